This is an optimization exercise on Yosys and OpenROAD, whose aim is small area, not a production implementation. RTL that was checked went through simulation tests only; none was proved equivalent to the original. Order is by start time. A run may have started before the one above it ended, and the first run may already hold edits. Some runs may be left out. An edit can pass the tests and still lose a function that they never use. The RTL of runs 7 to 9 was laid out without a check of its function. The clock port is modelled as an ideal driver; clocking choices that lean on that would not hold on a real chip.

<file path="design/flow/config.mk">
export PLATFORM = sky130hd
export DESIGN_NAME = sdram_controller
export DESIGN_NICKNAME = sdram_controller
export VERILOG_FILES = /design/flow/design.v
export SDC_FILE = /design/flow/constraint.sdc
export NUM_CORES = 4
export LEC_CHECK = 0
export CAP_MARGIN = 20
export CORE_MARGIN = 2
export CORE_UTILIZATION = 40
export PLACE_DENSITY = 0.6
export SLEW_MARGIN = 20
</file>
<file path="design/flow/constraint.sdc">
create_clock -name core_clock -period 7.5 [get_ports {clk}]
set_input_delay 1.5000 -clock core_clock [delete_from_list [all_inputs] [get_ports {clk}]]
set_output_delay 1.5000 -clock core_clock [all_outputs]
set_load 0.01 [all_outputs]
</file>
<file path="design/flow/design.v">
module sdram_controller (
    wr_addr,
    wr_data,
    wr_enable,
    rd_addr,
    rd_data,
    rd_ready,
    rd_enable,
    busy, rst_n, clk,
    addr, bank_addr, data_in, data_out, data_oe, clock_enable, cs_n, ras_n, cas_n, we_n,
    data_mask_low, data_mask_high
);
parameter ROW_WIDTH = 13;
parameter COL_WIDTH = 9;
parameter BANK_WIDTH = 2;
parameter SDRADDR_WIDTH = ROW_WIDTH > COL_WIDTH ? ROW_WIDTH : COL_WIDTH;
parameter HADDR_WIDTH = BANK_WIDTH + ROW_WIDTH + COL_WIDTH;
parameter CLK_FREQUENCY = 133;   
parameter REFRESH_TIME =  32;    
parameter REFRESH_COUNT = 8192;  
localparam CYCLES_BETWEEN_REFRESH = ( CLK_FREQUENCY
                                      * 1_000
                                      * REFRESH_TIME
                                    ) / REFRESH_COUNT;
localparam IDLE      = 5'b00000;
localparam INIT_NOP1 = 5'b01000,
           INIT_PRE1 = 5'b01001,
           INIT_NOP1_1=5'b00101,
           INIT_REF1 = 5'b01010,
           INIT_NOP2 = 5'b01011,
           INIT_REF2 = 5'b01100,
           INIT_NOP3 = 5'b01101,
           INIT_LOAD = 5'b01110,
           INIT_NOP4 = 5'b01111;
localparam REF_PRE  =  5'b00001,
           REF_NOP1 =  5'b00010,
           REF_REF  =  5'b00011,
           REF_NOP2 =  5'b00100;
localparam READ_ACT  = 5'b10000,
           READ_NOP1 = 5'b10001,
           READ_CAS  = 5'b10010,
           READ_NOP2 = 5'b10011,
           READ_READ = 5'b10100;
localparam WRIT_ACT  = 5'b11000,
           WRIT_NOP1 = 5'b11001,
           WRIT_CAS  = 5'b11010,
           WRIT_NOP2 = 5'b11011;
localparam CMD_PALL = 8'b10010001,
           CMD_REF  = 8'b10001000,
           CMD_NOP  = 8'b10111000,
           CMD_MRS  = 8'b10000000,
           CMD_BACT = 8'b10011000,
           CMD_READ = 8'b10101001,
           CMD_WRIT = 8'b10100001;
input  [HADDR_WIDTH-1:0]   wr_addr;
input  [15:0]              wr_data;
input                      wr_enable;
input  [HADDR_WIDTH-1:0]   rd_addr;
output [15:0]              rd_data;
input                      rd_enable;
output                     rd_ready;
output                     busy;
input                      rst_n;
input                      clk;
output [SDRADDR_WIDTH-1:0] addr;
output [BANK_WIDTH-1:0]    bank_addr;
input  [15:0]              data_in;
output [15:0]              data_out;
output                     data_oe;
output                     clock_enable;
output                     cs_n;
output                     ras_n;
output                     cas_n;
output                     we_n;
output                     data_mask_low;
output                     data_mask_high;
reg  [HADDR_WIDTH-1:0]   haddr_r;
reg  [15:0]              wr_data_r;
reg  [15:0]              rd_data_r;
reg                      busy;
reg                      data_mask_low_r;
reg                      data_mask_high_r;
reg [SDRADDR_WIDTH-1:0]  addr_r;
reg [BANK_WIDTH-1:0]     bank_addr_r;
reg                      rd_ready_r;
wire                     data_mask_low, data_mask_high;
assign data_mask_high = data_mask_high_r;
assign data_mask_low  = data_mask_low_r;
assign rd_data        = rd_data_r;
reg [3:0] state_cnt;
reg [9:0] refresh_cnt;
reg [7:0] command;
reg [4:0] state;
reg [7:0] command_nxt;
reg [3:0] state_cnt_nxt;
reg [4:0] next;
assign {clock_enable, cs_n, ras_n, cas_n, we_n} = command[7:3];
assign bank_addr      = (state[4]) ? bank_addr_r : command[2:1];
assign addr           = (state[4] | state == INIT_LOAD) ? addr_r : { {SDRADDR_WIDTH-11{1'b0}}, command[0], 10'd0 };
assign data_out = wr_data_r;
assign data_oe  = (state == WRIT_CAS);
assign rd_ready = rd_ready_r;
always @ (posedge clk)
  if (~rst_n)
    begin
    state <= INIT_NOP1;
    command <= CMD_NOP;
    state_cnt <= 4'hf;
    haddr_r <= {HADDR_WIDTH{1'b0}};
    wr_data_r <= 16'b0;
    rd_data_r <= 16'b0;
    busy <= 1'b0;
    end
  else
    begin
    state <= next;
    command <= command_nxt;
    if (!state_cnt)
      state_cnt <= state_cnt_nxt;
    else
      state_cnt <= state_cnt - 1'b1;
    if (wr_enable)
      wr_data_r <= wr_data;
    if (state == READ_READ)
      begin
      rd_data_r <= data_in;
      rd_ready_r <= 1'b1;
      end
    else
      rd_ready_r <= 1'b0;
    busy <= state[4];
    if (rd_enable)
      haddr_r <= rd_addr;
    else if (wr_enable)
      haddr_r <= wr_addr;
    end
always @ (posedge clk)
 if (~rst_n)
   refresh_cnt <= 10'b0;
 else
   if (state == REF_NOP2)
     refresh_cnt <= 10'b0;
   else
     refresh_cnt <= refresh_cnt + 1'b1;
always @*
begin
    if (state[4])
      {data_mask_low_r, data_mask_high_r} = 2'b00;
    else
      {data_mask_low_r, data_mask_high_r} = 2'b11;
   bank_addr_r = 2'b00;
   addr_r = {SDRADDR_WIDTH{1'b0}};
   if (state == READ_ACT | state == WRIT_ACT)
     begin
     bank_addr_r = haddr_r[HADDR_WIDTH-1:HADDR_WIDTH-(BANK_WIDTH)];
     addr_r = haddr_r[HADDR_WIDTH-(BANK_WIDTH+1):HADDR_WIDTH-(BANK_WIDTH+ROW_WIDTH)];
     end
   else if (state == READ_CAS | state == WRIT_CAS)
     begin
     bank_addr_r = haddr_r[HADDR_WIDTH-1:HADDR_WIDTH-(BANK_WIDTH)];
     addr_r = {
               {SDRADDR_WIDTH-(11){1'b0}},
               1'b1,                        
               {10-COL_WIDTH{1'b0}},
               haddr_r[COL_WIDTH-1:0]
              };
     end
   else if (state == INIT_LOAD)
     begin
     addr_r = {{SDRADDR_WIDTH-10{1'b0}}, 10'b1000110000};
     end
end
always @*
begin
   state_cnt_nxt = 4'd0;
   command_nxt = CMD_NOP;
   if (state == IDLE)
        if (refresh_cnt >= CYCLES_BETWEEN_REFRESH)
          begin
          next = REF_PRE;
          command_nxt = CMD_PALL;
          end
        else if (rd_enable)
          begin
          next = READ_ACT;
          command_nxt = CMD_BACT;
          end
        else if (wr_enable)
          begin
          next = WRIT_ACT;
          command_nxt = CMD_BACT;
          end
        else
          begin
          next = IDLE;
          end
    else
      if (!state_cnt)
        case (state)
          INIT_NOP1:
            begin
            next = INIT_PRE1;
            command_nxt = CMD_PALL;
            end
          INIT_PRE1:
            begin
            next = INIT_NOP1_1;
            end
          INIT_NOP1_1:
            begin
            next = INIT_REF1;
            command_nxt = CMD_REF;
            end
          INIT_REF1:
            begin
            next = INIT_NOP2;
            state_cnt_nxt = 4'd7;
            end
          INIT_NOP2:
            begin
            next = INIT_REF2;
            command_nxt = CMD_REF;
            end
          INIT_REF2:
            begin
            next = INIT_NOP3;
            state_cnt_nxt = 4'd7;
            end
          INIT_NOP3:
            begin
            next = INIT_LOAD;
            command_nxt = CMD_MRS;
            end
          INIT_LOAD:
            begin
            next = INIT_NOP4;
            state_cnt_nxt = 4'd1;
            end
          REF_PRE:
            begin
            next = REF_NOP1;
            end
          REF_NOP1:
            begin
            next = REF_REF;
            command_nxt = CMD_REF;
            end
          REF_REF:
            begin
            next = REF_NOP2;
            state_cnt_nxt = 4'd7;
            end
          WRIT_ACT:
            begin
            next = WRIT_NOP1;
            state_cnt_nxt = 4'd1;
            end
          WRIT_NOP1:
            begin
            next = WRIT_CAS;
            command_nxt = CMD_WRIT;
            end
          WRIT_CAS:
            begin
            next = WRIT_NOP2;
            state_cnt_nxt = 4'd1;
            end
          READ_ACT:
            begin
            next = READ_NOP1;
            state_cnt_nxt = 4'd1;
            end
          READ_NOP1:
            begin
            next = READ_CAS;
            command_nxt = CMD_READ;
            end
          READ_CAS:
            begin
            next = READ_NOP2;
            state_cnt_nxt = 4'd1;
            end
          READ_NOP2:
            begin
            next = READ_READ;
            end
          default:
            begin
            next = IDLE;
            end
          endcase
      else
        begin
        next = state;
        command_nxt = command;
        end
end
endmodule
</file>
<file path="design/flow/run.sh">
#!/bin/bash
# synth_recipe.tcl (not shown) runs the flow's synth.tcl, then flattens the netlist and writes it again
# the make line also repeats each setting of config.mk as NAME=value (left out here)
make -C /OpenROAD-flow-scripts/flow DESIGN_CONFIG=/design/flow/config.mk WORK_HOME=/design/flow/orfs CLKGATE_MAP_FILE= SYNTH_SCRIPT=/design/flow/synth_recipe.tcl finish
</file>
==> impl_metrics.tcl, run 1 <==
set metrics [dict create \
    outcome "no timing/DRC/antenna violations" \
    cts_sinks 92 \
    cts_hold_buf 0 \
    cts-root-buf "clkbuf_8" \
    cp_num_buf_inv 2 \
    top_level_ports 141 \
    synth-seq-cells 92 \
    gp_congestion 0.8983 \
    synth_top_family_by_area "simple AND/OR/NAND/NOR gates" \
    drt-total-wl_um 11350 \
    syn_area_um2 4209 \
    numCtsBuffers 9 \
    synth_ff_type "dfxtp_1" \
    finalHoldViolCount 0 \
    ys_warn_count 1 \
    cts_resized 0 \
    firstDrtPassIters 4 \
    clk_latency_ps 360 \
    viasPerCell 4.935 \
    synth_commonest_cells "nor2_1, dfxtp_1, mux2i_1, nand2_1, a21oi_1" \
    cp_slowest_cell "nor3_1" \
    grt.total_usage_pct 19.96 \
    synth_top_area_cell "dfxtp_1" \
    postCtsSetupRepairBufs 0 \
    critPathLaunchType "register" \
    yosys.area_share.simple_pct 20.78 \
    cap_violations 0 \
    worst_pin_slew_ps 872.9 \
    path_cells "inv_1, nor3_1, nor2_1, a21oi_1, clkdlybuf4s50_1" \
    grt_max_degree 62 \
    max_freq_ghz 0.2474 \
    syn-num-nets 588 \
    ys_seq_area_share_pct 44.00 \
    period_needed_ps 4042 \
    critPathMaxStageDelay_ps 710 \
    hp-class "reg -> reg" \
    synth_cells 494 \
    cp-end-kind "output port" \
    clk_path_buf_depth 2 \
    crit_arrival_ps 2540 \
    antenna_found_initial 0 \
    crit_path_max_fanout 8 \
    final.setup.tns_ps 0 \
    grt_pass1_vias 3506 \
    fin_crit_sh_pct 53.90 \
    async_reset_ff_share_pct 0 \
    synthTopCellsByArea "dfxtp_1, mux2i_1, nor2_1" \
    critPathTopFamily "simple AND/OR/NAND/NOR gates" \
    fp.dieW_um 106.6 \
    dp_hpwl_um 8119 \
    yosysMostFrequentCell "nor2_1" \
    synth_area_per_cell_um2 8.520 \
    crit_type "reg -> out" \
    num_vias 3736 \
    clock_skew_ps 10.06 \
    detail-route-antenna-nets 0 \
    drc_errors 0 \
    synthMuxAreaShare_pct 12.96 \
    setup_violations 0 \
    synth_top_area_share_pct 43.28 \
    area_growth_pct 38.94 \
    required_ps 6000 \
    synth-edff-count 1 \
    synth-xor-area-share_pct 1.665 \
    ys_types 58 \
    dieArea_um2 11360 \
    diodes 0 \
    grt_first_pass_wirelength_um 17950 \
    grt_setup_unrepaired "false" \
    routedWlPerCell_um 14.99 \
    drive_above_1_share_pct 5.636 \
    start_util_pct 40.95 \
    drt_iter0_markers 163 \
    rows 37 \
    drv_slew 0 \
    nFillCells 953 \
    nets 710 \
    die_h_um 106.6 \
    path_clk_slew_ps 90 \
    slew_headroom_pct 41.36 \
    h-tree-depth 3 \
    grt_overflow 0 \
    synth_compound_area_share_pct 12.63 \
    cts_tree "yes" \
    port_buffers 138 \
    synth_adder_area_share_pct 2.973 \
    placeableCoreArea_um2 10280 \
]
-- stage by stage --
step	instances	hold WS [ps]	setup WS, ps	utilization (%)	area [um^2]
after floorplan	494	423.8	4104	-	4209
after global placement	740	442.4	3198	54.86	5638
after detailed placement	740	436.6	3179	54.86	5638
after CTS	756	459.3	3409	56.83	5841
after global routing	757	481.8	3205	56.90	5848
final	757	457.2	3458	56.90	5848
-- final timing paths --
path         slack (ps)                    endpoint                        from  depth (start not counted)
max                3460                     addr[5]       state[4]$_SDFFE_PN0N_                          5
min                 460  rd_data_r[12]$_SDFFE_PN0P_  rd_data_r[12]$_SDFFE_PN0P_                          2
max reg2reg        4360                    register       state[1]$_SDFFE_PN0N_                          8
min reg2reg         460  rd_data_r[12]$_SDFFE_PN0P_  rd_data_r[12]$_SDFFE_PN0P_                          2
-- cell type report --
cell class / count / area [um^2] / share of cell area (%)
multi-input cells: 356 / 2155 / 36.84
flip-flops and latches: 92 / 1852 / 31.66
repair buffers: 143 / 1414 / 24.18
well taps: 136 / 170.2 / 2.910
clock buffers: 9 / 123.9 / 2.118
clock inverters: 7 / 78.83 / 1.348
inverters: 14 / 55.05 / 0.9414
-- routing by layer --
layer  GRT usage [%]  vias to the layer above  routed length (um)
li1                -                     1924                   -
met1           25.76                     1705                5208
met2           34.49                       96                5508
met3           2.492                       11                 447
met4           6.772                        0                 187
met5               0                        -                   0
-- cells in the final DEF, fill, tap and decap left out, types with 2 or more instances in the layout --
master and n:
a211o_1 2, a21oi_1 48, a311o_1 4, and2_1 4, and3_1 12, buf_4 4, clkbuf_8 9, clkdlybuf4s50_1 137
conb_1 2, dfxtp_1 91, ha_1 10, inv_1 10, inv_2 2, inv_4 2, inv_6 3, mux2i_1 53
nand2_1 53, nand3_1 15, nand4_1 2, nor2_1 94, nor2b_1 2, nor3_1 5, o21ai_0 6, o21ai_2 2
o221ai_1 2, o31ai_1 3, or3_1 3, xnor2_1 5, xor2_1 3
-- worst reg2reg max path, stage by stage, from the launching register on --
cell     delay [ps]
dfxtp_1         890
nor3_4          120
and2_1          310
nor3_1          560
inv_1           230
ha_1            350
and2_1          180
a311o_1         310
o32ai_1         110
-- kinds of logic (layout without fill, tap and decap cells) --
group,count (synthesis),count (layout)
other,2,2
adders and majority gates,10,10
buffers and inverters,46,173
DFF,92,92
and+or+nand+nor,199,199
AOI/OAI and AO/OA,83,83
muxes,54,54
xor gates and xnor gates,8,8
Power of run 1 is not shown: the default activity estimate is doubtful for this run.
==> run 2, diff against run 1 <==
==> design/flow/flow/run.sh (new file) <==
#!/bin/bash
# Standard ORFS layout, with each port buffered by the smallest buffer (buf_1).
set -euo pipefail
export BUFFER_PORTS_ARGS="-buffer_cell sky130_fd_sc_hd__buf_1"
bash standard.sh finish > flow_make.log 2>&1
==> design/flow/standard.sh (new file) <==
#!/bin/bash
# synth_recipe.tcl (not shown) runs the flow's synth.tcl, then flattens the netlist and writes it again
# the make line also repeats each setting of config.mk as NAME=value (left out here)
make -C /OpenROAD-flow-scripts/flow DESIGN_CONFIG=/design/flow/config.mk WORK_HOME=/design/flow/orfs CLKGATE_MAP_FILE= SYNTH_SCRIPT=/design/flow/synth_recipe.tcl "${@:-finish}"
removed: design/flow/run.sh
==> run 2 against run 1 <==
Critical endpoint is now addr[4]. Still clean. Hold slack hardly changed. Sequential share of layout area is 5.8 points higher. Synthesized area stayed put. Sequential cell count stayed put. Die area stayed put.
==> impl_metrics.tcl, run 2 <==
set metrics [dict create \
    outcome "no timing/DRC/antenna violations" \
    reg2reg_slack_ps 4370 \
    synth-seq-cells 92 \
    port_buffers 138 \
    slew_headroom_pct 39.68 \
    yosysMostFrequentCell "nor2_1" \
    grt_max_degree 62 \
    finalHoldViolCount 0 \
    setup_violations 0 \
    drc_errors 0 \
    rr_worst_depth 8 \
    placeableCoreArea_um2 10280 \
    fin_crit_sh_pct 48.36 \
    final_cell_mix "buf_1, nor2_1, dfxtp_1" \
    synth_cells 494 \
    syn_area_um2 4209 \
    synth_area_per_cell_um2 8.520 \
    gp_congestion 0.8679 \
    drt-total-wl_um 10520 \
    viasPerCell 5.029 \
    die_h_um 106.6 \
    rows 37 \
    crit_path_max_fanout 8 \
    final_common_cell "buf_1" \
    r2r_start "state[1]$_SDFFE_PN0N_" \
    cts_hold_buf 0 \
    final.setup.tns_ps 0 \
    fp.dieW_um 106.6 \
    start_util_pct 40.95 \
    dp_slack_ps 3569 \
    min_path_cells 2 \
    worst_pin_slew_ps 903.5 \
    dp_hpwl_um 7613 \
    max_freq_ghz 0.2757 \
    routedWlPerCell_um 13.94 \
    cap_violations 0 \
    cts_tree "yes" \
    synth_commonest_cells "nor2_1, dfxtp_1, mux2i_1, nand2_1, a21oi_1" \
    grt_overflow 0 \
    area_growth_pct 17.39 \
    critPathLaunchType "register" \
    async_reset_ff_share_pct 0 \
    cts_sinks 92 \
    crit_type "reg -> out" \
    path_clk_slew_ps 80 \
    firstDrtPassIters 4 \
    diodes 0 \
    nets 709 \
    drive_above_1_share_pct 5.008 \
    grt.total_usage_pct 18.60 \
    grt_pass1_vias 3492 \
    numCtsBuffers 9 \
    min_to "rd_data_r[14]$_SDFFE_PN0P_" \
    top_level_ports 141 \
    cts_resized 0 \
    h-tree-depth 3 \
    cp-end-kind "output port" \
    setup_ws_ps 3873 \
    synthTopCellsByArea "dfxtp_1, mux2i_1, nor2_1" \
    cts-root-buf "clkbuf_8" \
    postCtsSetupRepairBufs 0 \
    synth_top_area_share_pct 43.28 \
    grt_setup_unrepaired "false" \
    ys_types 58 \
    antenna_found_initial 0 \
    clk_path_buf_depth 2 \
    drv_slew 0 \
    num_vias 3797 \
    min_from "rd_data_r[14]$_SDFFE_PN0P_" \
    dieArea_um2 11360 \
    crit_arrival_ps 2130 \
    synth-edff-count 1 \
    clock_skew_ps 6.491 \
    period_needed_ps 3627 \
    syn-num-nets 588 \
    ys_seq_area_share_pct 44.00 \
    ys_warn_count 1 \
    drt_iter0_markers 245 \
    detail-route-antenna-nets 0 \
    hp-class "reg -> reg" \
    synth_top_area_cell "dfxtp_1" \
    required_ps 6000 \
    grt_first_pass_wirelength_um 17040 \
    clk_latency_ps 340 \
    synth_ff_type "dfxtp_1" \
]
## run 2: cell types whose count changed in the layout (fill, tap and decap cells not counted), moves of 2 or more
cell	change
clkbuf_1	+3
inv_6	-3
buf_1	+136
clkbuf_2	+2
clkdlybuf4s50_1	-137
## run 2: layout make-up
type / count / area, um^2
fill: 1043 / 5336
multi-input combinational: 356 / 2155
sequential: 92 / 1852
timing repair buffer: 142 / 548.0
tap: 136 / 170.2
clock buffer: 13 / 148.9
inverter: 14 / 55.05
clock inverter: 2 / 12.51
## run 2: cells by family after synthesis
logic type	count (synthesis)	share of synthesized area, %
simple gates	199	20.78
flops	92	44.00
compound gates	83	12.63
mux	54	12.96
buf+inv	46	4.816
fa+ha+maj	10	2.973
xor+xnor	8	1.665
other cells	2	0.1784
## run 2: how the worst max path moves through the flow
stage	startpoint	to	slack [ps]	cells past startpoint
4_1_cts	state[4]$_SDFFE_PN0N_	addr[5]	3790	5
5_1_grt	state[4]$_SDFFE_PN0N_	addr[5]	3590	5
2_1_floorplan	rst_n	register	4100	8
3_5_place_dp	rst_n	register	3570	8
6_report	state[4]$_SDFFE_PN0N_	addr[4]	3870	5
3_3_place_gp	rst_n	register	3690	8
## run 2: routing by layer
metal  up-vias  track usage [%]  wire length, um
li1       1919                -                -
met1      1742            25.12             4920
met2       123            30.07             4815
met3        13            3.343              609
met4         0            6.215              177
met5         -                0                0
## run 2: stage by stage
stage	cells	hold WS (ps)	instance area, um^2	util, %
2_1_floorplan	494	423.8	4209	-
4_1_cts	754	458.1	4936	48.03
6_report	755	457.5	4941	48.08
3_3_place_gp	739	440.2	4775	46.46
3_5_place_dp	739	446.2	4775	46.46
5_1_grt	755	485.1	4941	48.08
## run 2: critical path, cell delays in order (launching register included)
cell and delay (ps):
dfxtp_1 410, inv_1 180, nor3_1 700, nor2_1 150, a21oi_1 170, buf_1 170
Power of run 2 is not shown: the default activity estimate is doubtful for this run.
==> run 3, diff against run 2 <==
==> design/flow/design.v (replaced) <==
module sdram_controller (
    wr_addr,
    wr_data,
    wr_enable,
    rd_addr,
    rd_data,
    rd_ready,
    rd_enable,
    busy, rst_n, clk,
    addr, bank_addr, data_in, data_out, data_oe, clock_enable, cs_n, ras_n, cas_n, we_n,
    data_mask_low, data_mask_high
);
input  [23:0] wr_addr;
input  [15:0] wr_data;
input         wr_enable;
input  [23:0] rd_addr;
output [15:0] rd_data;
input         rd_enable;
output        rd_ready;
output        busy;
input         rst_n;
input         clk;
output [12:0] addr;
output [1:0]  bank_addr;
input  [15:0] data_in;
output [15:0] data_out;
output        data_oe;
output        clock_enable;
output        cs_n;
output        ras_n;
output        cas_n;
output        we_n;
output        data_mask_low;
output        data_mask_high;
localparam [9:0] C = 10'd1017;
reg [12:0] row_r;      
reg [8:0]  col_r;      
reg [1:0]  bank_r;     
reg [15:0] wr_data_r;
reg [15:0] rd_data_r;
reg [9:0]  rcnt;
reg        seq;        
reg        acc;        
reg        rd;         
reg [2:0]  phase;
wire post   = acc & phase[2] & phase[1] & (phase[0] | ~rd);
wire act    = acc & (phase == 3'd0);
wire cas    = acc & (phase == 3'd3);
wire dec    = (~seq & ~acc) | post;             
wire due    = rcnt[9] & ~rcnt[8];               
wire s_pall = seq & (rcnt == C + 10'd16 || rcnt == C - 10'd11);
wire s_ref  = seq & (rcnt == C + 10'd18 || rcnt == C + 10'd27 || rcnt == C - 10'd9);
wire s_mrs  = seq & (rcnt == C + 10'd36);
wire s_end  = (rcnt == C + 10'd38 || rcnt == C - 10'd1);
always @(posedge clk) begin
  if (rd_enable)
    {bank_r, col_r} <= {rd_addr[23:22], rd_addr[8:0]};
  else if (wr_enable)
    {bank_r, col_r} <= {wr_addr[23:22], wr_addr[8:0]};
  row_r <= rd_enable ? rd_addr[21:9] : wr_addr[21:9];
  if (wr_enable)
    wr_data_r <= wr_data;
  rd_data_r <= data_in;
  phase <= dec ? 3'd0 : phase + 3'd1;
  if (dec)
    rd <= rd_enable;
  if (~rst_n) begin
    seq  <= 1'b1;
    acc  <= 1'b0;
    rcnt <= C;
  end else if (dec) begin
    seq  <= due;
    acc  <= ~due & (rd_enable | wr_enable);
    rcnt <= due ? C - 10'd11 : rcnt + 10'd1;
  end else begin
    if (s_end)
      seq <= 1'b0;
    rcnt <= rcnt + 10'd1;
  end
end
assign clock_enable = 1'b1;
assign cs_n  = 1'b0;
assign ras_n = ~(act | s_pall | s_ref | s_mrs);
assign cas_n = ~(cas | s_ref | s_mrs);
assign we_n  = ~((cas & ~rd) | s_pall | s_mrs);
assign data_oe  = cas & ~rd;
assign data_out = wr_data_r;
assign data_mask_low  = ~acc | post;
assign data_mask_high = ~acc | post;
assign busy     = acc & (phase != 3'd0);
assign rd_ready = post & rd;
assign rd_data  = rd_data_r;
assign bank_addr = bank_r & {2{acc}};
assign addr[12:11] = row_r[12:11] & {2{acc}};
assign addr[10]    = acc ? (row_r[10] | ~act) : ~s_mrs;
assign addr[9]     = row_r[9] | ~acc;
assign addr[8:0]   = acc ? (act ? row_r[8:0] : col_r) : 9'h030;
endmodule
==> run 3 against run 2 <==
Global-route usage fell by 3.6 points. Die area shrank 32%. Register-to-register slack improved by 1200 ps. First-iteration DRC count shrank 78%.
==> impl_metrics.tcl, run 3 <==
set metrics [dict create \
    synth-seq-cells 72 \
    numCtsBuffers 9 \
    synth_ff_type "dfxtp_1" \
    path_clk_slew_ps 70 \
    crit_start "rcnt[5]$_SDFF_PN1_" \
    cp_num_buf_inv 1 \
    critPathTopFamily "simple AND/OR/NAND/NOR gates" \
    gp_congestion 0.7987 \
    r2r_start "acc$_SDFFE_PN0N_" \
    place_area_um2 3379 \
    diodes 0 \
    final_common_cell "buf_1" \
    largest_registers "rd_data_r: 16 flops, wr_data_r: 16 flops, row_r: 13 flops" \
    antenna_found_initial 0 \
    rr_worst_depth 4 \
    cts_sinks 72 \
    dieArea_um2 7705 \
    path_cells "or4_4, or4b_4, nor2_1, a21oi_1, buf_1" \
    clk_latency_ps 340 \
    worstSetupEndpoint "addr[10]" \
    synth-edff-count 28 \
    drv_slew 0 \
    cts_tree "yes" \
    grt_first_pass_wirelength_um 8769 \
    synth_cells 236 \
    critPathMaxStageDelay_ps 550 \
    required_ps 6000 \
    yosysMostFrequentCell "dfxtp_1" \
    fin_crit_sh_pct 47.85 \
    top_level_ports 141 \
    dp_hpwl_um 4279 \
    viasPerCell 4.449 \
    crit_arrival_ps 2090 \
    grt_max_degree 27 \
    final_area_um2 3573 \
    cts_resized 0 \
    slew_headroom_pct 40.69 \
    hold_ws_ps 457.9 \
    hp-class "reg -> reg" \
    setup_ws_ps 3911 \
    crit_path_max_fanout 6 \
    ys_types 33 \
    cts-root-buf "clkbuf_8" \
    grt_pass1_vias 1981 \
    routedWlPerCell_um 12.03 \
    placeableCoreArea_um2 6794 \
    cp_slowest_cell "or4_4" \
    area_growth_pct 27.27 \
    cp.depth 5 \
    final.setup.tns_ps 0 \
    grt_setup_unrepaired "false" \
    max_freq_ghz 0.2787 \
    fp.dieW_um 87.78 \
    h-tree-depth 3 \
    rows 30 \
    ys_seq_area_share_pct 61.32 \
    worst_pin_slew_ps 889.6 \
    cp-end-kind "output port" \
    die_h_um 87.78 \
    cts_hold_buf 0 \
    synthTopCellsByArea "dfxtp_1, edfxtp_1, mux2_2" \
    detail-route-antenna-nets 0 \
    outcome "no timing/DRC/antenna violations" \
    drive_above_1_share_pct 11.11 \
    clock_skew_ps 7.285 \
    clk_path_buf_depth 2 \
    async_reset_ff_share_pct 0 \
    synth_commonest_cells "dfxtp_1, nand2_1, edfxtp_1" \
    num_vias 2109 \
    drt-total-wl_um 5704 \
    setup_violations 0 \
    grt_overflow 0 \
    drc_errors 0 \
    crit_type "reg -> out" \
    nets 464 \
    worst_r2r_endpoint "seq$_SDFFE_PN1P_" \
    ys_warn_count 1 \
    cap_violations 0 \
    grt.total_usage_pct 14.95 \
    dp_slack_ps 4254 \
    postCtsSetupRepairBufs 0 \
    final_cell_mix "buf_1, dfxtp_1, nand2_1" \
    nFillCells 630 \
    synth_area_per_cell_um2 11.90 \
    drt_iter0_markers 53 \
    port_buffers 138 \
    syn-num-nets 327 \
    reg2reg_slack_ps 5580 \
    start_util_pct 41.33 \
    period_needed_ps 3589 \
    critPathLaunchType "register" \
    syn_area_um2 2808 \
    synth_top_area_share_pct 31.37 \
    synth_top_area_cell "dfxtp_1" \
    firstDrtPassIters 4 \
    finalHoldViolCount 0 \
]
run 3: routing by layer:
| layer | global-route usage (%) | part of all wire, % | up-vias |
|---|---|---|---|
| met3 | 5.655 | 6.8 | 4 |
| met5 | 0 | 0 | - |
| li1 | - | - | 1078 |
| met1 | 17.44 | 42 | 952 |
| met2 | 25.55 | 50 | 75 |
| met4 | 4.615 | 0.77 | 0 |
run 3: through the flow:
stage	utilization (%)	cells
3_5_place_dp	49.74	458
4_1_cts	52.60	474
3_3_place_gp	49.74	458
2_1_floorplan	-	236
6_report	52.60	474
5_1_grt	52.60	474
run 3: worst reg2reg max path: cells and delay by family, from the launching register on:
| family | cells | cell delay (ps) |
|---|---|---|
| DFF | 1 | 790 |
| AOI/OAI and AO/OA | 3 | 890 |
| and+or+nand+nor | 1 | 120 |
run 3: cell type report:
class                      count  area, um^2  area share (%)
clock inverter                 4       27.53          0.7703
inverter                      10       37.54           1.050
timing repair buffer         139       525.5           14.71
clock buffer                  12       166.4           4.657
multi-input combinational    141       974.7           27.28
tap                           96       120.1           3.361
sequential                    72        1722           48.18
run 3: kinds of logic after synthesis:
family / share of synthesized area (%)
and+or+nand+nor: 13.81
buffers and inverters: 3.966
other: 0.2675
DFF: 61.32
xor gates and xnor gates: 2.807
muxes: 9.626
AOI/OAI and AO/OA: 5.080
adders and majority gates: 3.119
run 3: worst min path at each step:
stage | from | slack (ps) | endpoint | depth (start not counted)
2_1_floorplan | phase[0]$_SDFF_PN0_ | 420 | phase[0]$_SDFF_PN0_ | 1
3_3_place_gp | phase[0]$_SDFF_PN0_ | 440 | phase[0]$_SDFF_PN0_ | 1
3_5_place_dp | phase[0]$_SDFF_PN0_ | 450 | phase[0]$_SDFF_PN0_ | 1
4_1_cts | phase[0]$_SDFF_PN0_ | 470 | phase[0]$_SDFF_PN0_ | 1
5_1_grt | phase[0]$_SDFF_PN0_ | 490 | phase[0]$_SDFF_PN0_ | 1
6_report | phase[0]$_SDFF_PN0_ | 460 | phase[0]$_SDFF_PN0_ | 1
Power of run 3 is not shown: the default activity estimate is doubtful for this run.
==> run 4, diff against run 3 <==
--- a/design/flow/config.mk
+++ b/design/flow/config.mk
@@ -10,2 +10,3 @@
 export CORE_UTILIZATION = 40
+export CTS_BUF_LIST = sky130_fd_sc_hd__clkbuf_4
 export PLACE_DENSITY = 0.6
==> run 4 against run 3 <==
Critical path type unchanged. Routed wire length is 0.51% lower. Highest routed layer unchanged. Sequential cell count unchanged. Still clean on timing, DRC and antenna. Clock-buffer cell count fell by 2. Synthesized cell count stayed put. Die area stayed put.
==> impl_metrics.tcl, run 4 <==
set metrics [dict create \
    critPathMaxStageDelay_ps 560 \
    grt_pass1_vias 1980 \
    critPathTopFamily "simple AND/OR/NAND/NOR gates" \
    clock_skew_ps 7.708 \
    numCtsBuffers 9 \
    worst_r2r_endpoint "seq$_SDFFE_PN1P_" \
    setup_ws_ps 3840 \
    use_met3_pct 5.090 \
    synth-seq-cells 72 \
    rows 30 \
    required_ps 6000 \
    drc_errors 0 \
    crit_arrival_ps 2160 \
    drv_slew 0 \
    async_reset_ff_share_pct 0 \
    largest_registers "rd_data_r: 16 flops, wr_data_r: 16 flops, row_r: 13 flops" \
    antenna_found_initial 0 \
    area_growth_pct 25.22 \
    grt_max_degree 27 \
    grt_setup_unrepaired "false" \
    hold_ws_ps 466.9 \
    placed_cells 458 \
    cts_resized 0 \
    diodes 0 \
    synth_cells 236 \
    synth_commonest_cells "dfxtp_1, nand2_1, edfxtp_1" \
    h-tree-depth 3 \
    firstDrtPassIters 4 \
    postCtsSetupRepairBufs 0 \
    cts-root-buf "clkbuf_4" \
    synthTopCellsByArea "dfxtp_1, edfxtp_1, mux2_2" \
    rr_worst_depth 4 \
    drt-total-wl_um 5675 \
    crit_type "reg -> out" \
    synth-edff-count 28 \
    hp-class "reg -> reg" \
    yosysMostFrequentCell "dfxtp_1" \
    grt_first_pass_wirelength_um 8776 \
    min_from "phase[0]$_SDFF_PN0_" \
    cp-end-kind "output port" \
    syn-num-nets 327 \
    dieArea_um2 7705 \
    r2r_start "acc$_SDFFE_PN0N_" \
    max_freq_ghz 0.2732 \
    nets 464 \
    period_needed_ps 3660 \
    port_buffers 138 \
    drt_iter0_markers 98 \
    synth_top_area_share_pct 31.37 \
    cap_violations 0 \
    routedWlPerCell_um 11.97 \
    grt_use_met1_pct 17.39 \
    worst_pin_slew_ps 867.2 \
    grt_overflow 0 \
    cts_hold_buf 0 \
    path_clk_slew_ps 120 \
    cts_sinks 72 \
    fp.dieW_um 87.78 \
    clk_latency_ps 400 \
    clk_path_buf_depth 2 \
    final_common_cell "buf_1" \
    setup_violations 0 \
    placeableCoreArea_um2 6794 \
    synth_ff_type "dfxtp_1" \
    nFillCells 635 \
    top_level_ports 141 \
    finalNonFillerCells 474 \
    cts_tree "yes" \
    synth_area_per_cell_um2 11.90 \
    fin_crit_sh_pct 48.81 \
    ys_seq_area_share_pct 61.32 \
    cp_num_buf_inv 1 \
    ys_warn_count 1 \
    syn_area_um2 2808 \
    ys_types 33 \
    outcome "no timing/DRC/antenna violations" \
    gp_congestion 0.7987 \
    synth_top_area_cell "dfxtp_1" \
    detail-route-antenna-nets 0 \
    start_util_pct 41.33 \
    dp_hpwl_um 4279 \
    cp.depth 5 \
    grt.total_usage_pct 14.90 \
    cp_slowest_cell "or4_4" \
    num_vias 2105 \
    dp_slack_ps 4254 \
    met2_usage_pct 25.62 \
    finalHoldViolCount 0 \
    crit_path_max_fanout 4 \
    viasPerCell 4.441 \
    die_h_um 87.78 \
    reg2reg_slack_ps 5570 \
    min_to "phase[0]$_SDFF_PN0_" \
    grt-busiest-layer "met2" \
    drive_above_1_share_pct 11.11 \
    min_path_cells 1 \
    critPathLaunchType "register" \
    final.setup.tns_ps 0 \
    final_cell_mix "buf_1, dfxtp_1, nand2_1" \
    slew_headroom_pct 42.19 \
    path_cells "or4_4, or4b_4, nor2_1, a21oi_1, buf_1" \
]
run 4: cell types whose count changed in the layout (fill, tap and decap cells not counted), sizes merged:
cell	delta
clkinv	+1
bufinv	+1
clkbuf	-2
run 4: final cells by class:
class | count | area [um^2] | share of cell area (%)
clock buffers | 10 | 75.07 | 2.135
clock inverters | 6 | 61.31 | 1.744
inverters | 10 | 37.54 | 1.068
multi-input cells | 141 | 974.7 | 27.72
flip-flops and latches | 72 | 1722 | 48.97
well taps | 96 | 120.1 | 3.416
repair buffers | 139 | 525.5 | 14.95
run 4: layer usage:
metal  vias to the layer above  routed length, um
li1                       1078                  -
met1                       948               2377
met2                        74               2862
met3                         5                390
met4                         0                 44
met5                         -                  0
run 4: worst max path at each step:
| stage | startpoint | endpoint |
|---|---|---|
| after floorplan | rcnt[5]$_SDFF_PN1_ | cas_n |
| final | rcnt[7]$_SDFF_PN1_ | addr[10] |
| after global placement | rcnt[5]$_SDFF_PN1_ | addr[10] |
| after detailed placement | phase[0]$_SDFF_PN0_ | addr[6] |
| after CTS | phase[0]$_SDFF_PN0_ | addr[6] |
| after global routing | phase[1]$_SDFF_PN0_ | addr[8] |
run 4: logic make-up (layout without fill, tap and decap cells):
family                   after synthesis  in the layout  share of synthesized area (%)
buffers and inverters                 23            165                          3.966
AND/OR/NAND/NOR                       78             78                          13.81
XOR/XNOR                               9              9                          2.807
AO/OA/AOI/OAI                         21             21                          5.080
adder cells (fa/ha/maj)                7              7                          3.119
multiplexers                          24             24                          9.626
flip-flops                            72             72                          61.32
other                                  2              2                         0.2675
run 4: per-stage QoR:
| step | area [um^2] | utilization [%] |
|---|---|---|
| final | 3516 | 51.75 |
| after global routing | 3516 | 51.75 |
| after CTS | 3516 | 51.75 |
| after detailed placement | 3379 | 49.74 |
| after global placement | 3379 | 49.74 |
| after floorplan | 2808 | - |
Power of run 4 is not shown: the default activity estimate is doubtful for this run.
==> run 5, diff against run 4 <==
==> design/flow/flow/run.sh (replaced) <==
#!/bin/bash
# Standard ORFS layout, with each port buffered by buf_1 and a small clock tree
# (no dummy clock loads).
set -euo pipefail
export BUFFER_PORTS_ARGS="-buffer_cell sky130_fd_sc_hd__buf_1"
export CTS_ARGS="-repair_clock_nets -dont_use_dummy_load -buf_list sky130_fd_sc_hd__clkbuf_8 -root_buf sky130_fd_sc_hd__clkbuf_8 -sink_clustering_enable -sink_clustering_size 40 -sink_clustering_max_diameter 200"
bash standard.sh finish > flow_make.log 2>&1
--- a/design/flow/config.mk
+++ b/design/flow/config.mk
@@ -10,3 +10,2 @@
 export CORE_UTILIZATION = 40
-export CTS_BUF_LIST = sky130_fd_sc_hd__clkbuf_4
 export PLACE_DENSITY = 0.6
==> run 5 against run 4 <==
First-iteration DRC count fell by 5.1%. Sequential cell count did not move. Largest cell class unchanged. Non-clock buffer count did not move. Synthesized area unchanged. Clock skew increased by 2.8 ps. Sequential share of layout area grew 0.17 points. Via count hardly changed. Global-route usage hardly changed. Routed wire length fell by 0.78%.
==> impl_metrics.tcl, run 5 <==
set metrics [dict create \
    outcome "no timing/DRC/antenna violations" \
    ys_types 33 \
    ys_warn_count 1 \
    crit_type "reg -> out" \
    critPathTopFamily "simple AND/OR/NAND/NOR gates" \
    grt_pass1_vias 1969 \
    nets 464 \
    crit_arrival_ps 2070 \
    final_common_cell "buf_1" \
    ys_seq_area_share_pct 61.32 \
    clock_skew_ps 10.48 \
    h-tree-depth 3 \
    place_area_um2 3379 \
    clk_path_buf_depth 2 \
    num_vias 2103 \
    yosys.area_share.simple_pct 13.81 \
    final.setup.tns_ps 0 \
    drc_errors 0 \
    synth_top_area_share_pct 31.37 \
    worst_pin_slew_ps 890.9 \
    critPathLaunchType "register" \
    placeableCoreArea_um2 6794 \
    clk_latency_ps 330 \
    cts_sinks 72 \
    synth_top_area_cell "dfxtp_1" \
    cts_hold_buf 0 \
    synth_commonest_cells "dfxtp_1, nand2_1, edfxtp_1" \
    final_cell_mix "buf_1, dfxtp_1, nand2_1" \
    detail-route-antenna-nets 0 \
    firstDrtPassIters 4 \
    postCtsSetupRepairBufs 0 \
    numCtsBuffers 9 \
    dp_hpwl_um 4279 \
    cts_resized 0 \
    max_freq_ghz 0.2801 \
    dieArea_um2 7705 \
    slew_headroom_pct 40.60 \
    port_buffers 138 \
    synth-edff-count 28 \
    syn_area_um2 2808 \
    drt_iter0_markers 93 \
    async_reset_ff_share_pct 0 \
    final_area_um2 3503 \
    cap_violations 0 \
    cts_tree "yes" \
    area_growth_pct 24.78 \
    grt_overflow 0 \
    path_cells "or4_4, or4b_4, nor2_1, a21oi_1, buf_1" \
    fin_crit_sh_pct 47.59 \
    synthTopCellsByArea "dfxtp_1, edfxtp_1, mux2_2" \
    synth_top_family_by_area "simple AND/OR/NAND/NOR gates" \
    synth-xor-area-share_pct 2.807 \
    synth_area_per_cell_um2 11.90 \
    grt_max_degree 27 \
    synth_cells 236 \
    synthMuxAreaShare_pct 9.626 \
    routedWlPerCell_um 12.06 \
    synth_adder_area_share_pct 3.119 \
    cp_num_buf_inv 1 \
    cp_slowest_cell "or4_4" \
    path_clk_slew_ps 60 \
    start_util_pct 41.33 \
    drv_slew 0 \
    synth_compound_area_share_pct 5.080 \
    viasPerCell 4.503 \
    period_needed_ps 3570 \
    gp_congestion 0.7987 \
    grt_setup_unrepaired "false" \
    finalHoldViolCount 0 \
    fp.dieW_um 87.78 \
    critPathMaxStageDelay_ps 560 \
    yosysMostFrequentCell "dfxtp_1" \
    setup_violations 0 \
    syn-num-nets 327 \
    synth_ff_type "dfxtp_1" \
    crit_path_max_fanout 4 \
    drt-total-wl_um 5631 \
    top_level_ports 141 \
    drive_above_1_share_pct 9.704 \
    antenna_found_initial 0 \
    synth-seq-cells 72 \
    cts-root-buf "clkbuf_8" \
    cp-end-kind "output port" \
    grt_first_pass_wirelength_um 8756 \
    nFillCells 634 \
    hp-class "reg -> reg" \
    required_ps 6000 \
    grt.total_usage_pct 14.94 \
    diodes 0 \
    largest_registers "rd_data_r: 16 flops, wr_data_r: 16 flops, row_r: 13 flops" \
    die_h_um 87.78 \
    rows 30 \
]
-- run 5: cell counts after synthesis --
Identical to the previous run, type by type.
-- run 5: final timing paths --
check / startpoint / endpoint / slack (ps) / cells after the start
setup / recovery: rcnt[7]$_SDFF_PN1_ / addr[10] / 3930 / 5
hold / removal: phase[0]$_SDFF_PN0_ / phase[0]$_SDFF_PN0_ / 460 / 1
setup reg to reg: acc$_SDFFE_PN0N_ / seq$_SDFFE_PN1P_ / 5580 / 4
hold reg to reg: phase[0]$_SDFF_PN0_ / phase[0]$_SDFF_PN0_ / 460 / 1
-- run 5: worst register-to-register path, cell delays in order (launching register included) --
cell	delay [ps]
dfxtp_1	780
nor2_1	120
a41o_1	310
a21oi_1	420
o21ai_0	150
-- run 5: per-layer routing --
metal  global-route usage (%)  share of wire (%)  routed length (um)  vias to the layer above
met3                    4.524                6.6                 374                        9
met5                        0                  0                   0                        -
met4                    6.713                1.5                  83                        0
li1                         -                  -                   -                     1072
met2                    25.55                 50                2794                       71
met1                    17.21                 42                2378                      951
-- run 5: cell families (layout without fill, tap and decap cells) --
kind of cell / Yosys count / after routing
AND/OR/NAND/NOR: 78 / 78
flip-flops: 72 / 72
multiplexers: 24 / 24
buffers and inverters: 23 / 158
AO/OA/AOI/OAI: 21 / 21
XOR/XNOR: 9 / 9
adder cells (fa/ha/maj): 7 / 7
other: 2 / 2
-- run 5: cell type report --
cell class / count / area [um^2] / share of cell area (%)
Sequential cell: 72 / 1722 / 49.14
Timing Repair Buffer: 139 / 525.5 / 15.00
Clock buffer: 9 / 123.9 / 3.536
Multi-Input combinational cell: 141 / 974.7 / 27.82
Inverter: 10 / 37.54 / 1.071
Tap cell: 96 / 120.1 / 3.429
-- run 5: metrics by stage --
| stage | setup WS [ps] | util, % | std cells | hold WS (ps) |
|---|---|---|---|---|
| final | 3930 | 51.57 | 467 | 456.7 |
| after global routing | 3708 | 51.57 | 467 | 493.4 |
| after CTS | 3873 | 51.57 | 467 | 464.0 |
| after detailed placement | 4254 | 49.74 | 458 | 448.3 |
| after global placement | 4287 | 49.74 | 458 | 442.3 |
| after floorplan | 4400 | - | 236 | 425.0 |
Power of run 5 is not shown: the default activity estimate is doubtful for this run.
==> run 6, diff against run 5 <==
==> design/flow/flow/run.sh (replaced) <==
#!/bin/bash
# Standard ORFS layout, with each port buffered by buf_1 and a small clock tree
# (no dummy clock loads).
set -euo pipefail
export BUFFER_PORTS_ARGS="-buffer_cell sky130_fd_sc_hd__buf_1"
export CTS_ARGS="-sink_clustering_enable -repair_clock_nets -dont_use_dummy_load -buf_list sky130_fd_sc_hd__clkbuf_4 -sink_clustering_size 24 -sink_clustering_max_diameter 100"
bash standard.sh finish > flow_make.log 2>&1
==> run 6 against run 5 <==
Still clean on timing, DRC and antenna. First-iteration DRC count increased by 17%. Global-route usage hardly changed. Clock skew increased by 2.6 ps. Register-to-register slack worse by 20 ps. Largest cell class unchanged.
==> impl_metrics.tcl, run 6 <==
set metrics [dict create \
    outcome "no timing/DRC/antenna violations" \
    synth-seq-cells 72 \
    synth_cells 236 \
    drc_errors 0 \
    cp-end-kind "output port" \
    postCtsSetupRepairBufs 0 \
    crit_type "reg -> out" \
    grt_pass1_vias 1969 \
    numCtsBuffers 9 \
    cts_sinks 72 \
    rows 30 \
    synth_area_per_cell_um2 11.90 \
    cts-root-buf "clkbuf_4" \
    synth_top_family_by_area "simple AND/OR/NAND/NOR gates" \
    cts_hold_buf 0 \
    synth_top_area_cell "dfxtp_1" \
    final_area_um2 3447 \
    syn_area_um2 2808 \
    clk_latency_ps 380 \
    num_vias 2096 \
    synthTopCellsByArea "dfxtp_1, edfxtp_1, mux2_2" \
    grt_first_pass_wirelength_um 8749 \
    grt_max_degree 27 \
    grt_setup_unrepaired "false" \
    firstDrtPassIters 4 \
    synth_commonest_cells "dfxtp_1, nand2_1, edfxtp_1" \
    grt_use_met1_pct 17.45 \
    drv_slew 0 \
    utilization_pct 50.74 \
    grt_overflow 0 \
    clock_skew_ps 13.04 \
    detail-route-antenna-nets 0 \
    synth-edff-count 28 \
    finalHoldViolCount 0 \
    yosysMostFrequentCell "dfxtp_1" \
    critPathLaunchType "register" \
    ys_types 33 \
    gp_congestion 0.7987 \
    met2_usage_pct 25.34 \
    area_growth_pct 22.77 \
    hp-class "reg -> reg" \
    synth_top_area_share_pct 31.37 \
    dieArea_um2 7705 \
    final_cell_mix "buf_1, dfxtp_1, nand2_1" \
    synth_adder_area_share_pct 3.119 \
    fp.dieW_um 87.78 \
    largest_registers "rd_data_r: 16 flops, wr_data_r: 16 flops, row_r: 13 flops" \
    syn-num-nets 327 \
    nets 464 \
    cap_violations 0 \
    die_h_um 87.78 \
    drive_above_1_share_pct 9.704 \
    routedWlPerCell_um 12.13 \
    clk_path_buf_depth 2 \
    crit_path_max_fanout 4 \
    port_buffers 138 \
    period_needed_ps 3633 \
    final_common_cell "buf_1" \
    drt_iter0_markers 109 \
    final.setup.tns_ps 0 \
    place_area_um2 3379 \
    dp_hpwl_um 4279 \
    yosys.area_share.simple_pct 13.81 \
    async_reset_ff_share_pct 0 \
    h-tree-depth 3 \
    grt-busiest-layer "met2" \
    synth-xor-area-share_pct 2.807 \
    cts_tree "yes" \
    fin_crit_sh_pct 48.44 \
    antenna_found_initial 0 \
    cts_resized 0 \
    synth_ff_type "dfxtp_1" \
    viasPerCell 4.488 \
    diodes 0 \
    top_level_ports 141 \
    start_util_pct 41.33 \
    ys_seq_area_share_pct 61.32 \
    synthMuxAreaShare_pct 9.626 \
    synth_compound_area_share_pct 5.080 \
    slew_headroom_pct 42.72 \
    placeableCoreArea_um2 6794 \
    setup_violations 0 \
    use_met3_pct 5.372 \
    required_ps 6000 \
    drt-total-wl_um 5667 \
    ys_warn_count 1 \
    path_clk_slew_ps 100 \
    max_freq_ghz 0.2752 \
    crit_arrival_ps 2130 \
    grt.total_usage_pct 14.90 \
    worst_pin_slew_ps 859.1 \
]
-- run 6: cell counts after synthesis --
Identical to the previous run, type by type.
-- run 6: routing by layer --
| layer | vias up | part of all wire (%) |
|---|---|---|
| met1 | 944 | 42 |
| li1 | 1070 | - |
| met5 | - | 0 |
| met4 | 0 | 0.85 |
| met2 | 77 | 51 |
| met3 | 5 | 6.8 |
-- run 6: per-stage QoR --
| step | cells | setup slack, ps | hold WS (ps) |
|---|---|---|---|
| after floorplan | 236 | 4400 | 425.0 |
| after global placement | 458 | 4287 | 442.3 |
| after detailed placement | 458 | 4254 | 448.3 |
| after CTS | 467 | 3798 | 472.7 |
| after global routing | 467 | 3618 | 503.3 |
| final | 467 | 3867 | 464.6 |
-- run 6: layout make-up --
| class | instances | area (um^2) |
|---|---|---|
| clock buffer | 9 | 67.56 |
| fill | 642 | 3347 |
| inverter | 10 | 37.54 |
| multi-input combinational | 141 | 974.7 |
| sequential | 72 | 1722 |
| tap | 96 | 120.1 |
| timing repair buffer | 139 | 525.5 |
-- run 6: worst paths after layout --
path	start	to	slack [ps]	cells after the start
worst min-delay path	phase[0]$_SDFF_PN0_	phase[0]$_SDFF_PN0_	460	1
worst max register to register	acc$_SDFFE_PN0N_	seq$_SDFFE_PN1P_	5560	4
worst min register to register	phase[0]$_SDFF_PN0_	phase[0]$_SDFF_PN0_	460	1
worst max-delay path	rcnt[7]$_SDFF_PN1_	addr[10]	3870	5
-- run 6: cell families after synthesis --
group	Yosys count
compound gates	21
mux	24
flops	72
fa+ha+maj	7
simple gates	78
other cells	2
xor+xnor	9
buf+inv	23
-- run 6: worst max-delay path: stages, from the launching register on --
cell and delay, ps:
dfxtp_1 350, or4_4 560, or4b_4 520, nor2_1 100
a21oi_1 50, buf_1 160
Power of run 6 is not shown: the default activity estimate is doubtful for this run.
==> run 7, diff against run 6 <==
--- a/design/flow/design.v
+++ b/design/flow/design.v
@@ -34,3 +34,4 @@
 output        data_mask_high;
-localparam [9:0] C = 10'd1017;
+localparam [9:0] S0  = 10'd363;    
+localparam [9:0] SM11 = 10'd291;   
 reg [12:0] row_r;      
@@ -41,2 +42,3 @@
 reg [9:0]  rcnt;
+reg        ref_due;    
 reg        seq;        
@@ -49,7 +51,9 @@
 wire dec    = (~seq & ~acc) | post;             
-wire due    = rcnt[9] & ~rcnt[8];               
-wire s_pall = seq & (rcnt == C + 10'd16 || rcnt == C - 10'd11);
-wire s_ref  = seq & (rcnt == C + 10'd18 || rcnt == C + 10'd27 || rcnt == C - 10'd9);
-wire s_mrs  = seq & (rcnt == C + 10'd36);
-wire s_end  = (rcnt == C + 10'd38 || rcnt == C - 10'd1);
+wire [9:0] rcnt_next = {rcnt[8:0], rcnt[9] ^ rcnt[2]};
+wire at518  = ~rcnt[8] & ~rcnt[7] & ~rcnt[4] & ~rcnt[3] & ~rcnt[1] & ~rcnt[0];
+wire s_pall = seq & ~rcnt[4] & ~rcnt[3] & ~rcnt[2];                  
+wire s_ref  = seq & ((~rcnt[6] & ~rcnt[5] & ~rcnt[4]) |
+                     (~rcnt[9] & rcnt[7] & rcnt[4] & ~rcnt[2]));    
+wire s_mrs  = seq & ~rcnt[4] & ~rcnt[2] & ~rcnt[1];                  
+wire s_end  = ~rcnt[6] & rcnt[5] & ~rcnt[3] & rcnt[2];               
 always @(posedge clk) begin
@@ -67,13 +71,19 @@
   if (~rst_n) begin
-    seq  <= 1'b1;
-    acc  <= 1'b0;
-    rcnt <= C;
-  end else if (dec) begin
-    seq  <= due;
-    acc  <= ~due & (rd_enable | wr_enable);
-    rcnt <= due ? C - 10'd11 : rcnt + 10'd1;
+    seq     <= 1'b1;
+    acc     <= 1'b0;
+    ref_due <= 1'b0;
+    rcnt    <= S0;
+  end else if (dec & ref_due) begin
+    seq     <= 1'b1;
+    acc     <= 1'b0;
+    ref_due <= 1'b0;
+    rcnt    <= SM11;
   end else begin
+    if (dec)
+      acc <= rd_enable | wr_enable;
     if (s_end)
       seq <= 1'b0;
-    rcnt <= rcnt + 10'd1;
+    if (at518)
+      ref_due <= 1'b1;
+    rcnt <= rcnt_next;
   end
@@ -94,3 +104,3 @@
 assign addr[12:11] = row_r[12:11] & {2{acc}};
-assign addr[10]    = acc ? (row_r[10] | ~act) : ~s_mrs;
+assign addr[10]    = acc ? (row_r[10] | ~act) : rcnt[1];   
 assign addr[9]     = row_r[9] | ~acc;
==> run 7 against run 6 <==
Final cell count fell by 10%. Critical path depth is 1 higher. Global-route usage grew 1.2 points. Clock-buffer cell count stayed put. Clock skew grew 12 ps. Setup slack worse by 73 ps. Synthesized area decreased by 5.0%. Highest routed layer unchanged. Sequential share of layout area is 2.8 points higher. Still clean. Hold slack lost 32 ps. Via count decreased by 3.1%.
==> impl_metrics.tcl, run 7 <==
set metrics [dict create \
    synth-edff-count 28 \
    ys_warn_count 1 \
    synth_commonest_cells "dfxtp_1, edfxtp_1, nand2_1" \
    setup_violations 0 \
    num_vias 2032 \
    cts_resized 0 \
    start_util_pct 41.77 \
    path_clk_slew_ps 90 \
    slew_headroom_pct 40.36 \
    hp-class "reg -> reg" \
    utilization_pct 51.70 \
    synth-seq-cells 73 \
    outcome "no timing/DRC/antenna violations" \
    routedWlPerCell_um 13.92 \
    grt_first_pass_wirelength_um 8887 \
    grt_setup_unrepaired "false" \
    area_growth_pct 23.78 \
    rows 29 \
    path_cells "inv_1, ha_1, nor2b_1, nand2_1, a21boi_0, buf_1" \
    drt-total-wl_um 5848 \
    synth_top_family_by_area "multiplexers" \
    min_path_cells 1 \
    top_level_ports 141 \
    crit_arrival_ps 2210 \
    die_h_um 85.67 \
    setup_ws_ps 3794 \
    ys_types 36 \
    viasPerCell 4.838 \
    crit_path_max_fanout 10 \
    synth-xor-area-share_pct 0.3283 \
    cap_violations 0 \
    firstDrtPassIters 4 \
    cp_slowest_cell "nor2b_1" \
    dieArea_um2 7338 \
    syn_area_um2 2668 \
    synth_top_area_cell "dfxtp_1" \
    grt_pass1_vias 1959 \
    synth_top_area_share_pct 33.77 \
    drv_slew 0 \
    antenna_found_initial 0 \
    drive_above_1_share_pct 11.95 \
    critPathMaxStageDelay_ps 660 \
    drt_iter0_markers 106 \
    critPathTopFamily "simple AND/OR/NAND/NOR gates" \
    cts_tree "yes" \
    dp_slack_ps 4183 \
    final.setup.tns_ps 0 \
    grt_max_degree 28 \
    cp.depth 6 \
    cts-root-buf "clkbuf_4" \
    clk_path_buf_depth 2 \
    yosys.area_share.simple_pct 9.428 \
    cts_sinks 73 \
    synth_cells 205 \
    drc_errors 0 \
    clock_skew_ps 25.10 \
    worst_pin_slew_ps 894.6 \
    clk_latency_ps 390 \
    fin_crit_sh_pct 49.41 \
    largest_registers "rd_data_r: 16 flops, wr_data_r: 16 flops, row_r: 13 flops" \
    min_from "rcnt[8]$_SDFF_PP1_" \
    dp_hpwl_um 4335 \
    max_freq_ghz 0.2698 \
    synth_ff_type "dfxtp_1" \
    synthMuxAreaShare_pct 10.13 \
    yosysMostFrequentCell "dfxtp_1" \
    required_ps 6000 \
    final_common_cell "buf_1" \
    synth_adder_area_share_pct 1.407 \
    finalNonFillerCells 420 \
    numCtsBuffers 9 \
    nets 432 \
    r2r_start "acc$_SDFFE_PP0P_" \
    synth_compound_area_share_pct 9.991 \
    postCtsSetupRepairBufs 0 \
    port_buffers 138 \
    finalHoldViolCount 0 \
    placeableCoreArea_um2 6386 \
    async_reset_ff_share_pct 0 \
    cp-end-kind "output port" \
    gp_congestion 0.8306 \
    h-tree-depth 3 \
    placed_cells 411 \
    period_needed_ps 3706 \
    cts_hold_buf 0 \
    syn-num-nets 292 \
    synth_area_per_cell_um2 13.01 \
    ys_seq_area_share_pct 65.29 \
    cp_num_buf_inv 2 \
    grt_overflow 0 \
    crit_start "phase[0]$_SDFF_PP0_" \
    crit_type "reg -> out" \
    detail-route-antenna-nets 0 \
    synthTopCellsByArea "dfxtp_1, edfxtp_1, mux2_2" \
    diodes 0 \
    critPathLaunchType "register" \
    fp.dieW_um 85.67 \
    final_cell_mix "buf_1, dfxtp_1, edfxtp_1" \
    rr_worst_depth 4 \
    grt.total_usage_pct 16.06 \
]
-- run 7: logic make-up after synthesis --
family / Yosys count
buf+inv: 17
compound gates: 34
mux: 24
xor+xnor: 1
simple gates: 51
other cells: 2
fa+ha+maj: 3
flops: 73
-- run 7: final cells by class --
type,instances,area [um^2]
clock buffers,9,67.56
fillers,610,3084
inverters,7,28.78
multi-input cells,115,842.1
flip-flops and latches,73,1742
well taps,77,96.34
repair buffers,139,525.5
-- run 7: worst paths after layout --
path / slack, ps / end
max reg2reg: 5740 / rcnt[1]$_SDFF_PP1_
min: 430 / rcnt[9]$_SDFF_PP0_
max: 3790 / addr[7]
min reg2reg: 430 / rcnt[9]$_SDFF_PP0_
-- run 7: routing by layer --
layer / vias to the layer above / part of all wire (%) / track usage (%)
met5: - / 0 / 0
met4: 0 / 2.2 / 7.648
met3: 11 / 7.6 / 4.716
met2: 101 / 46 / 26.21
met1: 920 / 44 / 19.57
li1: 1000 / - / -
-- run 7: through the flow --
step	area, um^2	hold WS, ps
2_1_floorplan	2668	415.1
3_3_place_gp	3234	441.1
3_5_place_dp	3234	445.7
4_1_cts	3302	437.6
5_1_grt	3302	468.6
6_report	3302	432.1
Power of run 7 is not shown: the default activity estimate is doubtful for this run.
==> run 8, diff against run 7 <==
--- a/design/flow/design.v
+++ b/design/flow/design.v
@@ -37,4 +37,6 @@
 reg [12:0] row_r;      
-reg [8:0]  col_r;      
-reg [1:0]  bank_r;     
+reg [8:0]  col_n;      
+reg [1:0]  bank_n;     
+wire [8:0] col_r  = ~col_n;
+wire [1:0] bank_r = ~bank_n;
 reg [15:0] wr_data_r;
@@ -58,10 +60,11 @@
 wire s_end  = ~rcnt[6] & rcnt[5] & ~rcnt[3] & rcnt[2];               
+wire ld_rd = rd_enable;
+wire ld_wr = ~rd_enable & wr_enable;
+wire hold  = ~rd_enable & ~wr_enable;
 always @(posedge clk) begin
-  if (rd_enable)
-    {bank_r, col_r} <= {rd_addr[23:22], rd_addr[8:0]};
-  else if (wr_enable)
-    {bank_r, col_r} <= {wr_addr[23:22], wr_addr[8:0]};
+  {bank_n, col_n} <= ~(({11{ld_rd}} & {rd_addr[23:22], rd_addr[8:0]}) |
+                     ({11{ld_wr}} & {wr_addr[23:22], wr_addr[8:0]}) |
+                     ({11{hold}}  & {bank_r, col_r}));
   row_r <= rd_enable ? rd_addr[21:9] : wr_addr[21:9];
-  if (wr_enable)
-    wr_data_r <= wr_data;
+  wr_data_r <= ({16{wr_enable}} & wr_data) | ({16{~wr_enable}} & wr_data_r);
   rd_data_r <= data_in;
==> design/flow/flow/run.sh (replaced) <==
#!/bin/bash
# The standard ORFS layout with three changes to how it is made:
#  - synthesis maps logic with an area-oriented ABC script (abc_area_map.script)
#    in place of ORFS's delay-oriented one; everything else in synthesis,
#    including the flip-flops and their names, is the standard synthesis;
#  - each port is buffered by the smallest buffer (buf_1);
#  - the clock tree uses clkbuf_4 and no dummy loads.
set -euo pipefail
rm -rf scripts_area
cp -r "$FLOW_HOME/scripts" scripts_area
cp flow/abc_area_map.script scripts_area/abc_speed.script
export SCRIPTS_DIR="$PWD/scripts_area"
export BUFFER_PORTS_ARGS="-buffer_cell sky130_fd_sc_hd__buf_1"
export CTS_ARGS="-sink_clustering_enable -repair_clock_nets -dont_use_dummy_load -buf_list sky130_fd_sc_hd__clkbuf_4"
bash standard.sh finish > flow_make.log 2>&1
==> design/flow/flow/abc_area_map.script (new file) <==
strash
dch
amap
topo
==> run 8 against run 7 <==
Core utilization up 2.3 points. Clock skew increased by 7.9 ps. Final area decreased by 8.2%. Synthesized area is 11% lower. Via count is 4.1% lower. Final cell count decreased by 0.71%. Setup slack got worse by 170 ps. Routed wire length is 4.7% lower. Critical path type unchanged.
==> impl_metrics.tcl, run 8 <==
set metrics [dict create \
    crit_top_cell "clkinv_1" \
    fin_crit_sh_pct 51.64 \
    critPathLaunchType "register" \
    start_util_pct 42.12 \
    min_from "rcnt[0]$_SDFF_PP1_" \
    clock_skew_ps 32.98 \
    dp_hpwl_um 4218 \
    synth_cells 199 \
    cts_hold_buf 0 \
    finalHoldViolCount 0 \
    required_ps 6000 \
    drt_iter0_markers 111 \
    ys_types 23 \
    cts_resized 0 \
    diodes 0 \
    synth_top_area_share_pct 47.46 \
    grt_max_degree 29 \
    crit_type "reg -> out" \
    synth_commonest_cells "dfxtp_1, clkinv_1, edfxtp_1" \
    drt-total-wl_um 5574 \
    routedWlPerCell_um 13.37 \
    drv_slew 0 \
    grt_first_pass_wirelength_um 8832 \
    max_freq_ghz 0.2582 \
    async_reset_ff_share_pct 0 \
    setup_ws_ps 3627 \
    area_growth_pct 28.28 \
    cts_tree "yes" \
    path_cells "clkinv_1, ha_1, clkinv_1, o21ai_0, clkinv_1, a21oi_1, buf_1" \
    grt-busiest-layer "met2" \
    synth-edff-count 17 \
    detail-route-antenna-nets 0 \
    clk_path_buf_depth 2 \
    cp_slowest_cell "o21ai_0" \
    slew_headroom_pct 37.41 \
    grt_setup_unrepaired "false" \
    ys_seq_area_share_pct 69.07 \
    hp-class "reg -> reg" \
    dieArea_um2 6537 \
    firstDrtPassIters 4 \
    final.setup.tns_ps 0 \
    cts-root-buf "clkbuf_4" \
    syn_area_um2 2362 \
    synth_area_per_cell_um2 11.87 \
    yosysMostFrequentCell "dfxtp_1" \
    synth-seq-cells 73 \
    clk_latency_ps 380 \
    grt_overflow 0 \
    cp-end-kind "output port" \
    period_needed_ps 3873 \
    h-tree-depth 3 \
    port_buffers 138 \
    grt.total_usage_pct 18.24 \
    syn-num-nets 286 \
    die_h_um 80.85 \
    gp_congestion 0.7614 \
    synth_top_area_cell "dfxtp_1" \
    numCtsBuffers 9 \
    drive_above_1_share_pct 3.188 \
    setup_violations 0 \
    antenna_found_initial 0 \
    met2_usage_pct 29.01 \
    final_common_cell "buf_1" \
    top_level_ports 141 \
    rows 27 \
    num_vias 1948 \
    outcome "no timing/DRC/antenna violations" \
    cts_sinks 73 \
    drc_errors 0 \
    dp_slack_ps 3967 \
    fp.dieW_um 80.85 \
    postCtsSetupRepairBufs 0 \
    synth_ff_type "dfxtp_1" \
    grt_use_met1_pct 22.88 \
    ys_warn_count 1 \
    critPathMaxStageDelay_ps 730 \
    synthTopCellsByArea "dfxtp_1, edfxtp_1, a22o_1" \
    grt_pass1_vias 1880 \
    viasPerCell 4.671 \
    crit_arrival_ps 2370 \
    r2r_start "rd$_DFFE_PP_" \
    final_cell_mix "buf_1, dfxtp_1, clkinv_1" \
    use_met3_pct 4.333 \
    crit_path_max_fanout 8 \
    nets 434 \
    crit_start "phase[0]$_SDFF_PP0_" \
    worst_pin_slew_ps 929.0 \
    cap_violations 0 \
    placeableCoreArea_um2 5608 \
    path_clk_slew_ps 80 \
]
==> run 8: cell types whose count changed in the layout (fill, tap and decap cells not counted), moves of 8 or more <==
cell	change
clkinv_1	+27
mux2_2	-24
nand2_1	-16
a22o_1	+13
a222oi_1	+11
dfxtp_1	+11
edfxtp_1	-11
o21ai_0	+11
nor2b_1	+8
==> run 8: cell type report <==
class                           count  area (um^2)
Clock buffer                        9        67.56
Fill cell                         560         2577
Inverter                           28        105.1
Multi-Input combinational cell     95        603.1
Sequential cell                    73         1632
Tap cell                           72        90.09
Timing Repair Buffer              140        533.0
==> run 8: cells by family (layout without fill, tap and decap cells) <==
group | count (synthesis) | after routing | synth area share, %
AO/OA/AOI/OAI | 46 | 46 | 14.78
adder cells (fa/ha/maj) | 3 | 3 | 1.589
buffers and inverters | 31 | 177 | 5.402
flip-flops | 73 | 73 | 69.07
other | 2 | 2 | 0.3179
AND/OR/NAND/NOR | 44 | 44 | 8.845
==> run 8: through the flow <==
stage / hold slack (ps) / instances / area (um^2) / util (%)
after detailed placement: 434.7 / 408 / 2963 / 52.83
after global routing: 476.6 / 417 / 3030 / 54.04
after CTS: 455.2 / 417 / 3030 / 54.04
after floorplan: 419.6 / 199 / 2362 / -
after global placement: 433.2 / 408 / 2963 / 52.83
final: 454.7 / 417 / 3030 / 54.04
==> run 8: worst max-delay path: cells and delay by family (launching register included) <==
| kind | cells | cell delay [ps] |
|---|---|---|
| AOI/OAI and AO/OA | 2 | 950 |
| buffers and inverters | 4 | 570 |
| DFF | 1 | 350 |
| adders and majority gates | 1 | 140 |
==> run 8: final timing paths <==
check	end	slack, ps	cells after the start
hold / removal	rcnt[1]$_SDFF_PP1_	450	1
hold reg to reg	rcnt[1]$_SDFF_PP1_	450	1
setup reg to reg	rcnt[1]$_SDFF_PP1_	5480	8
setup / recovery	addr[4]	3630	7
==> run 8: layer usage <==
layer	vias to the layer above	part of all wire (%)
met2	89	48
li1	997	-
met4	0	2.2
met5	-	0
met3	11	7.8
met1	851	42
Power of run 8 is not shown: the default activity estimate is doubtful for this run.
==> run 9, diff against run 8 <==
--- a/design/flow/flow/run.sh
+++ b/design/flow/flow/run.sh
@@ -6,3 +6,4 @@
 #  - each port is buffered by the smallest buffer (buf_1);
-#  - the clock tree uses clkbuf_4 and no dummy loads.
+#  - the clock tree uses clkbuf_4 and no dummy loads; after it is built,
+#    post_cts.tcl upsizes the clock buffers whose output slew is high.
 set -euo pipefail
@@ -13,2 +14,3 @@
 export BUFFER_PORTS_ARGS="-buffer_cell sky130_fd_sc_hd__buf_1"
+export POST_CTS_TCL="$PWD/flow/post_cts.tcl"
 export CTS_ARGS="-sink_clustering_enable -repair_clock_nets -dont_use_dummy_load -buf_list sky130_fd_sc_hd__clkbuf_4"
==> design/flow/flow/post_cts.tcl (new file) <==
estimate_parasitics -placement
set upsized 0
foreach inst [get_cells clkbuf_*] {
  set out [get_pins -of_objects $inst -filter "direction==output"]
  if {[get_property $out slew_max] > 0.095} {
    replace_cell $inst sky130_fd_sc_hd__clkbuf_8
    incr upsized
  }
}
puts "post_cts: upsized $upsized clock buffers"
if {$upsized > 0} {
  detailed_placement
  estimate_parasitics -placement
}
==> run 9 against run 8 <==
Via count decreased by 0.31%. Global-route usage increased by 0.071 points. Sequential share of layout area decreased by 0.33 points. Largest cell class unchanged. Critical endpoint unchanged. Fmax decreased by 0.37%. Routed wire length decreased by 0.32%. Synthesized cell count unchanged. Non-clock buffer count unchanged. Register-to-register slack got worse by 30 ps. Hold slack got worse by 7.6 ps. First-iteration DRC count decreased by 1.8%.
==> impl_metrics.tcl, run 9 <==
set metrics [dict create \
    num_vias 1942 \
    synth_area_per_cell_um2 11.87 \
    nFillCells 556 \
    cp_slowest_cell "o21ai_0" \
    diodes 0 \
    crit_path_max_fanout 8 \
    slew_headroom_pct 37.63 \
    antenna_found_initial 0 \
    critPathTopFamily "compound AO/OA/AOI/OAI gates" \
    drt_iter0_markers 109 \
    dieArea_um2 6537 \
    final_cell_mix "buf_1, dfxtp_1, clkinv_1" \
    gp_congestion 0.7614 \
    cap_violations 0 \
    worst_pin_slew_ps 925.8 \
    final_area_um2 3049 \
    critPathLaunchType "register" \
    async_reset_ff_share_pct 0 \
    cts_tree "yes" \
    ys_seq_area_share_pct 69.07 \
    routedWlPerCell_um 13.32 \
    ys_warn_count 1 \
    finalHoldViolCount 0 \
    fp.dieW_um 80.85 \
    ys_types 23 \
    synth-seq-cells 73 \
    grt.total_usage_pct 18.31 \
    grt_pass1_vias 1876 \
    syn_area_um2 2362 \
    area_growth_pct 29.08 \
    start_util_pct 42.12 \
    period_needed_ps 3887 \
    setup_violations 0 \
    nets 434 \
    crit_type "reg -> out" \
    final.setup.tns_ps 0 \
    grt_overflow 0 \
    synth_top_area_share_pct 47.46 \
    port_buffers 138 \
    outcome "no timing/DRC/antenna violations" \
    viasPerCell 4.657 \
    regArea_um2 1632 \
    synth_cells 199 \
    detail-route-antenna-nets 0 \
    synth_commonest_cells "dfxtp_1, clkinv_1, edfxtp_1" \
    grt_max_degree 29 \
    drc_errors 0 \
    crit_top_cell "clkinv_1" \
    hp-class "reg -> reg" \
    rows 27 \
    crit_arrival_ps 2390 \
    top_level_ports 141 \
    dp_hpwl_um 4218 \
    drv_slew 0 \
    required_ps 6000 \
    yosysMostFrequentCell "dfxtp_1" \
    grt_setup_unrepaired "false" \
    path_cells "clkinv_1, ha_1, clkinv_1, o21ai_0, clkinv_1, a21oi_1, buf_1" \
    syn-num-nets 286 \
    critPathMaxStageDelay_ps 720 \
    max_freq_ghz 0.2573 \
    final_common_cell "buf_1" \
    synthTopCellsByArea "dfxtp_1, edfxtp_1, a22o_1" \
    cts_sinks 73 \
    path_clk_slew_ps 80 \
    drt-total-wl_um 5556 \
    clock_skew_ps 22.01 \
    placeableCoreArea_um2 5608 \
    cp_num_buf_inv 4 \
    grt_first_pass_wirelength_um 8845 \
    multi_input_area_um2 603.1 \
    clk_latency_ps 390 \
    synth_ff_type "dfxtp_1" \
    hold_ws_ps 447.1 \
    firstDrtPassIters 4 \
    synth_top_area_cell "dfxtp_1" \
    fin_crit_sh_pct 51.83 \
    synth-edff-count 17 \
    drive_above_1_share_pct 3.188 \
    die_h_um 80.85 \
    place_area_um2 2963 \
    cp-end-kind "output port" \
]
-- run 9: cell counts after synthesis --
Identical to the previous run, type by type.
-- run 9: metrics by stage --
step / utilization, % / instances / setup WS, ps
after floorplan: - / 199 / 4488
after global placement: 52.83 / 408 / 3978
after detailed placement: 52.83 / 408 / 3967
after global routing: 54.37 / 417 / 3382
final: 54.37 / 417 / 3613
-- run 9: worst reg2reg max path: stages, from the launching register on --
cell and delay [ps]:
edfxtp_1 330, clkinv_1 100, o2111ai_1 220, o21ai_0 280
clkinv_1 140, nor2b_1 90, nor2b_1 240, clkinv_1 260
or2_0 250
-- run 9: final cells by class --
cell class | count | area share, %
tap | 72 | 2.954
inverter | 28 | 3.447
multi-input combinational | 95 | 19.78
timing repair buffer | 140 | 17.48
clock buffer | 9 | 2.831
sequential | 73 | 53.51
-- run 9: per-layer routing --
metal / global-route usage [%] / vias up / part of all wire, %
met3: 4.667 / 11 / 7.9
met2: 29.01 / 85 / 49
met4: 10.00 / 0 / 2.2
li1: - / 995 / -
met1: 22.88 / 851 / 41
met5: 0 / - / 0
-- run 9: logic make-up (layout without fill, tap and decap cells) --
logic type	Yosys count	count (layout)	synth area share (%)
other cells	2	2	0.3179
compound gates	46	46	14.78
simple gates	44	44	8.845
flops	73	73	69.07
buf+inv	31	177	5.402
fa+ha+maj	3	3	1.589
-- run 9: path summary, 6_finish.rpt --
path	cells after the start	startpoint	endpoint	slack, ps
worst max register to register	8	rd$_DFFE_PP_	rcnt[8]$_SDFF_PP1_	5450
worst min-delay path	1	rcnt[8]$_SDFF_PP1_	rcnt[9]$_SDFF_PP0_	450
worst min register to register	1	rcnt[8]$_SDFF_PP1_	rcnt[9]$_SDFF_PP0_	450
worst max-delay path	7	phase[0]$_SDFF_PP0_	addr[4]	3610
Power of run 9 is not shown: the default activity estimate is doubtful for this run.
==> run 10, diff against run 9 <==
--- a/design/flow/design.v
+++ b/design/flow/design.v
@@ -49,5 +49,6 @@
 reg [2:0]  phase;
-wire post   = acc & phase[2] & phase[1] & (phase[0] | ~rd);
-wire act    = acc & (phase == 3'd0);
-wire cas    = acc & (phase == 3'd3);
+wire ph_in  = phase[2] ? (~phase[1] & phase[0]) : (phase[1] | ~phase[0]);
+wire post   = acc & phase[2] & ~phase[0] & (~phase[1] | ~rd);    
+wire act    = acc & (phase == 3'b000);
+wire cas    = acc & (phase == 3'b101);
 wire dec    = (~seq & ~acc) | post;             
@@ -68,5 +69,6 @@
   row_r <= rd_enable ? rd_addr[21:9] : wr_addr[21:9];
-  wr_data_r <= ({16{wr_enable}} & wr_data) | ({16{~wr_enable}} & wr_data_r);
+  if (wr_enable)
+    wr_data_r <= wr_data;
   rd_data_r <= data_in;
-  phase <= dec ? 3'd0 : phase + 3'd1;
+  phase <= dec ? 3'b000 : {phase[1:0], ph_in};
   if (dec)
==> run 10 against run 9 <==
Global-route usage decreased by 0.79 points. Via count decreased by 0.82%. Synthesized cell count decreased by 1.0%. Final area decreased by 0.78%. Sequential cell count unchanged. Die area decreased by 1.2%. Clock skew decreased by 3.6 ps. Core utilization decreased by 0.097 points. Sequential share of layout area increased by 0.42 points. Non-clock buffer count decreased by 1. First-iteration DRC count decreased by 22%. Setup slack improved by 400 ps. Still clean.
==> impl_metrics.tcl, run 10 <==
set metrics [dict create \
    drt_iter0_markers 85 \
    largest_registers "rd_data_r: 16 flops, wr_data_r: 16 flops, row_r: 13 flops" \
    ys_warn_count 1 \
    synth_top_area_cell "dfxtp_1" \
    finalHoldViolCount 0 \
    ys_types 23 \
    grt_first_pass_wirelength_um 8376 \
    yosysMostFrequentCell "dfxtp_1" \
    synth-edff-count 17 \
    gp_congestion 0.7413 \
    nFillCells 556 \
    clock_skew_ps 18.41 \
    synth_ff_type "dfxtp_1" \
    drive_above_1_share_pct 2.924 \
    met2_length_um 2527 \
    die_h_um 80.38 \
    crit_type "reg -> out" \
    cp-end-kind "output port" \
    cap_violations 0 \
    fin_crit_sh_pct 46.44 \
    crit_path_max_fanout 7 \
    synth_top_area_share_pct 48.04 \
    grt_max_degree 29 \
    final_common_cell "buf_1" \
    outcome "no timing/DRC/antenna violations" \
    multi_input_area_um2 585.6 \
    hp-class "reg -> reg" \
    final.setup.tns_ps 0 \
    async_reset_ff_share_pct 0 \
    period_needed_ps 3483 \
    grt_overflow 0 \
    final_cell_mix "buf_1, dfxtp_1, clkinv_1" \
    regArea_um2 1632 \
    num_vias 1926 \
    syn_area_um2 2333 \
    firstDrtPassIters 5 \
    synthTopCellsByArea "dfxtp_1, edfxtp_1, a22o_1" \
    start_util_pct 41.86 \
    dieArea_um2 6461 \
    slew_headroom_pct 39.12 \
    top_level_ports 141 \
    synth_area_per_cell_um2 11.85 \
    placeableCoreArea_um2 5574 \
    min_to "phase[2]$_SDFF_PP0_" \
    port_buffers 138 \
    worst_pin_slew_ps 913.2 \
    dp_hpwl_um 4214 \
    crit_arrival_ps 1980 \
    wl_met3_um 527 \
    grt_setup_unrepaired "false" \
    synth_commonest_cells "dfxtp_1, clkinv_1, nor2_1" \
    synth-seq-cells 73 \
    cts_sinks 73 \
    fp.dieW_um 80.38 \
    ys_seq_area_share_pct 69.92 \
    drv_slew 0 \
    grt.total_usage_pct 17.52 \
    min_from "phase[1]$_SDFF_PP0_" \
    drc_errors 0 \
    antenna_found_initial 0 \
    cts_tree "yes" \
    r2r_start "phase[1]$_SDFF_PP0_" \
    wirelength_met1_um 2232 \
    routed.top_layer "met4" \
    synth_cells 197 \
    detail-route-antenna-nets 0 \
    area_growth_pct 29.65 \
    critPathLaunchType "register" \
    min_path_cells 2 \
    setup_violations 0 \
    rr_worst_depth 8 \
    grt_pass1_vias 1806 \
    viasPerCell 4.652 \
    rows 27 \
    drt-total-wl_um 5387 \
    syn-num-nets 282 \
    worst_r2r_endpoint "rcnt[8]$_SDFF_PP1_" \
    diodes 0 \
    path_clk_slew_ps 90 \
    clk_latency_ps 330 \
    max_freq_ghz 0.2871 \
    required_ps 6000 \
    routedWlPerCell_um 13.01 \
    reg2reg_slack_ps 5460 \
    nets 429 \
]
## run 10: cell count changes after synthesis, sizes merged, moves of 2 or more
cell,change
clkinv,-3
nor2,+4
nor3,-2
ha,-2
nand2,+2
## run 10: worst max-delay path, cell delays in order, from the launching register on
cell	delay, ps
dfxtp_1	450
clkinv_1	250
nor2_1	280
clkinv_1	240
o21ai_0	240
buf_1	190
## run 10: how the worst max path moves through the flow
stage / start / to / slack (ps) / cells after the start
6_report: acc$_SDFFE_PP0P_ / addr[3] / 4020 / 5
5_1_grt: acc$_SDFFE_PP0P_ / addr[3] / 3730 / 5
3_5_place_dp: wr_enable / col_n[5]$_DFF_P_ / 4270 / 3
3_3_place_gp: wr_enable / col_n[1]$_DFF_P_ / 4330 / 3
2_1_floorplan: acc$_SDFFE_PP0P_ / addr[0] / 4620 / 4
## run 10: logic make-up after synthesis
logic type | after synthesis | synth area share (%)
AOI/OAI and AO/OA | 45 | 14.80
adders and majority gates | 1 | 0.5361
buffers and inverters | 28 | 4.987
DFF | 73 | 69.92
other | 2 | 0.3218
and+or+nand+nor | 48 | 9.437
## run 10: layer usage
layer | up-vias | track usage, %
li1 | 985 | -
met5 | - | 0
met1 | 833 | 20.64
met2 | 99 | 28.08
met3 | 9 | 6.067
met4 | 0 | 9.153
## run 10: per-stage QoR
step	instance area (um^2)	hold slack (ps)	instances	utilization [%]	worst slack (ps)
after floorplan	2333	419.6	197	-	4625
after global placement	2927	446.9	405	52.50	4328
after detailed placement	2927	442.1	405	52.50	4270
after global routing	3025	477.2	414	54.28	3734
final	3025	460.1	414	54.28	4017
## run 10: final cells by class
type | count | area share, %
clock buffer | 9 | 3.267
inverter | 25 | 3.102
multi-input combinational | 96 | 19.35
sequential | 73 | 53.93
tap | 72 | 2.978
timing repair buffer | 139 | 17.37
Power of run 10 is not shown: the default activity estimate is doubtful for this run.
==> run 11, diff against run 10 <==
--- a/design/flow/flow/post_cts.tcl
+++ b/design/flow/flow/post_cts.tcl
@@ -4,3 +4,3 @@
   set out [get_pins -of_objects $inst -filter "direction==output"]
-  if {[get_property $out slew_max] > 0.095} {
+  if {[get_property $out slew_max] > 0.11} {
     replace_cell $inst sky130_fd_sc_hd__clkbuf_8
--- a/design/flow/config.mk
+++ b/design/flow/config.mk
@@ -9,4 +9,4 @@
 export CORE_MARGIN = 2
-export CORE_UTILIZATION = 40
-export PLACE_DENSITY = 0.6
+export CORE_UTILIZATION = 60
+export PLACE_DENSITY = 0.75
 export SLEW_MARGIN = 20
==> run 11 against run 10 <==
Final area decreased by 1.6%. Die area decreased by 32%. Final cell count decreased by 5.6%. Core utilization increased by 26 points. Global-route usage increased by 9.9 points. Synthesized area unchanged. Critical path depth unchanged. Via count increased by 4.4%. Non-clock buffer count increased by 1. Synthesized cell count unchanged. Sequential cell count unchanged. Hold slack got worse by 0.72 ps. Largest cell class unchanged. Highest routed layer unchanged.
==> impl_metrics.tcl, run 11 <==
set metrics [dict create \
    outcome "no timing/DRC/antenna violations" \
    worst_pin_slew_ps 821.8 \
    utilization_pct 80.73 \
    die_h_um 66.37 \
    nets 430 \
    path_clk_slew_ps 100 \
    grt_pass1_vias 1826 \
    final_common_cell "buf_1" \
    num_vias 2010 \
    cp-end-kind "output port" \
    fp.dieW_um 66.37 \
    drt_iter0_markers 179 \
    async_reset_ff_share_pct 0 \
    drive_above_1_share_pct 3.207 \
    fin_crit_sh_pct 45.94 \
    start_util_pct 63.26 \
    nFillCells 253 \
    synth-seq-cells 73 \
    synthTopCellsByArea "dfxtp_1, edfxtp_1, a22o_1" \
    grt_overflow 0 \
    slew_headroom_pct 45.01 \
    hp-class "reg -> reg" \
    ys_warn_count 1 \
    final_cell_mix "buf_1, dfxtp_1, clkinv_1" \
    drt-total-wl_um 5686 \
    cts_sinks 73 \
    max_freq_ghz 0.2903 \
    rows 22 \
    dp_slack_ps 4432 \
    synth_ff_type "dfxtp_1" \
    firstDrtPassIters 6 \
    dieArea_um2 4404 \
    grt_first_pass_wirelength_um 8576 \
    syn_area_um2 2333 \
    synth_cells 197 \
    top_level_ports 141 \
    dp_hpwl_um 4456 \
    met2_usage_pct 45.50 \
    final.setup.tns_ps 0 \
    synth_commonest_cells "dfxtp_1, clkinv_1, nor2_1" \
    grt_use_met1_pct 31.99 \
    antenna_found_initial 0 \
    diodes 0 \
    placeableCoreArea_um2 3689 \
    synth_area_per_cell_um2 11.85 \
    cts_tree "yes" \
    grt_setup_unrepaired "false" \
    yosysMostFrequentCell "dfxtp_1" \
    grt.total_usage_pct 27.46 \
    setup_ws_ps 4055 \
    largest_registers "rd_data_r: 16 flops, wr_data_r: 16 flops, row_r: 13 flops" \
    grt_max_degree 29 \
    critPathLaunchType "register" \
    period_needed_ps 3445 \
    crit_arrival_ps 1950 \
    clk_latency_ps 340 \
    ys_types 23 \
    setup_violations 0 \
    gp_congestion 0.7860 \
    area_growth_pct 27.61 \
    drv_slew 0 \
    cap_violations 0 \
    clock_skew_ps 14.93 \
    viasPerCell 5.141 \
    use_met3_pct 10.39 \
    crit_path_max_fanout 7 \
    grt-busiest-layer "met2" \
    detail-route-antenna-nets 0 \
    ys_seq_area_share_pct 69.92 \
    port_buffers 138 \
    drc_errors 0 \
    syn-num-nets 282 \
    synth_top_area_share_pct 48.04 \
    finalHoldViolCount 0 \
    synth_top_area_cell "dfxtp_1" \
    required_ps 6000 \
    routedWlPerCell_um 14.54 \
    crit_type "reg -> out" \
    synth-edff-count 17 \
]
[run 11: cell type report]
cell class	count	area, um^2	share of cell area [%]
Sequential cell	73	1632	54.79
Multi-Input combinational cell	96	585.6	19.66
Timing Repair Buffer	140	533.0	17.90
Inverter	25	93.84	3.151
Clock buffer	9	73.82	2.479
Tap cell	48	60.06	2.017
[run 11: path summary, 6_finish.rpt]
path                            depth (start not counted)            endpoint  slack (ps)           startpoint
worst max-delay path                                    5             addr[7]        4050     acc$_SDFFE_PP0P_
worst min-delay path                                    1  rcnt[9]$_SDFF_PP0_         460   rcnt[8]$_SDFF_PP1_
worst max register to register                          8  rcnt[1]$_SDFF_PP1_        5350  phase[1]$_SDFF_PP0_
worst min register to register                          1  rcnt[9]$_SDFF_PP0_         460   rcnt[8]$_SDFF_PP1_
[run 11: worst max-delay path: stages (launching register included)]
cell and delay (ps):
dfxtp_1 440, clkinv_1 200, nor2_1 290, clkinv_1 260
o21ai_0 240, buf_1 180
[run 11: cell families (layout without fill, tap and decap cells)]
| logic type | Yosys count | after routing | share of synthesized area [%] |
|---|---|---|---|
| simple gates | 48 | 48 | 9.437 |
| fa+ha+maj | 1 | 1 | 0.5361 |
| other cells | 2 | 2 | 0.3218 |
| buf+inv | 28 | 174 | 4.987 |
| compound gates | 45 | 45 | 14.80 |
| flops | 73 | 73 | 69.92 |
[run 11: through the flow]
| step | instances | hold WS, ps | area [um^2] |
|---|---|---|---|
| 2_1_floorplan | 197 | 419.6 | 2333 |
| 3_3_place_gp | 382 | 432.5 | 2904 |
| 3_5_place_dp | 382 | 459.6 | 2904 |
| 5_1_grt | 391 | 479.2 | 2978 |
| 6_report | 391 | 459.4 | 2978 |
[run 11: layer usage]
metal	up-vias	wire (um)
li1	987	-
met3	12	482
met1	904	2148
met5	-	0
met2	107	2943
met4	0	113
Power of run 11 is not shown: the default activity estimate is doubtful for this run.
==> run 12, diff against run 11 <==
--- a/design/flow/config.mk
+++ b/design/flow/config.mk
@@ -9,4 +9,4 @@
 export CORE_MARGIN = 2
-export CORE_UTILIZATION = 60
-export PLACE_DENSITY = 0.75
+export CORE_UTILIZATION = 40
+export PLACE_DENSITY = 0.6
 export SLEW_MARGIN = 20
==> run 12 against run 11 <==
Synthesized area did not move. Register-to-register slack improved by 130 ps. Via count fell by 4.5%. Global-route usage fell by 9.9 points. Hold slack improved by 0.70 ps. Critical path type unchanged. Critical endpoint is now addr[3]. Highest routed layer unchanged.
==> impl_metrics.tcl, run 12 <==
set metrics [dict create \
    required_ps 6000 \
    port_buffers 138 \
    yosysMostFrequentCell "dfxtp_1" \
    crit_arrival_ps 1980 \
    num_vias 1919 \
    critPathMaxStageDelay_ps 450 \
    grt_pass1_vias 1801 \
    cp_num_buf_inv 3 \
    drc_errors 0 \
    nets 429 \
    routedWlPerCell_um 12.93 \
    rows 27 \
    largest_registers "rd_data_r: 16 flops, wr_data_r: 16 flops, row_r: 13 flops" \
    placeableCoreArea_um2 5574 \
    drv_slew 0 \
    diodes 0 \
    die_h_um 80.38 \
    utilization_pct 53.94 \
    cap_violations 0 \
    path_clk_slew_ps 90 \
    start_util_pct 41.86 \
    area_growth_pct 28.85 \
    synth_top_family_by_area "compound AO/OA/AOI/OAI gates" \
    dp_hpwl_um 4214 \
    synth_top_area_share_pct 48.04 \
    synth_area_per_cell_um2 11.85 \
    grt.total_usage_pct 17.54 \
    detail-route-antenna-nets 0 \
    synth_adder_area_share_pct 0.5362 \
    synth_cells 197 \
    gp_congestion 0.7413 \
    top_level_ports 141 \
    hp-class "reg -> reg" \
    synth-xor-area-share_pct 0 \
    finalHoldViolCount 0 \
    final_cell_mix "buf_1, dfxtp_1, clkinv_1" \
    synth_compound_area_share_pct 14.80 \
    crit_top_cell "clkinv_1" \
    clk_latency_ps 340 \
    dp_slack_ps 4270 \
    setup_ws_ps 4021 \
    drive_above_1_share_pct 2.924 \
    grt_first_pass_wirelength_um 8390 \
    setup_violations 0 \
    synth_ff_type "dfxtp_1" \
    period_needed_ps 3479 \
    ys_types 23 \
    drt-total-wl_um 5354 \
    synth_commonest_cells "dfxtp_1, clkinv_1, nor2_1" \
    outcome "no timing/DRC/antenna violations" \
    firstDrtPassIters 4 \
    syn-num-nets 282 \
    grt_setup_unrepaired "false" \
    cts_tree "yes" \
    antenna_found_initial 0 \
    clock_skew_ps 28.10 \
    synth-seq-cells 73 \
    dieArea_um2 6461 \
    path_cells "clkinv_1, nor2_1, clkinv_1, o21ai_0, buf_1" \
    synth_top_area_cell "dfxtp_1" \
    critPathTopFamily "buffers and inverters" \
    grt_max_degree 29 \
    yosys.area_share.simple_pct 9.437 \
    crit_type "reg -> out" \
    worst_pin_slew_ps 921.1 \
    synth-edff-count 17 \
    synthTopCellsByArea "dfxtp_1, edfxtp_1, a22o_1" \
    ys_warn_count 1 \
    drt_iter0_markers 89 \
    fin_crit_sh_pct 46.39 \
    syn_area_um2 2333 \
    ys_seq_area_share_pct 69.92 \
    async_reset_ff_share_pct 0 \
    fp.dieW_um 80.38 \
    viasPerCell 4.635 \
    grt_overflow 0 \
    synthMuxAreaShare_pct 0 \
    cp_slowest_cell "dfxtp_1" \
    cp-end-kind "output port" \
    crit_path_max_fanout 7 \
    max_freq_ghz 0.2874 \
    final_common_cell "buf_1" \
    slew_headroom_pct 38.59 \
    cts_sinks 73 \
    final.setup.tns_ps 0 \
    critPathLaunchType "register" \
]
run 12: cell counts after synthesis:
Identical to the previous run, type by type.
run 12: worst register-to-register path, stage by stage, from the launching register on:
cell,delay (ps)
dfxtp_1,360
clkinv_1,90
o2111ai_1,210
o21ai_0,260
clkinv_1,140
nor2b_1,80
nor2b_1,240
clkinv_1,270
or2_0,260
run 12: layout make-up:
class | count | area [um^2]
Clock buffer | 9 | 80.08
Fill cell | 561 | 2567
Inverter | 25 | 93.84
Multi-Input combinational cell | 96 | 585.6
Sequential cell | 73 | 1632
Tap cell | 72 | 90.09
Timing Repair Buffer | 139 | 525.5
run 12: through the flow:
step	cells	hold WS (ps)	cell area, um^2
floorplan	197	419.6	2333
global route	414	492.0	3007
finish	414	460.1	3007
detailed placement	405	442.1	2927
global placement	405	446.9	2927
run 12: metal layers:
metal	GRT usage [%]	part of all wire (%)	wire length, um	vias up
met5	0	0	0	-
met4	9.153	1.6	85	0
met3	6.067	9.9	529	7
met2	28.00	47	2527	96
met1	20.79	41	2210	832
li1	-	-	-	984
run 12: final timing paths:
check | startpoint | to | slack [ps] | cells after the start
worst max register to register | phase[1]$_SDFF_PP0_ | rcnt[1]$_SDFF_PP1_ | 5480 | 8
worst max-delay path | acc$_SDFFE_PP0P_ | addr[3] | 4020 | 5
worst min-delay path | phase[1]$_SDFF_PP0_ | phase[2]$_SDFF_PP0_ | 460 | 2
worst min register to register | phase[1]$_SDFF_PP0_ | phase[2]$_SDFF_PP0_ | 460 | 2
run 12: logic make-up after synthesis:
group / count (synthesis)
fa+ha+maj: 1
flops: 73
buf+inv: 28
compound gates: 45
other cells: 2
simple gates: 48
Power of run 12 is not shown: the default activity estimate is doubtful for this run.
==> run 13, diff against run 12 <==
--- a/design/flow/design.v
+++ b/design/flow/design.v
@@ -36,3 +36,4 @@
 localparam [9:0] SM11 = 10'd291;   
-reg [12:0] row_r;      
+reg [12:0] row_n;      
+wire [12:0] row_r = ~row_n;
 reg [8:0]  col_n;      
@@ -43,3 +44,5 @@
 reg [15:0] rd_data_r;
-reg [9:0]  rcnt;
+reg [9:0]  rcnt_q;     
+localparam [9:0] RMASK = 10'b1010101010;
+wire [9:0] rcnt = rcnt_q ^ RMASK;
 reg        ref_due;    
@@ -68,3 +71,3 @@
                      ({11{hold}}  & {bank_r, col_r}));
-  row_r <= rd_enable ? rd_addr[21:9] : wr_addr[21:9];
+  row_n <= ~(rd_enable ? rd_addr[21:9] : wr_addr[21:9]);
   if (wr_enable)
@@ -79,3 +82,3 @@
     ref_due <= 1'b0;
-    rcnt    <= S0;
+    rcnt_q  <= S0 ^ RMASK;
   end else if (dec & ref_due) begin
@@ -84,3 +87,3 @@
     ref_due <= 1'b0;
-    rcnt    <= SM11;
+    rcnt_q  <= SM11 ^ RMASK;
   end else begin
@@ -92,3 +95,3 @@
       ref_due <= 1'b1;
-    rcnt <= rcnt_next;
+    rcnt_q <= rcnt_next ^ RMASK;
   end
==> run 13 against run 12 <==
Critical path depth is the same. Sequential cell count is the same. Clock skew shrank 12 ps. Sequential share of layout area grew 1.1 points. Setup slack lost 40 ps. Global-route usage grew 0.28 points. Core utilization shrank 0.053 points. Clock-buffer cell count is the same. Final cell count shrank 2.7%. Critical path type unchanged.
==> impl_metrics.tcl, run 13 <==
set metrics [dict create \
    worst_r2r_endpoint "rcnt_q[1]$_SDFF_PP0_" \
    cap_violations 0 \
    critPathLaunchType "register" \
    async_reset_ff_share_pct 0 \
    synth-edff-count 17 \
    synth-seq-cells 73 \
    num_vias 1952 \
    finalHoldViolCount 0 \
    synth_area_per_cell_um2 12.23 \
    r2r_start "phase[1]$_SDFF_PP0_" \
    synthTopCellsByArea "dfxtp_1, edfxtp_1, o22ai_1" \
    synthMuxAreaShare_pct 0 \
    syn_area_um2 2262 \
    required_ps 6000 \
    synth_cells 185 \
    setup_violations 0 \
    start_util_pct 41.34 \
    drt_iter0_markers 119 \
    largest_registers "rd_data_r: 16 flops, wr_data_r: 16 flops, row_n: 13 flops" \
    crit_path_max_fanout 8 \
    cts_sinks 73 \
    antenna_found_initial 0 \
    fin_crit_sh_pct 46.91 \
    path_clk_slew_ps 90 \
    rows 27 \
    top_level_ports 141 \
    placed_cells 394 \
    grt.total_usage_pct 17.82 \
    final.setup.tns_ps 0 \
    clock_skew_ps 16.52 \
    port_buffers 138 \
    synth-xor-area-share_pct 0 \
    detail-route-antenna-nets 0 \
    grt_setup_unrepaired "false" \
    area_growth_pct 30.37 \
    yosysMostFrequentCell "dfxtp_1" \
    synth_compound_area_share_pct 14.82 \
    ys_seq_area_share_pct 72.12 \
    grt_first_pass_wirelength_um 8397 \
    final_common_cell "buf_1" \
    placeableCoreArea_um2 5473 \
    synth_top_family_by_area "compound AO/OA/AOI/OAI gates" \
    crit_type "reg -> out" \
    reg2reg_slack_ps 5450 \
    drt-total-wl_um 5467 \
    ys_types 25 \
    gp_congestion 0.7485 \
    viasPerCell 4.844 \
    drive_above_1_share_pct 3.323 \
    grt_overflow 0 \
    min_from "rcnt_q[8]$_SDFF_PP1_" \
    die_h_um 79.20 \
    ys_warn_count 1 \
    nFillCells 539 \
    hold_ws_ps 392.4 \
    synth_adder_area_share_pct 0.5531 \
    grt_pass1_vias 1804 \
    worst_pin_slew_ps 863.8 \
    finalNonFillerCells 403 \
    dp_hpwl_um 4115 \
    final_cell_mix "buf_1, dfxtp_1, clkinv_1" \
    drc_errors 0 \
    cp-end-kind "output port" \
    nets 418 \
    cts_tree "yes" \
    min_to "rcnt_q[9]$_SDFF_PP1_" \
    synth_top_area_share_pct 49.56 \
    synth_ff_type "dfxtp_1" \
    syn-num-nets 270 \
    rr_worst_depth 8 \
    slew_headroom_pct 42.20 \
    routedWlPerCell_um 13.57 \
    dp_slack_ps 4316 \
    crit_arrival_ps 2020 \
    outcome "no timing/DRC/antenna violations" \
    yosys.area_share.simple_pct 7.190 \
    firstDrtPassIters 4 \
    dieArea_um2 6273 \
    setup_ws_ps 3982 \
    grt_max_degree 29 \
    min_path_cells 1 \
    fp.dieW_um 79.20 \
    synth_top_area_cell "dfxtp_1" \
    max_freq_ghz 0.2842 \
    hp-class "reg -> reg" \
    period_needed_ps 3518 \
    diodes 0 \
    clk_latency_ps 330 \
    drv_slew 0 \
    synth_commonest_cells "dfxtp_1, clkinv_1, o22ai_1" \
]
==> run 13: final cells by class <==
type | count | area (um^2) | area share, %
flip-flops and latches | 73 | 1632 | 55.32
repair buffers | 140 | 533.0 | 18.07
multi-input cells | 85 | 518.0 | 17.56
inverters | 24 | 90.09 | 3.055
well taps | 72 | 90.09 | 3.055
clock buffers | 9 | 86.33 | 2.927
==> run 13: layer usage <==
| metal | vias up | share of wire [%] | GRT usage [%] |
|---|---|---|---|
| li1 | 960 | - | - |
| met4 | 0 | 1.7 | 8.793 |
| met2 | 92 | 49 | 30.08 |
| met5 | - | 0 | 0 |
| met3 | 8 | 8.8 | 4.432 |
| met1 | 892 | 40 | 21.09 |
==> run 13: cells by family (layout without fill, tap and decap cells) <==
logic type,after synthesis,count (layout)
compound gates,45,45
fa+ha+maj,1,1
buf+inv,27,173
flops,73,73
other cells,2,2
simple gates,37,37
==> run 13: worst max-delay path: stages, from the launching register on <==
cell and delay [ps]:
dfxtp_1 460, clkinv_1 220, nor2_1 260, clkinv_1 290, o22ai_1 260, buf_1 190
==> run 13: through the flow <==
step	utilization [%]	cell area, um^2
after floorplan	-	2262
after global placement	52.31	2863
after detailed placement	52.31	2863
after global routing	53.89	2949
final	53.89	2949
==> run 13: worst max path at each step <==
stage,from,to,slack (ps)
after global routing,acc$_SDFFE_PP0P_,addr[8],3790
after floorplan,acc$_SDFFE_PP0P_,addr[0],4620
after detailed placement,acc$_SDFFE_PP0P_,addr[7],4320
final,acc$_SDFFE_PP0P_,addr[7],3980
after global placement,acc$_SDFFE_PP0P_,addr[7],4380
Power of run 13 is not shown: the default activity estimate is doubtful for this run.
==> run 14, diff against run 13 <==
--- a/design/flow/design.v
+++ b/design/flow/design.v
@@ -42,4 +42,4 @@
 wire [1:0] bank_r = ~bank_n;
-reg [15:0] wr_data_r;
-reg [15:0] rd_data_r;
+reg [15:0] dq_n;       
+wire [15:0] dq = ~dq_n;
 reg [9:0]  rcnt_q;     
@@ -67,2 +67,5 @@
 wire hold  = ~rd_enable & ~wr_enable;
+wire dq_cap  = rd & ~dec;
+wire dq_wr   = ~dq_cap & wr_enable;
+wire dq_hold = ~dq_cap & ~wr_enable;
 always @(posedge clk) begin
@@ -72,5 +75,5 @@
   row_n <= ~(rd_enable ? rd_addr[21:9] : wr_addr[21:9]);
-  if (wr_enable)
-    wr_data_r <= wr_data;
-  rd_data_r <= data_in;
+  dq_n <= ~(({16{dq_cap}} & data_in) |
+            ({16{dq_wr}}  & wr_data) |
+            ({16{dq_hold}} & dq));
   phase <= dec ? 3'b000 : {phase[1:0], ph_in};
@@ -104,3 +107,3 @@
 assign data_oe  = cas & ~rd;
-assign data_out = wr_data_r;
+assign data_out = dq;
 assign data_mask_low  = ~acc | post;
@@ -109,3 +112,3 @@
 assign rd_ready = post & rd;
-assign rd_data  = rd_data_r;
+assign rd_data  = dq;
 assign bank_addr = bank_r & {2{acc}};
==> run 14 against run 13 <==
Clock-buffer cell count stayed put. First-iteration DRC count up 18%. Fmax rose by 1.8%. Critical path depth stayed put. Sequential share of layout area decreased by 13 points. Clock skew is 1.2 ps higher. Global-route usage grew 0.66 points. Hold slack worse by 8.7 ps. Via count is 7.7% higher. Sequential cell count fell by 16. Die area is 5.2% lower. Core utilization is 1.5 points lower. Highest routed layer unchanged.
==> impl_metrics.tcl, run 14 <==
set metrics [dict create \
    multi_input_area_um2 686.9 \
    yosysMostFrequentCell "dfxtp_1" \
    outcome "no timing/DRC/antenna violations" \
    viasPerCell 4.934 \
    drt-total-wl_um 5430 \
    synth_ff_type "dfxtp_1" \
    async_reset_ff_share_pct 0 \
    top_level_ports 141 \
    setup_violations 0 \
    die_h_um 77.12 \
    ys_seq_area_share_pct 53.83 \
    finalHoldViolCount 0 \
    clock_skew_ps 17.75 \
    start_util_pct 41.60 \
    crit_top_cell "clkinv_1" \
    grt_pass1_vias 1983 \
    diodes 0 \
    syn_area_um2 2138 \
    dp_hpwl_um 4180 \
    path_cells "clkinv_1, nor2_1, clkinv_1, o22ai_1, buf_1" \
    crit_path_max_fanout 8 \
    final.setup.tns_ps 0 \
    ys_types 22 \
    synth_commonest_cells "dfxtp_1, clkinv_1, a222oi_1" \
    final_cell_mix "buf_1, dfxtp_1, clkinv_1" \
    path_clk_slew_ps 90 \
    synth-edff-count 1 \
    clk_latency_ps 310 \
    ys_warn_count 1 \
    required_ps 6000 \
    synth_top_area_share_pct 52.43 \
    firstDrtPassIters 5 \
    placeableCoreArea_um2 5140 \
    critPathLaunchType "register" \
    synth_top_area_cell "dfxtp_1" \
    slew_headroom_pct 31.50 \
    detail-route-antenna-nets 0 \
    cap_violations 0 \
    critPathMaxStageDelay_ps 470 \
    synth_area_per_cell_um2 9.462 \
    regArea_um2 1151 \
    routedWlPerCell_um 12.75 \
    grt_setup_unrepaired "false" \
    worst_pin_slew_ps 1024 \
    drive_above_1_share_pct 3.090 \
    fp.dieW_um 77.12 \
    port_buffers 138 \
    num_vias 2102 \
    cp_slowest_cell "dfxtp_1" \
    nFillCells 518 \
    synth_cells 226 \
    fin_crit_sh_pct 46.11 \
    rows 26 \
    nets 443 \
    cp-end-kind "output port" \
    crit_type "reg -> out" \
    largest_reg_flops 16 \
    gp_congestion 0.7898 \
    drv_slew 0 \
    max_freq_ghz 0.2892 \
    grt_first_pass_wirelength_um 8659 \
    synth-seq-cells 57 \
    hp-class "reg -> reg" \
    cts_sinks 57 \
    dieArea_um2 5947 \
    grt_max_degree 29 \
    grt.total_usage_pct 18.48 \
    cts_tree "yes" \
    largest_registers "dq_n: 16 flops, row_n: 13 flops, rcnt_q: 10 flops" \
    period_needed_ps 3458 \
    grt_overflow 0 \
    final_common_cell "buf_1" \
    drc_errors 0 \
    crit_arrival_ps 1960 \
    area_growth_pct 25.80 \
    drt_iter0_markers 140 \
    synthTopCellsByArea "dfxtp_1, a222oi_1, clkinv_1" \
    top_register "dq_n" \
    syn-num-nets 311 \
    antenna_found_initial 0 \
]
run 14: cell type report:
cell class,count,area share [%]
multi-input cells,108,25.53
inverters,42,5.860
well taps,70,3.256
clock buffers,9,2.744
flip-flops and latches,57,42.79
repair buffers,140,19.81
run 14: worst max-delay path: cells and delay by family (launching register included):
family,cells,cell delay [ps]
buffers and inverters,3,650
DFF,1,470
and+or+nand+nor,1,280
AOI/OAI and AO/OA,1,220
run 14: final timing paths:
path / from / endpoint / slack [ps] / cells past startpoint
worst max-delay path: acc$_SDFFE_PP0P_ / addr[1] / 4040 / 5
worst min-delay path: rcnt_q[8]$_SDFF_PP1_ / rcnt_q[9]$_SDFF_PP1_ / 380 / 1
worst max register to register: acc$_SDFFE_PP0P_ / dq_n[1]$_DFF_P_ / 4990 / 5
worst min register to register: rcnt_q[8]$_SDFF_PP1_ / rcnt_q[9]$_SDFF_PP1_ / 380 / 1
run 14: kinds of logic (layout without fill, tap and decap cells):
kind of cell	after synthesis	in the layout	share of synthesized area, %
adders and majority gates	1	1	0.5850
buffers and inverters	61	191	14.04
DFF	57	57	53.83
AOI/OAI and AO/OA	58	58	21.88
other	2	2	0.3512
and+or+nand+nor	47	47	9.305
run 14: routing by layer:
metal / track usage, % / up-vias / routed length [um] / part of all wire, %
met5: 0 / - / 0 / 0
met4: 9.821 / 0 / 68 / 1.3
met3: 6.706 / 6 / 571 / 11
met2: 29.04 / 113 / 2440 / 45
met1: 22.07 / 917 / 2351 / 43
li1: - / 1066 / - / -
run 14: stage by stage:
stage / cell area (um^2) / worst slack (ps) / hold slack, ps / instances / utilization (%)
after global routing: 2690 / 3826 / 397.8 / 426 / 52.34
after detailed placement: 2616 / 4393 / 369.6 / 417 / 50.90
after global placement: 2616 / 4472 / 366.2 / 417 / 50.90
after floorplan: 2138 / 4622 / 357.6 / 226 / -
final: 2690 / 4042 / 383.7 / 426 / 52.34
Power of run 14 is not shown: the default activity estimate is doubtful for this run.
==> run 15, diff against run 14 <==
--- a/design/flow/design.v
+++ b/design/flow/design.v
@@ -48,5 +48,6 @@
 reg        ref_due;    
-reg        seq;        
-reg        acc;        
-reg        rd;         
+reg [1:0]  mode;
+wire       acc = mode[1];               
+wire       rd  = mode[0];               
+wire       seq = ~mode[1] & mode[0];    
 reg [2:0]  phase;
@@ -56,3 +57,3 @@
 wire cas    = acc & (phase == 3'b101);
-wire dec    = (~seq & ~acc) | post;             
+wire dec    = (mode == 2'b00) | post;          
 wire [9:0] rcnt_next = {rcnt[8:0], rcnt[9] ^ rcnt[2]};
@@ -79,7 +80,4 @@
   phase <= dec ? 3'b000 : {phase[1:0], ph_in};
-  if (dec)
-    rd <= rd_enable;
   if (~rst_n) begin
-    seq     <= 1'b1;
-    acc     <= 1'b0;
+    mode    <= 2'b01;
     ref_due <= 1'b0;
@@ -87,4 +85,3 @@
   end else if (dec & ref_due) begin
-    seq     <= 1'b1;
-    acc     <= 1'b0;
+    mode    <= 2'b01;
     ref_due <= 1'b0;
@@ -93,5 +90,5 @@
     if (dec)
-      acc <= rd_enable | wr_enable;
-    if (s_end)
-      seq <= 1'b0;
+      mode <= {rd_enable | wr_enable, rd_enable};
+    else if (seq & s_end)
+      mode <= 2'b00;
     if (at518)
==> run 15 against run 14 <==
Highest routed layer unchanged. Still clean. Critical endpoint is now addr[0]. Largest cell class unchanged. Critical path depth stayed put. Core utilization hardly changed. Routed wire length is 0.88% higher. Sequential share of layout area is 0.84 points lower. Global-route usage is 0.47 points higher. Fmax is 3.4% lower.
==> impl_metrics.tcl, run 15 <==
set metrics [dict create \
    synth-edff-count 0 \
    synthTopCellsByArea "dfxtp_1, a222oi_1, clkinv_1" \
    outcome "no timing/DRC/antenna violations" \
    path_cells "clkinv_1, nor2_1, clkinv_1, o22ai_1, buf_1" \
    required_ps 6000 \
    placeableCoreArea_um2 5107 \
    syn_area_um2 2117 \
    cap_violations 0 \
    detail-route-antenna-nets 0 \
    async_reset_ff_share_pct 0 \
    hold_ws_ps 399.2 \
    area_growth_pct 26.24 \
    synth_top_family_by_area "compound AO/OA/AOI/OAI gates" \
    rows 26 \
    synthMuxAreaShare_pct 0 \
    ys_types 24 \
    fp.dieW_um 76.75 \
    synth-xor-area-share_pct 0 \
    synth_adder_area_share_pct 0.5910 \
    clk_latency_ps 340 \
    critPathLaunchType "register" \
    setup_violations 0 \
    synth_cells 225 \
    drc_errors 0 \
    diodes 0 \
    num_vias 2128 \
    top_register "dq_n" \
    final_cell_mix "buf_1, dfxtp_1, clkinv_1" \
    largest_registers "dq_n: 16 flops, row_n: 13 flops, rcnt_q: 10 flops" \
    synth_ff_type "dfxtp_1" \
    syn-num-nets 310 \
    finalHoldViolCount 0 \
    drv_slew 0 \
    nets 440 \
    dp_hpwl_um 4216 \
    synth_top_area_share_pct 52.96 \
    ys_seq_area_share_pct 52.96 \
    crit_type "reg -> out" \
    crit_path_max_fanout 8 \
    grt_first_pass_wirelength_um 8990 \
    routedWlPerCell_um 12.95 \
    path_clk_slew_ps 90 \
    utilization_pct 52.33 \
    drive_above_1_share_pct 2.550 \
    viasPerCell 5.031 \
    period_needed_ps 3579 \
    hp-class "reg -> reg" \
    max_freq_ghz 0.2794 \
    grt.total_usage_pct 18.95 \
    gp_congestion 0.7621 \
    firstDrtPassIters 6 \
    largest_reg_flops 16 \
    cts_tree "yes" \
    final.setup.tns_ps 0 \
    synth-seq-cells 56 \
    slew_headroom_pct 42.39 \
    clock_skew_ps 13.12 \
    die_h_um 76.75 \
    port_buffers 138 \
    synth_top_area_cell "dfxtp_1" \
    antenna_found_initial 0 \
    cts_sinks 56 \
    grt_max_degree 28 \
    final_common_cell "buf_1" \
    nFillCells 525 \
    start_util_pct 41.45 \
    cp_slowest_cell "dfxtp_1" \
    grt_pass1_vias 1910 \
    grt_overflow 0 \
    cp-end-kind "output port" \
    crit_top_cell "clkinv_1" \
    crit_arrival_ps 2080 \
    fin_crit_sh_pct 47.71 \
    yosysMostFrequentCell "dfxtp_1" \
    ys_warn_count 1 \
    yosys.area_share.simple_pct 8.865 \
    top_level_ports 141 \
    synth_area_per_cell_um2 9.409 \
    drt-total-wl_um 5478 \
    synth_commonest_cells "dfxtp_1, clkinv_1, a222oi_1, nor2_1, o22ai_1" \
    worst_pin_slew_ps 861.0 \
    critPathMaxStageDelay_ps 460 \
    synth_compound_area_share_pct 23.05 \
    dieArea_um2 5891 \
    drt_iter0_markers 165 \
    grt_setup_unrepaired "false" \
]
[run 15: cell families after synthesis]
family          after synthesis
compound gates               60
fa+ha+maj                     1
buf+inv                      61
flops                        56
other cells                   2
simple gates                 45
[run 15: final timing paths]
check                            start                    to  slack, ps  cells after the start
setup / recovery  mode[1]$_SDFFE_PP0P_               addr[0]       3920                      5
hold / removal    rcnt_q[8]$_SDFF_PP1_  rcnt_q[9]$_SDFF_PP1_        400                      1
setup reg to reg  mode[0]$_SDFFE_PP1P_       dq_n[2]$_DFF_P_       5340                      7
hold reg to reg   rcnt_q[8]$_SDFF_PP1_  rcnt_q[9]$_SDFF_PP1_        400                      1
[run 15: cell type report]
cell class / instances / area, um^2 / area share, %
clock buffer: 5 / 62.56 / 2.341
inverter: 42 / 157.7 / 5.899
multi-input combinational: 108 / 695.7 / 26.03
sequential: 56 / 1121 / 41.95
tap: 70 / 87.58 / 3.277
timing repair buffer: 142 / 548.0 / 20.51
[run 15: routing by layer]
metal  part of all wire (%)  wire length, um  global-route usage (%)  vias up
met1                     45             2466                   24.74      951
met3                    8.7              477                   5.647        6
met5                      0                0                       0        -
met4                   0.93               51                   4.364        0
li1                       -                -                       -     1065
met2                     45             2483                   30.88      106
[run 15: worst max-delay path: cells and delay by family (launching register included)]
kind                   cells  cell delay [ps]
flip-flops                 1              460
buffers and inverters      3              730
AO/OA/AOI/OAI              1              240
AND/OR/NAND/NOR            1              320
[run 15: stage by stage]
step,setup slack [ps],cell area (um^2),std cells
2_1_floorplan,4591,2117,225
3_3_place_gp,4378,2595,416
3_5_place_dp,4258,2595,416
5_1_grt,3690,2673,423
6_report,3921,2673,423
Power of run 15 is not shown: the default activity estimate is doubtful for this run.
==> run 16, diff against run 15 <==
--- a/design/flow/config.mk
+++ b/design/flow/config.mk
@@ -7,6 +7,7 @@
 export LEC_CHECK = 0
-export CAP_MARGIN = 20
+export CAP_MARGIN = 0
 export CORE_MARGIN = 2
 export CORE_UTILIZATION = 40
+export GPL_TIMING_DRIVEN = 0
 export PLACE_DENSITY = 0.6
-export SLEW_MARGIN = 20
+export SLEW_MARGIN = 0
==> run 16 against run 15 <==
Still clean. Core utilization is 2.4 points higher. Final cell count is 3.8% higher. Critical path depth rose by 3. Final area increased by 4.5%. First-iteration DRC count down 27%. Sequential cell count unchanged. Clock-buffer cell count unchanged. Die area stayed put. Sequential share of layout area fell by 1.8 points. Hold slack lost 4.7 ps. Global-route usage grew 0.11 points. Clock skew is 4.6 ps lower. Highest routed layer unchanged.
==> impl_metrics.tcl, run 16 <==
set metrics [dict create \
    outcome "no timing/DRC/antenna violations" \
    detail-route-antenna-nets 0 \
    rows 26 \
    max_freq_ghz 0.2733 \
    synth-seq-cells 56 \
    routedWlPerCell_um 12.84 \
    drc_errors 0 \
    setup_violations 0 \
    drt-total-wl_um 5637 \
    nFillCells 519 \
    critPathTopFamily "simple AND/OR/NAND/NOR gates" \
    yosysMostFrequentCell "dfxtp_1" \
    finalNonFillerCells 439 \
    crit_arrival_ps 2160 \
    required_ps 6000 \
    yosys.area_share.simple_pct 8.865 \
    nets 456 \
    cap_violations 0 \
    clk_latency_ps 340 \
    dp_slack_ps 3965 \
    synth-edff-count 0 \
    synth_compound_area_share_pct 23.05 \
    fin_crit_sh_pct 48.79 \
    synthMuxAreaShare_pct 0 \
    async_reset_ff_share_pct 0 \
    cp_slowest_cell "dfxtp_1" \
    placed_cells 433 \
    drv_slew 0 \
    dieArea_um2 5891 \
    fp.dieW_um 76.75 \
    drive_above_1_share_pct 6.775 \
    path_clk_slew_ps 90 \
    antenna_found_initial 0 \
    synth_cells 225 \
    final_cell_mix "buf_1, dfxtp_1, clkinv_1" \
    setup_ws_ps 3841 \
    largest_reg_flops 16 \
    crit_path_max_fanout 8 \
    grt_overflow 0 \
    cp_num_buf_inv 2 \
    die_h_um 76.75 \
    final_common_cell "buf_1" \
    critPathMaxStageDelay_ps 480 \
    utilization_pct 54.68 \
    num_vias 2144 \
    final.setup.tns_ps 0 \
    largest_registers "dq_n: 16 flops, row_n: 13 flops, rcnt_q: 10 flops" \
    ys_seq_area_share_pct 52.96 \
    path_cells "clkinv_1, nand2_1, nor2_1, nand2_1, nor2_1, a311o_1, nor3_1, buf_1" \
    area_growth_pct 31.91 \
    grt_pass1_vias 1949 \
    port_buffers 138 \
    firstDrtPassIters 5 \
    synth_top_area_cell "dfxtp_1" \
    syn_area_um2 2117 \
    grt_first_pass_wirelength_um 9094 \
    synthTopCellsByArea "dfxtp_1, a222oi_1, clkinv_1" \
    worst_pin_slew_ps 1125 \
    cts_tree "yes" \
    gp_congestion 0.7465 \
    top_register "dq_n" \
    synth_top_area_share_pct 52.96 \
    dp_hpwl_um 4238 \
    grt.total_usage_pct 19.06 \
    slew_headroom_pct 25.03 \
    ys_warn_count 1 \
    synth_top_family_by_area "compound AO/OA/AOI/OAI gates" \
    clock_skew_ps 8.512 \
    cts_sinks 56 \
    synth_ff_type "dfxtp_1" \
    synth_commonest_cells "dfxtp_1, clkinv_1, a222oi_1, nor2_1, o22ai_1" \
    viasPerCell 4.884 \
    grt_max_degree 28 \
    ys_types 24 \
    drt_iter0_markers 121 \
    synth-xor-area-share_pct 0 \
    hp-class "reg -> reg" \
    diodes 0 \
    cp-end-kind "output port" \
    grt_setup_unrepaired "false" \
    start_util_pct 41.45 \
    crit_type "reg -> out" \
    critPathLaunchType "register" \
    synth_adder_area_share_pct 0.5910 \
    period_needed_ps 3659 \
    synth_area_per_cell_um2 9.409 \
    top_level_ports 141 \
    finalHoldViolCount 0 \
    syn-num-nets 310 \
    placeableCoreArea_um2 5107 \
]
[run 16: area by class of cell]
class | instances | area, um^2 | share of cell area (%)
multi-input cells | 108 | 695.7 | 24.91
well taps | 70 | 87.58 | 3.136
inverters | 42 | 157.7 | 5.645
flip-flops and latches | 56 | 1121 | 40.14
clock buffers | 5 | 62.56 | 2.240
repair buffers | 139 | 525.5 | 18.82
plain buffers | 19 | 142.6 | 5.108
[run 16: through the flow]
step | instance area, um^2 | hold WS [ps]
after global placement | 2723 | 373.7
after detailed placement | 2723 | 375.0
final | 2793 | 394.5
after floorplan | 2117 | 357.6
after global routing | 2793 | 410.2
[run 16: layer usage]
| metal | vias up | global-route usage [%] | wire [um] |
|---|---|---|---|
| met2 | 110 | 31.93 | 2582 |
| met3 | 7 | 6.235 | 538 |
| li1 | 1090 | - | - |
| met1 | 937 | 23.21 | 2458 |
| met5 | - | 0 | 0 |
| met4 | 0 | 5.818 | 58 |
[run 16: worst paths after layout]
path                                            from              endpoint  slack, ps  cells after the start
worst max-delay path            mode[1]$_SDFFE_PP0P_                 ras_n       3840                      8
worst max register to register  mode[1]$_SDFFE_PP0P_       dq_n[9]$_DFF_P_       4820                      6
worst min-delay path            rcnt_q[8]$_SDFF_PP1_  rcnt_q[9]$_SDFF_PP1_        390                      1
worst min register to register  rcnt_q[8]$_SDFF_PP1_  rcnt_q[9]$_SDFF_PP1_        390                      1
[run 16: kinds of logic (layout without fill, tap and decap cells)]
kind of cell | Yosys count | count (layout)
buffers and inverters | 61 | 205
AND/OR/NAND/NOR | 45 | 45
AO/OA/AOI/OAI | 60 | 60
other | 2 | 2
flip-flops | 56 | 56
adder cells (fa/ha/maj) | 1 | 1
Power of run 16 is not shown: the default activity estimate is doubtful for this run.
==> run 17, diff against run 16 <==
--- a/design/flow/config.mk
+++ b/design/flow/config.mk
@@ -10,3 +10,2 @@
 export CORE_UTILIZATION = 40
-export GPL_TIMING_DRIVEN = 0
 export PLACE_DENSITY = 0.6
==> run 17 against run 16 <==
Setup slack better by 78 ps. Critical endpoint is now addr[0]. Critical path depth shrank 3. Final area is 4.8% lower. Global-route usage is 0.11 points lower. Via count decreased by 0.93%.
==> impl_metrics.tcl, run 17 <==
set metrics [dict create \
    ys_types 24 \
    clk_latency_ps 340 \
    synthTopCellsByArea "dfxtp_1, a222oi_1, clkinv_1" \
    top_level_ports 141 \
    ys_warn_count 1 \
    met2_length_um 2476 \
    syn-num-nets 310 \
    synth_commonest_cells "dfxtp_1, clkinv_1, a222oi_1, nor2_1, o22ai_1" \
    finalHoldViolCount 0 \
    grt_overflow 0 \
    largest_registers "dq_n: 16 flops, row_n: 13 flops, rcnt_q: 10 flops" \
    crit_type "reg -> out" \
    start_util_pct 41.45 \
    top_register "dq_n" \
    setup_violations 0 \
    required_ps 6000 \
    synth-seq-cells 56 \
    synth_cells 225 \
    firstDrtPassIters 7 \
    grt_pass1_vias 1910 \
    regArea_um2 1121 \
    num_vias 2124 \
    path_clk_slew_ps 90 \
    yosysMostFrequentCell "dfxtp_1" \
    final.setup.tns_ps 0 \
    drc_errors 0 \
    final_common_cell "buf_1" \
    grt_first_pass_wirelength_um 8990 \
    min_from "rcnt_q[8]$_SDFF_PP1_" \
    dieArea_um2 5891 \
    syn_area_um2 2117 \
    area_growth_pct 25.53 \
    clock_skew_ps 13.47 \
    rows 26 \
    cp-end-kind "output port" \
    routed.top_layer "met4" \
    critPathLaunchType "register" \
    gp_congestion 0.7621 \
    synth-edff-count 0 \
    crit_arrival_ps 2080 \
    async_reset_ff_share_pct 0 \
    dp_hpwl_um 4216 \
    fin_crit_sh_pct 47.74 \
    grt.total_usage_pct 18.95 \
    crit_path_max_fanout 8 \
    die_h_um 76.75 \
    drt_iter0_markers 179 \
    viasPerCell 5.045 \
    port_buffers 138 \
    cts_sinks 56 \
    synth_ff_type "dfxtp_1" \
    grt_setup_unrepaired "false" \
    synth_top_area_cell "dfxtp_1" \
    fp.dieW_um 76.75 \
    synth_top_area_share_pct 52.96 \
    nFillCells 525 \
    wl_met3_um 484 \
    routedWlPerCell_um 13.00 \
    worst_pin_slew_ps 1076 \
    outcome "no timing/DRC/antenna violations" \
    drt-total-wl_um 5472 \
    max_freq_ghz 0.2793 \
    placeableCoreArea_um2 5107 \
    cap_violations 0 \
    synth_area_per_cell_um2 9.409 \
    grt_max_degree 28 \
    final_cell_mix "buf_1, dfxtp_1, clkinv_1" \
    ys_seq_area_share_pct 52.96 \
    drv_slew 0 \
    crit_start "mode[1]$_SDFFE_PP0P_" \
    slew_headroom_pct 28.01 \
    nets 438 \
    cts_tree "yes" \
    hp-class "reg -> reg" \
    r2r_start "mode[1]$_SDFFE_PP0P_" \
    diodes 0 \
    detail-route-antenna-nets 0 \
    multi_input_area_um2 695.7 \
    wirelength_met1_um 2460 \
    largest_reg_flops 16 \
    antenna_found_initial 0 \
    period_needed_ps 3581 \
    drive_above_1_share_pct 1.994 \
]
==> run 17: cell types whose count changed in the layout (fill, tap and decap cells not counted), sizes merged <==
cell,previous run,this run
buf,158,140
==> run 17: area by class of cell <==
type | instances | area share, %
clock buffers | 5 | 2.354
well taps | 70 | 3.296
flip-flops and latches | 56 | 42.18
repair buffers | 140 | 20.06
inverters | 42 | 5.932
multi-input cells | 108 | 26.18
==> run 17: final timing paths <==
check	end	slack [ps]	cells after the start
worst max register to register	dq_n[2]$_DFF_P_	5120	5
worst min register to register	rcnt_q[9]$_SDFF_PP1_	400	1
worst max-delay path	addr[0]	3920	5
worst min-delay path	rcnt_q[9]$_SDFF_PP1_	400	1
==> run 17: stage by stage <==
| step | hold WS [ps] | area (um^2) | std cells | setup WS [ps] | utilization [%] |
|---|---|---|---|---|---|
| final | 400.0 | 2658 | 421 | 3919 | 52.03 |
| after global routing | 418.9 | 2658 | 421 | 3690 | 52.03 |
| after global placement | 370.3 | 2595 | 416 | 4378 | 50.81 |
| after floorplan | 357.6 | 2117 | 225 | 4591 | - |
| after detailed placement | 380.1 | 2595 | 416 | 4258 | 50.81 |
==> run 17: cells by family after synthesis <==
family / after synthesis / share of synthesized area (%)
flops: 56 / 52.96
compound gates: 60 / 23.05
buf+inv: 61 / 14.18
other cells: 2 / 0.3547
fa+ha+maj: 1 / 0.5909
simple gates: 45 / 8.866
==> run 17: critical path, cell delays in order (launching register included) <==
cell      delay, ps
dfxtp_1         460
clkinv_1        280
nor2_1          320
clkinv_1        280
o22ai_1         240
buf_1           170
==> run 17: metal layers <==
| metal | vias to the layer above | track usage, % |
|---|---|---|
| li1 | 1060 | - |
| met3 | 6 | 5.647 |
| met5 | - | 0 |
| met1 | 952 | 24.74 |
| met4 | 0 | 4.364 |
| met2 | 106 | 30.88 |
Power of run 17 is not shown: the default activity estimate is doubtful for this run.
==> run 18, diff against run 17 <==
==> design/flow/flow/post_cts.tcl (replaced) <==
estimate_parasitics -placement
set upsized 0
foreach inst [get_cells clkbuf_*] {
  set out [get_pins -of_objects $inst -filter "direction==output"]
  if {[get_property $out slew_max] <= 0.11} { continue }
  foreach m {buf_6 clkbuf_8 clkbuf_16} {
    replace_cell $inst sky130_fd_sc_hd__$m
    estimate_parasitics -placement
    if {[get_property $out slew_max] <= 0.11} { break }
  }
  incr upsized
}
puts "post_cts: upsized $upsized clock buffers"
if {$upsized > 0} {
  detailed_placement
  estimate_parasitics -placement
}
==> run 18 against run 17 <==
Still clean. Synthesized cell count is the same. Setup slack gained 13 ps. Final cell count is the same. Synthesized area is the same. Core utilization shrank 0.20 points. Die area is the same. Final area shrank 0.38%. Clock skew grew 1.0 ps. Clock-buffer cell count is the same.
==> impl_metrics.tcl, run 18 <==
set metrics [dict create \
    firstDrtPassIters 4 \
    synth-seq-cells 56 \
    period_needed_ps 3568 \
    top_level_ports 141 \
    synth_area_per_cell_um2 9.409 \
    hp-class "reg -> reg" \
    crit_path_max_fanout 8 \
    rows 26 \
    port_buffers 138 \
    viasPerCell 5.040 \
    nets 438 \
    synth_ff_type "dfxtp_1" \
    synth_compound_area_share_pct 23.05 \
    clk_latency_ps 320 \
    gp_congestion 0.7621 \
    ys_types 24 \
    synth-edff-count 0 \
    yosys.area_share.simple_pct 8.865 \
    clock_skew_ps 14.50 \
    crit_type "reg -> out" \
    synth_commonest_cells "dfxtp_1, clkinv_1, a222oi_1, nor2_1, o22ai_1" \
    final_common_cell "buf_1" \
    synth_top_area_cell "dfxtp_1" \
    grt_first_pass_wirelength_um 8990 \
    fp.dieW_um 76.75 \
    critPathLaunchType "register" \
    synth_top_family_by_area "compound AO/OA/AOI/OAI gates" \
    path_clk_slew_ps 90 \
    start_util_pct 41.45 \
    worst_pin_slew_ps 1078 \
    grt_setup_unrepaired "false" \
    final_cell_mix "buf_1, dfxtp_1, clkinv_1" \
    area_growth_pct 25.06 \
    synth_top_area_share_pct 52.96 \
    num_vias 2122 \
    utilization_pct 51.84 \
    nFillCells 528 \
    hold_ws_ps 401.2 \
    diodes 0 \
    final.setup.tns_ps 0 \
    dp_hpwl_um 4216 \
    die_h_um 76.75 \
    drv_slew 0 \
    drc_errors 0 \
    grt_overflow 0 \
    cp-end-kind "output port" \
    dieArea_um2 5891 \
    routedWlPerCell_um 12.96 \
    cts_sinks 56 \
    yosysMostFrequentCell "dfxtp_1" \
    required_ps 6000 \
    drive_above_1_share_pct 1.994 \
    fin_crit_sh_pct 47.58 \
    grt_max_degree 28 \
    placeableCoreArea_um2 5107 \
    synthMuxAreaShare_pct 0 \
    crit_arrival_ps 2070 \
    synthTopCellsByArea "dfxtp_1, a222oi_1, clkinv_1" \
    drt_iter0_markers 169 \
    syn_area_um2 2117 \
    cts_tree "yes" \
    setup_violations 0 \
    largest_registers "dq_n: 16 flops, row_n: 13 flops, rcnt_q: 10 flops" \
    synth_cells 225 \
    grt.total_usage_pct 18.95 \
    detail-route-antenna-nets 0 \
    slew_headroom_pct 27.87 \
    max_freq_ghz 0.2803 \
    ys_seq_area_share_pct 52.96 \
    syn-num-nets 310 \
    largest_reg_flops 16 \
    grt_pass1_vias 1910 \
    outcome "no timing/DRC/antenna violations" \
    cap_violations 0 \
    ys_warn_count 1 \
    synth-xor-area-share_pct 0 \
    top_register "dq_n" \
    async_reset_ff_share_pct 0 \
    finalHoldViolCount 0 \
    drt-total-wl_um 5456 \
    synth_adder_area_share_pct 0.5910 \
    antenna_found_initial 0 \
]
==> run 18: cell counts after synthesis <==
No cell type changed its count.
==> run 18: cell families (layout without fill, tap and decap cells) <==
kind of cell | after synthesis | after routing
AO/OA/AOI/OAI | 60 | 60
other | 2 | 2
adder cells (fa/ha/maj) | 1 | 1
flip-flops | 56 | 56
AND/OR/NAND/NOR | 45 | 45
buffers and inverters | 61 | 187
==> run 18: final cells by class <==
cell class / instances / area, um^2 / share of cell area, %
clock buffer: 5 / 52.55 / 1.985
inverter: 42 / 157.7 / 5.955
multi-input combinational: 108 / 695.7 / 26.28
sequential: 56 / 1121 / 42.34
tap: 70 / 87.58 / 3.308
timing repair buffer: 140 / 533.0 / 20.13
==> run 18: through the flow <==
stage | setup slack, ps | instances | cell area, um^2
floorplan | 4591 | 225 | 2117
detailed placement | 4258 | 416 | 2595
global route | 3704 | 421 | 2648
finish | 3932 | 421 | 2648
global placement | 4378 | 416 | 2595
==> run 18: worst max-delay path, stage by stage (launching register included) <==
cell and delay (ps):
dfxtp_1 470, clkinv_1 280, nor2_1 320, clkinv_1 280, o22ai_1 230, buf_1 180
==> run 18: final timing paths <==
kind	startpoint	end	slack [ps]	cells past startpoint
hold reg to reg	rcnt_q[8]$_SDFF_PP1_	rcnt_q[9]$_SDFF_PP1_	400	1
setup reg to reg	mode[1]$_SDFFE_PP0P_	dq_n[2]$_DFF_P_	5120	5
hold / removal	rcnt_q[8]$_SDFF_PP1_	rcnt_q[9]$_SDFF_PP1_	400	1
setup / recovery	mode[1]$_SDFFE_PP0P_	addr[8]	3930	5
==> run 18: per-layer routing <==
layer | up-vias | GRT usage [%] | part of all wire [%]
li1 | 1058 | - | -
met2 | 110 | 30.88 | 46
met1 | 948 | 24.74 | 44
met4 | 0 | 4.364 | 0.93
met3 | 6 | 5.647 | 8.9
met5 | - | 0 | 0
Power of run 18 is not shown: the default activity estimate is doubtful for this run.
==> run 19, diff against run 18 <==
==> design/flow/flow/run.sh (replaced) <==
#!/bin/bash
# The standard ORFS layout (standard.sh) with these changes to how it is made:
#  - synthesis maps the logic with an area-oriented ABC script
#    (abc_area_map.script) in place of ORFS's delay-oriented one; everything
#    else in synthesis, including the flip-flops, their cells and names, is
#    the standard synthesis;
#  - each port is buffered by the smallest buffer (buf_1);
set -euo pipefail
rm -rf scripts_area
cp -r "$FLOW_HOME/scripts" scripts_area
cp flow/abc_area_map.script scripts_area/abc_speed.script
export SCRIPTS_DIR="$PWD/scripts_area"
export BUFFER_PORTS_ARGS="-buffer_cell sky130_fd_sc_hd__buf_1"
export POST_CTS_TCL="$PWD/flow/post_cts.tcl"
export CTS_ARGS="-sink_clustering_enable -repair_clock_nets -dont_use_dummy_load -buf_list sky130_fd_sc_hd__clkbuf_4"
bash standard.sh finish > flow_make.log 2>&1
==> run 19 against run 18 <==
Sequential cell count unchanged. Final cell count unchanged. Non-clock buffer count unchanged. Sequential share of layout area unchanged. Critical path depth unchanged. First-iteration DRC count unchanged. Synthesized area unchanged. Clock-buffer cell count unchanged. Largest cell class unchanged.
==> impl_metrics.tcl, run 19 <==
set metrics [dict create \
    grt_overflow 0 \
    dp_hpwl_um 4216 \
    viasPerCell 5.040 \
    crit_arrival_ps 2070 \
    crit_top_cell "clkinv_1" \
    drive_above_1_share_pct 1.994 \
    cp-end-kind "output port" \
    syn-num-nets 310 \
    clock_skew_ps 14.50 \
    drc_errors 0 \
    nets 438 \
    r2r_start "mode[1]$_SDFFE_PP0P_" \
    slew_headroom_pct 27.87 \
    synth-seq-cells 56 \
    start_util_pct 41.45 \
    drv_slew 0 \
    rows 26 \
    worst_pin_slew_ps 1078 \
    synth_cells 225 \
    firstDrtPassIters 4 \
    yosysMostFrequentCell "dfxtp_1" \
    gp_congestion 0.7621 \
    placeableCoreArea_um2 5107 \
    synth-edff-count 0 \
    nFillCells 528 \
    detail-route-antenna-nets 0 \
    setup_violations 0 \
    port_buffers 138 \
    critPathMaxStageDelay_ps 470 \
    path_clk_slew_ps 90 \
    synth_top_area_cell "dfxtp_1" \
    area_growth_pct 25.06 \
    critPathTopFamily "buffers and inverters" \
    diodes 0 \
    routedWlPerCell_um 12.96 \
    clk_latency_ps 320 \
    reg2reg_slack_ps 5120 \
    grt.total_usage_pct 18.95 \
    finalNonFillerCells 421 \
    synth_top_area_share_pct 52.96 \
    fin_crit_sh_pct 47.58 \
    ys_seq_area_share_pct 52.96 \
    grt_setup_unrepaired "false" \
    grt_pass1_vias 1910 \
    min_from "rcnt_q[8]$_SDFF_PP1_" \
    fp.dieW_um 76.75 \
    num_vias 2122 \
    top_level_ports 141 \
    synth_commonest_cells "dfxtp_1, clkinv_1, a222oi_1, nor2_1, o22ai_1" \
    crit_path_max_fanout 8 \
    synthTopCellsByArea "dfxtp_1, a222oi_1, clkinv_1" \
    final.setup.tns_ps 0 \
    cts_tree "yes" \
    final_cell_mix "buf_1, dfxtp_1, clkinv_1" \
    grt_max_degree 28 \
    worst_r2r_endpoint "dq_n[2]$_DFF_P_" \
    largest_registers "dq_n: 16 flops, row_n: 13 flops, rcnt_q: 10 flops" \
    utilization_pct 51.84 \
    syn_area_um2 2117 \
    path_cells "clkinv_1, nor2_1, clkinv_1, o22ai_1, buf_1" \
    dieArea_um2 5891 \
    cp_slowest_cell "dfxtp_1" \
    outcome "no timing/DRC/antenna violations" \
    rr_worst_depth 5 \
    largest_reg_flops 16 \
    synth_ff_type "dfxtp_1" \
    final_common_cell "buf_1" \
    crit_type "reg -> out" \
    drt_iter0_markers 169 \
    ys_types 24 \
    cts_sinks 56 \
    max_freq_ghz 0.2803 \
    finalHoldViolCount 0 \
    die_h_um 76.75 \
    hp-class "reg -> reg" \
    antenna_found_initial 0 \
    ys_warn_count 1 \
    drt-total-wl_um 5456 \
    min_to "rcnt_q[9]$_SDFF_PP1_" \
    async_reset_ff_share_pct 0 \
    cap_violations 0 \
    min_path_cells 1 \
    top_register "dq_n" \
    critPathLaunchType "register" \
    placed_cells 416 \
    period_needed_ps 3568 \
    required_ps 6000 \
    cp_num_buf_inv 3 \
    grt_first_pass_wirelength_um 8990 \
    synth_area_per_cell_um2 9.409 \
]
run 19: cell counts after synthesis:
Identical to the previous run, type by type.
run 19: layout make-up:
cell class	count	area (um^2)	share of cell area, %
timing repair buffer	140	533.0	20.13
clock buffer	5	52.55	1.985
multi-input combinational	108	695.7	26.28
tap	70	87.58	3.308
inverter	42	157.7	5.955
sequential	56	1121	42.34
run 19: cell families (layout without fill, tap and decap cells):
kind of cell,after synthesis,after routing,share of synthesized area (%)
compound gates,60,60,23.05
fa+ha+maj,1,1,0.5909
other cells,2,2,0.3547
flops,56,56,52.96
buf+inv,61,187,14.18
simple gates,45,45,8.866
run 19: worst max path at each step:
stage | startpoint | to | slack (ps) | cells after the start
2_1_floorplan | mode[1]$_SDFFE_PP0P_ | ras_n | 4590 | 7
3_3_place_gp | mode[1]$_SDFFE_PP0P_ | addr[6] | 4380 | 5
3_5_place_dp | mode[1]$_SDFFE_PP0P_ | addr[3] | 4260 | 5
5_1_grt | mode[1]$_SDFFE_PP0P_ | addr[8] | 3700 | 5
6_report | mode[1]$_SDFFE_PP0P_ | addr[8] | 3930 | 5
run 19: per-stage QoR:
stage	hold slack [ps]	worst slack, ps	instance area (um^2)
after floorplan	357.6	4591	2117
after global placement	370.3	4378	2595
after detailed placement	380.1	4258	2595
after global routing	420.9	3704	2648
final	401.2	3932	2648
run 19: per-layer routing:
| layer | vias to the layer above | global-route usage [%] | wire length, um | share of wire (%) |
|---|---|---|---|---|
| met3 | 6 | 5.647 | 485 | 8.9 |
| met5 | - | 0 | 0 | 0 |
| met1 | 948 | 24.74 | 2422 | 44 |
| met2 | 110 | 30.88 | 2496 | 46 |
| li1 | 1058 | - | - | - |
| met4 | 0 | 4.364 | 51 | 0.93 |
Power of run 19 is not shown: the default activity estimate is doubtful for this run.
==> run 20, diff against run 19 <==
--- a/design/flow/flow/post_cts.tcl
+++ b/design/flow/flow/post_cts.tcl
@@ -1,3 +1,11 @@
+proc post_cts_max_clk_slew {} {
+  set mx 0
+  foreach p [get_pins -hierarchical */CLK] {
+    set s [get_property $p slew_max]
+    if {$s > $mx} { set mx $s }
+  }
+  return $mx
+}
 estimate_parasitics -placement
-set upsized 0
+set resized 0
 foreach inst [get_cells clkbuf_*] {
@@ -10,6 +18,15 @@
   }
-  incr upsized
+  incr resized
 }
-puts "post_cts: upsized $upsized clock buffers"
-if {$upsized > 0} {
+foreach inst [get_cells clkbuf_*] {
+  if {[get_property $inst ref_name] ne "sky130_fd_sc_hd__clkbuf_4"} { continue }
+  foreach m {clkbuf_1 clkbuf_2 clkbuf_4} {
+    replace_cell $inst sky130_fd_sc_hd__$m
+    estimate_parasitics -placement
+    if {$m eq "clkbuf_4" || [post_cts_max_clk_slew] <= 0.11} { break }
+  }
+  if {$m ne "clkbuf_4"} { incr resized }
+}
+puts "post_cts: resized $resized clock buffers, max clock pin slew [post_cts_max_clk_slew]"
+if {$resized > 0} {
   detailed_placement
==> run 20 against run 19 <==
Register-to-register slack better by 20 ps. First-iteration DRC count up 4.7%. Fmax down 4.2%. Routed wire length up 0.31%. Synthesized cell count unchanged. Clock skew about the same. Non-clock buffer count unchanged. Setup slack worse by 160 ps. Critical path depth unchanged. Sequential share of layout area up 0.060 points. Synthesized area unchanged. Via count about the same. Critical endpoint is now addr[0]. Highest routed layer unchanged.
==> impl_metrics.tcl, run 20 <==
set metrics [dict create \
    outcome "no timing/DRC/antenna violations" \
    period_needed_ps 3726 \
    crit_type "reg -> out" \
    final.setup.tns_ps 0 \
    fin_crit_sh_pct 49.68 \
    synth_top_family_by_area "compound AO/OA/AOI/OAI gates" \
    synth-xor-area-share_pct 0 \
    synth_area_per_cell_um2 9.409 \
    drive_above_1_share_pct 1.709 \
    largest_registers "dq_n: 16 flops, row_n: 13 flops, rcnt_q: 10 flops" \
    synth_commonest_cells "dfxtp_1, clkinv_1, a222oi_1, nor2_1, o22ai_1" \
    grt_max_degree 28 \
    rows 26 \
    area_growth_pct 24.88 \
    final_cell_mix "buf_1, dfxtp_1, clkinv_1" \
    cts_sinks 56 \
    reg2reg_slack_ps 5140 \
    drt-total-wl_um 5473 \
    required_ps 6000 \
    max_freq_ghz 0.2684 \
    detail-route-antenna-nets 0 \
    ys_warn_count 1 \
    crit_path_max_fanout 8 \
    drc_errors 0 \
    synth_ff_type "dfxtp_1" \
    async_reset_ff_share_pct 0 \
    grt.total_usage_pct 18.95 \
    syn-num-nets 310 \
    grt_pass1_vias 1915 \
    synth_top_area_share_pct 52.96 \
    start_util_pct 41.45 \
    critPathMaxStageDelay_ps 470 \
    synthMuxAreaShare_pct 0 \
    synth_compound_area_share_pct 23.05 \
    synth_cells 225 \
    finalHoldViolCount 0 \
    largest_reg_flops 16 \
    grt_setup_unrepaired "false" \
    path_clk_slew_ps 90 \
    cap_violations 0 \
    cp_slowest_cell "dfxtp_1" \
    multi_input_area_um2 695.7 \
    crit_top_cell "clkinv_1" \
    synth_adder_area_share_pct 0.5910 \
    cp-end-kind "output port" \
    crit_arrival_ps 2230 \
    routedWlPerCell_um 13.00 \
    port_buffers 138 \
    rr_worst_depth 5 \
    dieArea_um2 5891 \
    path_cells "clkinv_1, nor2_1, clkinv_1, o22ai_1, buf_1" \
    hp-class "reg -> reg" \
    critPathLaunchType "register" \
    ys_types 24 \
    final_common_cell "buf_1" \
    cp.depth 5 \
    synthTopCellsByArea "dfxtp_1, a222oi_1, clkinv_1" \
    top_level_ports 141 \
    num_vias 2121 \
    die_h_um 76.75 \
    diodes 0 \
    placeableCoreArea_um2 5107 \
    grt_first_pass_wirelength_um 8983 \
    viasPerCell 5.038 \
    firstDrtPassIters 7 \
    synth_top_area_cell "dfxtp_1" \
    synth-edff-count 0 \
    synth-seq-cells 56 \
    nets 438 \
    clock_skew_ps 14.21 \
    antenna_found_initial 0 \
    ys_seq_area_share_pct 52.96 \
    gp_congestion 0.7621 \
    worst_pin_slew_ps 1070 \
    grt_overflow 0 \
    setup_violations 0 \
    syn_area_um2 2117 \
    clk_latency_ps 480 \
    drv_slew 0 \
    dp_hpwl_um 4216 \
    yosys.area_share.simple_pct 8.865 \
    cp_num_buf_inv 3 \
    slew_headroom_pct 28.39 \
    min_path_cells 1 \
    yosysMostFrequentCell "dfxtp_1" \
    fp.dieW_um 76.75 \
    drt_iter0_markers 177 \
    regArea_um2 1121 \
    cts_tree "yes" \
    top_register "dq_n" \
    critPathTopFamily "buffers and inverters" \
    nFillCells 528 \
]
run 20: cell counts after synthesis:
Identical to the previous run, type by type.
run 20: worst reg2reg max path: stages (launching register included):
cell	delay [ps]
dfxtp_1	470
o2111ai_1	190
o21ai_0	250
nor2_1	160
nor2_1	820
a222oi_1	290
run 20: cell type report:
type	count	area share, %
multi-input combinational	108	26.31
inverter	42	5.963
sequential	56	42.40
timing repair buffer	140	20.16
tap	70	3.313
clock buffer	5	1.846
run 20: layer usage:
metal | up-vias | share of wire (%) | track usage, %
met4 | 0 | 0.44 | 6.000
met2 | 108 | 46 | 30.88
met5 | - | 0 | 0
met3 | 2 | 8.7 | 4.588
met1 | 953 | 45 | 24.74
li1 | 1058 | - | -
run 20: cell families (layout without fill, tap and decap cells):
family          after synthesis  count (layout)
other cells                   2               2
flops                        56              56
simple gates                 45              45
fa+ha+maj                     1               1
buf+inv                      61             187
compound gates               60              60
run 20: metrics by stage:
step                      cells  instance area, um^2  util (%)  hold slack, ps  setup slack [ps]
after floorplan             225                 2117         -           357.6              4591
after global placement      416                 2595     50.81           370.3              4378
after detailed placement    416                 2595     50.81           380.1              4258
final                       421                 2644     51.76           400.9              3774
after global routing        421                 2644     51.76           421.6              3507
run 20: path summary, 6_finish.rpt:
kind	endpoint	start
worst min-delay path	rcnt_q[9]$_SDFF_PP1_	rcnt_q[8]$_SDFF_PP1_
worst max-delay path	addr[0]	mode[1]$_SDFFE_PP0P_
worst max register to register	dq_n[2]$_DFF_P_	mode[1]$_SDFFE_PP0P_
worst min register to register	rcnt_q[9]$_SDFF_PP1_	rcnt_q[8]$_SDFF_PP1_
Power of run 20 is not shown: the default activity estimate is doubtful for this run.
==> run 21, diff against run 20 <==
--- a/design/flow/design.v
+++ b/design/flow/design.v
@@ -48,3 +48,4 @@
 reg        ref_due;    
-reg [1:0]  mode;
+reg [1:0]  mode_n;     
+wire [1:0] mode = ~mode_n;
 wire       acc = mode[1];               
@@ -81,3 +82,3 @@
   if (~rst_n) begin
-    mode    <= 2'b01;
+    mode_n  <= ~2'b01;
     ref_due <= 1'b0;
@@ -85,3 +86,3 @@
   end else if (dec & ref_due) begin
-    mode    <= 2'b01;
+    mode_n  <= ~2'b01;
     ref_due <= 1'b0;
@@ -90,5 +91,5 @@
     if (dec)
-      mode <= {rd_enable | wr_enable, rd_enable};
+      mode_n <= ~{rd_enable | wr_enable, rd_enable};
     else if (seq & s_end)
-      mode <= 2'b00;
+      mode_n <= ~2'b00;
     if (at518)
==> run 21 against run 20 <==
Still clean on timing, DRC and antenna. Clock-buffer cell count unchanged. Critical path depth unchanged. Global-route usage up 0.67 points. Sequential share of layout area increased by 0.36 points. Hold slack worse by 11 ps. Final area shrank 0.85%. Non-clock buffer count is the same. Critical endpoint is now addr[5]. Highest routed layer unchanged.
==> impl_metrics.tcl, run 21 <==
set metrics [dict create \
    outcome "no timing/DRC/antenna violations" \
    critPathLaunchType "register" \
    cts_tree "yes" \
    wl_met3_um 534 \
    min_path_cells 1 \
    routed.top_layer "met4" \
    rr_worst_depth 7 \
    worst_r2r_endpoint "dq_n[2]$_DFF_P_" \
    synthTopCellsByArea "dfxtp_1, a222oi_1, buf_4" \
    grt_setup_unrepaired "false" \
    reg2reg_slack_ps 4730 \
    cap_violations 0 \
    final.setup.tns_ps 0 \
    synth-seq-cells 56 \
    crit_arrival_ps 2020 \
    max_freq_ghz 0.2839 \
    grt.total_usage_pct 19.62 \
    firstDrtPassIters 4 \
    crit_top_cell "clkinv_1" \
    viasPerCell 4.950 \
    largest_registers "dq_n: 16 flops, row_n: 13 flops, rcnt_q: 10 flops" \
    placed_cells 415 \
    final_cell_mix "buf_1, dfxtp_1, nor2_1" \
    fp.dieW_um 76.34 \
    start_util_pct 41.25 \
    place_area_um2 2571 \
    grt_max_degree 28 \
    gp_congestion 0.8678 \
    met2_length_um 2522 \
    ys_types 22 \
    required_ps 6000 \
    wirelength_met1_um 2322 \
    finalHoldViolCount 0 \
    drc_errors 0 \
    hold_ws_ps 390.1 \
    cp_slowest_cell "dfxtp_1" \
    slew_headroom_pct 29.77 \
    top_register "dq_n" \
    crit_type "reg -> out" \
    async_reset_ff_share_pct 0 \
    crit_path_max_fanout 8 \
    top_level_ports 141 \
    worst_pin_slew_ps 1050 \
    yosysMostFrequentCell "dfxtp_1" \
    diodes 0 \
    grt_overflow 0 \
    drv_slew 0 \
    path_clk_slew_ps 90 \
    synth_area_per_cell_um2 9.345 \
    detail-route-antenna-nets 0 \
    nets 437 \
    placeableCoreArea_um2 5075 \
    final_common_cell "buf_1" \
    drive_above_1_share_pct 2.000 \
    num_vias 2079 \
    synth_commonest_cells "dfxtp_1, nor2_1, clkinv_1" \
    min_from "rcnt_q[8]$_SDFF_PP1_" \
    drt-total-wl_um 5465 \
    final_area_um2 2621 \
    r2r_start "mode_n[1]$_SDFFE_PP1P_" \
    syn-num-nets 309 \
    area_growth_pct 25.22 \
    path_cells "clkinv_1, nand2_1, clkinv_1, a22oi_1, buf_1" \
    clk_latency_ps 360 \
    syn_area_um2 2093 \
    finalNonFillerCells 420 \
    die_h_um 76.34 \
    dp_hpwl_um 4157 \
    period_needed_ps 3522 \
    hp-class "reg -> reg" \
    cts_sinks 56 \
    synth_cells 224 \
    synth_ff_type "dfxtp_1" \
    grt_first_pass_wirelength_um 9183 \
    dieArea_um2 5828 \
    grt_pass1_vias 2003 \
    port_buffers 138 \
    synth-edff-count 0 \
    clock_skew_ps 23.26 \
    ys_seq_area_share_pct 53.56 \
    largest_reg_flops 16 \
    synth_top_area_cell "dfxtp_1" \
    routedWlPerCell_um 13.01 \
    critPathMaxStageDelay_ps 480 \
    ys_warn_count 1 \
    setup_violations 0 \
    antenna_found_initial 0 \
    drt_iter0_markers 114 \
    rows 26 \
    min_to "rcnt_q[9]$_SDFF_PP1_" \
    synth_top_area_share_pct 53.56 \
    cp-end-kind "output port" \
    fin_crit_sh_pct 46.97 \
]
-- run 21: logic make-up (layout without fill, tap and decap cells) --
| kind of cell | count (synthesis) | count (layout) | share of synthesized area (%) |
|---|---|---|---|
| AOI/OAI and AO/OA | 59 | 59 | 22.24 |
| DFF | 56 | 56 | 53.56 |
| and+or+nand+nor | 55 | 55 | 10.70 |
| buffers and inverters | 51 | 177 | 12.55 |
| other | 2 | 2 | 0.3588 |
| adders and majority gates | 1 | 1 | 0.5976 |
-- run 21: how the worst max path moves through the flow --
stage | start | end | slack (ps) | depth (start not counted)
floorplan | mode_n[1]$_SDFFE_PP1P_ | ras_n | 4760 | 4
global placement | mode_n[1]$_SDFFE_PP1P_ | addr[10] | 4360 | 5
detailed placement | rd_enable | col_n[0]$_DFF_P_ | 4330 | 6
global route | mode_n[1]$_SDFFE_PP1P_ | addr[5] | 3740 | 5
finish | mode_n[1]$_SDFFE_PP1P_ | addr[5] | 3980 | 5
-- run 21: per-layer routing --
layer,GRT usage [%],vias up
met5,0,-
met2,33.72,115
met4,6.364,0
li1,-,1054
met3,6.635,8
met1,22.96,902
-- run 21: through the flow --
| step | util, % | setup slack [ps] |
|---|---|---|
| 5_1_grt | 51.65 | 3735 |
| 2_1_floorplan | - | 4761 |
| 6_report | 51.65 | 3978 |
| 3_3_place_gp | 50.67 | 4363 |
| 3_5_place_dp | 50.67 | 4328 |
-- run 21: worst max-delay path: cells and delay by family (launching register included) --
kind	cells	cell delay, ps
buffers and inverters	3	650
flip-flops	1	480
AND/OR/NAND/NOR	1	300
AO/OA/AOI/OAI	1	230
-- run 21: cell type report --
| class | instances | area (um^2) |
|---|---|---|
| fillers | 529 | 2454 |
| repair buffers | 140 | 533.0 |
| multi-input cells | 117 | 709.4 |
| flip-flops and latches | 56 | 1121 |
| inverters | 32 | 120.1 |
| well taps | 70 | 87.58 |
| clock buffers | 5 | 50.05 |
Power of run 21 is not shown: the default activity estimate is doubtful for this run.
==> run 22, diff against run 21 <==
--- a/design/flow/flow/run.sh
+++ b/design/flow/flow/run.sh
@@ -13,2 +13,3 @@
 export BUFFER_PORTS_ARGS="-buffer_cell sky130_fd_sc_hd__buf_1"
+export POST_FLOORPLAN_TCL="$PWD/flow/post_floorplan.tcl"
 export POST_CTS_TCL="$PWD/flow/post_cts.tcl"
==> design/flow/flow/post_floorplan.tcl (new file) <==
# After floorplan: drive the constant-0 and constant-1 nets from one tie cell
# (sky130's conb_1 has both a HI and a LO output) instead of two.
set block [ord::get_db_block]
set hi_inst ""
set lo_inst ""
foreach inst [$block getInsts] {
  if {[[$inst getMaster] getName] ne "sky130_fd_sc_hd__conb_1"} { continue }
  set hi_net [[$inst findITerm HI] getNet]
  set lo_net [[$inst findITerm LO] getNet]
  if {$hi_net ne "NULL" && $lo_net eq "NULL" && $hi_inst eq ""} { set hi_inst $inst }
  if {$lo_net ne "NULL" && $hi_net eq "NULL" && $lo_inst eq ""} { set lo_inst $inst }
}
if {$hi_inst ne "" && $lo_inst ne ""} {
  set lo_net [[$lo_inst findITerm LO] getNet]
  [$lo_inst findITerm LO] disconnect
  [$hi_inst findITerm LO] connect $lo_net
  puts "post_floorplan: [$lo_inst getName] merged into [$hi_inst getName]"
  odb::dbInst_destroy $lo_inst
}
==> run 22 against run 21 <==
Critical path depth did not move. Routed wire length fell by 1.7%. Global-route usage fell by 1.4 points. Clock-buffer cell count did not move. Register-to-register slack got worse by 40 ps. Final cell count fell by 0.24%. Sequential share of layout area rose by 0.082 points. Non-clock buffer count did not move. Setup slack got worse by 170 ps. Final area fell by 0.19%.
==> impl_metrics.tcl, run 22 <==
set metrics [dict create \
    syn-num-nets 309 \
    period_needed_ps 3695 \
    dp_hpwl_um 4100 \
    cts_tree "yes" \
    required_ps 6000 \
    synth_top_area_share_pct 53.56 \
    crit_path_max_fanout 8 \
    top_level_ports 141 \
    largest_reg_flops 16 \
    drt_iter0_markers 82 \
    critPathLaunchType "register" \
    async_reset_ff_share_pct 0 \
    slew_headroom_pct 32.46 \
    viasPerCell 4.945 \
    cap_violations 0 \
    nets 437 \
    synth_commonest_cells "dfxtp_1, nor2_1, clkinv_1" \
    r2r_start "mode_n[1]$_SDFFE_PP1P_" \
    outcome "no timing/DRC/antenna violations" \
    detail-route-antenna-nets 0 \
    die_h_um 76.34 \
    drc_errors 0 \
    nFillCells 506 \
    min_path_cells 1 \
    rows 26 \
    hp-class "reg -> reg" \
    clk_latency_ps 530 \
    cp-end-kind "output port" \
    max_freq_ghz 0.2706 \
    start_util_pct 41.25 \
    routedWlPerCell_um 12.82 \
    min_to "rcnt_q[9]$_SDFF_PP1_" \
    grt_pass1_vias 1888 \
    firstDrtPassIters 4 \
    grt.total_usage_pct 18.20 \
    synth-edff-count 0 \
    dieArea_um2 5828 \
    ys_warn_count 1 \
    reg2reg_slack_ps 4690 \
    ys_types 22 \
    area_growth_pct 24.99 \
    clock_skew_ps 14.22 \
    syn_area_um2 2093 \
    drt-total-wl_um 5370 \
    yosysMostFrequentCell "dfxtp_1" \
    rr_worst_depth 8 \
    finalHoldViolCount 0 \
    num_vias 2072 \
    top_register "dq_n" \
    fp.dieW_um 76.34 \
    drv_slew 0 \
    grt_first_pass_wirelength_um 8549 \
    synth_ff_type "dfxtp_1" \
    worst_r2r_endpoint "dq_n[6]$_DFF_P_" \
    synth_top_area_cell "dfxtp_1" \
    worst_pin_slew_ps 1009 \
    final.setup.tns_ps 0 \
    grt_setup_unrepaired "false" \
    setup_violations 0 \
    grt_overflow 0 \
    antenna_found_initial 0 \
    gp_congestion 0.8937 \
    port_buffers 138 \
    path_clk_slew_ps 90 \
    diodes 0 \
    fin_crit_sh_pct 49.27 \
    ys_seq_area_share_pct 53.56 \
    drive_above_1_share_pct 1.719 \
    final_common_cell "buf_1" \
    synth_area_per_cell_um2 9.345 \
    synth-seq-cells 56 \
    synth_cells 224 \
    crit_type "reg -> out" \
    placeableCoreArea_um2 5075 \
    grt_max_degree 28 \
    utilization_pct 51.55 \
    largest_registers "dq_n: 16 flops, row_n: 13 flops, rcnt_q: 10 flops" \
    crit_arrival_ps 2200 \
    final_cell_mix "buf_1, dfxtp_1, nor2_1" \
    cts_sinks 56 \
    synthTopCellsByArea "dfxtp_1, a222oi_1, buf_4" \
    min_from "rcnt_q[8]$_SDFF_PP1_" \
]
## run 22: cell counts after synthesis
No cell type changed its count.
## run 22: per-layer routing
metal / up-vias / wire, um / GRT usage [%]
met5: - / 0 / 0
met1: 895 / 2277 / 21.10
li1: 1057 / - / -
met4: 0 / 81 / 6.000
met2: 113 / 2536 / 31.95
met3: 7 / 474 / 5.569
## run 22: metrics by stage
step | instances | hold WS (ps) | worst slack, ps | cell area, um^2
2_1_floorplan | 224 | 357.6 | 4761 | 2093
3_3_place_gp | 414 | 369.9 | 4375 | 2567
3_5_place_dp | 414 | 378.4 | 4335 | 2567
5_1_grt | 419 | 444.9 | 3585 | 2616
6_report | 419 | 398.1 | 3805 | 2616
## run 22: worst max-delay path by stage
stage / cells past startpoint / endpoint / start
2_1_floorplan: 4 / ras_n / mode_n[1]$_SDFFE_PP1P_
3_5_place_dp: 6 / col_n[1]$_DFF_P_ / rd_enable
3_3_place_gp: 5 / ras_n / mode_n[1]$_SDFFE_PP1P_
6_report: 5 / ras_n / mode_n[1]$_SDFFE_PP1P_
5_1_grt: 5 / ras_n / mode_n[1]$_SDFFE_PP1P_
## run 22: layout make-up
class / instances / area (um^2) / share of cell area [%]
flip-flops and latches: 56 / 1121 / 42.85
multi-input cells: 116 / 705.7 / 26.97
repair buffers: 140 / 533.0 / 20.37
inverters: 32 / 120.1 / 4.591
well taps: 70 / 87.58 / 3.348
clock buffers: 5 / 48.80 / 1.865
## run 22: worst max-delay path: stages (launching register included)
cell and delay [ps]:
dfxtp_1 490, clkinv_1 240, nand2_1 310, clkinv_1 210
nor3_1 240, buf_1 180
## run 22: cell families (layout without fill, tap and decap cells)
| kind of cell | Yosys count | count (layout) | synth area share [%] |
|---|---|---|---|
| compound gates | 59 | 59 | 22.24 |
| fa+ha+maj | 1 | 1 | 0.5976 |
| buf+inv | 51 | 177 | 12.55 |
| flops | 56 | 56 | 53.56 |
| other cells | 2 | 1 | 0.3588 |
| simple gates | 55 | 55 | 10.70 |
Power of run 22 is not shown: the default activity estimate is doubtful for this run.
==> run 23, diff against run 22 <==
==> design/flow/run.sh (new file) <==
#!/bin/bash
# synth_recipe.tcl (not shown) runs the flow's synth.tcl, then flattens the netlist and writes it again
# the make line also repeats each setting of config.mk as NAME=value (left out here)
make -C /OpenROAD-flow-scripts/flow DESIGN_CONFIG=/design/flow/config.mk WORK_HOME=/design/flow/orfs CLKGATE_MAP_FILE= SYNTH_SCRIPT=/design/flow/synth_recipe.tcl finish
removed: design/flow/flow/run.sh
removed: design/flow/flow/abc_area_map.script
removed: design/flow/flow/post_cts.tcl
removed: design/flow/flow/post_floorplan.tcl
removed: design/flow/standard.sh
==> run 23 against run 22 <==
Setup slack worse by 6.5 ps. Non-clock buffer count unchanged. Critical path type unchanged. Fmax shrank 0.18%. Final cell count is 8.4% higher.
==> impl_metrics.tcl, run 23 <==
set metrics [dict create \
    synth_cells 259 \
    drc_errors 0 \
    finalHoldViolCount 0 \
    grt_pass1_vias 2165 \
    final.setup.tns_ps 0 \
    die_h_um 83.73 \
    cts_hold_buf 0 \
    hold_ws_ps 392.0 \
    ys_types 38 \
    largest_registers "dq_n: 16 flops, row_n: 13 flops, rcnt_q: 10 flops" \
    synthMuxAreaShare_pct 22.00 \
    grt.total_usage_pct 18.34 \
    setup_violations 0 \
    clk_path_buf_depth 2 \
    largest_reg_flops 16 \
    top_level_ports 141 \
    worst_r2r_endpoint "dq_n[4]$_DFF_P_" \
    placeableCoreArea_um2 6241 \
    drt-total-wl_um 6186 \
    nets 461 \
    path_clk_slew_ps 100 \
    grt_max_degree 41 \
    synth_top_area_cell "dfxtp_1" \
    cts_tree "yes" \
    final_cell_mix "clkdlybuf4s50_1, dfxtp_1, mux2i_1" \
    min_path_cells 1 \
    cp_slowest_cell "nor4_1" \
    grt_setup_unrepaired "false" \
    ys_seq_area_share_pct 44.09 \
    cts_resized 0 \
    fp.dieW_um 83.73 \
    hp-class "reg -> reg" \
    worst_pin_slew_ps 751.9 \
    synth_top_family_by_area "multiplexers" \
    synth-edff-count 0 \
    synth_ff_type "dfxtp_1" \
    grt_overflow 0 \
    synth_area_per_cell_um2 9.816 \
    dp_hpwl_um 4591 \
    cap_violations 0 \
    required_ps 6000 \
    drive_above_1_share_pct 8.488 \
    path_cells "nor4_1, a22oi_1, clkdlybuf4s50_1" \
    syn_area_um2 2542 \
    num_vias 2142 \
    syn-num-nets 344 \
    firstDrtPassIters 4 \
    ys_warn_count 1 \
    viasPerCell 4.718 \
    routedWlPerCell_um 13.63 \
    grt_first_pass_wirelength_um 10360 \
    diodes 0 \
    crit_start "mode_n[1]$_SDFFE_PP1P_" \
    rr_worst_depth 3 \
    synth_adder_area_share_pct 0.4921 \
    min_from "rcnt_q[8]$_SDFF_PP1_" \
    area_growth_pct 55.22 \
    critPathLaunchType "register" \
    synth-xor-area-share_pct 0.3445 \
    h-tree-depth 2 \
    outcome "no timing/DRC/antenna violations" \
    numCtsBuffers 5 \
    critPathTopFamily "simple AND/OR/NAND/NOR gates" \
    period_needed_ps 3702 \
    gp_congestion 0.7897 \
    top_register "dq_n" \
    crit_arrival_ps 2200 \
    synth_commonest_cells "dfxtp_1, mux2i_1, buf_4" \
    port_buffers 138 \
    synth-seq-cells 56 \
    antenna_found_initial 0 \
    min_to "rcnt_q[9]$_SDFF_PP1_" \
    synthTopCellsByArea "dfxtp_1, mux2i_1, mux2_2" \
    fin_crit_sh_pct 49.35 \
    cp_num_buf_inv 1 \
    crit_type "reg -> out" \
    r2r_start "mode_n[1]$_SDFFE_PP1P_" \
    cp-end-kind "output port" \
    synth_top_area_share_pct 44.09 \
    final_common_cell "clkdlybuf4s50_1" \
    rows 29 \
    clk_latency_ps 310 \
    detail-route-antenna-nets 0 \
    crit_path_max_fanout 15 \
    drv_slew 0 \
    max_freq_ghz 0.2702 \
    yosysMostFrequentCell "dfxtp_1" \
    yosys.area_share.simple_pct 12.25 \
    cts_sinks 56 \
    reg2reg_slack_ps 5760 \
    nFillCells 554 \
    dieArea_um2 7010 \
    slew_headroom_pct 49.41 \
    postCtsSetupRepairBufs 0 \
    synth_compound_area_share_pct 9.990 \
    async_reset_ff_share_pct 0 \
    clock_skew_ps 6.308 \
    critPathMaxStageDelay_ps 740 \
    cts-root-buf "clkbuf_8" \
    drt_iter0_markers 72 \
    start_util_pct 40.74 \
]
## run 23: through the flow
| stage | utilization, % | cells | cell area (um^2) | worst slack (ps) |
|---|---|---|---|---|
| 2_1_floorplan | - | 259 | 2542 | 4805 |
| 3_3_place_gp | 61.45 | 446 | 3835 | 4140 |
| 3_5_place_dp | 61.45 | 446 | 3835 | 4129 |
| 4_1_cts | 63.23 | 454 | 3946 | 3747 |
| 5_1_grt | 63.23 | 454 | 3946 | 3602 |
| 6_report | 63.23 | 454 | 3946 | 3798 |
## run 23: routing by layer
metal  part of all wire [%]  routed length, um  up-vias  GRT usage [%]
li1                       -                  -     1088              -
met1                     46               2827      949          23.68
met2                     46               2843       98          29.82
met3                    7.0                433        7          5.539
met4                    1.3                 81        0          5.132
met5                      0                  0        -              0
## run 23: worst max path at each step
| stage | slack [ps] | depth (start not counted) | to |
|---|---|---|---|
| final | 3800 | 3 | addr[4] |
| after global routing | 3600 | 3 | addr[5] |
| after CTS | 3750 | 3 | addr[4] |
| after detailed placement | 4130 | 3 | addr[4] |
| after global placement | 4140 | 3 | addr[10] |
| after floorplan | 4810 | 5 | cas_n |
## run 23: final cells by class
class	count	area [um^2]	share of cell area (%)
Clock buffer	5	68.82	1.744
Clock inverter	3	42.54	1.078
Inverter	18	67.56	1.712
Multi-Input combinational cell	155	1154	29.23
Sequential cell	56	1121	28.41
Tap cell	77	96.34	2.441
Timing Repair Buffer	140	1396	35.38
## run 23: logic make-up (layout without fill, tap and decap cells)
logic type      Yosys count  count (layout)
buf+inv                  48             166
compound gates           37              37
fa+ha+maj                 1               1
mux                      54              54
simple gates             60              60
xor+xnor                  1               1
flops                    56              56
other cells               2               2
Power of run 23 is not shown: the default activity estimate is doubtful for this run.
==> run 24, diff against run 23 <==
==> design/flow/flow/run.sh (new file) <==
#!/bin/bash
# The standard ORFS layout (standard.sh) with these changes to how it is made:
#  - synthesis maps the logic with an area-oriented ABC script
#    (abc_area_map.script) in place of ORFS's delay-oriented one; everything
#    else in synthesis, including the flip-flops, their cells and names, is
#    the standard synthesis;
#  - each port is buffered by the smallest buffer (buf_1);
set -euo pipefail
rm -rf scripts_area
cp -r "$FLOW_HOME/scripts" scripts_area
cp flow/abc_area_map.script scripts_area/abc_speed.script
export SCRIPTS_DIR="$PWD/scripts_area"
export BUFFER_PORTS_ARGS="-buffer_cell sky130_fd_sc_hd__buf_1"
export POST_FLOORPLAN_TCL="$PWD/flow/post_floorplan.tcl"
export POST_CTS_TCL="$PWD/flow/post_cts.tcl"
export CTS_ARGS="-sink_clustering_enable -repair_clock_nets -dont_use_dummy_load -buf_list sky130_fd_sc_hd__clkbuf_4"
bash standard.sh finish > flow_make.log 2>&1
==> design/flow/flow/abc_area_map.script (new file) <==
strash
dch
amap
topo
==> design/flow/flow/post_cts.tcl (new file) <==
proc post_cts_max_clk_slew {} {
  set mx 0
  foreach p [get_pins -hierarchical */CLK] {
    set s [get_property $p slew_max]
    if {$s > $mx} { set mx $s }
  }
  return $mx
}
estimate_parasitics -placement
set resized 0
foreach inst [get_cells clkbuf_*] {
  set out [get_pins -of_objects $inst -filter "direction==output"]
  if {[get_property $out slew_max] <= 0.11} { continue }
  foreach m {buf_6 clkbuf_8 clkbuf_16} {
    replace_cell $inst sky130_fd_sc_hd__$m
    estimate_parasitics -placement
    if {[get_property $out slew_max] <= 0.11} { break }
  }
  incr resized
}
foreach inst [get_cells clkbuf_*] {
  if {[get_property $inst ref_name] ne "sky130_fd_sc_hd__clkbuf_4"} { continue }
  foreach m {clkbuf_1 clkbuf_2 clkbuf_4} {
    replace_cell $inst sky130_fd_sc_hd__$m
    estimate_parasitics -placement
    if {$m eq "clkbuf_4" || [post_cts_max_clk_slew] <= 0.11} { break }
  }
  if {$m ne "clkbuf_4"} { incr resized }
}
puts "post_cts: resized $resized clock buffers, max clock pin slew [post_cts_max_clk_slew]"
if {$resized > 0} {
  detailed_placement
  estimate_parasitics -placement
}
==> design/flow/flow/post_floorplan.tcl (new file) <==
# After floorplan: drive the constant-0 and constant-1 nets from one tie cell
# (sky130's conb_1 has both a HI and a LO output) instead of two.
set block [ord::get_db_block]
set hi_inst ""
set lo_inst ""
foreach inst [$block getInsts] {
  if {[[$inst getMaster] getName] ne "sky130_fd_sc_hd__conb_1"} { continue }
  set hi_net [[$inst findITerm HI] getNet]
  set lo_net [[$inst findITerm LO] getNet]
  if {$hi_net ne "NULL" && $lo_net eq "NULL" && $hi_inst eq ""} { set hi_inst $inst }
  if {$lo_net ne "NULL" && $hi_net eq "NULL" && $lo_inst eq ""} { set lo_inst $inst }
}
if {$hi_inst ne "" && $lo_inst ne ""} {
  set lo_net [[$lo_inst findITerm LO] getNet]
  [$lo_inst findITerm LO] disconnect
  [$hi_inst findITerm LO] connect $lo_net
  puts "post_floorplan: [$lo_inst getName] merged into [$hi_inst getName]"
  odb::dbInst_destroy $lo_inst
}
==> design/flow/standard.sh (new file) <==
#!/bin/bash
# synth_recipe.tcl (not shown) runs the flow's synth.tcl, then flattens the netlist and writes it again
# the make line also repeats each setting of config.mk as NAME=value (left out here)
make -C /OpenROAD-flow-scripts/flow DESIGN_CONFIG=/design/flow/config.mk WORK_HOME=/design/flow/orfs CLKGATE_MAP_FILE= SYNTH_SCRIPT=/design/flow/synth_recipe.tcl "${@:-finish}"
--- a/design/flow/config.mk
+++ b/design/flow/config.mk
@@ -9,4 +9,4 @@
 export CORE_MARGIN = 2
-export CORE_UTILIZATION = 40
-export PLACE_DENSITY = 0.6
+export CORE_UTILIZATION = 60
+export PLACE_DENSITY = 0.85
 export SLEW_MARGIN = 0
removed: design/flow/run.sh
==> run 24 against run 23 <==
Still clean on timing, DRC and antenna. Critical path type unchanged. Final area decreased by 34%. Die area decreased by 43%. Setup slack improved by 110 ps. Sequential share of layout area increased by 15 points. Synthesized area decreased by 18%. Largest cell class is now registers. Routed wire length decreased by 13%. Highest routed layer unchanged. Critical path depth increased by 2. Via count increased by 0.23%. Non-clock buffer count unchanged.
==> impl_metrics.tcl, run 24 <==
set metrics [dict create \
    drive_above_1_share_pct 1.719 \
    grt_overflow 0 \
    nFillCells 271 \
    wl_met3_um 455 \
    required_ps 6000 \
    synth-seq-cells 56 \
    wirelength_met1_um 2126 \
    multi_input_area_um2 705.7 \
    largest_registers "dq_n: 16 flops, row_n: 13 flops, rcnt_q: 10 flops" \
    setup_violations 0 \
    synth_commonest_cells "dfxtp_1, nor2_1, clkinv_1" \
    viasPerCell 5.435 \
    rows 21 \
    r2r_start "mode_n[1]$_SDFFE_PP1P_" \
    min_to "rcnt_q[7]$_SDFF_PP1_" \
    grt_setup_unrepaired "false" \
    synth_area_per_cell_um2 9.345 \
    slew_headroom_pct 28.85 \
    cp-end-kind "output port" \
    crit_path_max_fanout 8 \
    synth_ff_type "dfxtp_1" \
    reg2reg_slack_ps 4670 \
    critPathLaunchType "register" \
    dieArea_um2 3977 \
    cts_tree "yes" \
    ys_types 22 \
    clk_latency_ps 470 \
    synthTopCellsByArea "dfxtp_1, a222oi_1, buf_4" \
    path_clk_slew_ps 100 \
    syn-num-nets 309 \
    routedWlPerCell_um 13.58 \
    detail-route-antenna-nets 0 \
    diodes 0 \
    clock_skew_ps 19.59 \
    met2_length_um 2702 \
    async_reset_ff_share_pct 0 \
    drt_iter0_markers 153 \
    cts_sinks 56 \
    top_register "dq_n" \
    grt_pass1_vias 1923 \
    regArea_um2 1121 \
    fp.dieW_um 63.07 \
    die_h_um 63.07 \
    gp_congestion 0.8330 \
    dp_hpwl_um 4125 \
    top_level_ports 141 \
    firstDrtPassIters 5 \
    final_common_cell "buf_1" \
    drc_errors 0 \
    finalHoldViolCount 0 \
    port_buffers 138 \
    routed.top_layer "met4" \
    period_needed_ps 3587 \
    max_freq_ghz 0.2788 \
    drv_slew 0 \
    crit_arrival_ps 2090 \
    num_vias 2147 \
    synth_cells 224 \
    yosysMostFrequentCell "dfxtp_1" \
    largest_reg_flops 16 \
    drt-total-wl_um 5366 \
    synth-edff-count 0 \
    final_cell_mix "buf_1, dfxtp_1, nor2_1" \
    cap_violations 0 \
    min_from "rcnt_q[6]$_SDFF_PN1_" \
    ys_seq_area_share_pct 53.56 \
    grt.total_usage_pct 26.98 \
    fin_crit_sh_pct 47.83 \
    nets 437 \
    area_growth_pct 23.55 \
    start_util_pct 62.73 \
    syn_area_um2 2093 \
    outcome "no timing/DRC/antenna violations" \
    hp-class "reg -> reg" \
    final.setup.tns_ps 0 \
    worst_r2r_endpoint "dq_n[5]$_DFF_P_" \
    min_path_cells 1 \
    grt_first_pass_wirelength_um 8459 \
    placeableCoreArea_um2 3337 \
    synth_top_area_share_pct 53.56 \
    grt_max_degree 28 \
    rr_worst_depth 7 \
    synth_top_area_cell "dfxtp_1" \
    ys_warn_count 1 \
    antenna_found_initial 0 \
    worst_pin_slew_ps 1063 \
    crit_type "reg -> out" \
]
-- run 24: cell count changes in the layout (fill, tap and decap cells not counted), sizes merged, moves of 6 or more --
| cell | change |
|---|---|
| o22ai | +13 |
| nand2 | -9 |
| o21ai | -11 |
| buf | +142 |
| inv | -18 |
| clkdlybuf4s50 | -138 |
| mux2i | -39 |
| a221oi | +12 |
| nor2 | +24 |
| nand2b | -6 |
| mux2 | -15 |
| clkinv | +31 |
| a222oi | +16 |
| nor2b | -12 |
-- run 24: cells by family (layout without fill, tap and decap cells) --
logic type	after synthesis	in the layout	synth area share, %
other	2	1	0.3588
and+or+nand+nor	55	55	10.70
AOI/OAI and AO/OA	59	59	22.24
adders and majority gates	1	1	0.5976
buffers and inverters	51	177	12.55
DFF	56	56	53.56
-- run 24: per-stage QoR --
stage | setup WS [ps] | area, um^2 | utilization, % | hold slack, ps | cells
6_report | 3913 | 2586 | 77.50 | 400.2 | 395
5_1_grt | 3670 | 2586 | 77.50 | 420.7 | 395
3_5_place_dp | 4329 | 2537 | 76.04 | 384.8 | 390
3_3_place_gp | 4457 | 2537 | 76.04 | 365.8 | 390
2_1_floorplan | 4761 | 2093 | - | 357.6 | 224
-- run 24: how the worst max path moves through the flow --
stage                           startpoint                to
floorplan           mode_n[1]$_SDFFE_PP1P_             ras_n
detailed placement               rd_enable  col_n[2]$_DFF_P_
finish              mode_n[1]$_SDFFE_PP1P_             ras_n
global route        mode_n[1]$_SDFFE_PP1P_             ras_n
global placement                 rd_enable  col_n[4]$_DFF_P_
-- run 24: routing by layer --
layer | track usage, % | vias to the layer above
met1 | 32.49 | 961
met4 | 10.00 | 0
met3 | 6.250 | 8
li1 | - | 1054
met2 | 46.81 | 124
met5 | 0 | -
-- run 24: layout make-up --
type	instances	area share [%]
flip-flops and latches	56	43.35
well taps	46	2.225
inverters	32	4.644
multi-input cells	116	27.29
clock buffers	5	1.887
repair buffers	140	20.61
-- run 24: worst max-delay path, cell delays in order, from the launching register on --
cell and delay, ps:
dfxtp_1 480, clkinv_1 230, nand2_1 290, clkinv_1 190, nor3_1 250, buf_1 180
Power of run 24 is not shown: the default activity estimate is doubtful for this run.
==> run 25, diff against run 24 <==
--- a/design/flow/config.mk
+++ b/design/flow/config.mk
@@ -9,4 +9,4 @@
 export CORE_MARGIN = 2
-export CORE_UTILIZATION = 60
-export PLACE_DENSITY = 0.85
+export CORE_UTILIZATION = 40
+export PLACE_DENSITY = 0.9
 export SLEW_MARGIN = 0
==> run 25 against run 24 <==
Still clean on timing, DRC and antenna. Setup slack worse by 66 ps. Synthesized area is the same. Register-to-register slack about the same. Critical path depth unchanged. Clock-buffer cell count is the same. Clock skew increased by 53 ps. Hold slack got worse by 2.2 ps. Non-clock buffer count did not move. First-iteration DRC count down 44%. Die area up 47%. Final cell count up 6.1%. Final area is 1.3% higher. Largest cell class unchanged.
==> impl_metrics.tcl, run 25 <==
set metrics [dict create \
    routedWlPerCell_um 13.28 \
    syn-num-nets 309 \
    area_growth_pct 25.10 \
    clk_latency_ps 550 \
    worst_r2r_endpoint "dq_n[10]$_DFF_P_" \
    setup_violations 0 \
    grt_first_pass_wirelength_um 8707 \
    outcome "no timing/DRC/antenna violations" \
    syn_area_um2 2093 \
    max_freq_ghz 0.2737 \
    antenna_found_initial 0 \
    diodes 0 \
    cts_sinks 56 \
    drt-total-wl_um 5563 \
    rows 26 \
    final_common_cell "buf_1" \
    synth-seq-cells 56 \
    synthTopCellsByArea "dfxtp_1, a222oi_1, buf_4" \
    place_area_um2 2567 \
    drc_errors 0 \
    final.setup.tns_ps 0 \
    rr_worst_depth 8 \
    synth_area_per_cell_um2 9.345 \
    path_cells "clkinv_1, nand2_1, clkinv_1, nor3_1, buf_1" \
    largest_registers "dq_n: 16 flops, row_n: 13 flops, rcnt_q: 10 flops" \
    synth_ff_type "dfxtp_1" \
    ys_warn_count 1 \
    clock_skew_ps 73.07 \
    drt_iter0_markers 85 \
    synth_cells 224 \
    period_needed_ps 3653 \
    cap_violations 0 \
    grt.total_usage_pct 18.60 \
    final_area_um2 2619 \
    num_vias 2122 \
    grt_max_degree 28 \
    top_register "dq_n" \
    grt_setup_unrepaired "false" \
    required_ps 6000 \
    path_clk_slew_ps 90 \
    largest_reg_flops 16 \
    drv_slew 0 \
    port_buffers 138 \
    yosysMostFrequentCell "dfxtp_1" \
    cp_slowest_cell "dfxtp_1" \
    nets 437 \
    cp-end-kind "output port" \
    firstDrtPassIters 4 \
    viasPerCell 5.064 \
    crit_start "mode_n[1]$_SDFFE_PP1P_" \
    crit_type "reg -> out" \
    fin_crit_sh_pct 48.71 \
    synth_top_area_cell "dfxtp_1" \
    ys_seq_area_share_pct 53.56 \
    hp-class "reg -> reg" \
    finalHoldViolCount 0 \
    grt_pass1_vias 1966 \
    critPathMaxStageDelay_ps 480 \
    worst_pin_slew_ps 1012 \
    crit_path_max_fanout 8 \
    synth_top_area_share_pct 53.56 \
    fp.dieW_um 76.34 \
    die_h_um 76.34 \
    top_level_ports 141 \
    reg2reg_slack_ps 4680 \
    drive_above_1_share_pct 1.719 \
    crit_arrival_ps 2150 \
    worstSetupEndpoint "ras_n" \
    grt_overflow 0 \
    crit_top_cell "clkinv_1" \
    final_cell_mix "buf_1, dfxtp_1, nor2_1" \
    ys_types 22 \
    synth_commonest_cells "dfxtp_1, nor2_1, clkinv_1" \
    synth-edff-count 0 \
    cts_tree "yes" \
    r2r_start "mode_n[1]$_SDFFE_PP1P_" \
    gp_congestion 0.8890 \
    dp_hpwl_um 4312 \
    nFillCells 486 \
    critPathLaunchType "register" \
    slew_headroom_pct 32.31 \
    async_reset_ff_share_pct 0 \
    start_util_pct 41.25 \
    placeableCoreArea_um2 5075 \
    detail-route-antenna-nets 0 \
    dieArea_um2 5828 \
]
## run 25: cell families after synthesis
group	share of synthesized area [%]
AO/OA/AOI/OAI	22.24
flip-flops	53.56
AND/OR/NAND/NOR	10.70
buffers and inverters	12.55
other	0.3588
adder cells (fa/ha/maj)	0.5976
## run 25: critical path: cells and delay by family, from the launching register on
kind                   cells  cell delay [ps]
buffers and inverters      3              610
and+or+nand+nor            2              570
DFF                        1              480
## run 25: how the worst min path moves through the flow
stage / startpoint / to / slack [ps] / cells after the start
2_1_floorplan: rcnt_q[8]$_SDFF_PP1_ / rcnt_q[9]$_SDFF_PP1_ / 360 / 1
3_3_place_gp: rcnt_q[8]$_SDFF_PP1_ / rcnt_q[9]$_SDFF_PP1_ / 360 / 1
3_5_place_dp: rcnt_q[8]$_SDFF_PP1_ / rcnt_q[9]$_SDFF_PP1_ / 380 / 1
5_1_grt: rcnt_q[8]$_SDFF_PP1_ / rcnt_q[9]$_SDFF_PP1_ / 420 / 1
6_report: rcnt_q[8]$_SDFF_PP1_ / rcnt_q[9]$_SDFF_PP1_ / 400 / 1
## run 25: through the flow
step                      cells  hold slack, ps  worst slack [ps]  utilization, %
after global placement      414           362.3              4421           50.59
after floorplan             224           357.6              4761               -
after global routing        419           416.4              3663           51.60
final                       419           398.0              3847           51.60
after detailed placement    414           380.9              4337           50.59
## run 25: metal layers
layer / up-vias / share of wire (%) / global-route usage [%]
met5: - / 0 / 0
met3: 12 / 7.7 / 5.095
met1: 929 / 41 / 20.46
met2: 120 / 50 / 34.60
li1: 1061 / - / -
met4: 0 / 1.5 / 5.636
## run 25: area by class of cell
class | count | area (um^2) | area share, %
Clock buffer | 5 | 51.30 | 1.959
Timing Repair Buffer | 140 | 533.0 | 20.35
Inverter | 32 | 120.1 | 4.587
Multi-Input combinational cell | 116 | 705.7 | 26.95
Sequential cell | 56 | 1121 | 42.81
Tap cell | 70 | 87.58 | 3.344
Power of run 25 is not shown: the default activity estimate is doubtful for this run.
==> run 26, diff against run 25 <==
--- a/design/flow/flow/run.sh
+++ b/design/flow/flow/run.sh
@@ -13,2 +13,3 @@
 export BUFFER_PORTS_ARGS="-buffer_cell sky130_fd_sc_hd__buf_1"
+export GPL_KEEP_OVERFLOW=0
 export POST_FLOORPLAN_TCL="$PWD/flow/post_floorplan.tcl"
--- a/design/flow/config.mk
+++ b/design/flow/config.mk
@@ -10,3 +10,3 @@
 export CORE_UTILIZATION = 40
-export PLACE_DENSITY = 0.9
+export PLACE_DENSITY = 0.6
 export SLEW_MARGIN = 0
==> run 26 against run 25 <==
Die area is the same. Non-clock buffer count shrank 2. Routed wire length shrank 2.8%. Setup slack lost 73 ps. Clock skew shrank 57 ps. Critical endpoint is now addr[5]. Via count shrank 1.1%. Final cell count shrank 0.48%. Critical path depth is the same.
==> impl_metrics.tcl, run 26 <==
set metrics [dict create \
    fp.dieW_um 76.34 \
    crit_path_max_fanout 8 \
    diodes 0 \
    hp-class "reg -> reg" \
    clk_latency_ps 500 \
    final_common_cell "buf_1" \
    rows 26 \
    firstDrtPassIters 5 \
    gp_congestion 0.8761 \
    synth_top_area_cell "dfxtp_1" \
    crit_arrival_ps 2230 \
    syn-num-nets 309 \
    routedWlPerCell_um 12.97 \
    setup_violations 0 \
    fin_crit_sh_pct 49.69 \
    cts_tree "yes" \
    grt_max_degree 28 \
    path_clk_slew_ps 100 \
    async_reset_ff_share_pct 0 \
    setup_ws_ps 3774 \
    drt-total-wl_um 5407 \
    start_util_pct 41.25 \
    grt_overflow 0 \
    finalHoldViolCount 0 \
    utilization_pct 51.26 \
    drv_slew 0 \
    drc_errors 0 \
    finalNonFillerCells 417 \
    dp_slack_ps 3528 \
    placed_cells 412 \
    cts_sinks 56 \
    dieArea_um2 5828 \
    cap_violations 0 \
    largest_reg_flops 16 \
    final_cell_mix "buf_1, dfxtp_1, nor2_1" \
    top_level_ports 141 \
    viasPerCell 5.031 \
    grt_setup_unrepaired "false" \
    nFillCells 514 \
    critPathLaunchType "register" \
    nets 435 \
    ys_types 22 \
    max_freq_ghz 0.2684 \
    num_vias 2098 \
    final.setup.tns_ps 0 \
    detail-route-antenna-nets 0 \
    ys_warn_count 1 \
    drive_above_1_share_pct 1.153 \
    largest_registers "dq_n: 16 flops, row_n: 13 flops, rcnt_q: 10 flops" \
    required_ps 6000 \
    area_growth_pct 24.27 \
    synth_area_per_cell_um2 9.345 \
    top_register "dq_n" \
    cp-end-kind "output port" \
    dp_hpwl_um 4086 \
    synth-edff-count 0 \
    ys_seq_area_share_pct 53.56 \
    die_h_um 76.34 \
    drt_iter0_markers 95 \
    synth_cells 224 \
    synth_top_area_share_pct 53.56 \
    outcome "no timing/DRC/antenna violations" \
    synthTopCellsByArea "dfxtp_1, a222oi_1, buf_4" \
    period_needed_ps 3726 \
    clock_skew_ps 16.07 \
    crit_type "reg -> out" \
    slew_headroom_pct 14.51 \
    synth-seq-cells 56 \
    grt_pass1_vias 1923 \
    grt.total_usage_pct 18.27 \
    port_buffers 138 \
    antenna_found_initial 0 \
    yosysMostFrequentCell "dfxtp_1" \
    placeableCoreArea_um2 5075 \
    synth_commonest_cells "dfxtp_1, nor2_1, clkinv_1" \
    grt_first_pass_wirelength_um 8562 \
    worst_pin_slew_ps 1278 \
    synth_ff_type "dfxtp_1" \
    syn_area_um2 2093 \
]
run 26: final timing paths:
kind | from | endpoint | slack [ps] | cells after the start
setup / recovery | mode_n[1]$_SDFFE_PP1P_ | addr[5] | 3770 | 5
hold / removal | rcnt_q[8]$_SDFF_PP1_ | rcnt_q[9]$_SDFF_PP1_ | 390 | 1
setup reg to reg | mode_n[1]$_SDFFE_PP1P_ | dq_n[14]$_DFF_P_ | 4170 | 8
hold reg to reg | rcnt_q[8]$_SDFF_PP1_ | rcnt_q[9]$_SDFF_PP1_ | 390 | 1
run 26: final cells by class:
cell class	count	area [um^2]	share of cell area (%)
repair buffers	138	518.0	19.91
flip-flops and latches	56	1121	43.10
clock buffers	5	48.80	1.876
inverters	32	120.1	4.618
multi-input cells	116	705.7	27.13
well taps	70	87.58	3.367
run 26: layer usage:
metal  vias to the layer above  GRT usage, %  share of wire, %
met1                       926         21.37                43
met3                         6         5.687               9.2
met5                         -             0                 0
met4                         0         6.182               1.3
li1                       1050             -                 -
met2                       116         31.68                46
run 26: through the flow:
step	hold slack, ps	instance area (um^2)
detailed placement	372.4	2552
global placement	368.2	2552
finish	391.8	2601
floorplan	357.6	2093
global route	423.9	2601
run 26: worst max-delay path, stage by stage, from the launching register on:
cell and delay [ps]:
dfxtp_1 480, clkinv_1 240, nand2_1 330, clkinv_1 230, a22oi_1 270, buf_1 180
run 26: cell families (layout without fill, tap and decap cells):
family | after synthesis | after routing | share of synthesized area [%]
AOI/OAI and AO/OA | 59 | 59 | 22.24
adders and majority gates | 1 | 1 | 0.5976
buffers and inverters | 51 | 175 | 12.55
DFF | 56 | 56 | 53.56
other | 2 | 1 | 0.3588
and+or+nand+nor | 55 | 55 | 10.70
Power of run 26 is not shown: the default activity estimate is doubtful for this run.
==> run 27, diff against run 26 <==
--- a/design/flow/flow/run.sh
+++ b/design/flow/flow/run.sh
@@ -7,2 +7,3 @@
 #  - each port is buffered by the smallest buffer (buf_1);
+#  - post_floorplan.tcl drives the constant outputs from one tie cell;
 set -euo pipefail
==> run 27 against run 26 <==
Final area stayed put. Synthesized cell count stayed put. Hold slack stayed put. Fmax stayed put. Routed wire length stayed put. Global-route usage stayed put. Synthesized area stayed put. Final cell count stayed put. Critical path depth stayed put. Clock-buffer cell count stayed put.
==> impl_metrics.tcl, run 27 <==
set metrics [dict create \
    final_cell_mix "buf_1, dfxtp_1, nor2_1" \
    cts_tree "yes" \
    grt_pass1_vias 1923 \
    rr_worst_depth 8 \
    synth_area_per_cell_um2 9.345 \
    synth_ff_type "dfxtp_1" \
    dieArea_um2 5828 \
    drc_errors 0 \
    detail-route-antenna-nets 0 \
    drt_iter0_markers 95 \
    worst_pin_slew_ps 1278 \
    async_reset_ff_share_pct 0 \
    max_freq_ghz 0.2684 \
    drt-total-wl_um 5407 \
    cap_violations 0 \
    grt_first_pass_wirelength_um 8562 \
    viasPerCell 5.031 \
    diodes 0 \
    min_path_cells 1 \
    path_clk_slew_ps 100 \
    fp.dieW_um 76.34 \
    crit_type "reg -> out" \
    routedWlPerCell_um 12.97 \
    outcome "no timing/DRC/antenna violations" \
    hp-class "reg -> reg" \
    start_util_pct 41.25 \
    grt_setup_unrepaired "false" \
    top_register "dq_n" \
    synthTopCellsByArea "dfxtp_1, a222oi_1, buf_4" \
    fin_crit_sh_pct 49.69 \
    critPathLaunchType "register" \
    syn-num-nets 309 \
    setup_violations 0 \
    rows 26 \
    grt.total_usage_pct 18.27 \
    synth_cells 224 \
    final.setup.tns_ps 0 \
    yosysMostFrequentCell "dfxtp_1" \
    area_growth_pct 24.27 \
    largest_registers "dq_n: 16 flops, row_n: 13 flops, rcnt_q: 10 flops" \
    dp_hpwl_um 4086 \
    placed_cells 412 \
    synth_top_area_cell "dfxtp_1" \
    cp_slowest_cell "dfxtp_1" \
    finalNonFillerCells 417 \
    synth_commonest_cells "dfxtp_1, nor2_1, clkinv_1" \
    grt_max_degree 28 \
    cts_sinks 56 \
    num_vias 2098 \
    drive_above_1_share_pct 1.153 \
    synth-seq-cells 56 \
    top_level_ports 141 \
    final_common_cell "buf_1" \
    crit_path_max_fanout 8 \
    clk_latency_ps 500 \
    ys_types 22 \
    synth_top_area_share_pct 53.56 \
    slew_headroom_pct 14.51 \
    gp_congestion 0.8761 \
    critPathMaxStageDelay_ps 480 \
    crit_top_cell "clkinv_1" \
    antenna_found_initial 0 \
    clock_skew_ps 16.07 \
    synth-edff-count 0 \
    period_needed_ps 3726 \
    firstDrtPassIters 5 \
    nFillCells 514 \
    largest_reg_flops 16 \
    required_ps 6000 \
    path_cells "clkinv_1, nand2_1, clkinv_1, a22oi_1, buf_1" \
    placeableCoreArea_um2 5075 \
    grt_overflow 0 \
    die_h_um 76.34 \
    crit_arrival_ps 2230 \
    ys_warn_count 1 \
    syn_area_um2 2093 \
    drv_slew 0 \
    nets 435 \
    port_buffers 138 \
    finalHoldViolCount 0 \
    ys_seq_area_share_pct 53.56 \
    cp-end-kind "output port" \
]
==> run 27: cell counts in the layout (fill, tap and decap cells not counted) <==
No cell type changed its count.
==> run 27: critical path, delay by kind of cell (launching register included) <==
family / cells / cell delay (ps)
buf+inv: 3 / 650
flops: 1 / 480
simple gates: 1 / 330
compound gates: 1 / 270
==> run 27: metrics by stage <==
stage                     hold slack, ps  setup slack [ps]  utilization [%]  instance area, um^2
after floorplan                    357.6              4761                -                 2093
after global placement             368.2              3669            50.30                 2552
after detailed placement           372.4              3528            50.30                 2552
after global routing               423.9              3537            51.26                 2601
final                              391.8              3774            51.26                 2601
==> run 27: area by class of cell <==
class,instances,area [um^2],share of cell area [%]
Multi-Input combinational cell,116,705.7,27.13
Inverter,32,120.1,4.618
Clock buffer,5,48.80,1.876
Tap cell,70,87.58,3.367
Sequential cell,56,1121,43.10
Timing Repair Buffer,138,518.0,19.91
==> run 27: per-layer routing <==
| metal | vias to the layer above | wire length, um | GRT usage, % |
|---|---|---|---|
| met2 | 116 | 2491 | 31.68 |
| li1 | 1050 | - | - |
| met5 | - | 0 | 0 |
| met4 | 0 | 68 | 6.182 |
| met3 | 6 | 499 | 5.687 |
| met1 | 926 | 2348 | 21.37 |
==> run 27: cells by family after synthesis <==
| group | after synthesis | synth area share [%] |
|---|---|---|
| other | 2 | 0.3588 |
| DFF | 56 | 53.56 |
| buffers and inverters | 51 | 12.55 |
| and+or+nand+nor | 55 | 10.70 |
| AOI/OAI and AO/OA | 59 | 22.24 |
| adders and majority gates | 1 | 0.5976 |
==> run 27: final timing paths <==
kind / from / endpoint / slack (ps)
setup reg to reg: mode_n[1]$_SDFFE_PP1P_ / dq_n[14]$_DFF_P_ / 4170
setup / recovery: mode_n[1]$_SDFFE_PP1P_ / addr[5] / 3770
hold reg to reg: rcnt_q[8]$_SDFF_PP1_ / rcnt_q[9]$_SDFF_PP1_ / 390
hold / removal: rcnt_q[8]$_SDFF_PP1_ / rcnt_q[9]$_SDFF_PP1_ / 390
Power of run 27 is not shown: the default activity estimate is doubtful for this run.

-- afterwards: timing with drivers on the ports --
The results above use ideal ports. As a check the final layouts listed here were re-extracted and re-timed, cells and wires unchanged. Step 1: set_driving_cell puts a clkbuf_16 on clk and a buf_2 on each other input, an assumption about the parent block. Step 2, shift: input delay + t, output delay - t, t = (earliest + latest rising clock arrival at the registers) / 2. This alone moves slack from input paths to output paths. a / b / c = ideal ports / drivers / drivers and shift; a / b = the first two.
run | t (ns) | setup WS [ns] | latest minus earliest clock arrival (ns) | worst register clock-pin slew, ns | worst data-port slew with drivers (ns)
run 1 | 0.387 | 3.458 / 3.421 / 3.139 | 0.013 / 0.013 | 0.10 / 0.10 | 0.06
run 2 | 0.370 | 3.873 / 3.842 / 3.526 | 0.006 / 0.006 | 0.09 / 0.09 | 0.06
run 3 | 0.362 | 3.911 / 3.883 / 4.245 | 0.010 / 0.010 | 0.08 / 0.08 | 0.04
run 4 | 0.417 | 3.840 / 3.813 / 4.230 | 0.014 / 0.014 | 0.12 / 0.12 | 0.04
run 5 | 0.354 | 3.930 / 3.902 / 4.256 | 0.023 / 0.024 | 0.08 / 0.08 | 0.04
run 6 | 0.406 | 3.867 / 3.840 / 4.246 | 0.037 / 0.037 | 0.12 / 0.12 | 0.04
run 7 | 0.410 | 3.794 / 3.766 / 4.176 | 0.039 / 0.040 | 0.12 / 0.12 | 0.05
run 8 | 0.402 | 3.627 / 3.600 / 4.003 | 0.053 / 0.053 | 0.13 / 0.13 | 0.05
run 9 | 0.406 | 3.613 / 3.586 / 3.992 | 0.028 / 0.028 | 0.09 / 0.09 | 0.05
run 10 | 0.351 | 4.017 / 3.986 / 4.292 | 0.025 / 0.026 | 0.09 / 0.09 | 0.05
run 11 | 0.356 | 4.055 / 4.027 / 4.383 | 0.020 / 0.021 | 0.10 / 0.10 | 0.06
run 12 | 0.351 | 4.021 / 3.990 / 4.300 | 0.031 / 0.032 | 0.11 / 0.11 | 0.05
run 13 | 0.354 | 3.982 / 3.956 / 4.309 | 0.029 / 0.029 | 0.10 / 0.10 | 0.05
run 14 | 0.339 | 4.042 / 4.012 / 4.351 | 0.023 / 0.023 | 0.09 / 0.09 | 0.04
run 15 | 0.358 | 3.921 / 3.896 / 4.255 | 0.013 / 0.013 | 0.09 / 0.09 | 0.05
run 16 | 0.361 | 3.841 / 3.817 / 3.997 | 0.010 / 0.010 | 0.09 / 0.09 | 0.05
run 17 | 0.360 | 3.919 / 3.894 / 4.254 | 0.014 / 0.014 | 0.09 / 0.09 | 0.05
run 18 | 0.343 | 3.932 / 3.907 / 4.249 | 0.015 / 0.015 | 0.10 / 0.10 | 0.05
run 19 | 0.343 | 3.932 / 3.907 / 4.249 | 0.015 / 0.015 | 0.10 / 0.10 | 0.05
run 20 | 0.499 | 3.774 / 3.749 / 4.249 | 0.014 / 0.015 | 0.10 / 0.10 | 0.05
run 21 | 0.377 | 3.978 / 3.953 / 4.330 | 0.023 / 0.024 | 0.10 / 0.10 | 0.05
run 22 | 0.548 | 3.805 / 3.780 / 4.328 | 0.014 / 0.014 | 0.11 / 0.11 | 0.04
run 23 | 0.333 | 3.798 / 3.770 / 4.103 | 0.007 / 0.006 | 0.10 / 0.10 | 0.05
run 24 | 0.481 | 3.913 / 3.888 / 4.325 | 0.020 / 0.021 | 0.10 / 0.10 | 0.05
run 25 | 0.541 | 3.847 / 3.821 / 4.335 | 0.075 / 0.074 | 0.10 / 0.10 | 0.05
run 26 | 0.521 | 3.774 / 3.748 / 3.509 | 0.016 / 0.016 | 0.10 / 0.10 | 0.04
run 27 | 0.521 | 3.774 / 3.748 / 3.509 | 0.016 / 0.016 | 0.10 / 0.10 | 0.04
After both steps setup and hold are still met in every run listed. For run 2, which loses most, drivers alone change the setup slack by -0.031 ns; drivers and shift together by -0.347 ns.
